From an optimization exercise on the open Yosys and OpenROAD flow, aimed at small area; shortcuts taken in it are not production practice. In this exercise RTL edits were held to simulation tests only and were not proved equivalent to the original. The runs stand in the order in which they began. Some may have run side by side, so a run need not build on the results above it, and the first need not be the original design. Not every run is shown, and edits may drop behaviour that the tests do not exercise. Power and IR drop assume default switching activity.

$ cat flow/design.v
module ClockDivider100(clk, reset, clk100, tick);
	input clk;
	input reset;
	output reg clk100;
	output wire tick; 
	reg [27:0] counter;
	parameter dnew = 16;
	always @(posedge clk)
		begin
			if(reset)
				begin
					counter <= 28'd0;
					clk100 <= 1'b0;
				end
			else
				begin
					counter <= counter + 28'd1;
						if(counter>= (dnew-1))
							counter <= 28'd0;
							clk100 <= (counter<dnew/2)?1'b1:1'b0;
				end
		end
	assign tick = ~clk100 & ((counter<dnew/2)?1'b1:1'b0);
endmodule
module RockPaperScissorCases(Clock, reset, tick, state, fpgachoice, LEDn, choice, h0, h1, h2, h3 , h4, h5, ctn, score,wins,losses);
	input Clock;
	input reset;
	input tick;
	input [1:0] state;
	input [1:0] score;
	input [2:0] choice;
	input [7:0] ctn;
	input [7:0] fpgachoice;
	input [3:0] wins;
	input [3:0] losses;
	output wire [9:0] LEDn;
	output wire [7:0] h0;
	output wire [7:0] h1;
	output wire [7:0] h2;
	output wire [7:0] h3;
	output wire [7:0] h4;
	output wire [7:0] h5;
	reg [9:0] LED;
	reg [7:0] a0;
	reg [7:0] a1;
	reg [7:0] a2;
	reg [7:0] a3;
	reg [7:0] a4;
	reg [7:0] a5;
	always@ (posedge Clock)
		if(reset)
		begin
		LED <= 0;
		a0 <= 0;
		a1 <= 0;
		a2 <= 0;
		a3 <= 0;
		a4 <= 0;
		a5 <= 0;
		end
		else if(tick)
		begin
		if(state == 0)
			begin
				LED[9:0] <= 10'b0000000000;
				a1 <= 64;
				a3<=0;
				a4<=0;
				a5<=0;
				if(wins == 0)
				a2 <= 7'b0111111;
				if(wins == 1)
				a2 <= 7'b0000110;
				if(wins == 2)
				a2 <= 7'b1011011;
				if(wins == 3)
				a2 <= 7'b1001111;
				if(wins == 4)
				a2 <= 7'b1100110;
				if(wins == 5)
				a2 <= 7'b1101101;
				if(wins == 6)
				a2 <= 7'b1111101;
				if(wins == 7)
				a2<= 7'b0000111;
				if(wins == 8)
				a2 <= 7'b1111111;
				if(wins == 9)
				a2<= 7'b1101111;
				if(losses == 0)
				a0 <= 7'b0111111;
				if(losses == 1)
				a0 <= 7'b0000110;
				if(losses == 2)
				a0 <= 7'b1011011;
				if(losses == 3)
				a0 <= 7'b1001111;
				if(losses == 4)
				a0 <= 7'b1100110;
				if(losses == 5)
				a0 <= 7'b1101101;
				if(losses == 6)
				a0 <= 7'b1111101;
				if(losses == 7)
				a0<= 7'b0000111;
				if(losses == 8)
				a0 <= 7'b1111111;
				if(losses == 9)
				a0<= 7'b1101111;
			end
			else if(state == 1)
			begin
				LED[9:0] <= 10'b1000000000;
				if(fpgachoice<19) 
				begin
				a0 <= 57;
				a1 <= 57;
				a2 <= 63;
				a3 <= 49;
				a4 <= 0;
				a5 <= 0;
				end
				else if(fpgachoice<39) 
				begin
				a0 <= 49;
				a1 <= 121;
				a2 <= 115;
				a3 <= 119;
				a4 <= 115;
				a5 <= 0;
				end
				else if(fpgachoice<59) 
				begin
				a0 <= 49;
				a1 <= 63;
				a2 <= 109;
				a3 <= 6;
				a4 <= 57;
				a5 <= 109;
				end
				else if(fpgachoice<79) 
				begin
				a0 <= 94;
				a1 <= 49;
				a2 <= 119;
				a3 <= 109;
				a4 <= 6;
				a5 <= 56;
				end
				else if(fpgachoice<99) 
				begin
				a0 <= 57;
				a1 <= 57;
				a2 <= 63;
				a3 <= 115;
				a4 <= 109;
				a5 <= 0;
				end
			end
			else if(state == 2)
			begin
			if(score == 1)
			begin
			if(ctn < 10)
			LED[9:0] <= 10'b1000000000;
			else if(ctn < 20)
			LED[9:0] <= 10'b0100000000;
			else if(ctn < 30)
			LED[9:0] <= 10'b0010000000;
			else if(ctn < 40)
			LED[9:0] <= 10'b0001000000;
			else if(ctn < 50)
			LED[9:0] <= 10'b0000100000;
			else if(ctn < 60)
			LED[9:0] <= 10'b0000010000;
			else if(ctn < 70)
			LED[9:0] <= 10'b0000001000;
			else if(ctn < 80)
			LED[9:0] <= 10'b0000000100;
			else if(ctn < 90)
			LED[9:0] <= 10'b0000000010;
			else if(ctn < 100)
			LED[9:0] <= 10'b0000000001;
			else if(ctn > 100)
			LED[9:0] <= 10'b1111111111;
			a0 <= 55;
			a1 <= 6;
			a2 <= 62;
			a3 <= 62;
			a4 <= 0;
			a5 <= 0;
			end
			else if(score == 2)
			begin
			a0 <= 121;
			a1 <= 6;
			a2 <= 78;
			a3 <= 0;
			a4 <= 0;
			a5 <= 0;
			end
			else
			begin
			a0 <= 109;
			a1 <= 109;
			a2 <= 63;
			a3 <= 6;
			a4 <= 0;
			a5 <= 0;
			LED[9:0] <= 0;
			end
			end
		end
		assign LEDn = LED;
		assign h0 = a0;
		assign h1 = a1;
		assign h2 = a2;
		assign h3 = a3;
		assign h4 = a4;
		assign h5 = a5;
endmodule
module RockPaperScissor(
	input 		          		MAX10_CLK1_50,
	input 		          		reset,
	output		     [7:0]		HEX0,
	output		     [7:0]		HEX1,
	output		     [7:0]		HEX2,
	output		     [7:0]		HEX3,
	output		     [7:0]		HEX4,
	output		     [7:0]		HEX5,
	input 		     [1:0]		KEY,
	output		     [9:0]		LEDR,
	input 		     [9:0]		SW
);
	wire OnOff = SW[0];
	wire R = SW[1];
	wire P = SW[2];
	wire S = SW[3];
	wire L = SW[4];
	wire Sp = SW[5];
	wire restart = ~KEY[1];
	wire clk = MAX10_CLK1_50;
	wire clk100HZ;
	wire tick100HZ;
	wire [9:0] LED_N;
	wire [7:0] H0;
	wire [7:0] H1;
	wire [7:0] H2;
	wire [7:0] H3;
	wire [7:0] H4;
	wire [7:0] H5;
	reg [1:0] state_reg;
	reg [2:0] choice;
	reg [7:0] counter;
	reg [7:0] fpgachoice;
	reg [8:0] delay;
	reg [1:0] score;
	reg [3:0] wins;
	reg [3:0] losses;
	parameter idle = 2'b00;
	parameter pick = 2'b01;
	parameter result = 2'b10;
	parameter display = 2'b11;
	always@(posedge clk)
		if(reset)
		fpgachoice <= 0;
		else if(tick100HZ)
		begin
		fpgachoice <= fpgachoice + 1;
		if(fpgachoice == 99)
		fpgachoice <= 0;
		end
	always @(posedge clk)
		if(reset)
		begin
		state_reg <= idle;
		choice <= 0;
		counter <= 0;
		delay <= 0;
		score <= 0;
		wins <= 0;
		losses <= 0;
		end
		else if(tick100HZ)
		begin 
		if(restart)
		begin
		wins <= 0;
		losses <= 0;
		end
			case (state_reg) 
				idle:		if(OnOff & R)
								begin
								state_reg <= pick;
								choice <= 1;
								end
							else if(OnOff & P)
								begin
								state_reg <= pick;
								choice <= 2;
								end
							else if(OnOff & S)
								begin
								state_reg <= pick;
								choice <= 3;
								end
							else if(OnOff & L)
								begin
								state_reg <= pick;
								choice <= 4;
								end
							else if(OnOff & Sp)
								begin
								state_reg <= pick;
								choice <= 5;
								end
							else state_reg <= idle;
				pick:		if(OnOff & (fpgachoice > 0)) 
							begin
								state_reg <= display;
								if(choice == 1 & fpgachoice < 19) 
								begin
								score <= 2; 
								end
								else if(choice == 2 & fpgachoice < 19)  
								begin
								score <= 1;
								wins <= wins + 1; 
								end
								else if(choice == 3 & fpgachoice < 19) 
								begin
								score <= 3;
								losses <= losses + 1; 
								end
								else if(choice == 4 & fpgachoice < 19) 
								begin
								score <= 3;
								losses <= losses + 1;
								end
								else if(choice == 5 & fpgachoice < 19)
								begin
								score <= 1;
								wins <= wins +1;
								end
								else if(choice == 1 & fpgachoice < 39)
								begin
								score <= 1;
								losses<=losses+1;
								end
								else if(choice == 2 & fpgachoice < 39)
								begin
								score <= 2;
								end
								else if(choice == 3 & fpgachoice < 39)
								begin
								score <= 1;
								wins<=wins+1;
								end
								else if(choice == 4 & fpgachoice < 39)
								begin
								score <= 1;
								wins<=wins + 1;
								end
								else if(choice == 5 & fpgachoice < 39)
								begin
								score <= 3;
								losses<=losses+1;
								end
								else if(choice == 1 & fpgachoice < 59)
								begin
								score <= 1;
								wins<=wins+1;
								end
								else if(choice == 2 & fpgachoice < 59)
								begin
								score <= 3;
								losses<=losses+1;
								end
								else if(choice == 3 & fpgachoice < 59)
								begin
								score <= 2;
								end
								else if(choice == 4 & fpgachoice < 59)
								begin
								score <= 3;
								losses<=losses + 1;
								end
								else if(choice == 5 & fpgachoice < 59)
								begin
								score <= 1;
								wins<=wins+1;
								end
								else if(choice == 1 & fpgachoice < 79)
								begin
								score <= 1;
								wins<=wins+1;
								end
								else if(choice == 2 & fpgachoice < 79)
								begin
								score <= 3;
								losses<=losses+1;
								end
								else if(choice == 3 & fpgachoice < 79)
								begin
								score <= 1;
								wins<=wins+1;
								end
								else if(choice == 4 & fpgachoice < 79)
								begin
								score <= 2;
								end
								else if(choice == 5 & fpgachoice < 79)
								begin
								score <= 3;
								losses<=losses+1;
								end
								else if(choice == 1 & fpgachoice < 99)
								begin
								score <= 3;
								losses<=losses+1;
								end
								else if(choice == 2 & fpgachoice < 99)
								begin
								score <= 1;
								wins<=wins+1;
								end
								else if(choice == 3 & fpgachoice < 99)
								begin
								score <= 3;
								losses<=losses+1;
								end
								else if(choice == 4 & fpgachoice < 99)
								begin
								score <= 1;
								wins<=wins+1;
								end
								else if(choice == 5 & fpgachoice < 99)
								begin
								score <= 2;
								end
							end
							else								  state_reg <= pick;
				display: if(OnOff & (delay>200))
							begin
							state_reg <= result;
							delay <= 0; 
							end
							else
							begin
							state_reg <= display;
							delay <= delay +1; 
							end
				result:	if(!OnOff)
							begin
							score <= 0; 
							state_reg <= idle;
							end
							else					
							begin
							state_reg <= result;
							counter <= counter + 1;
							if(counter >120)
							counter <= 0; 
							end
				default:										state_reg <= idle;
			endcase
		end
	ClockDivider100 CLK_MUT(clk, reset, clk100HZ, tick100HZ);
	RockPaperScissorCases Cases_MUT(clk, reset, tick100HZ, state_reg, fpgachoice, LED_N, choice, H0, H1, H2, H3, H4, H5, counter, score, wins,losses);
	assign LEDR = LED_N;
	assign HEX0 = ~H0;
	assign HEX1 = ~H1;
	assign HEX2 = ~H2;
	assign HEX3 = ~H3;
	assign HEX4 = ~H4;
	assign HEX5 = ~H5;
endmodule
$ cat flow/run.sh
#!/bin/bash
# synth_recipe.tcl (not shown) runs the flow's synth.tcl, then flattens the netlist and writes it again
# the make line also repeats each setting of config.mk as NAME=value (left out here)
make -C /OpenROAD-flow-scripts/flow DESIGN_CONFIG=/design/flow/config.mk WORK_HOME=/design/flow/orfs CLKGATE_MAP_FILE= SYNTH_SCRIPT=/design/flow/synth_recipe.tcl finish
$ cat flow/config.mk
export PLATFORM = sky130hd
export DESIGN_NAME = RockPaperScissor
export DESIGN_NICKNAME = RockPaperScissor
export VERILOG_FILES = /design/flow/design.v
export SDC_FILE = /design/flow/constraint.sdc
export NUM_CORES = 4
export LEC_CHECK = 0
export CAP_MARGIN = 20
export CORE_MARGIN = 2
export CORE_UTILIZATION = 40
export PLACE_DENSITY = 0.6
export SLEW_MARGIN = 20
$ cat flow/constraint.sdc
create_clock -name core_clock -period 5.0 [get_ports {MAX10_CLK1_50}]
set_input_delay 1.0000 -clock core_clock [delete_from_list [all_inputs] [get_ports {MAX10_CLK1_50}]]
set_output_delay 1.0000 -clock core_clock [all_outputs]
set_load 0.01 [all_outputs]
==> impl_results.md, run 1 <==
- Design area: 7830 µm²
- Global Route Usage Sum: 0.195
- Synth Register Bits: 115
- Post-DP HPWL: 11.7 mm
- Relative slew slack: 0.301
- Leading registers by flop count: CLK_MUT.counter (28), Cases_MUT.LED (10), delay (9)
- Top reg by flops: CLK_MUT.counter
- DR vias/cell: 5.46
- Post-synth top flop: dfxtp_1
- Post-synth EDFFs: 0
- CTS H-tree lvls: 4
- Status: timing/DRC/antenna clean
- Post-Place Cell Area: 7250 µm²
- Detailed Route WL: 16.9 mm
- First-pass DRT Iterations: 6
- Area delta synth->final: 20.3%
- Peak Freq: 0.309 GHz
- Starting DRT DRC Count: 342
- Residual DRC: 0
- Root Buffer: clkbuf_16
- Skew-Pair Late Insertion Delay: 0.41 ns
- Critical Path Start Type: flip-flop
- GR Overflow Total: 0
- Cell count after synthesis: 857
- Clock buffer depth: 2
- Hold_ws: 0.448 ns
- Worst setup EP type: flip-flop
- Ant diodes: 0
- Starting Density: 0.410
- Wire per inst: 14.9 µm
- Post-synth ARST share: 0
- CTS tree: done
- Die footprint: 17300 µm²
- CTS Hold Bufs: 0
- Post-cts resize count: 0
- Worst hold path class: flip-flop to flip-flop
- Critical path class: flip-flop to flip-flop
- I/O Buffers: 59
- Final Critical Period: 3.24 ns
- Critical Path Fanout Max: 12
- Number of global-route vias before repair: 5684
- Netlist Area Pre-Place: 6510 µm²
- TritonCTS buffer count: 17
- Max FFs per register: 28
- Worst Max-Slew Pin Slew: 1.05 ns
- Tcrit/Tclk final: 0.647
- Clock skew: 0.00602 ns
- Final setup viols: 0
- Crit path required time: 5.30 ns
- Vias: 6187
- Chip Height: 132 µm
- Clk pin slew, worst setup/hold paths: 0.05 ns
- Share of layout cells above drive strength 1: 0.0577
- Post-synthesis sequential area ratio: 0.354
- Die W: 132 µm
- Max_cap viols: 0
- Commonest non-fill, non-tap cells in the layout: dfxtp_1 (115), nor2_1 (95), a21oi_1 (82)
- Most common cell after layout, fill and taps aside: dfxtp_1
- Antenna viol nets, final: 0
- Avg Cell Area, Syn: 7.59 µm²
- Final hold violation count: 0
- Netlist cell types: 70
- Max Slew Vio Count: 0
- Largest net degree at the start of global routing: 36
- # IOs: 72
- Global-route wire length before repair: 28.0 mm
- Sum Neg Setup Slack: 0 ns
- CP arrival: 3.53 ns
- Synthesis Warnings: 3
- RSZ-0062 raised after global routing: false
- # rows: 46
- Initial antenna violation count: 0
- Post-CTS Repair Setup Buffers: 0
- NumNets Final: 942
- # clock sinks: 115
- Core Region: 15900 µm²
- Final RePlAce weighted congestion: 0.923
## metal layers
layer / routed length (µm) / global-route usage
met1: 8000 / 0.263
met2: 7740 / 0.312
met3: 993 / 0.0444
met4: 191 / 0.0550
met5: 0 / 0
## final cells by class
type | count | area [µm²]
Clock buffer | 22 | 474
Clock inverter | 9 | 105
Tap cell | 216 | 270
Inverter | 65 | 244
Timing Repair Buffer | 68 | 653
Sequential cell | 115 | 2300
Multi-Input combinational cell | 639 | 3780
Fill cell | 1637 | 8060
## per-stage QoR
step / setup slack, ns / instances / utilization
after floorplan: 2.35 / 886 / -
after global placement: 1.75 / 1103 / 0.456
after detailed placement: 1.74 / 1103 / 0.456
after CTS: 1.74 / 1134 / 0.493
after global routing: 1.49 / 1134 / 0.493
final: 1.76 / 1134 / 0.493
## synth_stat cells (all sizes together) (7+ instances only)
master  instances  area, µm²
or3            14       87.6
nor4           10       68.8
xor2           10       87.6
dfxtp         115       2300
ha             22        275
o22ai           8       50.1
nand2          77        289
a31oi          15       93.8
nor2b           7       43.8
nor2           97        369
inv            64        240
buf            23        139
nand2b          8       50.1
mux2i          11        110
nand3          21        105
xnor2          10       87.6
nand4          12       75.1
o21bai          7       52.6
nor3           37        190
a21oi          82        410
o31ai          11       87.6
o211ai          8       60.1
a211oi         17        140
clkbuf         44        165
o21ai          42        225
## kinds of logic (layout without fill, tap and decap cells)
family,Yosys count,count (layout),synth area share
and+or+nand+nor,310,310,0.227
AOI/OAI and AO/OA,244,244,0.246
buffers and inverters,132,164,0.0842
DFF,115,115,0.354
adders and majority gates,22,22,0.0423
xor gates and xnor gates,20,20,0.0269
muxes,12,12,0.0187
other,2,31,0.00115
## worst max-delay path, cell delays in order, from the launching register on
cell and delay (ns):
dfxtp_1 0.35, ha_1 0.35, a211oi_1 0.48, o21ai_1 0.36, or3_1 0.45, a311oi_1 0.73, nor2_1 0.12, a311o_1 0.29
## path summary, 6_finish.rpt
| kind | startpoint | end | slack [ns] | depth (start not counted) |
|---|---|---|---|---|
| worst max register to register | fpgachoice[0] | losses[3] | 1.76 | 7 |
| worst min register to register | CLK_MUT.counter[0] | CLK_MUT.counter[0] | 0.45 | 1 |
| worst min-delay path | CLK_MUT.counter[0] | CLK_MUT.counter[0] | 0.45 | 1 |
| worst max-delay path | fpgachoice[0] | losses[3] | 1.76 | 7 |
Power of run 1 is not shown: the default activity estimate is doubtful for this run.
==> inputs of run 2 (changes only) <==
==> flow/design.v (replaced) <==
module ClockDivider100(
	input clk,
	input reset,
	output tick,
	output [4:0] band,   
	output v99,
	output v0
);
	reg [3:0] div;
	always @(posedge clk)
		if (reset) div <= 4'd0;
		else div <= div + 4'd1;
	assign tick = (div == 4'd0);
	reg [1:0] pa;    
	reg [2:0] pb;    
	reg [2:0] bj;    
	wire p19 = pa[1] & pa[0] & pb[2] & ~pb[0];
	wire p1  = ~pa[1] & pa[0] & ~pb[1] & pb[0];
	assign band[0] = ~bj[2] & ~bj[0];
	assign band[1] = ~bj[1] &  bj[0];
	assign band[2] = ~bj[2] &  bj[1];
	assign band[3] =  bj[2] &  bj[0];
	assign band[4] =  bj[1] & ~bj[0];
	assign v99     =  bj[2] & ~bj[1];
	assign v0 = band[0] & p1;
	always @(posedge clk)
		if (reset) begin
			pa <= 2'd1; pb <= 3'b001; bj <= 3'b000;
		end else if (tick) begin
			pa <= pa + 2'd1;
			pb <= {pb[1] & pb[0], pb[0], ~pb[2]};
			if (p19 | v99) bj <= {bj[1:0], ~bj[2]};
		end
endmodule
module RockPaperScissorCases(
	input  [4:0] dc,
	input  [3:0] wr,
	input  [3:0] lr,
	output [9:0] LEDR,
	output [6:0] a0, a1, a2, a3, a4, a5
);
	localparam C_BLANK = 4'd0,
	           C_P0 = 4'd1,
	           C_P1 = 4'd2,
	           C_P2 = 4'd3,
	           C_P3 = 4'd4,
	           C_P4 = 4'd5,
	           C_RT = 4'd6,
	           C_RL = 4'd7,
	           C_IW0 = 4'd8,
	           C_IT0 = 4'd9,
	           C_IL0 = 4'd10,
	           C_IW1 = 4'd12,
	           C_IT1 = 4'd13,
	           C_IL1 = 4'd14;
	wire rw = dc[4];
	wire [3:0] c = dc[3:0];
	wire ci = ~rw & (c == C_IW0 || c == C_IT0 || c == C_IL0 || c == C_IW1 || c == C_IT1 || c == C_IL1);
	function [6:0] seg;
		input [3:0] n;
		seg = ({7{n == 4'd0}} & 7'd63)  | ({7{n == 4'd1}} & 7'd6)   | ({7{n == 4'd2}} & 7'd91) |
		      ({7{n == 4'd3}} & 7'd79)  | ({7{n == 4'd4}} & 7'd102) | ({7{n == 4'd5}} & 7'd109) |
		      ({7{n == 4'd6}} & 7'd125) | ({7{n == 4'd7}} & 7'd7)   | ({7{n == 4'd8}} & 7'd127) |
		      ({7{n == 4'd9}} & 7'd111);
	endfunction
	wire [41:0] w =
		({42{rw}} & {7'd0, 7'd0, 7'd62, 7'd62, 7'd6, 7'd55}) |
		({42{~rw & c == C_P0}} & {7'd0,   7'd0,   7'd49,  7'd63,  7'd57,  7'd57}) |
		({42{~rw & c == C_P1}} & {7'd0,   7'd115, 7'd119, 7'd115, 7'd121, 7'd49}) |
		({42{~rw & c == C_P2}} & {7'd109, 7'd57,  7'd6,   7'd109, 7'd63,  7'd49}) |
		({42{~rw & c == C_P3}} & {7'd56,  7'd6,   7'd109, 7'd119, 7'd49,  7'd94}) |
		({42{~rw & c == C_P4}} & {7'd0,   7'd109, 7'd115, 7'd63,  7'd57,  7'd57}) |
		({42{~rw & (c == C_IW0 || c == C_IW1)}} & {7'd0, 7'd0, 7'd0, 7'd62, 7'd64, 7'd55}) |
		({42{~rw & (c == C_RT || c == C_IT0 || c == C_IT1)}} & {7'd0, 7'd0, 7'd0, 7'd78, 7'd6, 7'd121}) |
		({42{~rw & (c == C_RL || c == C_IL0 || c == C_IL1)}} & {7'd0, 7'd0, 7'd6, 7'd63, 7'd109, 7'd109});
	wire lsh = ci & (lr < 4'd10);
	wire wsh = ci & (wr < 4'd10);
	assign a0 = lsh ? seg(lr) : w[6:0];
	assign a1 = ci ? 7'd64 : w[13:7];
	assign a2 = wsh ? seg(wr) : w[20:14];
	assign a3 = ci ? 7'd0 : w[27:21];
	assign a4 = w[34:28];
	assign a5 = w[41:35];
	wire pos0 = ~rw & (c == C_P0 || c == C_P1 || c == C_P2 || c == C_P3 || c == C_P4 ||
	                   c == C_RT || c == C_IW1 || c == C_IT1 || c == C_IL1);
	wire all = rw & (c == 4'd11 || c == 4'd12 || c == 4'd13);
	genvar k;
	generate for (k = 0; k < 10; k = k + 1) begin : g_led
		if (k == 9) assign LEDR[k] = all | pos0 | (rw & c == 4'd1);
		else assign LEDR[k] = all | (rw & c == 4'd10 - k);
	end endgenerate
endmodule
module RockPaperScissor(
	input        MAX10_CLK1_50,
	input        reset,
	output [7:0] HEX0,
	output [7:0] HEX1,
	output [7:0] HEX2,
	output [7:0] HEX3,
	output [7:0] HEX4,
	output [7:0] HEX5,
	input  [1:0] KEY,
	output [9:0] LEDR,
	input  [9:0] SW
);
	wire clk = MAX10_CLK1_50;
	wire on = SW[0];
	wire restart = ~KEY[1];
	localparam C_BLANK = 4'd0,
	           C_P0 = 4'd1,
	           C_P1 = 4'd2,
	           C_P2 = 4'd3,
	           C_P3 = 4'd4,
	           C_P4 = 4'd5,
	           C_RT = 4'd6,
	           C_RL = 4'd7,
	           C_IW0 = 4'd8,
	           C_IT0 = 4'd9,
	           C_IL0 = 4'd10,
	           C_IW1 = 4'd12,
	           C_IT1 = 4'd13,
	           C_IL1 = 4'd14;
	localparam S_IDLE = 2'd0, S_PICK = 2'd1, S_DISP = 2'd3, S_RES = 2'd2;
	wire tick, v99, v0;
	wire [4:0] band;
	ClockDivider100 u_div(.clk(clk), .reset(reset), .tick(tick), .band(band), .v99(v99), .v0(v0));
	reg [1:0] st;
	reg [8:0] rd;      
	reg [1:0] rs;      
	reg [3:0] wr, lr;  
	reg pend;
	reg cu2;           
	reg [2:0] cu5;     
	reg [3:0] cd;      
	reg [4:0] dc;      
	wire [4:0] m = rd[4:0];    
	wire win  = band[0] & (m[1] | m[4]) | band[1] & (m[2] | m[3]) | band[2] & (m[0] | m[4]) |
	            band[3] & (m[0] | m[2]) | band[4] & (m[1] | m[3]);
	wire tie  = band[0] & m[0] | band[1] & m[1] | band[2] & m[2] | band[3] & m[3] | band[4] & m[4];
	wire loss = band[0] & (m[2] | m[3]) | band[1] & (m[0] | m[4]) | band[2] & (m[1] | m[3]) |
	            band[3] & (m[1] | m[4]) | band[4] & (m[0] | m[2]);
	wire wshow = win | band[1] & m[0];    
	wire go = on & ~v0;
	wire upd = (st == S_PICK) & go & ~v99;
	wire [3:0] ew = pend ? 4'd0 : wr;
	wire [3:0] el = pend ? 4'd0 : lr;
	wire cu9 = cu2 & (cu5 == 3'b110);
	wire cu0 = ~cu2 & (cu5 == 3'b000);
	wire cu1 = cu2 & (cu5 == 3'b001);
	wire wrap = (cd == 4'd13) & cu1;
	wire [3:0] c = dc[3:0];
	wire rw = dc[4];
	wire isw = rw | c == C_IW0 | c == C_IW1;
	wire ist = ~rw & (c == C_RT | c == C_IT0 | c == C_IT1);
	wire isi = ~rw & (c == C_IW0 | c == C_IT0 | c == C_IL0 | c == C_IW1 | c == C_IT1 | c == C_IL1);
	wire [3:0] pcls = band[0] ? C_P0 : band[1] ? C_P1 : band[2] ? C_P2 : band[3] ? C_P3 : C_P4;
	always @(posedge clk)
		if (reset) begin
			st <= S_IDLE; wr <= 4'd0; lr <= 4'd0; pend <= 1'b0;
			cu2 <= 1'b0; cu5 <= 3'b000; cd <= 4'd1; dc <= {1'b0, C_BLANK};
		end else if (tick) begin
			if (st == S_IDLE) begin
				wr <= ew; lr <= el; pend <= restart;
			end else if (upd) begin
				pend <= 1'b0;
				wr <= (win & ~restart) ? wr + 4'd1 : (win & restart) ? ew + 4'd1 : restart ? 4'd0 : ew;
				lr <= (loss & ~restart) ? lr + 4'd1 : (loss & restart) ? el + 4'd1 : restart ? 4'd0 : el;
			end else
				pend <= pend | restart;
			case (st)
				S_IDLE: begin
					dc <= {1'b0, isw ? C_IW0 : ist ? C_IT0 : C_IL0};
					if (on & (SW[1] | SW[2] | SW[3] | SW[4] | SW[5])) begin
						st <= S_PICK;
						rd[4:0] <= {SW[5] & ~SW[4] & ~SW[3] & ~SW[2] & ~SW[1],
						            SW[4] & ~SW[3] & ~SW[2] & ~SW[1],
						            SW[3] & ~SW[2] & ~SW[1],
						            SW[2] & ~SW[1],
						            SW[1]};
					end
				end
				S_PICK: begin
					if (~v99) dc <= {1'b0, pcls};
					else if (isi) dc <= {1'b0, isw ? C_IW1 : ist ? C_IT1 : C_IL1};
					if (go) begin
						st <= S_DISP; rd <= 9'd0;
						rs <= {tie, wshow};
					end
				end
				S_DISP: begin
					rd <= rd + 9'd1;
					if (on && rd > 9'd200) st <= S_RES;
				end
				default: begin  
					if (rs[0]) begin
						if (!(cd == 4'd11 && cu0)) dc <= {1'b1, cd};
						else if (!rw) dc <= {1'b1, 4'd1};
					end else if (rs[1]) dc <= {1'b0, C_RT};
					else dc <= {1'b0, C_RL};
					if (!on) st <= S_IDLE;
					else begin
						cu2 <= wrap ? 1'b0 : ~cu2;
						cu5 <= wrap ? 3'b000 : {cu5[1] & cu5[0], cu5[0], ~cu5[2]};
						if (wrap) cd <= 4'd1;
						else if (cu9) cd <= cd + 4'd1;
					end
				end
			endcase
		end
	wire [6:0] a0, a1, a2, a3, a4, a5;
	RockPaperScissorCases u_out(.dc(dc), .wr(wr), .lr(lr), .LEDR(LEDR),
		.a0(a0), .a1(a1), .a2(a2), .a3(a3), .a4(a4), .a5(a5));
	assign HEX0 = {1'b1, ~a0};
	assign HEX1 = {1'b1, ~a1};
	assign HEX2 = {1'b1, ~a2};
	assign HEX3 = {1'b1, ~a3};
	assign HEX4 = {1'b1, ~a4};
	assign HEX5 = {1'b1, ~a5};
endmodule
==> run 2 against run 1 <==
Still clean on timing, DRC and antenna; first-iteration DRC count increased by 3.5%; routed wire length down 31%; die area decreased by 33%; synthesized area down 34%; worst setup slack got worse by 0.82 ns; non-clock buffer count decreased by 6; sequential share of layout area decreased by 8.1 points; global-route usage is 1.3 points higher; clock skew grew 0.0053 ns; synthesized cell count shrank 32%; final cell count shrank 35%; critical endpoint is now HEX2[0]; largest cell class unchanged; highest routed layer unchanged.
==> impl_results.md, run 2 <==
- Chip Height: 107 µm (-18%)
- Slowest-stage cell, CP: dfxtp_1
- Filler cell count in the final layout: 1057 (-35%)
- # clock sinks: 47 (-59%)
- Final Critical Period: 4.06 ns (+0.824 ns)
- Worst Setup EP: HEX2[0]
- Detailed Route WL: 11.7 mm (-31%)
- Largest net degree at the start of global routing: 39 (+8.3%)
- Fin util: 0.476 (-0.0174)
- Sum Neg Setup Slack: 0 ns (unchanged)
- Wire per inst: 15.7 µm (+5.4%)
- Synthesis Warnings: 3 (unchanged)
- Worst hold path class: flip-flop to flip-flop
- # rows: 37 (-20%)
- Post-DP HPWL: 8.46 mm (-28%)
- Max_cap viols: 0 (unchanged)
- Setup ws final: 0.940 ns (-0.824 ns)
- Synth Register Bits: 47 (-59%)
- Final hold violation count: 0 (unchanged)
- Area delta synth->final: 15.2%
- # IOs: 72 (unchanged)
- Post-cts resize count: 0 (unchanged)
- CTS Hold Bufs: 0 (unchanged)
- Netlist cell types: 74 (+5.7%)
- Max FFs per register: 9 (-68%)
- Initial antenna violation count: 0 (unchanged)
- Worst setup EP type: output pin
- Cell count after synthesis: 583 (-32%)
- First-pass DRT Iterations: 5 (-1)
- Worst vdd ir: 236 µV
- Leakage: 1.75 nW
- Post-synth top flop: dfxtp_1
- Skew-Pair Late Insertion Delay: 0.31 ns (-0.10 ns)
- Starting Density: 0.413 (+0.00319)
- Core Region: 10400 µm² (-35%)
- Final RePlAce weighted congestion: 0.831 (-9.9%)
- Relative slew slack: 0.348 (+0.0467)
- Status: timing/DRC/antenna clean
- Top reg by flops: rd
- Critical path, cell by cell: inv_1, nor2_1, nor2_1, a221oi_1, o21ai_0, clkdlybuf4s50_1
- R2R cell count: 5 (-2)
- Tcrit/Tclk final: 0.812 (+0.165)
- CTS H-tree lvls: 2 (-2)
- Power per cell area: 460 nW/µm²
- Worst Max-Slew Pin Slew: 0.977 ns (-0.0714 ns)
- CP dominant cell by count: nor2_1
- I/O Buffers: 59 (unchanged)
- Residual DRC: 0 (unchanged)
- Most numerous cell in the Yosys netlist: nor2_1
- Die W: 107 µm (-18%)
- TritonCTS buffer count: 5 (-12)
- CTS tree: done
- Post-synth top cells: nor2_1 (70), nand2_1 (52), o21ai_0 (44)
- Worst Path Buf+Inv: 2 (+2)
- Reg2reg end: dc[0]
- Largest area contributor in the netlist: dfxtp_1
- CP arrival: 3.06 ns (-0.47 ns)
- Clk pin slew, worst setup/hold paths: 0.11 ns (+0.06 ns)
- Leading registers by flop count: rd (9), dc (5)
- Critical path class: flip-flop to output pin
- Most common cell after layout, fill and taps aside: nor2_1
- Post-synth ARST share: 0 (unchanged)
- Vias: 4341 (-30%)
- Number of global-route vias before repair: 3993 (-30%)
- Post-CTS Repair Setup Buffers: 0 (unchanged)
- Final setup viols: 0 (unchanged)
- Reg2reg setup slack: 2.28 ns (+0.52 ns)
- Starting DRT DRC Count: 354 (+3.5%)
- Commonest non-fill, non-tap cells in the layout: nor2_1 (70), clkdlybuf4s50_1 (59), nand2_1 (52)
- Netlist Area Pre-Place: 4280 µm² (-34%)
- Crit path required time: 4.00 ns (-1.30 ns)
- Share of layout cells above drive strength 1: 0.0430 (-0.0148)
- Post-synth EDFFs: 11 (+11)
- Global Route Usage Sum: 0.208 (+0.0132)
- Root Buffer: clkbuf_8
- RSZ-0062 raised after global routing: false
- Crit path depth: 6 (-1)
- R2R Path Start: dc[3]
- Clock skew: 0.0113 ns (+0.00526 ns)
- Antenna viol nets, final: 0 (unchanged)
- Worst stage delay on the critical path: 0.84 ns (+0.11 ns)
- Clock buffer depth: 2 (unchanged)
- Critical path's top delay family: buffers and inverters
- DR vias/cell: 5.86 (+7.4%)
- Setup Slack @ Placement: 1.35 ns (-0.391 ns)
- Finished Layout Cells: 741 (-35%)
- GR Overflow Total: 0 (unchanged)
- Synth top area share: 0.168 (-0.185)
- Post-synthesis sequential area ratio: 0.246 (-0.108)
- Critical Path Start Type: flip-flop
- NumNets Final: 641 (-32%)
- Die footprint: 11500 µm² (-33%)
- Critical Path Fanout Max: 24 (+12)
- Crit. Startpoint: dc[1]
- Peak Freq: 0.246 GHz (-20%)
- Main area contributors after synthesis: dfxtp_1 (17%), edfxtp_1 (7.7%), ha_1 (6.7%)
- Cell count after placement: 733 (-34%)
- Avg Cell Area, Syn: 7.34 µm² (-3.3%)
- Global-route wire length before repair: 19.9 mm (-29%)
- Ant diodes: 0 (unchanged)
- Max Slew Vio Count: 0 (unchanged)
## run 2: cell count changes after synthesis, moves of 9 or more
cell      change
a21oi_1      -46
a31oi_1      -11
dfxtp_1      -79
edfxtp_1     +11
inv_1        -34
nand2_1      -25
nor2_1       -25
nor3_1       -25
nor4_1        -9
or3_1        -10
## run 2: cell type report
cell class	instances	area, µm²	area share
flip-flops and latches	47	1050	0.213
clock buffers	5	68.8	0.0140
well taps	136	170	0.0345
multi-input cells	458	2890	0.586
repair buffers	62	613	0.124
clock inverters	3	26.3	0.00533
inverters	30	113	0.0228
## run 2: worst min path at each step
stage | endpoint | cells past startpoint | slack (ns) | startpoint
after floorplan | u_div.div[0] | 1 | 0.43 | u_div.div[0]
after global placement | u_div.div[0] | 1 | 0.45 | u_div.div[0]
after detailed placement | u_div.div[0] | 1 | 0.46 | u_div.div[0]
after CTS | u_div.div[0] | 1 | 0.48 | u_div.div[0]
after global routing | u_div.div[0] | 1 | 0.50 | u_div.div[0]
final | u_div.div[0] | 1 | 0.47 | u_div.div[0]
## run 2: stage by stage
step | area, µm² | hold WS, ns | power (mW)
2_1_floorplan | 4300 | 0.430 | 1.47
3_3_place_gp | 4840 | 0.446 | 2.00
6_report | 4930 | 0.474 | 2.27
4_1_cts | 4930 | 0.483 | 2.28
5_1_grt | 4930 | 0.495 | 2.48
3_5_place_dp | 4840 | 0.456 | 2.02
## run 2: routing by layer
layer  vias to the layer above  global-route usage  share of wire  routed length, µm
met5                         -                   0              0                  0
met4                         0              0.0421          0.012                136
met3                        12              0.0218          0.051                590
met2                       126               0.352           0.49               5660
met1                      2072               0.288           0.45               5270
li1                       2131                   -              -                  -
## run 2: where the power goes
part	leakage (nW)	internal, mW	total (mW)	switching, mW
Clock	0.0491	0.103	0.253	0.150
Sequential	0.398	0.449	0.587	0.138
Combinational	1.30	0.665	1.43	0.762
Total	1.75	1.22	2.27	1.05
## run 2: cell families after synthesis
logic type | synth area share
and+or+nand+nor | 0.261
AOI/OAI and AO/OA | 0.285
buffers and inverters | 0.0848
DFF | 0.246
adders and majority gates | 0.0672
xor gates and xnor gates | 0.0286
muxes | 0.0266
other | 0.000876
## run 2: worst reg2reg max path, delay by kind of cell (launching register included)
family          cells  cell delay (ns)
compound gates      4             0.96
simple gates        1             0.77
flops               1             0.90
==> inputs of run 3 (changes only) <==
==> flow/flow/run.sh (new file) <==
#!/bin/bash
# Layout flow: the standard flow (standard.sh, unchanged synthesis and steps) with two
# different choices inside it:
#  - port buffers use sky130_fd_sc_hd__buf_1 (the default picks clkdlybuf4s50_1, 2.7x larger);
#  - clock tree synthesis does not add dummy load cells.
# Every port still gets its buffer; the clock still reaches every register through buffers.
set -euo pipefail
export BUFFER_PORTS_ARGS="-buffer_cell sky130_fd_sc_hd__buf_1"
export CTS_ARGS="-sink_clustering_enable -repair_clock_nets -dont_use_dummy_load"
bash standard.sh > standard_flow.log 2>&1
==> flow/standard.sh (new file) <==
#!/bin/bash
# synth_recipe.tcl (not shown) runs the flow's synth.tcl, then flattens the netlist and writes it again
# the make line also repeats each setting of config.mk as NAME=value (left out here)
make -C /OpenROAD-flow-scripts/flow DESIGN_CONFIG=/design/flow/config.mk WORK_HOME=/design/flow/orfs CLKGATE_MAP_FILE= SYNTH_SCRIPT=/design/flow/synth_recipe.tcl "${@:-finish}"
removed: flow/run.sh
==> run 3 against run 2 <==
Still clean; total power fell by 11%; non-clock buffer count unchanged; critical path depth down 2; design area is 7.9% lower; register-to-register slack is essentially flat; first-iteration DRC count shrank 5.1%; global-route usage decreased by 1.3 points; die area unchanged; clock skew rose by 0.018 ns; hold slack gained 0.0049 ns; worst setup slack better by 0.37 ns; critical endpoint is now HEX0[1].
==> impl_results.md, run 3 <==
- Die W: 107 µm (unchanged)
- Post-synth top cells: nor2_1 (70), nand2_1 (52), o21ai_0 (44)
- Most numerous cell in the Yosys netlist: nor2_1
- GR Overflow Total: 0 (unchanged)
- Share of layout cells above drive strength 1: 0.0399 (-0.00311)
- Final Critical Period: 3.69 ns (-0.365 ns)
- Max Slew Vio Count: 0 (unchanged)
- Power per cell area: 444 nW/µm² (-3.5%)
- Max FFs per register: 9 (unchanged)
- Crit path required time: 4.00 ns (about the same)
- Pwr Total: 2.02 mW (-11%)
- # rows: 37 (unchanged)
- Root Buffer: clkbuf_8
- Top reg by flops: rd
- Netlist cell types: 74 (unchanged)
- Final hold violation count: 0 (unchanged)
- Main area contributors after synthesis: dfxtp_1 (17%), edfxtp_1 (7.7%), ha_1 (6.7%)
- Status: timing/DRC/antenna clean
- CP arrival: 2.69 ns (-0.37 ns)
- Synthesis Warnings: 3 (unchanged)
- Vias: 4347 (+0.14%)
- Critical path class: flip-flop to output pin
- Leading registers by flop count: rd (9), dc (5)
- Post-Place Cell Area: 4470 µm² (-7.6%)
- Most common cell after layout, fill and taps aside: nor2_1
- CTS Hold Bufs: 0 (unchanged)
- Worst vdd ir: 186 µV (-21%)
- Global Route Usage Sum: 0.195 (-0.0132)
- Worst hold path class: flip-flop to flip-flop
- Post-DP HPWL: 8.06 mm (-4.8%)
- Avg Cell Area, Syn: 7.34 µm² (unchanged)
- First-pass DRT Iterations: 5 (unchanged)
- Critical Path Fanout Max: 30 (+25%)
- Post-synth ARST share: 0 (unchanged)
- Number of global-route vias before repair: 3859 (-3.4%)
- Synth top area share: 0.168 (unchanged)
- Largest net degree at the start of global routing: 39 (unchanged)
- CTS tree: done
- Largest area contributor in the netlist: dfxtp_1
- DR vias/cell: 5.89 (+0.55%)
- CTS H-tree lvls: 2 (unchanged)
- Cell count after synthesis: 583 (unchanged)
- Post-synth top flop: dfxtp_1
- Final RePlAce weighted congestion: 0.887 (+6.8%)
- Setup Slack @ Placement: 1.70 ns (+0.343 ns)
- Initial antenna violation count: 0 (unchanged)
- Netlist Area Pre-Place: 4280 µm² (unchanged)
- Area delta synth->final: 6.11%
- Multi-input logic area: 2900 µm² (+0.22%)
- RSZ-0062 raised after global routing: false
- Design area: 4540 µm² (-7.9%)
- Clock skew: 0.0291 ns (+0.0178 ns)
- Critical Path Start Type: flip-flop
- # IOs: 72 (unchanged)
- Seq. cell area: 1050 µm² (unchanged)
- Post-synthesis sequential area ratio: 0.246 (unchanged)
- Tcrit/Tclk final: 0.739 (-0.0730)
- Post-cts resize count: 0 (unchanged)
- Synth Register Bits: 47 (unchanged)
- TritonCTS buffer count: 5 (unchanged)
- Post-CTS Repair Setup Buffers: 0 (unchanged)
- Worst setup EP type: output pin
- Clk pin slew, worst setup/hold paths: 0.10 ns (about the same)
- Die footprint: 11500 µm² (unchanged)
- Commonest non-fill, non-tap cells in the layout: nor2_1 (70), buf_1 (59), nand2_1 (52)
- Antenna viol nets, final: 0 (unchanged)
- Final setup viols: 0 (unchanged)
- Filler cell count in the final layout: 1088 (+2.9%)
- # clock sinks: 47 (unchanged)
- Detailed Route WL: 11.3 mm (-3.1%)
- Max_cap viols: 0 (unchanged)
- Relative slew slack: 0.336 (-0.0119)
- Peak Freq: 0.271 GHz (+9.9%)
- Chip Height: 107 µm (unchanged)
- Core Region: 10400 µm² (unchanged)
- Residual DRC: 0 (unchanged)
- Post-synth EDFFs: 11 (unchanged)
- NumNets Final: 641 (unchanged)
- Sum Neg Setup Slack: 0 ns (unchanged)
- I/O Buffers: 59 (unchanged)
- Worst Max-Slew Pin Slew: 0.995 ns (+0.0178 ns)
- Ant diodes: 0 (unchanged)
- Starting DRT DRC Count: 336 (-5.1%)
- Global-route wire length before repair: 18.5 mm (-6.6%)
- Setup ws final: 1.31 ns (+0.365 ns)
- Wire per inst: 15.3 µm (-2.7%)
- Starting Density: 0.413 (unchanged)
- Skew-Pair Late Insertion Delay: 0.32 ns (about the same)
- Clock buffer depth: 2 (unchanged)
- Leakage: 1.57 nW (-10%)
run 3: report_power, final:
part / leakage, nW / internal [mW] / switching [mW]
logic: 1.14 / 0.449 / 0.763
clock network: 0.0359 / 0.0906 / 0.127
registers: 0.398 / 0.449 / 0.136
total: 1.57 / 0.989 / 1.03
run 3: per-layer routing:
layer / GRT usage / vias up / share of wire
met3: 0.0224 / 10 / 0.051
met5: 0 / - / 0
li1: - / 2123 / -
met1: 0.271 / 2078 / 0.46
met2: 0.320 / 136 / 0.47
met4: 0.0531 / 0 / 0.011
run 3: layout make-up:
cell class,instances,share of cell area
well taps,136,0.0375
inverters,30,0.0248
repair buffers,62,0.0537
clock buffers,5,0.0152
multi-input cells,458,0.637
flip-flops and latches,47,0.231
run 3: logic make-up (layout without fill, tap and decap cells):
group / count (synthesis) / count (layout) / synth area share
fa+ha+maj: 23 / 23 / 0.0672
other cells: 1 / 7 / 0.000876
simple gates: 226 / 226 / 0.261
mux: 11 / 11 / 0.0266
flops: 47 / 47 / 0.246
compound gates: 177 / 177 / 0.285
buf+inv: 84 / 97 / 0.0848
xor+xnor: 14 / 14 / 0.0286
run 3: metrics by stage:
stage	hold WS (ns)	util	cells
finish	0.479	0.438	738
global route	0.502	0.438	738
CTS	0.480	0.437	738
detailed placement	0.464	0.431	733
global placement	0.448	0.431	733
floorplan	0.430	-	589
run 3: final timing paths:
path                startpoint           end  slack (ns)  cells past startpoint
setup / recovery         dc[3]       HEX0[1]        1.31                      4
hold / removal    u_div.div[0]  u_div.div[0]        0.48                      1
setup reg to reg         dc[3]         dc[0]        2.27                      5
hold reg to reg   u_div.div[0]  u_div.div[0]        0.48                      1
run 3: worst max-delay path, cell delays in order, from the launching register on:
cell      delay (ns)
dfxtp_1         0.92
nor2b_1         0.79
a211oi_1        0.23
mux2_2          0.32
buf_1           0.13
==> inputs of run 4 (changes only) <==
--- a/flow/design.v
+++ b/flow/design.v
@@ -7,14 +7,10 @@
 	output v0
 );
-	reg [3:0] div;
-	always @(posedge clk)
-		if (reset) div <= 4'd0;
-		else div <= div + 4'd1;
-	assign tick = (div == 4'd0);
-	reg [1:0] pa;    
-	reg [2:0] pb;    
+	reg [5:0] cnt;
+	reg [2:0] q5;    
 	reg [2:0] bj;    
-	wire p19 = pa[1] & pa[0] & pb[2] & ~pb[0];
-	wire p1  = ~pa[1] & pa[0] & ~pb[1] & pb[0];
+	assign tick = (cnt[3:0] == 4'd0);
+	wire p19 = cnt[5] & cnt[4] & q5[2] & ~q5[0];
+	wire p1  = ~cnt[5] & cnt[4] & ~q5[1] & q5[0];
 	assign band[0] = ~bj[2] & ~bj[0];
 	assign band[1] = ~bj[1] &  bj[0];
@@ -26,9 +22,9 @@
 	always @(posedge clk)
 		if (reset) begin
-			pa <= 2'd1; pb <= 3'b001; bj <= 3'b000;
-		end else if (tick) begin
-			pa <= pa + 2'd1;
-			pb <= {pb[1] & pb[0], pb[0], ~pb[2]};
-			if (p19 | v99) bj <= {bj[1:0], ~bj[2]};
+			cnt <= 6'd16; q5 <= 3'b001; bj <= 3'b000;
+		end else begin
+			cnt <= cnt + 6'd1;
+			q5 <= {q5[1] & q5[0], q5[0], ~q5[2]};
+			if (tick & (p19 | v99)) bj <= {bj[1:0], ~bj[2]};
 		end
 endmodule
@@ -59,8 +55,15 @@
 	function [6:0] seg;
 		input [3:0] n;
-		seg = ({7{n == 4'd0}} & 7'd63)  | ({7{n == 4'd1}} & 7'd6)   | ({7{n == 4'd2}} & 7'd91) |
-		      ({7{n == 4'd3}} & 7'd79)  | ({7{n == 4'd4}} & 7'd102) | ({7{n == 4'd5}} & 7'd109) |
-		      ({7{n == 4'd6}} & 7'd125) | ({7{n == 4'd7}} & 7'd7)   | ({7{n == 4'd8}} & 7'd127) |
-		      ({7{n == 4'd9}} & 7'd111);
+		reg w, x, y, z;
+		begin
+			{w, x, y, z} = n;
+			seg[0] = w | y | x & z | ~x & ~z;
+			seg[1] = ~x | ~y & ~z | y & z;
+			seg[2] = x | ~y | z;
+			seg[3] = w | ~x & ~z | ~x & y | y & ~z | x & ~y & z;
+			seg[4] = ~x & ~z | y & ~z;
+			seg[5] = w | ~y & ~z | x & ~y | x & ~z;
+			seg[6] = w | x & ~y | ~x & y | y & ~z;
+		end
 	endfunction
 	wire [41:0] w =
@@ -84,9 +87,9 @@
 	wire pos0 = ~rw & (c == C_P0 || c == C_P1 || c == C_P2 || c == C_P3 || c == C_P4 ||
 	                   c == C_RT || c == C_IW1 || c == C_IT1 || c == C_IL1);
-	wire all = rw & (c == 4'd11 || c == 4'd12 || c == 4'd13);
+	wire all = rw & (c == 4'd10 || c == 4'd11 || c == 4'd12);
 	genvar k;
 	generate for (k = 0; k < 10; k = k + 1) begin : g_led
-		if (k == 9) assign LEDR[k] = all | pos0 | (rw & c == 4'd1);
-		else assign LEDR[k] = all | (rw & c == 4'd10 - k);
+		if (k == 9) assign LEDR[k] = all | pos0 | (rw & c == 4'd0);
+		else assign LEDR[k] = all | (rw & c == 4'd9 - k);
 	end endgenerate
 endmodule
@@ -143,10 +146,11 @@
 	wire go = on & ~v0;
 	wire upd = (st == S_PICK) & go & ~v99;
-	wire [3:0] ew = pend ? 4'd0 : wr;
-	wire [3:0] el = pend ? 4'd0 : lr;
+	wire winc = upd & win, linc = upd & loss;
+	wire [3:0] yw = (pend | upd & ~win & restart) ? 4'd0 : wr;
+	wire [3:0] yl = (pend | upd & ~loss & restart) ? 4'd0 : lr;
 	wire cu9 = cu2 & (cu5 == 3'b110);
 	wire cu0 = ~cu2 & (cu5 == 3'b000);
 	wire cu1 = cu2 & (cu5 == 3'b001);
-	wire wrap = (cd == 4'd13) & cu1;
+	wire wrap = (cd == 4'd12) & cu1;
 	wire [3:0] c = dc[3:0];
 	wire rw = dc[4];
@@ -158,14 +162,11 @@
 		if (reset) begin
 			st <= S_IDLE; wr <= 4'd0; lr <= 4'd0; pend <= 1'b0;
-			cu2 <= 1'b0; cu5 <= 3'b000; cd <= 4'd1; dc <= {1'b0, C_BLANK};
+			cu2 <= 1'b0; cu5 <= 3'b000; cd <= 4'd0; dc <= {1'b0, C_BLANK};
 		end else if (tick) begin
-			if (st == S_IDLE) begin
-				wr <= ew; lr <= el; pend <= restart;
-			end else if (upd) begin
-				pend <= 1'b0;
-				wr <= (win & ~restart) ? wr + 4'd1 : (win & restart) ? ew + 4'd1 : restart ? 4'd0 : ew;
-				lr <= (loss & ~restart) ? lr + 4'd1 : (loss & restart) ? el + 4'd1 : restart ? 4'd0 : el;
-			end else
-				pend <= pend | restart;
+			pend <= (st == S_IDLE) ? restart : upd ? 1'b0 : pend | restart;
+			if ((st == S_IDLE) | upd) begin
+				wr <= yw + {3'd0, winc};
+				lr <= yl + {3'd0, linc};
+			end
 			case (st)
 				S_IDLE: begin
@@ -189,19 +190,19 @@
 				end
 				S_DISP: begin
-					rd <= rd + 9'd1;
+					rd[4:0] <= rd[4:0] + 5'd1;
+					if (&rd[4:0]) rd[8:5] <= rd[8:5] + 4'd1;
 					if (on && rd > 9'd200) st <= S_RES;
 				end
 				default: begin  
 					if (rs[0]) begin
-						if (!(cd == 4'd11 && cu0)) dc <= {1'b1, cd};
-						else if (!rw) dc <= {1'b1, 4'd1};
+						if (!(cd == 4'd10 && cu0)) dc <= {1'b1, cd};
+						else if (!rw) dc <= {1'b1, 4'd0};
 					end else if (rs[1]) dc <= {1'b0, C_RT};
 					else dc <= {1'b0, C_RL};
 					if (!on) st <= S_IDLE;
 					else begin
-						cu2 <= wrap ? 1'b0 : ~cu2;
+						cu2 <= ~wrap & ~cu2;
 						cu5 <= wrap ? 3'b000 : {cu5[1] & cu5[0], cu5[0], ~cu5[2]};
-						if (wrap) cd <= 4'd1;
-						else if (cu9) cd <= cd + 4'd1;
+						cd <= wrap ? 4'd0 : cd + {3'd0, cu9};
 					end
 				end
--- a/flow/config.mk
+++ b/flow/config.mk
@@ -6,4 +6,5 @@
 export NUM_CORES = 4
 export LEC_CHECK = 0
+export ABC_AREA = 1
 export CAP_MARGIN = 20
 export CORE_MARGIN = 2
==> run 4 against run 3 <==
Still clean; worst setup slack improved by 0.17 ns; die area down 15%; total power is 31% lower; maximum frequency up 4.7%; first-iteration DRC count down 46%; utilization is 0.89 points higher; flip-flop and latch count did not move; sequential power fell by 18%; register-to-register slack better by 0.39 ns; synthesized cell count down 3.3%; final cell count is 2.7% lower; critical endpoint is now HEX0[3].
==> impl_results.md, run 4 <==
- Status: timing/DRC/antenna clean
- Root Buffer: clkbuf_8
- Clk pin slew, worst setup/hold paths: 0.09 ns (about the same)
- Number of global-route vias before repair: 3477 (-9.9%)
- Main area contributors after synthesis: dfxtp_1 (20%), nand2_1 (11%), nor2_1 (9.7%)
- Synth top area share: 0.200 (+0.0318)
- Filler cell count in the final layout: 966 (-11%)
- Max Slew Vio Count: 0 (unchanged)
- Leading registers by flop count: rd (9), u_div.cnt (6), dc (5)
- Post-DP HPWL: 7.33 mm (-9.0%)
- Leakage: 1.76 nW (+12%)
- Power per cell area: 355 nW/µm² (-20%)
- NetSw: 0.645 mW (-37%)
- Ant diodes: 0 (unchanged)
- First-pass DRT Iterations: 5 (unchanged)
- Finished Layout Cells: 718 (-2.7%)
- Clock power share: 0.152 (+0.044)
- Worst hold stages: 1 (unchanged)
- Int Pwr: 0.738 mW (-25%)
- CTS H-tree lvls: 2 (unchanged)
- CTS tree: done
- Netlist Area Pre-Place: 3600 µm² (-16%)
- R2R Path Start: st[1]
- Cell count after placement: 713 (-2.7%)
- TritonCTS buffer count: 5 (unchanged)
- Skew-Pair Late Insertion Delay: 0.30 ns (-0.02 ns)
- Seq pwr share: 0.347 (+0.057)
- Final setup viols: 0 (unchanged)
- Commonest non-fill, non-tap cells in the layout: nand2_1 (110), nor2_1 (93), inv_1 (76)
- Avg Cell Area, Syn: 6.38 µm² (-13%)
- Synthesis Warnings: 3 (unchanged)
- Final Critical Period: 3.53 ns (-0.167 ns)
- Crit path required time: 4.00 ns (about the same)
- Clock skew: 0.0213 ns (-0.00777 ns)
- I/O Buffers: 59 (unchanged)
- Starting Density: 0.413 (about the same)
- Worst setup EP type: output pin
- Area delta synth->final: 8.23%
- RSZ-0062 raised after global routing: false
- Worst vdd ir: 178 µV (-4.2%)
- Largest net degree at the start of global routing: 24 (-38%)
- R2R cell count: 13 (+8)
- Initial antenna violation count: 0 (unchanged)
- Core Region: 8720 µm² (-16%)
- GR Overflow Total: 0 (unchanged)
- Switching share of power: 0.466 (-0.0431)
- Global Route Usage Sum: 0.191 (-0.00428)
- Top reg by flops: rd
- Post-synth top cells: nand2_1 (110), nor2_1 (93), inv_1 (76)
- Reg2reg end: wr[1]
- Comb power frac: 0.501 (-0.101)
- Global-route wire length before repair: 15.7 mm (-15%)
- CTS Hold Bufs: 0 (unchanged)
- Top Metal Used: met4
- Vias: 3726 (-14%)
- Most common cell after layout, fill and taps aside: nand2_1
- Post-synth ARST share: 0 (unchanged)
- Final hold violation count: 0 (unchanged)
- Starting DRT DRC Count: 181 (-46%)
- Peak Freq: 0.283 GHz (+4.7%)
- Wire per inst: 12.8 µm (-16%)
- NumNets Final: 644 (+0.47%)
- Seq. cell area: 1050 µm² (unchanged)
- Reg2reg setup slack: 2.66 ns (+0.39 ns)
- Max_cap viols: 0 (unchanged)
- Die W: 98.9 µm (-8.0%)
- Pwr Total: 1.38 mW (-31%)
- Chip Height: 98.9 µm (-8.0%)
- Critical Path Start Type: flip-flop
- Post-cts resize count: 0 (unchanged)
- DR vias/cell: 5.19 (-12%)
- Netlist cell types: 42 (-43%)
- Synth Register Bits: 47 (unchanged)
- Multi-input logic area: 2110 µm² (-27%)
- Share of layout cells above drive strength 1: 0.0475 (+0.00767)
- Tcrit/Tclk final: 0.706 (-0.0334)
- WHS Endpoint: u_div.q5[0]
- Residual DRC: 0 (unchanged)
- Metal3 WL: 542 µm (-6.4%)
- DR WL met2: 4.26 mm (-21%)
- Sum Neg Setup Slack: 0 ns (unchanged)
- Cell count after synthesis: 564 (-3.3%)
- Min-delay src: u_div.q5[2]
- # clock sinks: 47 (unchanged)
- Largest area contributor in the netlist: dfxtp_1
- Final RePlAce weighted congestion: 0.894 (+0.78%)
- Antenna viol nets, final: 0 (unchanged)
- Post-synth EDFFs: 11 (unchanged)
- Worst Max-Slew Pin Slew: 1.07 ns (+0.0762 ns)
- Relative slew slack: 0.280 (-0.0565)
- Worst hold path class: flip-flop to flip-flop
- Clock buffer depth: 2 (unchanged)
- # rows: 34 (-8.1%)
- Critical path class: flip-flop to output pin
- Die footprint: 9780 µm² (-15%)
- Critical Path Fanout Max: 16 (-47%)
- Max FFs per register: 9 (unchanged)
- Post-CTS Repair Setup Buffers: 0 (unchanged)
- M1 WL: 4.32 mm (-17%)
- # IOs: 72 (unchanged)
- Post-synth top flop: dfxtp_1
- Detailed Route WL: 9.22 mm (-18%)
- Post-synthesis sequential area ratio: 0.292 (+0.0463)
- Most numerous cell in the Yosys netlist: nand2_1
- CP arrival: 2.53 ns (-0.16 ns)
==> run 4: cell count changes after synthesis, moves of 8 or more <==
cell / change
inv_1: +46
a221oi_1: -8
nand3_1: +9
clkbuf_1: -33
and2_1: -10
nand2_1: +58
xnor2_1: -10
mux2i_1: -8
nand2b_1: -10
nor2b_1: -12
nor3_1: +8
nor2_1: +23
==> run 4: how the worst max path moves through the flow <==
| stage | slack, ns | endpoint | cells after the start | startpoint |
|---|---|---|---|---|
| after floorplan | 2.42 | HEX1[5] | 9 | dc[1] |
| after global routing | 1.20 | HEX0[3] | 9 | dc[4] |
| after detailed placement | 1.82 | HEX0[3] | 9 | dc[4] |
| after global placement | 1.82 | HEX0[3] | 6 | dc[4] |
| final | 1.47 | HEX0[3] | 9 | dc[4] |
| after CTS | 1.47 | HEX0[3] | 9 | dc[4] |
==> run 4: kinds of logic (layout without fill, tap and decap cells) <==
family,count (synthesis),in the layout,share of synthesized area
AO/OA/AOI/OAI,100,100,0.163
AND/OR/NAND/NOR,288,288,0.346
buffers and inverters,107,147,0.129
flip-flops,47,47,0.292
other,1,7,0.00104
XOR/XNOR,3,3,0.00730
adder cells (fa/ha/maj),18,18,0.0625
==> run 4: worst max-delay path: stages (launching register included) <==
cell	delay, ns
dfxtp_1	0.68
inv_2	0.24
nand3_1	0.47
a21oi_2	0.11
inv_1	0.11
nand2_1	0.10
nor3_1	0.15
nand2_1	0.08
o41ai_1	0.08
buf_1	0.19
==> run 4: through the flow <==
| stage | hold WS (ns) | setup WS [ns] | area (µm²) | util |
|---|---|---|---|---|
| 4_1_cts | 0.416 | 1.47 | 3900 | 0.447 |
| 3_5_place_dp | 0.393 | 1.82 | 3830 | 0.439 |
| 2_1_floorplan | 0.366 | 2.42 | 3620 | - |
| 6_report | 0.411 | 1.47 | 3900 | 0.447 |
| 5_1_grt | 0.428 | 1.20 | 3900 | 0.447 |
| 3_3_place_gp | 0.375 | 1.82 | 3830 | 0.439 |
==> run 4: layout make-up <==
cell class	instances	share of cell area
flip-flops and latches	47	0.270
multi-input cells	416	0.541
clock buffers	5	0.0177
repair buffers	59	0.0568
inverters	83	0.0799
well taps	108	0.0347
==> run 4: per-layer routing <==
layer / up-vias / track usage
met5: - / 0
met4: 0 / 0.0453
met3: 8 / 0.0333
met2: 112 / 0.332
met1: 1672 / 0.246
li1: 1934 / -
==> run 4: power groups by stage <==
stage               combinational [mW]  sequential (mW)  clock [mW]
floorplan                        0.515            0.472           0
global placement                 0.687            0.488           0
detailed placement               0.694            0.489           0
CTS                              0.697            0.480       0.218
global route                     0.793            0.489       0.231
finish                           0.693            0.481       0.210
==> inputs of run 5 (changes only) <==
==> flow/flow/run.sh (replaced) <==
#!/bin/bash
# Layout flow: the standard flow (standard.sh) with its synthesis unchanged, then
#  1. the combinational logic of the synthesised netlist mapped again by ABC for area
#     (flip-flops kept as they are, same cells and names);
#  2. the rest of the standard flow from that netlist, with port buffers of
#     sky130_fd_sc_hd__buf_1 (the default picks clkdlybuf4s50_1) and a clock tree
#     without dummy loads.
# Every port still gets its buffer; the clock reaches every register through buffers.
# Each tool's output goes to a log file of its own in this folder.
set -euo pipefail
WORK=$(pwd)
R=$WORK/orfs/results/$FLOW_PLATFORM/RockPaperScissor/base
LIB=$FLOW_HOME/platforms/sky130hd/lib/sky130_fd_sc_hd__tt_025C_1v80.lib
YOSYS=$FLOW_HOME/../tools/install/yosys/bin/yosys
export BUFFER_PORTS_ARGS="-buffer_cell sky130_fd_sc_hd__buf_1"
export CTS_ARGS="-sink_clustering_enable -repair_clock_nets -dont_use_dummy_load"

# 1. standard synthesis
bash standard.sh synth > flow_synth.log 2>&1
cp $R/1_2_yosys.v $WORK/synth_standard.v

# 2. map the combinational logic again
mkdir -p $WORK/remap
python3 $WORK/flow/mkmodels.py $LIB $WORK/remap > $WORK/remap/mkmodels.log 2>&1
# the platform's don't-use cells
DU="-dont_use sky130_fd_sc_hd__probe_p_8 -dont_use sky130_fd_sc_hd__probec_p_8 -dont_use sky130_fd_sc_hd__lpflow_bleeder_1 -dont_use sky130_fd_sc_hd__lpflow_clkbufkapwr_1 -dont_use sky130_fd_sc_hd__lpflow_clkbufkapwr_16 -dont_use sky130_fd_sc_hd__lpflow_clkbufkapwr_2 -dont_use sky130_fd_sc_hd__lpflow_clkbufkapwr_4 -dont_use sky130_fd_sc_hd__lpflow_clkbufkapwr_8 -dont_use sky130_fd_sc_hd__lpflow_clkinvkapwr_1 -dont_use sky130_fd_sc_hd__lpflow_clkinvkapwr_16 -dont_use sky130_fd_sc_hd__lpflow_clkinvkapwr_2 -dont_use sky130_fd_sc_hd__lpflow_clkinvkapwr_4 -dont_use sky130_fd_sc_hd__lpflow_clkinvkapwr_8 -dont_use sky130_fd_sc_hd__lpflow_decapkapwr_12 -dont_use sky130_fd_sc_hd__lpflow_decapkapwr_3 -dont_use sky130_fd_sc_hd__lpflow_decapkapwr_4 -dont_use sky130_fd_sc_hd__lpflow_decapkapwr_6 -dont_use sky130_fd_sc_hd__lpflow_decapkapwr_8 -dont_use sky130_fd_sc_hd__lpflow_inputiso0n_1 -dont_use sky130_fd_sc_hd__lpflow_inputiso0p_1 -dont_use sky130_fd_sc_hd__lpflow_inputiso1n_1 -dont_use sky130_fd_sc_hd__lpflow_inputiso1p_1 -dont_use sky130_fd_sc_hd__lpflow_inputisolatch_1 -dont_use sky130_fd_sc_hd__lpflow_isobufsrc_1 -dont_use sky130_fd_sc_hd__lpflow_isobufsrc_16 -dont_use sky130_fd_sc_hd__lpflow_isobufsrc_2 -dont_use sky130_fd_sc_hd__lpflow_isobufsrc_4 -dont_use sky130_fd_sc_hd__lpflow_isobufsrc_8 -dont_use sky130_fd_sc_hd__lpflow_isobufsrckapwr_16 -dont_use sky130_fd_sc_hd__lpflow_lsbuf_lh_hl_isowell_tap_1 -dont_use sky130_fd_sc_hd__lpflow_lsbuf_lh_hl_isowell_tap_2 -dont_use sky130_fd_sc_hd__lpflow_lsbuf_lh_hl_isowell_tap_4 -dont_use sky130_fd_sc_hd__lpflow_lsbuf_lh_isowell_4 -dont_use sky130_fd_sc_hd__lpflow_lsbuf_lh_isowell_tap_1 -dont_use sky130_fd_sc_hd__lpflow_lsbuf_lh_isowell_tap_2 -dont_use sky130_fd_sc_hd__lpflow_lsbuf_lh_isowell_tap_4"
$YOSYS -l $WORK/flow_remap.log -p "
read_verilog $WORK/remap/comb_models.v
read_verilog $WORK/remap/seq_models.v
read_verilog $WORK/synth_standard.v
hierarchy -top $FLOW_TOP
flatten
opt_clean -purge
techmap
opt -purge
abc -liberty $LIB $DU -script $WORK/flow/remap.abc
opt_clean -purge
hilomap -singleton -hicell sky130_fd_sc_hd__conb_1 HI -locell sky130_fd_sc_hd__conb_1 LO
opt_clean -purge
stat -liberty $LIB
write_verilog -noattr -nohex -nodec $WORK/remap/remapped.v
" > /dev/null
cp $WORK/remap/remapped.v $R/1_2_yosys.v

# 3. the rest of the standard flow from the new netlist
bash standard.sh do-1_synth > flow_synth_odb.log 2>&1
bash standard.sh > flow_layout.log 2>&1
==> flow/flow/mkmodels.py (new file) <==
#!/usr/bin/env python3
"""Write Verilog models of the platform's standard cells from its liberty file:
comb_models.v with each combinational cell's function, seq_models.v with the
other cells (flip-flops, latches, ...) as black boxes.
usage: mkmodels.py LIB OUTDIR"""
import re, sys

lib = open(sys.argv[1]).read()
out = sys.argv[2]
comb, seq = [], []
for c in re.split(r'\n\s*cell\s*\(', lib)[1:]:
    name = c.split(')')[0].strip().strip('"')
    is_seq = re.search(r'\n\s*(ff|latch|statetable)\s*\(', c) is not None
    pins, seen = [], set()
    for m in re.finditer(r'\n\s*pin\s*\(\s*"?(\w+)"?\s*\)\s*\{', c):
        start = i = m.end()
        depth = 1
        while depth:
            depth += {'{': 1, '}': -1}.get(c[i], 0)
            i += 1
        pb = c[start:i]
        d = re.search(r'direction\s*:\s*"?(\w+)"?', pb)
        f = re.search(r'function\s*:\s*"([^"]*)"', pb)
        if m.group(1) not in seen:
            seen.add(m.group(1))
            pins.append((m.group(1), d.group(1) if d else None, f.group(1) if f else None))
    ins = [p for p, d, f in pins if d == 'input']
    outs = [(p, f) for p, d, f in pins if d == 'output']
    ports = ', '.join(ins + [p for p, f in outs])
    decl = ''.join('  input %s;\n' % p for p in ins)
    if is_seq or not outs or any(f is None or 'VPWR' in f for p, f in outs):
        decl += ''.join('  output %s;\n' % p for p, f in outs)
        seq.append('(* blackbox *)\nmodule %s(%s);\n%sendmodule\n' % (name, ports, decl))
    else:
        decl += ''.join('  output %s;\n  assign %s = %s;\n' % (p, p, f) for p, f in outs)
        comb.append('module %s(%s);\n%sendmodule\n' % (name, ports, decl))
open(out + '/comb_models.v', 'w').write('\n'.join(comb))
open(out + '/seq_models.v', 'w').write('\n'.join(seq))
==> flow/flow/remap.abc (new file) <==
strash
&get -n
&deepsyn -T 60
&put
dch -f
amap
topo
==> run 5 against run 4 <==
Still clean; non-clock buffer count up 1; first-iteration DRC count down 18%; sequential power down 13%; hold slack worse by 0.0083 ns; critical path type unchanged; critical endpoint unchanged; largest cell class unchanged.
==> impl_results.md, run 5 <==
- Status: timing/DRC/antenna clean
- Filler cell count in the final layout: 717 (-26%)
- Skew-Pair Late Insertion Delay: 0.29 ns (about the same)
- CTS Hold Bufs: 0 (unchanged)
- R2R cell count: 9 (-4)
- # clock sinks: 47 (unchanged)
- Avg Cell Area, Syn: 6.88 µm² (+7.8%)
- Clock skew: 0.0167 ns (-0.00457 ns)
- Leakage: 1.02 nW (-42%)
- Final RePlAce weighted congestion: 0.921 (+3.0%)
- WHS Endpoint: u_div.q5[0]
- Critical Path Fanout Max: 9 (-7)
- Min-delay src: u_div.q5[2]
- Design area: 3160 µm² (-19%)
- Sum Neg Setup Slack: 0 ns (unchanged)
- CTS H-tree lvls: 2 (unchanged)
- Ant diodes: 0 (unchanged)
- Clock buffer depth: 2 (unchanged)
- Slowest-stage cell, CP: dfxtp_1
- Global Route Usage Sum: 0.198 (+0.00766)
- Detailed Route WL: 7.28 mm (-21%)
- Chip Height: 86.7 µm (-12%)
- Most common cell after layout, fill and taps aside: nor2_1
- Tcrit/Tclk final: 0.922 (+0.216)
- Worst stage delay on the critical path: 0.36 ns (-0.32 ns)
- Share of layout cells above drive strength 1: 0.0128 (-0.0347)
- Final setup viols: 0 (unchanged)
- Leading registers by flop count: rd (9), u_div.cnt (6), dc (5)
- Initial antenna violation count: 0 (unchanged)
- Synthesis Warnings: 3 (unchanged)
- CP dominant cell by count: nor2_1
- Clk pin slew, worst setup/hold paths: 0.09 ns (about the same)
- Peak Freq: 0.217 GHz (-23%)
- Final hold violation count: 0 (unchanged)
- Most Crowded Layer GR: met2
- GR Overflow Total: 0 (unchanged)
- Multi-input logic area: 1470 µm² (-30%)
- Residual DRC: 0 (unchanged)
- CTS tree: done
- Post-Place Cell Area: 3090 µm² (-19%)
- Final Critical Period: 4.61 ns (+1.08 ns)
- Post-DP HPWL: 5.84 mm (-20%)
- Starting Density: 0.408 (-0.00528)
- # IOs: 72 (unchanged)
- I/O Buffers: 59 (unchanged)
- Worst vdd ir: 151 µV (-15%)
- CP arrival: 3.61 ns (+1.08 ns)
- Netlist Area Pre-Place: 2740 µm² (-24%)
- First-pass DRT Iterations: 4 (-1)
- Crit path required time: 4.00 ns (about the same)
- DR vias/cell: 5.38 (+3.6%)
- Max Slew Vio Count: 0 (unchanged)
- Cell count after synthesis: 398 (-29%)
- Worst hold path class: flip-flop to flip-flop
- Worst hold stages: 1 (unchanged)
- Post-cts resize count: 0 (unchanged)
- # rows: 30 (-12%)
- Critical Path Start Type: flip-flop
- Max_cap viols: 0 (unchanged)
- Met3 usage: 0.0286 (-0.00476)
- Met2 Usage GRT: 0.344 (+0.0125)
- Top reg by flops: rd
- Critical path, cell by cell: nor2_1, clkinv_1, o22ai_1, nand2_1, o311ai_0, o21ai_0, nor2_1, clkinv_1, nor2_1, o221ai_1, o21a_1, or2_0, buf_1
- Number of global-route vias before repair: 2647 (-24%)
- Worst Max-Slew Pin Slew: 0.762 ns (-0.309 ns)
- Power per cell area: 304 nW/µm² (-14%)
- Worst setup EP type: output pin
- Seq. cell area: 1050 µm² (unchanged)
- Area delta synth->final: 15.3%
- NumNets Final: 485 (-25%)
- Commonest non-fill, non-tap cells in the layout: nor2_1 (92), clkinv_1 (65), buf_1 (59)
- Die W: 86.7 µm (-12%)
- Antenna viol nets, final: 0 (unchanged)
- Starting DRT DRC Count: 149 (-18%)
- Global-route wire length before repair: 12.1 mm (-23%)
- Reg2reg end: cd[0]
- Die footprint: 7520 µm² (-23%)
- Root Buffer: clkbuf_8
- TritonCTS buffer count: 5 (unchanged)
- R2R Path Start: u_div.cnt[0]
- RSZ-0062 raised after global routing: false
- Core Region: 6720 µm² (-23%)
- Setup Slack @ Placement: 0.763 ns (-1.06 ns)
- Relative slew slack: 0.492 (+0.212)
- Worst Path Buf+Inv: 3 (unchanged)
- Wire per inst: 13.3 µm (+3.2%)
- Critical path's top delay family: simple AND/OR/NAND/NOR gates
- Setup ws final: 0.391 ns (-1.08 ns)
- Reg2reg setup slack: 1.82 ns (-0.84 ns)
- Vias: 2952 (-21%)
- Largest net degree at the start of global routing: 15 (-38%)
- Critical path class: flip-flop to output pin
- Max FFs per register: 9 (unchanged)
- Grt met1 use: 0.252 (+0.00640)
- Post-CTS Repair Setup Buffers: 0 (unchanged)
-- run 5: routing by layer --
| metal | routed length (µm) | part of all wire |
|---|---|---|
| met1 | 3420 | 0.47 |
| met2 | 3310 | 0.45 |
| met3 | 391 | 0.054 |
| met4 | 155 | 0.021 |
| met5 | 0 | 0 |
-- run 5: layout make-up --
| class | instances | area share |
|---|---|---|
| clock buffers | 5 | 0.0218 |
| inverters | 65 | 0.0772 |
| multi-input cells | 292 | 0.464 |
| flip-flops and latches | 47 | 0.333 |
| well taps | 80 | 0.0317 |
| repair buffers | 60 | 0.0725 |
-- run 5: how the worst max path moves through the flow --
stage	slack, ns	cells past startpoint	startpoint	end
after global routing	0.08	13	dc[1]	HEX0[3]
after global placement	0.83	13	dc[1]	HEX0[3]
after detailed placement	0.76	13	dc[1]	HEX0[3]
final	0.39	13	dc[1]	HEX0[3]
after CTS	0.42	13	dc[1]	HEX0[3]
after floorplan	0.90	12	dc[0]	HEX0[3]
-- run 5: through the flow --
step | power (mW) | hold slack, ns | utilization | std cells
floorplan | 0.642 | 0.366 | - | 404
global route | 1.02 | 0.411 | 0.470 | 549
global placement | 0.760 | 0.377 | 0.460 | 544
detailed placement | 0.761 | 0.388 | 0.460 | 544
finish | 0.960 | 0.403 | 0.470 | 549
CTS | 0.964 | 0.404 | 0.470 | 549
-- run 5: worst reg2reg max path, delay by kind of cell (launching register included) --
family	cells	cell delay, ns
compound gates	2	0.65
flops	1	0.35
simple gates	6	1.71
buf+inv	1	0.35
-- run 5: report_power, final --
| group | internal [mW] | total, mW | switching, mW |
|---|---|---|---|
| sequential | 0.401 | 0.417 | 0.0161 |
| combinational | 0.106 | 0.337 | 0.231 |
| clock | 0.0904 | 0.206 | 0.116 |
| total | 0.597 | 0.960 | 0.363 |
==> inputs of run 6 (changes only) <==
--- a/flow/flow/run.sh
+++ b/flow/flow/run.sh
@@ -14,5 +14,5 @@
 YOSYS=$FLOW_HOME/../tools/install/yosys/bin/yosys
 export BUFFER_PORTS_ARGS="-buffer_cell sky130_fd_sc_hd__buf_1"
-export CTS_ARGS="-sink_clustering_enable -repair_clock_nets -dont_use_dummy_load"
+export CTS_ARGS="-sink_clustering_enable -repair_clock_nets -dont_use_dummy_load -buf_list sky130_fd_sc_hd__clkbuf_16 -root_buf sky130_fd_sc_hd__clkbuf_16 -sink_clustering_size 50 -sink_clustering_max_diameter 300"
 
 # 1. standard synthesis
==> run 6 against run 5 <==
Non-clock buffer count unchanged; largest power group unchanged; sequential power hardly changed; critical path depth unchanged; largest cell class unchanged; final cell count unchanged; global-route usage rose by 0.12 points.
==> impl_results.md, run 6 <==
- Status: timing/DRC/antenna clean
- # clock sinks: 47 (unchanged)
- Chip Height: 86.7 µm (unchanged)
- Critical Path Fanout Max: 9 (unchanged)
- First-pass DRT Iterations: 4 (unchanged)
- Post-DP HPWL: 5.84 mm (unchanged)
- Power per cell area: 328 nW/µm² (+8.1%)
- Top reg by flops: rd
- NetSw: 0.372 mW (+2.5%)
- Most common cell after layout, fill and taps aside: nor2_1
- Worst hold stages: 1 (unchanged)
- CTS tree: done
- Skew-Pair Late Insertion Delay: 0.28 ns (about the same)
- I/O Buffers: 59 (unchanged)
- Crit path required time: 4.00 ns (about the same)
- Peak Freq: 0.218 GHz (+0.62%)
- Max_cap viols: 0 (unchanged)
- Antenna viol nets, final: 0 (unchanged)
- Largest net degree at the start of global routing: 15 (unchanged)
- Wire per inst: 13.4 µm (+0.76%)
- Starting DRT DRC Count: 154 (+3.4%)
- Area delta synth->final: 17.4%
- Seq pwr share: 0.395 (-0.039)
- Worst hold path class: flip-flop to flip-flop
- Die W: 86.7 µm (unchanged)
- # IOs: 72 (unchanged)
- Share of layout cells above drive strength 1: 0.0128 (unchanged)
- TritonCTS buffer count: 5 (unchanged)
- Commonest non-fill, non-tap cells in the layout: nor2_1 (92), clkinv_1 (65), buf_1 (59)
- CTS H-tree lvls: 2 (unchanged)
- Switching share of power: 0.352 (-0.0256)
- Residual DRC: 0 (unchanged)
- Critical path class: flip-flop to output pin
- Global-route wire length before repair: 12.1 mm (+0.12%)
- NumNets Final: 485 (unchanged)
- Worst Max-Slew Pin Slew: 0.743 ns (-0.0195 ns)
- Final Critical Period: 4.58 ns (-0.0282 ns)
- Synthesis Warnings: 3 (unchanged)
- R2R cell count: 9 (unchanged)
- Ant diodes: 0 (unchanged)
- Design area: 3220 µm² (+1.8%)
- Critical Path Start Type: flip-flop
- Sum Neg Setup Slack: 0 ns (unchanged)
- Cell count after synthesis: 398 (unchanged)
- Leading registers by flop count: rd (9), u_div.cnt (6), dc (5)
- Clock power share: 0.286 (+0.071)
- Final hold violation count: 0 (unchanged)
- Min-delay src: u_div.q5[2]
- Final RePlAce weighted congestion: 0.921 (unchanged)
- Final setup viols: 0 (unchanged)
- WHS Endpoint: u_div.q5[0]
- Root Buffer: clkbuf_16
- Post-CTS Repair Setup Buffers: 0 (unchanged)
- Post-cts resize count: 0 (unchanged)
- Relative slew slack: 0.500 (+0.00774)
- Vias: 2954 (+0.068%)
- Global Route Usage Sum: 0.199 (+0.00120)
- DR vias/cell: 5.38 (about the same)
- Reg2reg setup slack: 1.83 ns (about the same)
- GR Overflow Total: 0 (unchanged)
- Clock skew: 0.0121 ns (-0.00467 ns)
- Post-Place Cell Area: 3090 µm² (unchanged)
- Clock buffer depth: 2 (unchanged)
- Core Region: 6720 µm² (unchanged)
- RSZ-0062 raised after global routing: false
- Max Slew Vio Count: 0 (unchanged)
- Reg2reg end: cd[0]
- Netlist Area Pre-Place: 2740 µm² (unchanged)
- Die footprint: 7520 µm² (unchanged)
- Detailed Route WL: 7.34 mm (+0.76%)
- Max FFs per register: 9 (unchanged)
- R2R Path Start: u_div.cnt[0]
- Clk pin slew, worst setup/hold paths: 0.06 ns (-0.03 ns)
- CP arrival: 3.58 ns (-0.03 ns)
- Number of global-route vias before repair: 2648 (+0.038%)
- Avg Cell Area, Syn: 6.88 µm² (unchanged)
- Comb power frac: 0.319 (-0.032)
- Worst setup EP type: output pin
- Starting Density: 0.408 (unchanged)
- CTS Hold Bufs: 0 (unchanged)
- Int Pwr: 0.684 mW (+15%)
- Worst vdd ir: 181 µV (+20%)
- Tcrit/Tclk final: 0.916 (-0.00564)
- Initial antenna violation count: 0 (unchanged)
- Leakage: 1.05 nW (+2.5%)
- # rows: 30 (unchanged)
[run 6: routing by layer]
| layer | vias up | GRT usage | part of all wire |
|---|---|---|---|
| met1 | 1298 | 0.251 | 0.46 |
| li1 | 1537 | - | - |
| met4 | 0 | 0.0668 | 0.016 |
| met3 | 8 | 0.0314 | 0.061 |
| met5 | - | 0 | 0 |
| met2 | 111 | 0.348 | 0.46 |
[run 6: final cells by class]
type / count / area (µm²)
multi-input cells: 292 / 1470
well taps: 80 / 100
flip-flops and latches: 47 / 1050
inverters: 65 / 244
fillers: 712 / 3500
repair buffers: 60 / 229
clock buffers: 5 / 125
[run 6: worst max path at each step]
| stage | from | endpoint | slack (ns) | cells after the start |
|---|---|---|---|---|
| after detailed placement | dc[1] | HEX0[3] | 0.76 | 13 |
| final | dc[1] | HEX0[3] | 0.42 | 13 |
| after floorplan | dc[0] | HEX0[3] | 0.90 | 12 |
| after CTS | dc[1] | HEX0[3] | 0.45 | 13 |
| after global placement | dc[1] | HEX0[3] | 0.83 | 13 |
| after global routing | dc[1] | HEX0[3] | 0.11 | 13 |
[run 6: power groups by stage]
stage / registers (mW) / logic [mW] / clock network (mW)
floorplan: 0.422 / 0.220 / 0
global placement: 0.425 / 0.335 / 0
detailed placement: 0.425 / 0.335 / 0
CTS: 0.417 / 0.337 / 0.309
global route: 0.420 / 0.379 / 0.322
finish: 0.418 / 0.337 / 0.302
[run 6: critical path: stages (launching register included)]
cell and delay (ns):
dfxtp_1 0.35, nor2_1 0.29, clkinv_1 0.21, o22ai_1 0.25, nand2_1 0.19, o311ai_0 0.19
o21ai_0 0.35, nor2_1 0.33, clkinv_1 0.14, nor2_1 0.32, o221ai_1 0.22, o21a_1 0.14
or2_0 0.19, buf_1 0.13
[run 6: per-stage QoR]
step | cells | util | setup WS (ns) | hold WS [ns] | total power, mW
floorplan | 404 | - | 0.901 | 0.366 | 0.642
global placement | 544 | 0.460 | 0.833 | 0.377 | 0.760
detailed placement | 544 | 0.460 | 0.763 | 0.388 | 0.761
CTS | 549 | 0.479 | 0.447 | 0.398 | 1.06
global route | 549 | 0.479 | 0.106 | 0.405 | 1.12
finish | 549 | 0.479 | 0.420 | 0.396 | 1.06
==> inputs of run 7 (changes only) <==
--- a/flow/flow/run.sh
+++ b/flow/flow/run.sh
@@ -13,6 +13,7 @@
 LIB=$FLOW_HOME/platforms/sky130hd/lib/sky130_fd_sc_hd__tt_025C_1v80.lib
 YOSYS=$FLOW_HOME/../tools/install/yosys/bin/yosys
+export SKIP_REPAIR_TIE_FANOUT=1
 export BUFFER_PORTS_ARGS="-buffer_cell sky130_fd_sc_hd__buf_1"
-export CTS_ARGS="-sink_clustering_enable -repair_clock_nets -dont_use_dummy_load -buf_list sky130_fd_sc_hd__clkbuf_16 -root_buf sky130_fd_sc_hd__clkbuf_16 -sink_clustering_size 50 -sink_clustering_max_diameter 300"
+export CTS_ARGS="-repair_clock_nets -dont_use_dummy_load -buf_list sky130_fd_sc_hd__clkbuf_16 -root_buf sky130_fd_sc_hd__clkbuf_16"
 
 # 1. standard synthesis
==> run 7 against run 6 <==
Largest cell class unchanged; count of clock-buffer cells in the layout unchanged; die area fell by 0.30%; global-route usage is 0.17 points higher; final cell count decreased by 4.7%; synthesized area fell by 0.32%; utilization fell by 0.20 points; critical path depth is 2 higher; still clean on timing, DRC and antenna; routed wire length down 0.59%; critical path type unchanged; sequential share of layout area up 0.32 points; worst setup slack improved by 0.043 ns; register-to-register slack gained 0.05 ns.
==> impl_results.md, run 7 <==
- Antenna viol nets, final: 0 (unchanged)
- Critical path class: flip-flop to output pin
- Slowest-stage cell, CP: dfxtp_1
- Commonest non-fill, non-tap cells in the layout: nor2_1 (77), buf_1 (59), clkinv_1 (57)
- Max Slew Vio Count: 0 (unchanged)
- Worst stage delay on the critical path: 0.52 ns (+0.17 ns)
- Peak Freq: 0.220 GHz (+0.94%)
- Crit. Startpoint: dc[0]
- Avg Cell Area, Syn: 7.22 µm² (+5.0%)
- I/O Buffers: 59 (unchanged)
- Max FFs per register: 9 (unchanged)
- Die W: 86.6 µm (-0.15%)
- DR vias/cell: 5.63 (+4.7%)
- Residual DRC: 0 (unchanged)
- Design area: 3180 µm² (-0.97%)
- Clock buffer depth: 2 (unchanged)
- Starting Density: 0.409 (+0.000979)
- Final hold violation count: 0 (unchanged)
- # clock sinks: 47 (unchanged)
- Clock skew: 0.00268 ns (-0.00939 ns)
- Global Route Usage Sum: 0.201 (+0.00167)
- Share of layout cells above drive strength 1: 0.0135 (+0.000751)
- Initial antenna violation count: 0 (unchanged)
- GR Overflow Total: 0 (unchanged)
- Leading registers by flop count: rd (9), u_div.cnt (6), dc (5)
- TritonCTS buffer count: 5 (unchanged)
- CP dominant cell by count: o21ai_0
- NumNets Final: 459 (-5.4%)
- Netlist Area Pre-Place: 2730 µm² (-0.32%)
- # rows: 30 (unchanged)
- Worst hold path class: flip-flop to flip-flop
- Leakage: 1.04 nW (-1.0%)
- Reg2reg setup slack: 1.88 ns (+0.05 ns)
- Post-cts resize count: 0 (unchanged)
- Final RePlAce weighted congestion: 0.925 (+0.47%)
- Worst Max-Slew Pin Slew: 1.02 ns (+0.281 ns)
- Critical path, cell by cell: clkinv_1, nor2_1, clkinv_1, a21oi_1, a22o_1, nand2_1, o21ai_0, o21ai_0, nor2_1, clkinv_1, o21ai_0, o21ai_0, nand2_1, o221ai_1, buf_1
- Worst vdd ir: 208 µV (+15%)
- Tcrit/Tclk final: 0.908 (-0.00851)
- Max_cap viols: 0 (unchanged)
- Power per cell area: 366 nW/µm² (+11%)
- Number of global-route vias before repair: 2614 (-1.3%)
- CTS H-tree lvls: 2 (unchanged)
- Wire per inst: 13.9 µm (+4.4%)
- Post-Place Cell Area: 3060 µm² (-1.0%)
- First-pass DRT Iterations: 4 (unchanged)
- Worst setup EP type: output pin
- Cell count after synthesis: 378 (-5.0%)
- Status: timing/DRC/antenna clean
- Post-CTS Repair Setup Buffers: 0 (unchanged)
- Post-DP HPWL: 5.74 mm (-1.6%)
- Critical Path Start Type: flip-flop
- Detailed Route WL: 7.29 mm (-0.59%)
- R2R Path Start: u_div.cnt[0]
- Largest net degree at the start of global routing: 15 (unchanged)
- Clk pin slew, worst setup/hold paths: 0.06 ns (about the same)
- Final Critical Period: 4.54 ns (-0.0425 ns)
- Min-delay src: u_div.q5[2]
- Vias: 2947 (-0.24%)
- Sum Neg Setup Slack: 0 ns (unchanged)
- Core Region: 6680 µm² (-0.56%)
- Root Buffer: clkbuf_16
- Ant diodes: 0 (unchanged)
- Synthesis Warnings: 3 (unchanged)
- CTS Hold Bufs: 0 (unchanged)
- Global-route wire length before repair: 12.1 mm (+0.29%)
- Critical Path Fanout Max: 10 (+1)
- Skew-Pair Late Insertion Delay: 0.28 ns (about the same)
- Most common cell after layout, fill and taps aside: nor2_1
- RSZ-0062 raised after global routing: false
- Relative slew slack: 0.311 (-0.188)
- Starting DRT DRC Count: 149 (-3.2%)
- Die footprint: 7500 µm² (-0.30%)
- Top reg by flops: rd
- Final setup viols: 0 (unchanged)
- Chip Height: 86.6 µm (-0.15%)
- CP arrival: 3.54 ns (-0.04 ns)
- Area delta synth->final: 16.6%
- CTS tree: done
- Crit path required time: 4.00 ns (about the same)
- # IOs: 72 (unchanged)
run 7: worst max-delay path: cells and delay by family, from the launching register on:
kind	cells	cell delay [ns]
buffers and inverters	4	0.77
AND/OR/NAND/NOR	4	0.76
flip-flops	1	0.52
AO/OA/AOI/OAI	7	1.20
run 7: where the power goes:
part           internal (mW)  leakage [nW]  total [mW]  switching [mW]
combinational          0.138         0.580       0.419           0.281
clock                  0.177        0.0616       0.304           0.127
sequential             0.413         0.396       0.443          0.0297
total                  0.728          1.04        1.17           0.438
run 7: final timing paths:
path	end	depth (start not counted)
min	u_div.q5[0]	1
min reg2reg	u_div.q5[0]	1
max reg2reg	wr[3]	10
max	HEX2[6]	15
run 7: per-stage QoR:
stage                     utilization  worst slack, ns  hold slack (ns)  instances  power (mW)
final                           0.477            0.462            0.388        523        1.17
after global placement          0.458            0.919            0.373        518       0.865
after floorplan                     -             1.07            0.366        378       0.725
after CTS                       0.477            0.571            0.387        523        1.17
after global routing            0.477            0.101            0.424        523        1.24
after detailed placement        0.458            0.888            0.376        518       0.868
run 7: layout make-up:
type | instances | area, µm²
timing repair buffer | 60 | 229
tap | 80 | 100
clock buffer | 5 | 125
multi-input combinational | 274 | 1470
fill | 695 | 3500
sequential | 47 | 1050
inverter | 57 | 214
run 7: per-layer routing:
layer	GRT usage	part of all wire	vias up
li1	-	-	1506
met1	0.251	0.47	1331
met2	0.353	0.47	99
met3	0.0343	0.049	11
met4	0.0625	0.017	0
met5	0	0	-
==> inputs of run 8 (changes only) <==
--- a/flow/flow/run.sh
+++ b/flow/flow/run.sh
@@ -6,5 +6,6 @@
 #     sky130_fd_sc_hd__buf_1 (the default picks clkdlybuf4s50_1) and a clock tree
 #     without dummy loads.
-# Every port still gets its buffer; the clock reaches every register through buffers.
+#  3. one tie cell for all constant outputs (SKIP_REPAIR_TIE_FANOUT), not one per output.
+# Every port but a constant output still gets its buffer; the clock reaches every register through buffers.
 # Each tool's output goes to a log file of its own in this folder.
 set -euo pipefail
@@ -15,5 +16,5 @@
 export SKIP_REPAIR_TIE_FANOUT=1
 export BUFFER_PORTS_ARGS="-buffer_cell sky130_fd_sc_hd__buf_1"
-export CTS_ARGS="-repair_clock_nets -dont_use_dummy_load -buf_list sky130_fd_sc_hd__clkbuf_16 -root_buf sky130_fd_sc_hd__clkbuf_16"
+export CTS_ARGS="-sink_clustering_enable -repair_clock_nets -dont_use_dummy_load"
 
 # 1. standard synthesis
==> run 8 against run 7 <==
Routed wire length increased by 1.2%; synthesized area increased by 0.32%; final cell count increased by 3.6%; first-iteration DRC count decreased by 15%; hold slack improved by 0.017 ns; total power decreased by 17%; global-route usage increased by 0.052 points; synthesized cell count increased by 5.3%; combinational power decreased by about 20%; critical path type unchanged; largest cell class unchanged.
==> impl_results.md, run 8 <==
- Critical path class: flip-flop to output pin
- Worst setup EP type: output pin
- Critical Path Fanout Max: 9 (-1)
- Netlist Area Pre-Place: 2740 µm² (+0.32%)
- # IOs: 72 (unchanged)
- Wire per inst: 13.6 µm (-2.3%)
- # rows: 30 (unchanged)
- Sum Neg Setup Slack: 0 ns (unchanged)
- GR Overflow Total: 0 (unchanged)
- Die W: 86.7 µm (+0.15%)
- Core Region: 6720 µm² (+0.56%)
- Filler cell count in the final layout: 745 (+7.2%)
- Leakage: 0.997 nW (-3.9%)
- Clock buffer depth: 2 (unchanged)
- Worst Max-Slew Pin Slew: 0.721 ns (-0.303 ns)
- Critical path's top delay family: simple AND/OR/NAND/NOR gates
- Multi-input logic area: 1450 µm² (-1.3%)
- Area delta synth->final: 14.3%
- Critical Path Start Type: flip-flop
- Most common cell after layout, fill and taps aside: nor2_1
- CP arrival: 3.52 ns (-0.02 ns)
- Cell count after placement: 537 (+3.7%)
- Antenna viol nets, final: 0 (unchanged)
- Worst hold path class: flip-flop to flip-flop
- Max Slew Vio Count: 0 (unchanged)
- Vias: 2948 (+0.034%)
- TritonCTS buffer count: 5 (unchanged)
- Power per cell area: 308 nW/µm² (-16%)
- Worst vdd ir: 208 µV (-0.22%)
- Detailed Route WL: 7.38 mm (+1.2%)
- Setup Slack @ Placement: 0.723 ns (-0.166 ns)
- Root Buffer: clkbuf_8
- Number of global-route vias before repair: 2679 (+2.5%)
- Worst stage delay on the critical path: 0.41 ns (-0.11 ns)
- Largest net degree at the start of global routing: 15 (unchanged)
- Status: timing/DRC/antenna clean
- Initial antenna violation count: 0 (unchanged)
- Peak Freq: 0.221 GHz (+0.43%)
- Worst Path Buf+Inv: 3 (-1)
- Cell count after synthesis: 398 (+5.3%)
- CTS tree: done
- Seq. cell area: 1050 µm² (unchanged)
- Final setup viols: 0 (unchanged)
- Share of layout cells above drive strength 1: 0.0130 (-0.000557)
- Setup ws final: 0.481 ns (+0.0193 ns)
- Residual DRC: 0 (unchanged)
- Top reg by flops: rd
- Leading registers by flop count: rd (9), u_div.cnt (6), dc (5)
- Final hold violation count: 0 (unchanged)
- # clock sinks: 47 (unchanged)
- Avg Cell Area, Syn: 6.88 µm² (-4.7%)
- Final Critical Period: 4.52 ns (-0.0193 ns)
- Critical path, cell by cell: nor2_1, clkinv_1, o22ai_1, nand2_1, o311ai_0, o21ai_1, nor2_1, clkinv_1, nor2_2, o221ai_1, o21a_1, or2_0, buf_1
- Tcrit/Tclk final: 0.904 (-0.00385)
- Max FFs per register: 9 (unchanged)
- Clock skew: 0.0177 ns (+0.0150 ns)
- Commonest non-fill, non-tap cells in the layout: nor2_1 (91), clkinv_1 (65), buf_1 (59)
- Global Route Usage Sum: 0.202 (+0.000518)
- Post-DP HPWL: 5.86 mm (+2.0%)
- Starting Density: 0.408 (-0.000979)
- Global-route wire length before repair: 12.2 mm (+0.11%)
- I/O Buffers: 59 (unchanged)
- DR vias/cell: 5.44 (-3.5%)
- Final RePlAce weighted congestion: 0.866 (-6.4%)
- Fin util: 0.466 (-0.0105)
- Finished Layout Cells: 542 (+3.6%)
- Clk pin slew, worst setup/hold paths: 0.09 ns (+0.03 ns)
- CTS Hold Bufs: 0 (unchanged)
- Crit path required time: 4.00 ns (about the same)
- First-pass DRT Iterations: 4 (unchanged)
- Slowest-stage cell, CP: dfxtp_1
- Synthesis Warnings: 3 (unchanged)
- CTS H-tree lvls: 2 (unchanged)
- Pwr Total: 0.964 mW (-17%)
- Starting DRT DRC Count: 126 (-15%)
- Die footprint: 7520 µm² (+0.30%)
- Skew-Pair Late Insertion Delay: 0.30 ns (+0.02 ns)
- RSZ-0062 raised after global routing: false
- Chip Height: 86.7 µm (+0.15%)
- NumNets Final: 478 (+4.1%)
- Max_cap viols: 0 (unchanged)
- Ant diodes: 0 (unchanged)
- Relative slew slack: 0.514 (+0.203)
- Hold_ws: 0.405 ns (+0.0173 ns)
- Reg2reg setup slack: 1.84 ns (-0.04 ns)
- Design area: 3130 µm² (-1.7%)
- Post-Place Cell Area: 3060 µm² (about the same)
## run 8: layer usage
layer / share of wire / track usage
met1: 0.46 / 0.254
met2: 0.47 / 0.355
met3: 0.059 / 0.0352
met4: 0.0096 / 0.0540
met5: 0 / 0
## run 8: repair_timing
action	in CTS	in global routing
endpoints found under the setup margin	0	2
hold endpoints to repair	0	0
gates resized for setup	0	2
buffers inserted	0	0
## run 8: path summary, 6_finish.rpt
kind	start	to	cells past startpoint
setup / recovery	dc[0]	HEX0[3]	13
hold / removal	u_div.q5[2]	u_div.q5[0]	1
hold reg to reg	u_div.q5[2]	u_div.q5[0]	1
setup reg to reg	u_div.cnt[0]	wr[3]	13
## run 8: layout make-up
| type | count | area share |
|---|---|---|
| clock buffer | 5 | 0.0220 |
| inverter | 65 | 0.0779 |
| multi-input combinational | 286 | 0.462 |
| sequential | 47 | 0.336 |
| tap | 80 | 0.0320 |
| timing repair buffer | 59 | 0.0707 |
## run 8: report_power, final
| part | switching [mW] | leakage [nW] | internal [mW] |
|---|---|---|---|
| clock | 0.118 | 0.0359 | 0.0904 |
| sequential | 0.0177 | 0.401 | 0.401 |
| combinational | 0.231 | 0.560 | 0.105 |
| total | 0.367 | 0.997 | 0.596 |
==> inputs of run 9 (changes only) <==
--- a/flow/design.v
+++ b/flow/design.v
@@ -124,5 +124,5 @@
 	           C_IT1 = 4'd13,
 	           C_IL1 = 4'd14;
-	localparam S_IDLE = 2'd0, S_PICK = 2'd1, S_DISP = 2'd3, S_RES = 2'd2;
+	localparam S_IDLE = 2'd2, S_PICK = 2'd0, S_DISP = 2'd1, S_RES = 2'd3;
 	wire tick, v99, v0;
 	wire [4:0] band;
@@ -161,5 +161,5 @@
 	always @(posedge clk)
 		if (reset) begin
-			st <= S_IDLE; wr <= 4'd0; lr <= 4'd0; pend <= 1'b0;
+			st <= S_IDLE; wr <= 4'd0; lr <= 4'd0; pend <= 1'b0; rd <= 9'd0; rs <= 2'd0;
 			cu2 <= 1'b0; cu5 <= 3'b000; cd <= 4'd0; dc <= {1'b0, C_BLANK};
 		end else if (tick) begin
--- a/flow/config.mk
+++ b/flow/config.mk
@@ -9,5 +9,5 @@
 export CAP_MARGIN = 20
 export CORE_MARGIN = 2
-export CORE_UTILIZATION = 40
+export CORE_UTILIZATION = 35
 export PLACE_DENSITY = 0.6
 export SLEW_MARGIN = 20
==> run 9 against run 8 <==
Sequential power decreased by 3%; routed wire length decreased by 4.4%; worst setup slack improved by 0.013 ns; utilization decreased by 4.2 points; highest routed layer unchanged; non-clock buffer count increased by 2; design area decreased by 0.68%; critical endpoint is now HEX2[2]; final cell count increased by 5.5%; count of clock-buffer cells in the layout unchanged; critical path type unchanged; largest cell class unchanged.
==> impl_results.md, run 9 <==
- Status: timing/DRC/antenna clean
- Cell count after placement: 567 (+5.6%)
- Detailed Route WL: 7.06 mm (-4.4%)
- Crit path required time: 4.00 ns (about the same)
- Chip Height: 91.5 µm (+5.5%)
- Max_cap viols: 0 (unchanged)
- Root Buffer: clkbuf_8
- Wire per inst: 12.3 µm (-9.4%)
- Pwr Total: 1.05 mW (+9.3%)
- Hold_ws: 0.392 ns (-0.0129 ns)
- Residual DRC: 0 (unchanged)
- Reg2reg setup slack: 2.20 ns (+0.36 ns)
- Global Route Usage Sum: 0.177 (-0.0244)
- Setup Slack @ Placement: 0.856 ns (+0.134 ns)
- Largest net degree at the start of global routing: 16 (+1)
- CTS Hold Bufs: 0 (unchanged)
- Filler cell count in the final layout: 818 (+9.8%)
- Reg2reg end: lr[0]
- Die W: 91.5 µm (+5.5%)
- Post-DP HPWL: 5.52 mm (-5.7%)
- Synthesis Warnings: 3 (unchanged)
- Leakage: 0.996 nW (-0.12%)
- Peak Freq: 0.222 GHz (+0.28%)
- Worst vdd ir: 117 µV (-43%)
- GR Overflow Total: 0 (unchanged)
- Final Critical Period: 4.51 ns (-0.0127 ns)
- Critical Path Start Type: flip-flop
- Worst Max-Slew Pin Slew: 0.741 ns (+0.0207 ns)
- DR vias/cell: 5.24 (-3.7%)
- Tcrit/Tclk final: 0.901 (-0.00254)
- Power per cell area: 339 nW/µm² (+10%)
- First-pass DRT Iterations: 5 (+1)
- Post-Place Cell Area: 3040 µm² (-0.61%)
- Final RePlAce weighted congestion: 0.877 (+1.3%)
- Die footprint: 8380 µm² (+11%)
- # rows: 31 (+3.3%)
- Clk pin slew, worst setup/hold paths: 0.07 ns (-0.02 ns)
- # IOs: 72 (unchanged)
- Cell count after synthesis: 407 (+2.3%)
- Commonest non-fill, non-tap cells in the layout: nor2_1 (104), clkinv_1 (66), buf_1 (59)
- Finished Layout Cells: 572 (+5.5%)
- Starting DRT DRC Count: 204 (+62%)
- # clock sinks: 47 (unchanged)
- R2R Path Start: u_div.bj[0]
- Top reg by flops: rd
- Relative slew slack: 0.506 (-0.00875)
- NumNets Final: 489 (+2.3%)
- Clock skew: 0.0122 ns (-0.00549 ns)
- Final setup viols: 0 (unchanged)
- Initial antenna violation count: 0 (unchanged)
- Share of layout cells above drive strength 1: 0.0148 (+0.00181)
- Critical Path Fanout Max: 14 (+5)
- WHS Endpoint: u_div.q5[0]
- Min-delay src: u_div.q5[2]
- Vias: 2995 (+1.6%)
- Clock buffer depth: 2 (unchanged)
- Sum Neg Setup Slack: 0 ns (unchanged)
- Worst hold path class: flip-flop to flip-flop
- Fin util: 0.424 (-0.0418)
- Max Slew Vio Count: 0 (unchanged)
- Worst setup EP type: output pin
- R2R cell count: 13 (unchanged)
- Max FFs per register: 9 (unchanged)
- Core Region: 7330 µm² (+9.1%)
- CTS H-tree lvls: 2 (unchanged)
- CTS tree: done
- Critical path class: flip-flop to output pin
- Leading registers by flop count: rd (9), u_div.cnt (6), dc (5)
- Setup ws final: 0.494 ns (+0.0127 ns)
- Number of global-route vias before repair: 2777 (+3.7%)
- RSZ-0062 raised after global routing: false
- Netlist Area Pre-Place: 2680 µm² (-2.1%)
- Post-cts resize count: 0 (unchanged)
- Most common cell after layout, fill and taps aside: nor2_1
- Avg Cell Area, Syn: 6.59 µm² (-4.3%)
- Worst hold stages: 1 (unchanged)
- I/O Buffers: 59 (unchanged)
- Ant diodes: 0 (unchanged)
- Starting Density: 0.366 (-0.0419)
- Area delta synth->final: 16.0%
- Antenna viol nets, final: 0 (unchanged)
- Final hold violation count: 0 (unchanged)
- Global-route wire length before repair: 12.5 mm (+2.6%)
- TritonCTS buffer count: 5 (unchanged)
- Design area: 3110 µm² (-0.68%)
- CP arrival: 3.51 ns (about the same)
- Skew-Pair Late Insertion Delay: 0.29 ns (about the same)
- Post-CTS Repair Setup Buffers: 0 (unchanged)
run 9: report_power, final:
part	total, mW	leakage [nW]	internal [mW]	switching (mW)
combinational	0.445	0.579	0.145	0.300
sequential	0.406	0.381	0.388	0.0181
clock	0.203	0.0359	0.0903	0.113
run 9: how the worst max path moves through the flow:
stage                     startpoint      end  slack, ns  cells after the start
final                          dc[4]  HEX2[2]       0.49                     15
after global routing           dc[4]  HEX2[2]       0.06                     15
after floorplan                dc[4]  HEX2[2]       1.19                     15
after global placement         dc[4]  HEX2[2]       0.86                     15
after CTS                      dc[4]  HEX2[2]       0.50                     15
after detailed placement       dc[4]  HEX2[2]       0.86                     15
run 9: layout make-up:
class	instances	area (µm²)	area share
Multi-Input combinational cell	294	1490	0.480
Sequential cell	47	941	0.302
Inverter	66	248	0.0796
Timing Repair Buffer	61	236	0.0760
Tap cell	99	124	0.0398
Clock buffer	5	68.8	0.0221
run 9: critical path: stages (launching register included):
cell      delay (ns)
dfxtp_1         0.60
clkinv_1        0.36
nand2_1         0.23
o21ai_0         0.15
nor2b_1         0.21
or2_0           0.31
nor2b_1         0.28
or3_1           0.17
nor2_1          0.04
nor2_1          0.19
clkinv_1        0.12
nor3_1          0.22
nor2_1          0.07
nor2_1          0.10
nor3_1          0.06
buf_1           0.12
run 9: layer usage:
metal,vias up,share of wire,track usage
met3,10,0.064,0.0299
li1,1566,-,-
met5,-,0,0
met4,0,0.017,0.0530
met2,93,0.45,0.301
met1,1326,0.47,0.229
==> inputs of run 10 (changes only) <==
--- a/flow/design.v
+++ b/flow/design.v
@@ -33,4 +33,5 @@
 	input  [3:0] wr,
 	input  [3:0] lr,
+	input        i9,     
 	output [9:0] LEDR,
 	output [6:0] a0, a1, a2, a3, a4, a5
@@ -46,11 +47,8 @@
 	           C_IW0 = 4'd8,
 	           C_IT0 = 4'd9,
-	           C_IL0 = 4'd10,
-	           C_IW1 = 4'd12,
-	           C_IT1 = 4'd13,
-	           C_IL1 = 4'd14;
+	           C_IL0 = 4'd10;
 	wire rw = dc[4];
 	wire [3:0] c = dc[3:0];
-	wire ci = ~rw & (c == C_IW0 || c == C_IT0 || c == C_IL0 || c == C_IW1 || c == C_IT1 || c == C_IL1);
+	wire ci = ~rw & (c == C_IW0 || c == C_IT0 || c == C_IL0);
 	function [6:0] seg;
 		input [3:0] n;
@@ -74,7 +72,7 @@
 		({42{~rw & c == C_P3}} & {7'd56,  7'd6,   7'd109, 7'd119, 7'd49,  7'd94}) |
 		({42{~rw & c == C_P4}} & {7'd0,   7'd109, 7'd115, 7'd63,  7'd57,  7'd57}) |
-		({42{~rw & (c == C_IW0 || c == C_IW1)}} & {7'd0, 7'd0, 7'd0, 7'd62, 7'd64, 7'd55}) |
-		({42{~rw & (c == C_RT || c == C_IT0 || c == C_IT1)}} & {7'd0, 7'd0, 7'd0, 7'd78, 7'd6, 7'd121}) |
-		({42{~rw & (c == C_RL || c == C_IL0 || c == C_IL1)}} & {7'd0, 7'd0, 7'd6, 7'd63, 7'd109, 7'd109});
+		({42{~rw & (c == C_IW0)}} & {7'd0, 7'd0, 7'd0, 7'd62, 7'd64, 7'd55}) |
+		({42{~rw & (c == C_RT || c == C_IT0)}} & {7'd0, 7'd0, 7'd0, 7'd78, 7'd6, 7'd121}) |
+		({42{~rw & (c == C_RL || c == C_IL0)}} & {7'd0, 7'd0, 7'd6, 7'd63, 7'd109, 7'd109});
 	wire lsh = ci & (lr < 4'd10);
 	wire wsh = ci & (wr < 4'd10);
@@ -86,5 +84,5 @@
 	assign a5 = w[41:35];
 	wire pos0 = ~rw & (c == C_P0 || c == C_P1 || c == C_P2 || c == C_P3 || c == C_P4 ||
-	                   c == C_RT || c == C_IW1 || c == C_IT1 || c == C_IL1);
+	                   c == C_RT) | ci & i9;
 	wire all = rw & (c == 4'd10 || c == 4'd11 || c == 4'd12);
 	genvar k;
@@ -120,8 +118,5 @@
 	           C_IW0 = 4'd8,
 	           C_IT0 = 4'd9,
-	           C_IL0 = 4'd10,
-	           C_IW1 = 4'd12,
-	           C_IT1 = 4'd13,
-	           C_IL1 = 4'd14;
+	           C_IL0 = 4'd10;
 	localparam S_IDLE = 2'd2, S_PICK = 2'd0, S_DISP = 2'd1, S_RES = 2'd3;
 	wire tick, v99, v0;
@@ -155,7 +150,6 @@
 	wire [3:0] c = dc[3:0];
 	wire rw = dc[4];
-	wire isw = rw | c == C_IW0 | c == C_IW1;
-	wire ist = ~rw & (c == C_RT | c == C_IT0 | c == C_IT1);
-	wire isi = ~rw & (c == C_IW0 | c == C_IT0 | c == C_IL0 | c == C_IW1 | c == C_IT1 | c == C_IL1);
+	wire isw = rw | c == C_IW0;
+	wire ist = ~rw & (c == C_RT | c == C_IT0);
 	wire [3:0] pcls = band[0] ? C_P0 : band[1] ? C_P1 : band[2] ? C_P2 : band[3] ? C_P3 : C_P4;
 	always @(posedge clk)
@@ -174,5 +168,5 @@
 					if (on & (SW[1] | SW[2] | SW[3] | SW[4] | SW[5])) begin
 						st <= S_PICK;
-						rd[4:0] <= {SW[5] & ~SW[4] & ~SW[3] & ~SW[2] & ~SW[1],
+						rd[5:0] <= {1'b0, SW[5] & ~SW[4] & ~SW[3] & ~SW[2] & ~SW[1],
 						            SW[4] & ~SW[3] & ~SW[2] & ~SW[1],
 						            SW[3] & ~SW[2] & ~SW[1],
@@ -183,5 +177,5 @@
 				S_PICK: begin
 					if (~v99) dc <= {1'b0, pcls};
-					else if (isi) dc <= {1'b0, isw ? C_IW1 : ist ? C_IT1 : C_IL1};
+					rd[5] <= 1'b1;
 					if (go) begin
 						st <= S_DISP; rd <= 9'd0;
@@ -210,5 +204,6 @@
 		end
 	wire [6:0] a0, a1, a2, a3, a4, a5;
-	RockPaperScissorCases u_out(.dc(dc), .wr(wr), .lr(lr), .LEDR(LEDR),
+	wire i9 = (st == S_DISP) | (st == S_RES) | (st == S_PICK) & rd[5];
+	RockPaperScissorCases u_out(.dc(dc), .wr(wr), .lr(lr), .i9(i9), .LEDR(LEDR),
 		.a0(a0), .a1(a1), .a2(a2), .a3(a3), .a4(a4), .a5(a5));
 	assign HEX0 = {1'b1, ~a0};
--- a/flow/config.mk
+++ b/flow/config.mk
@@ -9,5 +9,5 @@
 export CAP_MARGIN = 20
 export CORE_MARGIN = 2
-export CORE_UTILIZATION = 35
+export CORE_UTILIZATION = 30
 export PLACE_DENSITY = 0.6
 export SLEW_MARGIN = 20
==> run 10 against run 9 <==
The layout now fails its checks (setup timing); utilization is 3.7 points higher; synthesized cell count is 2.7% lower; largest cell class unchanged; critical endpoint is now HEX0[2]; clock skew is 0.0054 ns higher; routed wire length increased by 27%; maximum frequency decreased by 12%; via count is 13% higher; highest routed layer unchanged.
==> impl_results.md, run 10 <==
- Number of global-route vias before repair: 3132 (+13%)
- Reg2reg setup slack: 2.15 ns (-0.05 ns)
- Starting Density: 0.307 (-0.0585)
- Chip Height: 98.1 µm (+7.1%)
- Residual DRC: 0 (unchanged)
- Die W: 98.1 µm (+7.1%)
- R2R cell count: 8 (-5)
- Area delta synth->final: 50.0%
- Relative slew slack: 0.332 (-0.173)
- TritonCTS buffer count: 5 (unchanged)
- Skew-Pair Late Insertion Delay: 0.30 ns (about the same)
- Switching share of power: 0.370 (-0.0389)
- Root Buffer: clkbuf_8
- NetSw: 0.471 mW (+9.3%)
- Blocking Checks: setup timing
- Slowest-stage cell, CP: dfxtp_2
- Critical path, cell by cell: buf_4, nor2_4, clkinv_2, nor2_2, nor2_1, nand2_2, nor2_2, clkinv_1, nand2_1, nor2_4, nor2_4, nor2_4, or3_4, or2_4, nor2_4, inv_4, o41ai_4, o21a_1, or2_1, nor2_2, or3_4, o21ai_2, buf_2
- Global Route Usage Sum: 0.173 (-0.00414)
- Leakage: 1.51 nW (+51%)
- Top reg by flops: rd
- Critical Path Fanout Max: 3 (-11)
- Critical path class: flip-flop to output pin
- Initial antenna violation count: 0 (unchanged)
- Crit path depth: 23 (+8)
- Seq pwr share: 0.316 (-0.069)
- Worst stage delay on the critical path: 0.38 ns (-0.22 ns)
- # clock sinks: 47 (unchanged)
- Synthesis Warnings: 3 (unchanged)
- # IOs: 72 (unchanged)
- Sum Neg Setup Slack: -0.403 ns (-0.403 ns)
- Max_cap viols: 0 (unchanged)
- Max FFs per register: 9 (unchanged)
- Final Critical Period: 5.11 ns (+0.600 ns)
- DR vias/cell: 5.17 (-1.2%)
- Largest net degree at the start of global routing: 21 (+5)
- Worst Path Buf+Inv: 5 (+2)
- Critical path's top delay family: simple AND/OR/NAND/NOR gates
- Post-DP HPWL: 6.17 mm (+12%)
- Clock power share: 0.161 (-0.032)
- Starting DRT DRC Count: 147 (-28%)
- Worst setup EP type: output pin
- Commonest non-fill, non-tap cells in the layout: buf_4 (83), nor2_1 (76), buf_1 (52)
- GR Overflow Total: 0 (unchanged)
- Tcrit/Tclk final: 1.02 (+0.120)
- Worst Max-Slew Pin Slew: 0.989 ns (+0.247 ns)
- CTS tree: done
- Wire per inst: 13.7 µm (+11%)
- Clk pin slew, worst setup/hold paths: 0.08 ns (about the same)
- Clock buffer depth: 2 (unchanged)
- Cell count after synthesis: 396 (-2.7%)
- Status: finished with violations
- R2R Path Start: u_div.bj[0]
- Leading registers by flop count: rd (9), u_div.cnt (6), dc (5)
- Final setup viols: 5 (+5)
- Ant diodes: 0 (unchanged)
- Fin util: 0.461 (+0.0367)
- Die footprint: 9610 µm² (+15%)
- Crit path required time: 4.00 ns (about the same)
- Final hold violation count: 0 (unchanged)
- Antenna viol nets, final: 0 (unchanged)
- Share of layout cells above drive strength 1: 0.272 (+0.257)
- CP arrival: 4.11 ns (+0.60 ns)
- Reg2reg end: rd[2]
- I/O Buffers: 59 (unchanged)
- CP dominant cell by count: nor2_4
- Vias: 3374 (+13%)
- Peak Freq: 0.196 GHz (-12%)
- CTS H-tree lvls: 2 (unchanged)
- Core Region: 8640 µm² (+18%)
- Worst hold path class: flip-flop to flip-flop
- WHS Endpoint: u_div.q5[0]
- Worst vdd ir: 169 µV (+44%)
- Final RePlAce weighted congestion: 0.859 (-2.0%)
- Power per cell area: 320 nW/µm² (-5.7%)
- Netlist Area Pre-Place: 2650 µm² (-1.0%)
- Min-delay src: u_div.q5[2]
- Max Slew Vio Count: 0 (unchanged)
- Int Pwr: 0.801 mW (+29%)
- Clock skew: 0.0176 ns (+0.00539 ns)
- Most common cell after layout, fill and taps aside: buf_4
- Critical Path Start Type: flip-flop
- Avg Cell Area, Syn: 6.70 µm² (+1.7%)
- Detailed Route WL: 8.94 mm (+27%)
- RSZ-0062 raised after global routing: true
- Setup ws final: -0.106 ns (-0.600 ns)
- Global-route wire length before repair: 14.1 mm (+13%)
- NumNets Final: 560 (+15%)
- First-pass DRT Iterations: 4 (-1)
- CTS Hold Bufs: 0 (unchanged)
- Worst hold stages: 1 (unchanged)
- # rows: 34 (+9.7%)
- Comb power frac: 0.523 (+0.101)
- Hold_ws: 0.388 ns (-0.00465 ns)
## run 10: cell count changes in the layout (fill, tap and decap cells not counted), moves of 5 or more
cell / before / now
a221oi_1: 0 / 5
buf_1: 59 / 52
buf_2: 0 / 6
buf_4: 2 / 83
clkinv_1: 66 / 51
clkinv_2: 0 / 6
dfxtp_1: 47 / 42
nor2_1: 104 / 76
nor2_2: 0 / 8
nor2_4: 0 / 10
o21ai_0: 42 / 28
o22ai_1: 10 / 4
o32ai_1: 8 / 3
## run 10: how the worst max path moves through the flow
stage           from  slack, ns  endpoint
4_1_cts        dc[2]      -0.05   HEX2[2]
3_5_place_dp   dc[2]       0.06   HEX2[2]
3_3_place_gp   dc[2]       0.08   HEX0[2]
6_report       dc[3]      -0.11   HEX0[2]
5_1_grt        dc[3]      -0.30   HEX0[2]
2_1_floorplan  dc[4]      -0.06   HEX2[2]
## run 10: area by class of cell
class                           instances  area [µm²]
Clock buffer                            5        68.8
Timing Repair Buffer                  143         871
Inverter                               61         251
Multi-Input combinational cell        288        1700
Sequential cell                        47         952
Fill cell                             880        4650
Tap cell                              108         135
## run 10: routing by layer
| layer | GRT usage | wire length, µm |
|---|---|---|
| met4 | 0.0566 | 229 |
| met3 | 0.0315 | 515 |
| met5 | 0 | 0 |
| met2 | 0.296 | 4230 |
| met1 | 0.221 | 3970 |
## run 10: through the flow
| stage | instances | setup WS (ns) | power (mW) | instance area (µm²) |
|---|---|---|---|---|
| floorplan | 396 | -0.0611 | 0.665 | 2760 |
| global placement | 600 | 0.0797 | 0.865 | 3400 |
| detailed placement | 600 | 0.0641 | 0.868 | 3400 |
| CTS | 639 | -0.0452 | 1.19 | 3790 |
| global route | 652 | -0.297 | 1.34 | 3980 |
| finish | 652 | -0.106 | 1.27 | 3980 |
## run 10: what timing repair did
action,in CTS,in global routing
buffers inserted,34,13
gates resized for setup,27,31
pin swaps,9,10
setup endpoints to repair,5,7
## run 10: power by group through the flow
| stage | combinational, mW | sequential (mW) | clock [mW] |
|---|---|---|---|
| after floorplan | 0.253 | 0.412 | 0 |
| after global placement | 0.455 | 0.410 | 0 |
| after CTS | 0.578 | 0.402 | 0.214 |
| after detailed placement | 0.458 | 0.411 | 0 |
| final | 0.665 | 0.402 | 0.205 |
| after global routing | 0.706 | 0.404 | 0.227 |
==> inputs of run 11 (changes only) <==
--- a/flow/config.mk
+++ b/flow/config.mk
@@ -11,3 +11,4 @@
 export CORE_UTILIZATION = 30
 export PLACE_DENSITY = 0.6
+export SETUP_SLACK_MARGIN = 0.4
 export SLEW_MARGIN = 20
==> run 11 against run 10 <==
Still fails the layout checks on setup timing; final cell count increased by 1.5%; synthesized area unchanged; design area increased by 5.4%; utilization increased by 2.5 points; clock power about the same; clock skew increased by 0.0026 ns; critical path depth increased by 1; non-clock buffer count increased by 10; flip-flop and latch count unchanged; largest cell class unchanged; global-route usage increased by 0.26 points.
==> impl_results.md, run 11 <==
- Blocking Checks: setup timing
- Final hold violation count: 0 (unchanged)
- Skew-Pair Late Insertion Delay: 0.30 ns (about the same)
- Detailed Route WL: 9.80 mm (+9.6%)
- Final RePlAce weighted congestion: 0.894 (+4.0%)
- R2R cell count: 11 (+3)
- Worst hold path class: flip-flop to flip-flop
- # clock sinks: 47 (unchanged)
- Critical Path Fanout Max: 3 (unchanged)
- Initial antenna violation count: 0 (unchanged)
- Final setup viols: 6 (+1)
- Post-DP HPWL: 6.09 mm (-1.4%)
- Number of global-route vias before repair: 3131 (-0.032%)
- First-pass DRT Iterations: 4 (unchanged)
- Clock buffer depth: 2 (unchanged)
- # rows: 34 (unchanged)
- Finished Layout Cells: 662 (+1.5%)
- I/O Buffers: 59 (unchanged)
- Crit. Startpoint: dc[2]
- WHS Endpoint: u_div.q5[0]
- Power per cell area: 305 nW/µm² (-4.6%)
- Final Critical Period: 5.35 ns (+0.245 ns)
- Peak Freq: 0.187 GHz (-4.6%)
- Clk pin slew, worst setup/hold paths: 0.09 ns (about the same)
- Reg2reg setup slack: 2.12 ns (-0.03 ns)
- Worst vdd ir: 113 µV (-33%)
- Core Region: 8640 µm² (unchanged)
- CP arrival: 4.35 ns (+0.24 ns)
- Tcrit/Tclk final: 1.07 (+0.0490)
- Cell count after synthesis: 396 (unchanged)
- Pwr Total: 1.28 mW (+0.56%)
- Setup Slack @ Placement: -0.0441 ns (-0.108 ns)
- Vias: 3488 (+3.4%)
- Largest net degree at the start of global routing: 21 (unchanged)
- Met2 Usage GRT: 0.320 (+0.0248)
- Design area: 4200 µm² (+5.4%)
- TritonCTS buffer count: 5 (unchanged)
- Die footprint: 9610 µm² (unchanged)
- Crit path required time: 4.00 ns (about the same)
- Leading registers by flop count: rd (9), u_div.cnt (6), dc (5)
- Global-route wire length before repair: 14.3 mm (+0.88%)
- Max FFs per register: 9 (unchanged)
- Chip Height: 98.1 µm (unchanged)
- Clock skew: 0.0201 ns (+0.00255 ns)
- CTS Hold Bufs: 0 (unchanged)
- Critical Path Start Type: flip-flop
- Avg Cell Area, Syn: 6.70 µm² (unchanged)
- Grt met1 use: 0.219 (-0.00195)
- Post-Place Cell Area: 3330 µm² (-1.9%)
- Cell count after placement: 591 (-1.5%)
- Critical path class: flip-flop to output pin
- Global Route Usage Sum: 0.176 (+0.00263)
- RSZ-0062 raised after global routing: true
- Most common cell after layout, fill and taps aside: nor2_1
- Worst Max-Slew Pin Slew: 1.06 ns (+0.0674 ns)
- # IOs: 72 (unchanged)
- Setup ws final: -0.351 ns (-0.245 ns)
- Antenna viol nets, final: 0 (unchanged)
- DR vias/cell: 5.27 (+1.8%)
- Ant diodes: 0 (unchanged)
- Reg2reg end: lr[3]
- Met3 usage: 0.0265 (-0.00501)
- Worst hold stages: 1 (unchanged)
- Starting Density: 0.307 (unchanged)
- Max_cap viols: 0 (unchanged)
- Root Buffer: clkbuf_8
- Residual DRC: 0 (unchanged)
- Wire per inst: 14.8 µm (+8.0%)
- Max Slew Vio Count: 0 (unchanged)
- Netlist Area Pre-Place: 2650 µm² (unchanged)
- NumNets Final: 570 (+1.8%)
- Relative slew slack: 0.287 (-0.0455)
- Top reg by flops: rd
- CTS H-tree lvls: 2 (unchanged)
- Area delta synth->final: 58.2%
- Most Crowded Layer GR: met2
- Share of layout cells above drive strength 1: 0.292 (+0.0204)
- Min-delay src: u_div.q5[2]
- Worst setup EP type: output pin
- Leakage: 1.62 nW (+7.6%)
- GR Overflow Total: 0 (unchanged)
- Die W: 98.1 µm (unchanged)
- Status: finished with violations
- Synthesis Warnings: 3 (unchanged)
- R2R Path Start: u_div.cnt[0]
- CTS tree: done
- Starting DRT DRC Count: 262 (+78%)
- Commonest non-fill, non-tap cells in the layout: nor2_1 (76), buf_4 (59), clkinv_1 (54)
run 11: through the flow:
stage	TNS, ns	util	hold WS, ns
2_1_floorplan	-0.0611	-	0.367
3_3_place_gp	0	0.386	0.372
3_5_place_dp	-0.0441	0.386	0.384
4_1_cts	-0.205	0.452	0.399
5_1_grt	-2.30	0.486	0.413
6_report	-1.34	0.486	0.395
run 11: worst max-delay path by stage:
| stage | endpoint | depth (start not counted) |
|---|---|---|
| 2_1_floorplan | HEX2[2] | 22 |
| 3_3_place_gp | HEX0[2] | 22 |
| 6_report | HEX2[2] | 24 |
| 5_1_grt | HEX2[2] | 24 |
| 4_1_cts | HEX0[2] | 24 |
| 3_5_place_dp | HEX0[2] | 22 |
run 11: where the power goes:
group | internal, mW | switching, mW | leakage, nW | total, mW
clock | 0.0903 | 0.113 | 0.0359 | 0.204
combinational | 0.320 | 0.352 | 1.20 | 0.671
sequential | 0.388 | 0.0159 | 0.384 | 0.404
run 11: worst max-delay path, stage by stage, from the launching register on:
cell and delay, ns:
dfxtp_2 0.36, inv_4 0.04, nor4_4 0.32, clkinv_2 0.15, nor2_4 0.17, nor2_4 0.06, o21ai_4 0.09, nor2_4 0.08
nor2_4 0.14, nand2_2 0.10, nand2_4 0.10, clkinv_4 0.06, nor2_4 0.14, nor2_4 0.05, or3_4 0.33, or2_4 0.29
nor2_4 0.12, clkinv_2 0.06, a2111o_1 0.40, nand3_2 0.11, o32ai_2 0.09, or3_1 0.34, o21a_1 0.22, nor2_2 0.09
buf_2 0.13
run 11: layout make-up:
| class | count | area, µm² |
|---|---|---|
| tap | 108 | 135 |
| sequential | 47 | 952 |
| multi-input combinational | 288 | 1700 |
| fill | 816 | 4440 |
| inverter | 61 | 244 |
| timing repair buffer | 153 | 1090 |
| clock buffer | 5 | 68.8 |
run 11: layer usage:
layer / part of all wire / up-vias
li1: - / 1711
met1: 0.43 / 1637
met2: 0.50 / 123
met3: 0.054 / 17
met4: 0.023 / 0
met5: 0 / -
run 11: what timing repair did:
| item | in CTS | in global routing |
|---|---|---|
| setup buffers | 49 | 17 |
| pin swaps | 19 | 19 |
| resized for setup | 43 | 52 |
| endpoints found under the setup margin | 13 | 14 |
| gates cloned | 0 | 0 |
==> inputs of run 12 (changes only) <==
==> flow/design.v: back to that of run 9 <==
--- a/flow/config.mk
+++ b/flow/config.mk
@@ -11,4 +11,3 @@
 export CORE_UTILIZATION = 30
 export PLACE_DENSITY = 0.6
-export SETUP_SLACK_MARGIN = 0.4
 export SLEW_MARGIN = 20
==> run 12 against run 11 <==
Now clean on timing, DRC and antenna; routed wire length down 28%; critical endpoint unchanged; global-route usage down 2.8 points; worst setup slack better by 0.93 ns; highest routed layer unchanged; synthesized cell count up 2.8%; maximum frequency up 21%; clock power about the same; final cell count down 13%; critical path type unchanged; critical path depth down 8; sequential power about the same; via count down 13%; combinational power down 34%.
==> impl_results.md, run 12 <==
- Seq pwr share: 0.387 (+0.071)
- CP dominant cell by count: nor2_1
- Slowest-stage cell, CP: dfxtp_2
- CP arrival: 3.42 ns (-0.93 ns)
- Residual DRC: 0 (unchanged)
- Power per cell area: 338 nW/µm² (+11%)
- Cell count after synthesis: 407 (+2.8%)
- Cell count after placement: 574 (-2.9%)
- Critical Path Fanout Max: 14 (+11)
- Leakage: 0.987 nW (-39%)
- Clk pin slew, worst setup/hold paths: 0.09 ns (about the same)
- Worst setup EP type: output pin
- Clock buffer depth: 2 (unchanged)
- Initial antenna violation count: 0 (unchanged)
- Int Pwr: 0.620 mW (-22%)
- Die footprint: 9710 µm² (+0.99%)
- Clock skew: 0.0151 ns (-0.00503 ns)
- Die W: 98.5 µm (+0.49%)
- NumNets Final: 487 (-15%)
- Worst Max-Slew Pin Slew: 0.858 ns (-0.198 ns)
- Tcrit/Tclk final: 0.884 (-0.186)
- Wire per inst: 12.2 µm (-18%)
- Sum Neg Setup Slack: 0 ns (+1.34 ns)
- Antenna viol nets, final: 0 (unchanged)
- Post-DP HPWL: 5.58 mm (-8.3%)
- Filler cell count in the final layout: 957 (+17%)
- Post-CTS Repair Setup Buffers: 0 (-100%)
- Final hold violation count: 0 (unchanged)
- Finished Layout Cells: 579 (-13%)
- Leading registers by flop count: rd (9), u_div.cnt (6), dc (5)
- First-pass DRT Iterations: 5 (+1)
- Worst vdd ir: 124 µV (+9.8%)
- Critical path class: flip-flop to output pin
- Global-route wire length before repair: 12.2 mm (-15%)
- Clock power share: 0.193 (+0.034)
- Post-cts resize count: 0 (-100%)
- Max_cap viols: 0 (unchanged)
- Most common cell after layout, fill and taps aside: nor2_1
- # rows: 34 (unchanged)
- Share of layout cells above drive strength 1: 0.0170 (-0.275)
- Peak Freq: 0.226 GHz (+21%)
- Max Slew Vio Count: 0 (unchanged)
- GR Overflow Total: 0 (unchanged)
- Ant diodes: 0 (unchanged)
- Met3 usage: 0.0255 (-0.000953)
- Global Route Usage Sum: 0.147 (-0.0284)
- Comb power frac: 0.419 (-0.106)
- Netlist Area Pre-Place: 2680 µm² (+1.0%)
- Synthesis Warnings: 3 (unchanged)
- Design area: 3110 µm² (-26%)
- Starting DRT DRC Count: 162 (-38%)
- Status: timing/DRC/antenna clean
- CTS H-tree lvls: 2 (unchanged)
- Top reg by flops: rd
- Critical Path Start Type: flip-flop
- # IOs: 72 (unchanged)
- Grt met1 use: 0.198 (-0.0209)
- CTS Hold Bufs: 0 (unchanged)
- RSZ-0062 raised after global routing: false
- Area delta synth->final: 16.1%
- NetSw: 0.431 mW (-10%)
- Largest net degree at the start of global routing: 16 (-24%)
- TritonCTS buffer count: 5 (unchanged)
- Skew-Pair Late Insertion Delay: 0.30 ns (about the same)
- Crit path required time: 4.00 ns (about the same)
- # clock sinks: 47 (unchanged)
- I/O Buffers: 59 (unchanged)
- Most Crowded Layer GR: met2
- Worst stage delay on the critical path: 0.48 ns (+0.08 ns)
- Worst hold path class: flip-flop to flip-flop
- DR vias/cell: 5.22 (-1.0%)
- Critical path, cell by cell: nor2_1, nand2_1, o21ai_0, nor2_1, o21ai_0, or2_0, nor2b_1, or3_1, nor2_1, nor2_1, clkinv_1, nor3_1, nor2_1, nor2_1, nor3_1, buf_1
- Max FFs per register: 9 (unchanged)
- Met2 Usage GRT: 0.244 (-0.0760)
- Final setup viols: 0 (-6)
- Root Buffer: clkbuf_8
- Final RePlAce weighted congestion: 0.844 (-5.6%)
- Commonest non-fill, non-tap cells in the layout: nor2_1 (104), clkinv_1 (65), buf_1 (59)
- Chip Height: 98.5 µm (+0.49%)
- Post-Place Cell Area: 3040 µm² (-8.8%)
- Number of global-route vias before repair: 2704 (-14%)
- Detailed Route WL: 7.07 mm (-28%)
- Switching share of power: 0.410 (+0.0339)
- Avg Cell Area, Syn: 6.59 µm² (-1.7%)
- Final Critical Period: 4.42 ns (-0.931 ns)
- Starting Density: 0.309 (+0.00167)
- Vias: 3020 (-13%)
- Fin util: 0.359 (-0.127)
- CTS tree: done
- Core Region: 8680 µm² (+0.49%)
- Relative slew slack: 0.423 (+0.136)
-- run 12: metal layers --
metal  up-vias  wire length [µm]
met2       119              3170
met3         7               476
met5         -                 0
li1       1551                 -
met4         0                57
met1      1343              3370
-- run 12: worst paths after layout --
check	from	end	slack, ns	depth (start not counted)
setup / recovery	dc[4]	HEX2[2]	0.58	16
hold / removal	u_div.q5[2]	u_div.q5[0]	0.39	1
setup reg to reg	u_div.cnt[0]	cd[3]	1.84	12
hold reg to reg	u_div.q5[2]	u_div.q5[0]	0.39	1
-- run 12: metrics by stage --
step	worst slack [ns]	total power [mW]	hold WS (ns)
global placement	0.809	0.853	0.377
finish	0.581	1.05	0.394
detailed placement	0.747	0.855	0.381
floorplan	1.19	0.705	0.366
global route	0.230	1.14	0.415
CTS	0.372	1.06	0.398
-- run 12: critical path, delay by kind of cell, from the launching register on --
kind | cells | cell delay, ns
flops | 1 | 0.48
compound gates | 2 | 0.36
simple gates | 12 | 2.03
buf+inv | 2 | 0.25
-- run 12: final cells by class --
type                    instances  area, µm²  area share
well taps                     108        135      0.0434
clock buffers                   5       68.8      0.0221
multi-input cells             294       1490       0.480
inverters                      66        251      0.0808
flip-flops and latches         47        943       0.303
repair buffers                 59        221      0.0711
-- run 12: power by group through the flow --
stage	logic [mW]	clock network, mW	registers (mW)
floorplan	0.295	0	0.410
global placement	0.438	0	0.415
detailed placement	0.441	0	0.414
CTS	0.443	0.211	0.406
global route	0.501	0.226	0.409
finish	0.441	0.203	0.407
==> inputs of run 13 (changes only) <==
==> flow/design.v: back to that of run 10 <==
--- a/flow/flow/run.sh
+++ b/flow/flow/run.sh
@@ -2,4 +2,5 @@
 # Layout flow: the standard flow (standard.sh) with its synthesis unchanged, then
 #  1. the combinational logic of the synthesised netlist mapped again by ABC for area
+#     (deep AIG optimisation, then mapping with a delay target),
 #     (flip-flops kept as they are, same cells and names);
 #  2. the rest of the standard flow from that netlist, with port buffers of
==> flow/flow/remap.abc (replaced) <==
strash
&get -n
&deepsyn -T 60
&put
dch -f
map -D 1800
topo
==> run 13 against run 12 <==
Clock skew decreased by 0.0058 ns; global-route usage increased by 0.16 points; hold slack worse by 0.0021 ns; routed wire length rose by 3.9%; count of clock-buffer cells in the layout unchanged; first-iteration DRC count increased by 19%; synthesized area up 0.84%; total power decreased by 13%; register-to-register slack better by 0.50 ns; synthesized cell count increased by 6.9%; final cell count up 5.2%; largest power group is now sequential cells.
==> impl_results.md, run 13 <==
- Design area: 3140 µm² (+1.0%)
- Antenna viol nets, final: 0 (unchanged)
- Peak Freq: 0.224 GHz (-1.2%)
- Residual DRC: 0 (unchanged)
- Starting Density: 0.310 (+0.00108)
- Reg2reg end: lr[0]
- Die W: 98.9 µm (+0.40%)
- Status: timing/DRC/antenna clean
- First-pass DRT Iterations: 4 (-1)
- Multi-input logic area: 1470 µm² (-1.3%)
- Top reg by flops: rd
- Clk pin slew, worst setup/hold paths: 0.08 ns (about the same)
- Global-route wire length before repair: 12.2 mm (+0.57%)
- Skew-Pair Late Insertion Delay: 0.29 ns (about the same)
- Max_cap viols: 0 (unchanged)
- Post-Place Cell Area: 3080 µm² (+1.2%)
- Starting DRT DRC Count: 193 (+19%)
- Area delta synth->final: 16.3%
- Final hold violation count: 0 (unchanged)
- Fin util: 0.361 (+0.00184)
- DR vias/cell: 5.00 (-4.2%)
- Worst Max-Slew Pin Slew: 0.720 ns (-0.138 ns)
- Most common cell after layout, fill and taps aside: nor2_1
- Relative slew slack: 0.520 (+0.0971)
- Root Buffer: clkbuf_8
- Avg Cell Area, Syn: 6.22 µm² (-5.7%)
- Post-cts resize count: 0 (unchanged)
- Die footprint: 9790 µm² (+0.80%)
- # rows: 34 (unchanged)
- Clock buffer depth: 2 (unchanged)
- Post-CTS Repair Setup Buffers: 0 (unchanged)
- Setup Slack @ Placement: 0.856 ns (+0.110 ns)
- # clock sinks: 47 (unchanged)
- Max FFs per register: 9 (unchanged)
- # IOs: 72 (unchanged)
- Critical Path Fanout Max: 8 (-6)
- R2R Path Start: u_div.cnt[0]
- Crit path required time: 4.00 ns (about the same)
- I/O Buffers: 59 (unchanged)
- Final RePlAce weighted congestion: 0.892 (+5.6%)
- RSZ-0062 raised after global routing: false
- CTS Hold Bufs: 0 (unchanged)
- Filler cell count in the final layout: 989 (+3.3%)
- Leading registers by flop count: rd (9), u_div.cnt (6), dc (5)
- Wire per inst: 12.1 µm (-1.3%)
- Reg2reg setup slack: 2.34 ns (+0.50 ns)
- Share of layout cells above drive strength 1: 0.0220 (+0.00497)
- Sum Neg Setup Slack: 0 ns (unchanged)
- Max Slew Vio Count: 0 (unchanged)
- Pwr Total: 0.919 mW (-13%)
- R2R cell count: 11 (-1)
- Leakage: 1.12 nW (+13%)
- Worst Setup EP: HEX2[2]
- Cell count after placement: 604 (+5.2%)
- Worst setup EP type: output pin
- CTS tree: done
- Final Critical Period: 4.47 ns (+0.0526 ns)
- Tcrit/Tclk final: 0.894 (+0.0105)
- NumNets Final: 517 (+6.2%)
- CP arrival: 3.47 ns (+0.05 ns)
- Post-DP HPWL: 5.87 mm (+5.1%)
- Detailed Route WL: 7.34 mm (+3.9%)
- Chip Height: 98.9 µm (+0.40%)
- Ant diodes: 0 (unchanged)
- Largest net degree at the start of global routing: 18 (+2)
- Final setup viols: 0 (unchanged)
- Core Region: 8720 µm² (+0.49%)
- Vias: 3042 (+0.73%)
- Critical Path Start Type: flip-flop
- CTS H-tree lvls: 2 (unchanged)
- Worst vdd ir: 183 µV (+47%)
- Seq. cell area: 941 µm² (-0.27%)
- Finished Layout Cells: 609 (+5.2%)
- Netlist Area Pre-Place: 2700 µm² (+0.84%)
- Crit. Startpoint: dc[1]
- Initial antenna violation count: 0 (unchanged)
- Worst hold path class: flip-flop to flip-flop
- Number of global-route vias before repair: 2608 (-3.6%)
- Clock skew: 0.00930 ns (-0.00582 ns)
- Power per cell area: 292 nW/µm² (-13%)
- TritonCTS buffer count: 5 (unchanged)
- Critical path class: flip-flop to output pin
- Hold_ws: 0.392 ns (-0.00207 ns)
- Commonest non-fill, non-tap cells in the layout: nor2_1 (86), clkinv_1 (77), nand2_1 (68)
- Synthesis Warnings: 3 (unchanged)
- Global Route Usage Sum: 0.149 (+0.00165)
- GR Overflow Total: 0 (unchanged)
- Setup ws final: 0.528 ns (-0.0526 ns)
- Cell count after synthesis: 435 (+6.9%)
## run 13: worst max-delay path, stage by stage, from the launching register on
cell      delay [ns]
dfxtp_1         0.39
clkinv_1        0.15
nand3_1         0.19
nor2_1          0.38
nor2_1          0.10
o21ai_0         0.27
nor2_1          0.18
nor2_1          0.18
nand2_1         0.14
nand2_1         0.13
clkinv_1        0.09
nor2_1          0.20
nand3_1         0.14
o22ai_1         0.18
or2_2           0.15
nor2_1          0.04
nor2_1          0.09
nor2_1          0.05
buf_1           0.14
## run 13: cell type report
class,instances,share of cell area
sequential,47,0.299
tap,108,0.0430
clock buffer,5,0.0219
timing repair buffer,61,0.0752
inverter,77,0.0919
multi-input combinational,311,0.469
## run 13: layer usage
metal	GRT usage	wire length, µm	vias to the layer above
li1	-	-	1591
met1	0.205	3540	1335
met2	0.246	3200	110
met3	0.0227	537	6
met4	0.0327	70	0
met5	0	0	-
## run 13: how the worst min path moves through the flow
stage	startpoint	endpoint	slack, ns	cells past startpoint
detailed placement	u_div.q5[2]	u_div.q5[0]	0.37	1
CTS	u_div.q5[2]	u_div.q5[0]	0.39	1
floorplan	u_div.q5[2]	u_div.q5[0]	0.37	1
finish	u_div.q5[2]	u_div.q5[0]	0.39	1
global placement	u_div.q5[2]	u_div.q5[0]	0.37	1
global route	u_div.q5[2]	u_div.q5[0]	0.43	1
## run 13: where the power goes
part | internal [mW] | switching [mW]
sequential | 0.387 | 0.0130
clock | 0.0903 | 0.114
combinational | 0.0953 | 0.219
total | 0.572 | 0.347
==> inputs of run 14 (changes only) <==
==> flow/design.v: back to that of run 9 <==
--- a/flow/flow/run.sh
+++ b/flow/flow/run.sh
@@ -2,5 +2,6 @@
 # Layout flow: the standard flow (standard.sh) with its synthesis unchanged, then
 #  1. the combinational logic of the synthesised netlist mapped again by ABC for area
-#     (deep AIG optimisation, then mapping with a delay target),
+#     (deep AIG optimisation from eight seeds, keeping the smallest result whose
+#     delay estimate leaves margin),
 #     (flip-flops kept as they are, same cells and names);
 #  2. the rest of the standard flow from that netlist, with port buffers of
@@ -28,5 +29,9 @@
 # the platform's don't-use cells
 DU="-dont_use sky130_fd_sc_hd__probe_p_8 -dont_use sky130_fd_sc_hd__probec_p_8 -dont_use sky130_fd_sc_hd__lpflow_bleeder_1 -dont_use sky130_fd_sc_hd__lpflow_clkbufkapwr_1 -dont_use sky130_fd_sc_hd__lpflow_clkbufkapwr_16 -dont_use sky130_fd_sc_hd__lpflow_clkbufkapwr_2 -dont_use sky130_fd_sc_hd__lpflow_clkbufkapwr_4 -dont_use sky130_fd_sc_hd__lpflow_clkbufkapwr_8 -dont_use sky130_fd_sc_hd__lpflow_clkinvkapwr_1 -dont_use sky130_fd_sc_hd__lpflow_clkinvkapwr_16 -dont_use sky130_fd_sc_hd__lpflow_clkinvkapwr_2 -dont_use sky130_fd_sc_hd__lpflow_clkinvkapwr_4 -dont_use sky130_fd_sc_hd__lpflow_clkinvkapwr_8 -dont_use sky130_fd_sc_hd__lpflow_decapkapwr_12 -dont_use sky130_fd_sc_hd__lpflow_decapkapwr_3 -dont_use sky130_fd_sc_hd__lpflow_decapkapwr_4 -dont_use sky130_fd_sc_hd__lpflow_decapkapwr_6 -dont_use sky130_fd_sc_hd__lpflow_decapkapwr_8 -dont_use sky130_fd_sc_hd__lpflow_inputiso0n_1 -dont_use sky130_fd_sc_hd__lpflow_inputiso0p_1 -dont_use sky130_fd_sc_hd__lpflow_inputiso1n_1 -dont_use sky130_fd_sc_hd__lpflow_inputiso1p_1 -dont_use sky130_fd_sc_hd__lpflow_inputisolatch_1 -dont_use sky130_fd_sc_hd__lpflow_isobufsrc_1 -dont_use sky130_fd_sc_hd__lpflow_isobufsrc_16 -dont_use sky130_fd_sc_hd__lpflow_isobufsrc_2 -dont_use sky130_fd_sc_hd__lpflow_isobufsrc_4 -dont_use sky130_fd_sc_hd__lpflow_isobufsrc_8 -dont_use sky130_fd_sc_hd__lpflow_isobufsrckapwr_16 -dont_use sky130_fd_sc_hd__lpflow_lsbuf_lh_hl_isowell_tap_1 -dont_use sky130_fd_sc_hd__lpflow_lsbuf_lh_hl_isowell_tap_2 -dont_use sky130_fd_sc_hd__lpflow_lsbuf_lh_hl_isowell_tap_4 -dont_use sky130_fd_sc_hd__lpflow_lsbuf_lh_isowell_4 -dont_use sky130_fd_sc_hd__lpflow_lsbuf_lh_isowell_tap_1 -dont_use sky130_fd_sc_hd__lpflow_lsbuf_lh_isowell_tap_2 -dont_use sky130_fd_sc_hd__lpflow_lsbuf_lh_isowell_tap_4"
-$YOSYS -l $WORK/flow_remap.log -p "
+# ABC script: deep AIG optimisation with seed $1, then area mapping ($2 = map command)
+remap() {
+  local tag=$1 seed=$2 mapcmd=$3
+  printf 'strash\n&get -n\n&deepsyn -T 30 -S %s\n&put\ndch -f\n%s\ntopo\nstime -p\n' "$seed" "$mapcmd" > $WORK/remap/$tag.abc
+  $YOSYS -l $WORK/remap/$tag.log -p "
 read_verilog $WORK/remap/comb_models.v
 read_verilog $WORK/remap/seq_models.v
@@ -37,11 +42,34 @@
 techmap
 opt -purge
-abc -liberty $LIB $DU -script $WORK/flow/remap.abc
+abc -liberty $LIB $DU -script $WORK/remap/$tag.abc
 opt_clean -purge
 hilomap -singleton -hicell sky130_fd_sc_hd__conb_1 HI -locell sky130_fd_sc_hd__conb_1 LO
 opt_clean -purge
-stat -liberty $LIB
-write_verilog -noattr -nohex -nodec $WORK/remap/remapped.v
+tee -o $WORK/remap/$tag.stat stat -liberty $LIB
+write_verilog -noattr -nohex -nodec $WORK/remap/$tag.v
 " > /dev/null
+}
+# eight seeds, four at a time; keep the smallest netlist whose ABC delay estimate is at
+# most 2400 ps (the clock period is 5 ns, with 1 ns input and output delays)
+for s in 1 2 3 4 5 6 7 8; do
+  remap s$s $s amap &
+  if (( s % 4 == 0 )); then wait; fi
+done
+wait
+best=""; best_area=""
+for s in 1 2 3 4 5 6 7 8; do
+  area=$(sed -n "s/.*Chip area for module .* \([0-9.]*\)$/\1/p" $WORK/remap/s$s.stat | tail -1 || true)
+  delay=$(grep -o "Delay = *[0-9.]* ps" $WORK/remap/s$s.log | tail -1 | grep -o "[0-9.]*" | head -1 || true)
+  echo "seed $s area $area delay $delay" >> $WORK/flow_remap.log
+  if [[ -n "$area" && -n "$delay" ]] && awk "BEGIN{exit !($delay <= 2400)}"; then
+    if [[ -z "$best" ]] || awk "BEGIN{exit !($area < $best_area)}"; then best=s$s; best_area=$area; fi
+  fi
+done
+if [[ -z "$best" ]]; then
+  remap fallback 1 "map -D 1800"
+  best=fallback
+fi
+echo "chosen $best" >> $WORK/flow_remap.log
+cp $WORK/remap/$best.v $WORK/remap/remapped.v
 cp $WORK/remap/remapped.v $R/1_2_yosys.v
 
removed: flow/flow/remap.abc
==> run 14 against run 13 <==
Flip-flop and latch count did not move; sequential power rose by 2%; die area fell by 2.0%; clock skew rose by 0.0018 ns; worst setup slack got worse by 0.11 ns; clock power barely moved; critical endpoint is now HEX1[1]; critical path type unchanged; routed wire length fell by 2.8%; via count fell by 3.2%; synthesized cell count fell by 9.0%; register-to-register slack got worse by 0.65 ns.
==> impl_results.md, run 14 <==
- Status: timing/DRC/antenna clean
- CTS Hold Bufs: 0 (unchanged)
- Die footprint: 9590 µm² (-2.0%)
- Max Slew Vio Count: 0 (unchanged)
- WHS Endpoint: u_div.q5[0]
- Wire per inst: 12.5 µm (+3.9%)
- M1 WL: 3.50 mm (-1.2%)
- Worst Max-Slew Pin Slew: 0.909 ns (+0.189 ns)
- Worst vdd ir: 129 µV (-30%)
- Final hold violation count: 0 (unchanged)
- DR WL met2: 3.17 mm (-0.81%)
- Die W: 97.9 µm (-1.0%)
- NumNets Final: 478 (-7.5%)
- Skew-Pair Late Insertion Delay: 0.30 ns (about the same)
- Fin util: 0.359 (-0.00108)
- DR vias/cell: 5.17 (+3.5%)
- Critical path class: flip-flop to output pin
- RSZ-0062 raised after global routing: false
- CTS tree: done
- Worst hold path class: flip-flop to flip-flop
- First-pass DRT Iterations: 4 (unchanged)
- TritonCTS buffer count: 5 (unchanged)
- Max FFs per register: 9 (unchanged)
- Metal3 WL: 384 µm (-28%)
- Detailed Route WL: 7.14 mm (-2.8%)
- Most common cell after layout, fill and taps aside: nor2_1
- Vias: 2946 (-3.2%)
- Antenna viol nets, final: 0 (unchanged)
- Starting Density: 0.306 (-0.00361)
- Initial antenna violation count: 0 (unchanged)
- # clock sinks: 47 (unchanged)
- I/O Buffers: 59 (unchanged)
- Avg Cell Area, Syn: 6.68 µm² (+7.5%)
- Relative slew slack: 0.394 (-0.126)
- Clk pin slew, worst setup/hold paths: 0.07 ns (about the same)
- Area delta synth->final: 17.3%
- Root Buffer: clkbuf_8
- Peak Freq: 0.218 GHz (-2.5%)
- Setup ws final: 0.415 ns (-0.113 ns)
- Reg2reg end: dc[1]
- Post-Place Cell Area: 3020 µm² (-1.9%)
- Global-route wire length before repair: 12.0 mm (-2.2%)
- Tcrit/Tclk final: 0.917 (+0.0226)
- Largest net degree at the start of global routing: 19 (+1)
- GR Overflow Total: 0 (unchanged)
- Setup Slack @ Placement: 0.485 ns (-0.371 ns)
- Core Region: 8640 µm² (-0.98%)
- Global Route Usage Sum: 0.147 (-0.00219)
- Cell count after synthesis: 396 (-9.0%)
- Worst setup EP type: output pin
- CTS H-tree lvls: 2 (unchanged)
- R2R cell count: 17 (+6)
- Top reg by flops: rd
- Final setup viols: 0 (unchanged)
- Synthesis Warnings: 3 (unchanged)
- Starting DRT DRC Count: 103 (-47%)
- Sum Neg Setup Slack: 0 ns (unchanged)
- # rows: 34 (unchanged)
- Final Critical Period: 4.58 ns (+0.113 ns)
- Number of global-route vias before repair: 2642 (+1.3%)
- Min-delay src: u_div.q5[2]
- Clock skew: 0.0111 ns (+0.00177 ns)
- Design area: 3100 µm² (-1.3%)
- Clock buffer depth: 2 (unchanged)
- Final RePlAce weighted congestion: 0.921 (+3.3%)
- # IOs: 72 (unchanged)
- Critical Path Start Type: flip-flop
- Leakage: 0.993 nW (-11%)
- Netlist Area Pre-Place: 2650 µm² (-2.1%)
- Top Metal Used: met4
- Max_cap viols: 0 (unchanged)
- Crit path required time: 4.00 ns (about the same)
- Critical Path Fanout Max: 10 (+2)
- Leading registers by flop count: rd (9), u_div.cnt (6), dc (5)
- Ant diodes: 0 (unchanged)
- Commonest non-fill, non-tap cells in the layout: nor2_1 (89), clkinv_1 (68), buf_1 (59)
- Worst hold stages: 1 (unchanged)
- Reg2reg setup slack: 1.69 ns (-0.65 ns)
- Power per cell area: 347 nW/µm² (+19%)
- Share of layout cells above drive strength 1: 0.0281 (+0.00618)
- R2R Path Start: dc[4]
- Residual DRC: 0 (unchanged)
- Chip Height: 97.9 µm (-1.0%)
- CP arrival: 3.58 ns (+0.11 ns)
- Post-DP HPWL: 5.62 mm (-4.2%)
==> run 14: cell types whose count changed in the layout (fill, tap and decap cells not counted), moves of 4 or more <==
cell and change:
nand2_1 -36, a21oi_1 -10, o32ai_1 +8, a211oi_1 +8
nand4_1 -4, nand3_1 -12, a31oi_1 +6, o21ai_0 -12
clkinv_1 -9
==> run 14: layer usage <==
metal	vias up	track usage
met5	-	0
met3	8	0.0286
met4	0	0.0449
li1	1526	-
met2	83	0.239
met1	1329	0.197
==> run 14: how the worst max path moves through the flow <==
stage	from	endpoint	slack, ns	cells after the start
floorplan	dc[4]	HEX0[4]	0.63	15
CTS	dc[0]	HEX0[4]	0.15	17
global route	dc[4]	HEX1[1]	0.06	17
global placement	dc[0]	HEX0[4]	0.50	17
finish	dc[4]	HEX1[1]	0.42	17
detailed placement	dc[0]	HEX0[4]	0.49	17
==> run 14: worst max-delay path, cell delays in order, from the launching register on <==
cell,delay [ns]
dfxtp_1,0.56
clkinv_1,0.17
buf_4,0.20
nand3_1,0.22
nand2_1,0.15
a31oi_1,0.14
o311ai_0,0.17
nor2b_2,0.21
inv_2,0.13
nor2_2,0.06
clkinv_1,0.06
o21ai_0,0.10
a31oi_1,0.27
o21ai_1,0.13
nor2_1,0.17
nor2_1,0.09
or3_1,0.31
buf_1,0.13
==> run 14: report_power, final <==
part           switching (mW)  total [mW]  internal (mW)  leakage (nW)
sequential             0.0164       0.407          0.390         0.382
combinational           0.321       0.466          0.145         0.575
clock                   0.115       0.205         0.0903        0.0359
==> run 14: per-stage QoR <==
stage / hold slack, ns / instances / power [mW]
4_1_cts: 0.395 / 570 / 1.08
3_3_place_gp: 0.371 / 565 / 0.874
2_1_floorplan: 0.366 / 396 / 0.717
6_report: 0.390 / 570 / 1.08
5_1_grt: 0.438 / 570 / 1.15
3_5_place_dp: 0.377 / 565 / 0.874
==> run 14: layout make-up <==
type,instances,area [µm²]
Fill cell,963,5530
Multi-Input combinational cell,280,1460
Clock buffer,5,68.8
Tap cell,108,135
Sequential cell,47,941
Timing Repair Buffer,61,236
Inverter,69,259
==> run 14: repair_timing <==
| item | CTS | global route |
|---|---|---|
| resized for setup | 0 | 7 |
| setup endpoints to repair | 0 | 8 |
| setup buffers | 0 | 0 |
==> inputs of run 15 (changes only) <==
--- a/flow/config.mk
+++ b/flow/config.mk
@@ -7,7 +7,7 @@
 export LEC_CHECK = 0
 export ABC_AREA = 1
-export CAP_MARGIN = 20
+export CAP_MARGIN = 0
 export CORE_MARGIN = 2
 export CORE_UTILIZATION = 30
 export PLACE_DENSITY = 0.6
-export SLEW_MARGIN = 20
+export SLEW_MARGIN = 0
==> run 15 against run 14 <==
Still clean; synthesized area grew 0.14%; via count grew 0.54%; count of clock-buffer cells in the layout is the same; register-to-register slack lost 0.12 ns; synthesized cell count grew 1.0%; critical endpoint is now HEX2[5].
==> impl_results.md, run 15 <==
- Leading registers by flop count: rd (9), u_div.cnt (6), dc (5)
- Global Route Usage Sum: 0.150 (+0.00337)
- Number of global-route vias before repair: 2660 (+0.68%)
- CTS H-tree lvls: 2 (unchanged)
- Power per cell area: 345 nW/µm² (-0.75%)
- Crit path required time: 4.00 ns (about the same)
- Post-DP HPWL: 5.70 mm (+1.5%)
- Reg2reg end: cd[3]
- Tcrit/Tclk final: 0.863 (-0.0536)
- Detailed Route WL: 7.23 mm (+1.3%)
- Filler cell count in the final layout: 954 (-0.93%)
- Switching share of power: 0.421 (+0.00106)
- Cell count after placement: 568 (+0.53%)
- Post-Place Cell Area: 3010 µm² (-0.12%)
- Avg Cell Area, Syn: 6.63 µm² (-0.86%)
- Cell count after synthesis: 400 (+1.0%)
- Relative slew slack: 0.305 (-0.0889)
- Setup ws final: 0.683 ns (+0.268 ns)
- Antenna viol nets, final: 0 (unchanged)
- Critical Path Fanout Max: 10 (unchanged)
- Starting Density: 0.307 (+0.000435)
- # rows: 34 (unchanged)
- Die footprint: 9600 µm² (+0.13%)
- Max FFs per register: 9 (unchanged)
- Worst hold path class: flip-flop to flip-flop
- TritonCTS buffer count: 5 (unchanged)
- R2R cell count: 11 (-6)
- Setup Slack @ Placement: 1.10 ns (+0.612 ns)
- Netlist Area Pre-Place: 2650 µm² (+0.14%)
- WHS Endpoint: u_div.q5[0]
- Skew-Pair Late Insertion Delay: 0.31 ns (about the same)
- I/O Buffers: 59 (unchanged)
- # IOs: 72 (unchanged)
- Clk pin slew, worst setup/hold paths: 0.08 ns (about the same)
- Top reg by flops: rd
- Worst setup EP type: output pin
- CTS tree: done
- Worst Max-Slew Pin Slew: 1.03 ns (+0.124 ns)
- Max_cap viols: 0 (unchanged)
- DR vias/cell: 5.17 (about the same)
- Final RePlAce weighted congestion: 0.882 (-4.2%)
- Wire per inst: 12.6 µm (+0.76%)
- Status: timing/DRC/antenna clean
- Seq pwr share: 0.384 (+0.007)
- Residual DRC: 0 (unchanged)
- Critical path class: flip-flop to output pin
- Fin util: 0.357 (-0.00246)
- Sum Neg Setup Slack: 0 ns (unchanged)
- Finished Layout Cells: 573 (+0.53%)
- Commonest non-fill, non-tap cells in the layout: nor2_1 (95), clkinv_1 (64), buf_1 (59)
- # clock sinks: 47 (unchanged)
- Worst vdd ir: 126 µV (-1.8%)
- Final Critical Period: 4.32 ns (-0.268 ns)
- NetSw: 0.447 mW (-1.2%)
- NumNets Final: 481 (+0.63%)
- Crit. Startpoint: dc[4]
- Post-cts resize count: 0 (unchanged)
- Most common cell after layout, fill and taps aside: nor2_1
- Synthesis Warnings: 3 (unchanged)
- Reg2reg setup slack: 1.57 ns (-0.12 ns)
- Starting DRT DRC Count: 182 (+77%)
- Core Region: 8640 µm² (unchanged)
- Area delta synth->final: 16.3%
- Largest net degree at the start of global routing: 18 (-1)
- Clock buffer depth: 2 (unchanged)
- Critical Path Start Type: flip-flop
- Chip Height: 98.0 µm (about the same)
- Leakage: 0.996 nW (+0.38%)
- Clock skew: 0.0170 ns (+0.00590 ns)
- Clock power share: 0.196 (+0.006)
- Root Buffer: clkbuf_8
- Min-delay src: u_div.q5[2]
- Peak Freq: 0.232 GHz (+6.2%)
- Design area: 3080 µm² (-0.69%)
- CP arrival: 3.32 ns (-0.26 ns)
- Ant diodes: 0 (unchanged)
- RSZ-0062 raised after global routing: false
- Global-route wire length before repair: 12.2 mm (+1.8%)
- Worst hold stages: 1 (unchanged)
- Max Slew Vio Count: 0 (unchanged)
- CTS Hold Bufs: 0 (unchanged)
- Initial antenna violation count: 0 (unchanged)
- GR Overflow Total: 0 (unchanged)
- Share of layout cells above drive strength 1: 0.0129 (-0.0152)
- First-pass DRT Iterations: 4 (unchanged)
- Comb power frac: 0.420 (-0.012)
- Final setup viols: 0 (unchanged)
- Vias: 2962 (+0.54%)
- R2R Path Start: u_div.cnt[0]
- Int Pwr: 0.615 mW (-1.6%)
- Final hold violation count: 0 (unchanged)
- Post-CTS Repair Setup Buffers: 0 (unchanged)
- Die W: 98.0 µm (about the same)
==> run 15: power by group through the flow <==
stage	Sequential, mW	Combinational, mW	Clock, mW
after floorplan	0.411	0.294	0
after detailed placement	0.417	0.443	0
after global routing	0.411	0.498	0.234
final	0.408	0.446	0.208
after global placement	0.416	0.440	0
after CTS	0.408	0.444	0.215
==> run 15: stage by stage <==
step                hold slack, ns  power (mW)
global placement             0.378       0.856
global route                 0.414        1.14
CTS                          0.403        1.07
floorplan                    0.362       0.705
finish                       0.401        1.06
detailed placement           0.386       0.859
==> run 15: critical path: stages, from the launching register on <==
cell and delay, ns:
dfxtp_1 0.58, clkinv_1 0.37, nand2_1 0.16, nor2_1 0.07, nand2_1 0.09, clkinv_1 0.11, nor2_1 0.24, o21ai_0 0.23
a211oi_1 0.54, clkinv_1 0.24, o21ai_0 0.21, buf_1 0.18
==> run 15: final cells by class <==
| type | count | area, µm² | share of cell area |
|---|---|---|---|
| clock buffers | 5 | 68.8 | 0.0223 |
| inverters | 64 | 240 | 0.0779 |
| multi-input cells | 289 | 1470 | 0.476 |
| well taps | 108 | 135 | 0.0438 |
| repair buffers | 60 | 229 | 0.0743 |
| flip-flops and latches | 47 | 941 | 0.305 |
==> run 15: how the worst max path moves through the flow <==
stage	depth (start not counted)	to	slack, ns
floorplan	11	HEX1[1]	1.47
global placement	11	HEX2[5]	1.11
detailed placement	11	HEX2[5]	1.10
CTS	11	HEX2[5]	0.75
global route	11	HEX2[5]	0.39
finish	11	HEX2[5]	0.68
==> run 15: routing by layer <==
layer | share of wire | track usage | vias to the layer above
met4 | 0.012 | 0.0342 | 0
met3 | 0.064 | 0.0329 | 9
met2 | 0.45 | 0.254 | 93
li1 | - | - | 1544
met1 | 0.48 | 0.196 | 1316
met5 | 0 | 0 | -

==> port drivers added, routing unchanged <==
The flow's constraints put no driver on any port. The routed layouts listed below were extracted and timed again, unchanged, in two steps. Step 1 (the two cells are an assumption about what drives the block):
set clk [get_ports {MAX10_CLK1_50}]
set_driving_cell -lib_cell sky130_fd_sc_hd__clkbuf_16 $clk
set_driving_cell -lib_cell sky130_fd_sc_hd__buf_2 [delete_from_list [all_inputs] $clk]
Step 2 also shifts input and output timing later by t, the mid clock arrival at the registers, as if the neighbouring blocks saw the same clock. Three values: ideal, step 1, step 2; two values: the first two.
run	t, ns	setup WS [ns]	worst hold slack (ns)	clock arrival spread, ns
run 1	0.454	1.764 / 1.764 / 1.742	0.448 / 0.448 / 0.448	0.006 / 0.006
run 2	0.341	0.940 / 0.906 / 1.246	0.474 / 0.474 / 0.474	0.011 / 0.011
run 3	0.336	1.305 / 1.272 / 1.607	0.479 / 0.479 / 0.479	0.029 / 0.029
run 4	0.325	1.472 / 1.440 / 1.765	0.411 / 0.411 / 0.411	0.021 / 0.022
run 5	0.312	0.391 / 0.366 / 0.678	0.403 / 0.403 / 0.403	0.016 / 0.016
run 6	0.306	0.420 / 0.389 / 0.695	0.396 / 0.396 / 0.396	0.012 / 0.012
run 7	0.312	0.462 / 0.430 / 0.742	0.388 / 0.388 / 0.388	0.002 / 0.002
run 8	0.316	0.481 / 0.455 / 0.771	0.405 / 0.405 / 0.405	0.018 / 0.018
run 9	0.316	0.494 / 0.466 / 0.782	0.392 / 0.392 / 0.392	0.013 / 0.012
run 10	0.315	-0.106 / -0.132 / 0.183	0.388 / 0.388 / 0.388	0.018 / 0.018
run 11	0.317	-0.351 / -0.379 / -0.062	0.395 / 0.395 / 0.395	0.020 / 0.021
run 12	0.317	0.581 / 0.554 / 0.870	0.394 / 0.394 / 0.394	0.015 / 0.015
run 13	0.316	0.528 / 0.500 / 0.816	0.392 / 0.392 / 0.392	0.009 / 0.010
run 14	0.320	0.415 / 0.389 / 0.709	0.390 / 0.390 / 0.390	0.011 / 0.011
run 15	0.324	0.683 / 0.657 / 0.981	0.401 / 0.401 / 0.401	0.017 / 0.017
For run 1, which loses most, drivers alone change the setup slack by 0.000 ns; drivers and shift together by -0.022 ns.
